Context: an optimization exercise on an open-source flow, tuned for small area. The choices shown serve that exercise and are no tape-out recipe.
Only simulation tests tie the RTL to the original design; equivalence was not proved.
Runs are listed by start time; runs that overlapped did not see each other's results, and the first one shown may already differ from the original design.
Not every run is shown, and edits may drop behaviour that the tests do not exercise.
Power is estimated from default activity; no workload was simulated.

## flow/constraint.sdc

```tcl
create_clock -name core_clock -period 10.0 [get_ports {clk_in}]
set_input_delay 2.0000 -clock core_clock [delete_from_list [all_inputs] [get_ports {clk_in}]]
set_output_delay 2.0000 -clock core_clock [all_outputs]
set_load 0.01 [all_outputs]
```

## flow/block_buffer.mem

```
4
7
1
3
6
2
5
6
2
1
3
7
4
5
1
2
4
5
7
3
6
3
4
2
6
1
7
5
3
2
7
1
6
5
4
4
2
3
7
5
1
6
4
5
2
1
6
3
7
4
7
2
6
1
5
3
2
5
1
7
4
3
6
5
4
3
1
7
2
6
7
4
3
2
6
5
1
4
7
3
2
1
6
5
3
5
1
4
2
7
6
2
6
3
5
4
7
1
7
2
1
5
6
4
3
5
3
7
6
4
2
1
6
5
7
4
2
3
1
5
1
6
7
4
3
2
4
5
3
6
2
7
1
2
5
4
1
7
3
6
5
7
4
3
6
1
2
5
7
6
4
3
1
2
2
1
4
3
6
7
5
6
7
2
1
5
3
4
5
7
6
4
2
3
1
1
2
7
5
4
3
6
5
1
2
3
7
6
4
7
4
5
3
2
1
6
4
3
6
7
5
2
1
6
5
1
3
4
2
7
5
3
6
1
7
2
4
1
5
3
7
2
4
6
7
3
5
6
1
2
4
1
3
2
5
4
7
6
4
1
6
3
2
7
5
2
7
6
3
5
1
4
7
6
1
2
4
5
3
6
5
2
3
4
7
1
4
2
3
7
6
1
5
5
4
3
6
1
2
7
4
6
3
1
2
7
5
4
2
1
3
6
5
7
7
6
3
2
4
1
5
3
6
2
4
1
7
5
3
4
5
7
2
6
1
2
6
7
5
3
4
1
7
3
5
1
6
4
2
6
4
1
7
5
3
2
6
1
4
2
7
3
5
2
7
1
5
3
4
6
7
4
5
6
2
3
1
6
5
2
7
1
4
3
1
5
7
3
2
6
4
4
1
6
3
5
2
7
5
7
4
6
2
1
3
3
1
5
7
4
6
2
4
1
5
6
7
3
2
3
5
2
7
1
6
4
3
2
7
6
4
1
5
4
6
2
3
1
7
5
4
3
2
7
1
6
5
7
4
6
3
1
2
5
3
7
6
1
4
5
2
7
4
6
3
2
1
5
4
5
3
1
6
7
2
3
7
6
5
2
1
4
6
5
3
1
2
7
4
7
4
3
2
1
6
5
1
2
6
7
3
4
5
7
2
5
6
3
1
4
1
6
2
5
7
3
4
7
3
1
4
2
5
6
4
5
1
3
2
6
7
7
2
5
1
3
6
4
4
6
1
2
7
5
3
1
4
5
7
2
6
3
7
5
4
3
2
1
6
7
1
2
3
4
5
6
4
1
5
6
7
3
2
3
5
6
7
2
4
1
5
2
1
7
3
6
4
4
1
2
7
3
5
6
7
5
4
2
6
1
3
2
3
1
5
6
4
7
2
5
1
7
4
3
6
3
7
2
6
1
4
5
3
2
1
7
5
6
4
6
4
1
3
7
2
5
6
5
7
1
4
2
3
6
1
3
4
2
7
5
5
3
2
1
4
7
6
2
1
6
5
7
4
3
4
3
5
1
2
7
6
5
6
1
2
4
3
7
3
2
6
4
5
7
1
5
6
1
7
3
4
2
6
4
5
1
7
3
2
1
4
7
5
6
3
2
5
2
1
3
6
4
7
3
7
5
1
6
4
2
4
1
6
5
2
7
3
1
3
6
7
4
5
2
7
6
2
5
1
3
4
2
3
4
6
5
1
7
7
3
6
5
1
4
2
4
2
5
6
1
7
3
1
4
5
2
3
6
7
4
7
1
2
6
5
3
1
2
5
6
4
7
3
2
1
5
4
3
7
6
2
6
3
1
5
4
7
6
4
3
5
2
1
7
2
4
6
1
3
7
5
6
5
4
7
1
2
3
2
7
4
6
1
3
5
1
7
3
5
4
6
2
2
5
3
4
1
6
7
2
5
1
3
7
4
6
1
5
3
4
6
2
7
7
5
4
6
2
1
3
6
2
7
3
1
5
4
4
6
1
7
2
5
3
1
7
6
5
3
2
4
6
3
7
5
4
1
2
1
6
2
7
5
4
3
2
7
3
4
5
1
6
4
1
6
3
5
2
7
6
1
5
4
2
7
3
2
4
1
3
7
6
5
3
2
7
5
6
1
4
3
5
2
6
1
7
4
2
4
3
7
6
1
5
6
7
5
1
3
2
4
6
7
2
4
1
3
5
7
3
2
1
6
4
5
5
6
4
1
3
2
7
5
4
2
1
3
7
6
1
3
5
4
7
2
6
4
1
7
2
6
3
5
3
6
1
7
2
4
5
5
1
4
2
3
6
7
6
3
2
1
4
7
5
6
2
3
7
1
5
4
7
4
2
3
1
5
6
1
4
3
6
2
5
7
5
3
1
4
6
2
7
1
6
5
7
4
3
2
4
7
5
2
6
3
1
2
7
1
4
5
6
3
6
3
2
7
5
4
1
2
7
5
4
1
3
6
2
3
7
4
6
1
5
4
7
3
1
5
6
2
1
7
5
6
3
4
2
3
4
2
7
1
6
5
4
1
7
3
5
6
2
7
2
5
1
4
6
3
5
1
3
2
7
6
4
2
3
7
4
6
1
5
4
7
5
1
2
3
6
6
7
5
4
3
2
1
4
1
5
6
7
3
2
7
4
5
1
3
6
2
1
2
6
7
3
5
4
4
5
2
7
1
3
6
6
7
2
5
3
1
4
1
4
6
5
3
7
2
3
6
7
1
4
5
2
1
3
5
2
7
4
6
7
1
5
4
3
2
6
6
3
5
1
4
2
7
3
5
4
6
2
7
1
3
6
2
4
1
7
5
1
7
5
6
2
3
4
4
6
5
3
1
7
2
5
7
3
1
4
2
6
4
2
1
7
3
5
6
6
5
4
1
7
3
2
5
6
7
2
1
3
4
4
6
3
7
1
5
2
6
2
5
3
1
7
4
1
5
3
2
6
7
4
2
4
5
6
7
3
1
4
1
6
5
3
2
7
2
5
1
3
4
6
7
5
1
2
7
6
3
4
2
4
7
1
5
6
3
2
1
5
7
6
4
3
1
6
7
5
3
4
2
3
5
2
6
7
4
1
3
2
6
5
1
4
7
3
1
2
4
7
5
6
1
7
4
3
5
2
6
7
2
1
5
6
4
3
5
6
7
3
2
4
1
2
5
7
4
1
6
3
2
7
6
3
4
1
5
1
3
6
2
5
4
7
3
1
2
5
7
6
4
7
1
3
5
4
6
2
2
3
5
4
7
1
6
3
2
7
6
4
5
1
1
6
4
7
2
3
5
7
1
2
5
4
3
6
7
5
2
1
3
4
6
7
6
2
5
4
1
3
3
7
2
6
4
5
1
3
2
6
5
1
7
4
5
2
1
3
4
7
6
2
1
5
3
6
4
7
7
2
1
6
4
5
3
4
2
5
3
6
1
7
2
5
1
4
7
6
3
7
3
2
6
5
4
1
6
4
7
1
3
2
5
4
6
3
5
7
2
1
6
7
1
3
4
2
5
4
6
1
3
2
7
5
5
6
4
7
3
1
2
3
4
1
7
6
2
5
3
2
6
1
4
7
5
1
7
6
5
4
2
3
4
1
2
5
6
3
7
3
6
7
4
1
5
2
5
3
7
4
6
2
1
7
6
3
1
5
2
4
5
3
4
2
1
7
6
7
4
2
5
3
1
6
1
6
4
5
2
3
7
1
7
6
4
2
5
3
7
5
3
6
1
2
4
2
3
7
5
4
1
6
4
7
2
6
5
3
1
1
4
6
3
2
5
7
1
3
5
4
2
7
6
1
2
5
7
6
3
4
4
1
2
3
7
6
5
6
1
3
4
2
7
5
7
3
1
6
5
2
4
2
7
5
3
4
1
6
6
7
3
4
1
2
5
2
7
4
5
6
3
1
4
2
3
1
6
7
5
4
3
6
1
5
2
7
1
5
7
3
2
6
4
4
2
1
3
5
7
6
6
2
3
7
4
1
5
6
3
4
7
5
2
1
7
6
2
3
5
1
4
1
5
3
7
2
4
6
3
6
4
7
2
5
1
5
2
6
7
4
1
3
2
7
3
6
5
4
1
7
4
1
5
3
6
2
1
5
2
6
3
7
4
1
6
5
4
3
2
7
5
2
6
3
1
7
4
3
1
6
4
2
7
5
2
7
5
3
1
4
6
3
5
6
4
2
7
1
5
3
2
7
4
6
1
7
4
1
5
6
3
2
6
2
3
4
5
7
1
6
3
7
5
4
1
2
1
4
2
3
6
7
5
7
5
3
2
6
4
1
6
1
2
5
4
7
3
7
1
5
3
2
6
4
2
5
7
1
6
4
3
5
1
6
3
2
4
7
4
3
7
6
2
1
5
5
3
6
4
7
2
1
6
2
5
1
4
3
7
7
2
5
3
6
1
4
3
4
2
6
7
5
1
6
2
3
7
4
5
1
2
6
3
7
4
1
5
2
5
4
1
6
3
7
3
5
6
4
2
1
7
4
5
2
7
1
6
3
3
6
4
1
2
7
5
7
6
3
2
4
1
5
7
3
4
5
1
2
6
7
2
3
6
1
4
5
5
2
1
6
3
7
4
4
2
3
5
7
1
6
5
6
4
1
3
2
7
4
7
5
1
3
6
2
6
4
1
5
3
7
2
1
5
6
7
2
3
4
6
4
5
7
1
2
3
1
7
6
4
2
3
5
7
1
5
4
6
3
2
2
3
5
7
4
6
1
7
2
1
3
6
5
4
5
1
2
6
7
4
3
4
7
2
6
5
3
1
7
6
2
4
1
5
3
3
2
6
7
5
4
1
6
1
7
4
2
3
5
7
5
6
4
3
1
2
5
3
4
7
6
1
2
3
4
7
1
6
5
2
7
4
1
3
6
2
5
1
6
2
5
7
4
3
7
6
5
4
2
1
3
1
4
2
3
6
7
5
3
7
1
5
6
2
4
3
7
6
4
1
2
5
3
2
6
5
7
1
4
5
3
4
1
6
7
2
7
2
5
3
1
6
4
1
7
4
3
5
2
6
5
7
2
4
1
3
6
5
6
3
1
4
2
7
4
7
2
6
3
1
5
2
5
3
7
1
4
6
2
1
6
3
5
7
4
3
4
7
1
2
6
5
4
7
2
3
5
6
1
2
3
4
5
7
1
6
1
7
5
4
6
2
3
3
4
7
1
2
5
6
4
5
6
3
7
2
1
5
3
6
7
1
2
4
7
4
1
2
3
6
5
7
2
3
6
5
4
1
5
7
6
3
2
1
4
1
7
5
3
6
4
2
2
7
3
4
5
6
1
5
4
1
7
3
6
2
3
5
4
7
6
1
2
4
2
6
7
1
5
3
4
5
2
3
7
1
6
4
6
2
7
3
1
5
2
5
3
1
6
7
4
1
2
6
7
3
4
5
1
6
7
3
4
2
5
7
3
6
2
4
1
5
1
3
5
4
6
2
7
4
6
7
3
2
5
1
7
5
3
4
2
1
6
1
6
4
7
3
5
2
1
5
6
2
3
7
4
7
3
6
2
1
5
4
7
3
5
2
1
6
4
3
5
6
1
2
4
7
3
2
4
6
5
7
1
4
2
7
1
3
6
5
1
6
7
3
5
4
2
6
5
4
7
1
2
3
1
4
3
2
6
5
7
6
2
1
7
3
5
4
6
2
3
7
1
5
4
7
3
5
1
2
6
4
5
3
7
1
4
6
2
4
1
2
6
5
7
3
1
5
6
2
4
3
7
1
2
7
5
4
3
6
5
3
1
4
7
6
2
4
7
6
3
1
2
5
6
7
5
4
3
2
1
1
6
5
2
7
3
4
1
5
7
6
2
3
4
7
3
6
4
5
1
2
6
2
7
4
3
1
5
1
2
6
4
7
3
5
4
6
1
5
7
3
2
6
3
1
4
7
5
2
5
3
6
7
1
4
2
3
2
7
6
5
4
1
5
6
2
1
7
4
3
4
7
3
6
2
1
5
5
4
2
7
1
3
6
5
4
3
1
2
7
6
4
1
3
5
6
7
2
3
5
4
6
7
1
2
4
7
6
2
5
3
1
7
2
5
1
3
4
6
1
4
2
6
3
5
7
4
5
3
2
6
7
1
7
2
5
6
3
1
4
3
7
6
5
2
4
1
4
3
1
7
6
5
2
4
3
2
6
1
7
5
4
3
5
2
6
1
7
4
7
6
1
2
5
3
6
5
1
3
4
2
7
7
6
5
4
2
3
1
7
5
4
2
3
6
1
2
6
1
7
3
5
4
3
5
1
6
7
2
4
1
3
5
2
6
7
4
1
4
6
3
7
2
5
1
4
5
6
7
3
2
4
1
3
2
7
6
5
2
6
1
3
4
5
7
4
5
7
6
2
1
3
3
5
1
4
7
6
2
2
5
7
1
3
4
6
1
5
2
6
7
3
4
1
4
6
2
7
3
5
4
3
5
1
2
6
7
5
1
3
7
6
2
4
6
5
4
1
2
3
7
3
5
2
4
6
7
1
6
7
4
5
3
2
1
2
7
1
3
6
4
5
1
5
4
7
2
3
6
2
3
7
4
5
6
1
4
5
1
3
7
6
2
2
6
5
1
3
7
4
7
6
3
5
1
2
4
5
2
7
4
3
1
6
5
7
2
1
3
4
6
2
7
4
5
3
6
1
7
2
6
4
1
5
3
3
6
1
7
5
2
4
5
3
2
6
7
4
1
7
3
4
5
6
1
2
5
2
3
6
4
1
7
4
6
1
7
3
5
2
4
5
7
6
1
3
2
2
1
5
7
3
6
4
4
5
3
2
6
7
1
4
7
1
5
2
3
6
6
5
7
4
3
2
1
7
5
2
1
3
4
6
6
3
4
2
7
5
1
5
6
4
7
1
3
2
1
3
4
5
6
7
2
4
2
7
5
3
1
6
1
4
2
6
7
5
3
4
7
5
1
6
3
2
4
2
1
7
3
5
6
1
5
3
2
7
6
4
3
7
1
2
6
4
5
3
1
5
7
2
6
4
1
3
6
5
7
2
4
1
6
5
4
7
3
2
1
5
7
2
3
6
4
5
6
1
4
7
3
2
7
6
3
2
4
5
1
7
5
6
1
3
4
2
1
7
6
3
2
4
5
4
7
6
3
2
5
1
1
5
6
4
2
3
7
1
3
5
7
4
2
6
3
5
7
4
6
1
2
2
5
4
1
7
6
3
5
6
3
7
4
2
1
7
3
6
4
2
5
1
7
4
2
5
6
1
3
2
6
7
4
3
1
5
6
5
1
4
2
7
3
5
3
1
4
2
7
6
2
6
1
3
5
4
7
4
3
2
6
7
1
5
2
3
4
6
1
7
5
1
3
5
4
2
7
6
2
7
5
4
1
6
3
1
5
4
6
7
2
3
2
6
5
4
1
3
7
2
1
6
3
7
4
5
6
5
1
2
4
7
3
2
1
7
3
5
6
4
3
5
2
4
6
1
7
4
6
1
7
3
2
5
4
2
5
7
3
6
1
6
2
4
7
1
3
5
1
7
6
2
4
3
5
6
1
5
4
2
7
3
3
4
7
2
1
5
6
2
5
6
7
1
4
3
3
7
2
1
6
4
5
3
7
4
6
5
1
2
1
5
3
4
6
2
7
4
2
3
1
7
6
5
4
6
5
2
1
3
7
1
4
6
5
2
7
3
6
4
5
2
1
3
7
3
1
6
5
7
2
4
1
4
7
2
6
3
5
1
3
6
5
7
4
2
5
1
4
2
6
3
7
7
5
3
2
1
6
4
1
5
4
2
7
3
6
7
4
6
2
3
5
1
1
2
7
6
3
5
4
3
2
7
4
1
6
5
2
1
7
3
6
4
5
2
7
1
6
4
5
3
2
3
7
5
6
1
4
6
3
5
4
2
1
7
2
7
6
3
1
4
5
6
7
2
3
1
4
5
5
1
7
2
3
4
6
1
5
7
6
4
2
3
3
1
5
4
7
6
2
1
2
6
3
7
5
4
4
1
7
5
2
3
6
3
7
1
2
6
5
4
3
6
2
5
1
4
7
3
7
5
2
4
6
1
6
1
3
5
2
7
4
4
1
2
5
3
7
6
6
2
7
5
1
3
4
3
7
6
5
1
2
4
3
1
4
6
2
7
5
1
2
7
3
6
4
5
1
3
7
6
4
5
2
3
1
4
7
2
6
5
6
4
7
2
3
5
1
7
5
2
4
6
3
1
1
6
2
3
5
4
7
1
2
3
7
6
4
5
1
2
5
6
7
3
4
7
2
6
1
3
5
4
5
7
4
6
2
1
3
3
6
4
7
5
2
1
4
2
6
3
5
7
1
1
4
6
7
3
2
5
1
6
2
3
7
4
5
1
4
7
6
3
2
5
4
2
1
5
6
7
3
7
6
1
2
4
5
3
5
2
3
7
6
4
1
5
3
1
2
7
4
6
7
5
2
1
3
6
4
2
4
5
3
6
1
7
7
5
6
2
1
3
4
5
1
7
2
4
6
3
4
5
7
6
2
1
3
1
7
3
5
2
4
6
7
6
1
5
4
3
2
2
7
5
6
4
1
3
5
7
1
6
2
3
4
6
1
4
7
5
3
2
4
7
6
3
1
5
2
2
3
5
4
7
6
1
4
6
7
5
1
2
3
6
2
3
4
1
7
5
3
6
2
4
7
1
5
5
4
2
7
1
3
6
7
5
6
1
4
2
3
5
2
7
6
4
3
1
1
6
3
5
2
4
7
4
6
5
3
2
1
7
4
1
7
2
6
3
5
4
7
3
1
2
6
5
3
5
7
2
6
4
1
6
4
7
5
1
3
2
3
5
4
1
7
2
6
2
4
3
6
5
7
1
5
3
2
4
1
6
7
1
4
7
6
5
3
2
7
4
2
5
3
6
1
5
7
6
4
2
1
3
1
6
3
4
7
5
2
2
7
1
4
3
6
5
3
2
1
4
7
6
5
1
5
3
7
4
6
2
4
5
2
7
6
3
1
7
5
3
1
6
2
4
1
2
4
3
6
5
7
7
6
4
5
1
2
3
5
6
2
1
7
4
3
3
1
5
7
4
2
6
5
2
7
4
6
3
1
1
7
4
6
5
2
3
6
5
1
3
4
2
7
2
5
4
3
7
1
6
4
6
5
7
1
3
2
5
4
1
3
6
2
7
3
6
2
1
7
5
4
7
5
6
3
4
1
2
1
4
3
7
6
2
5
5
4
7
6
2
3
1
5
2
3
4
6
7
1
2
6
5
1
4
7
3
1
4
6
7
2
3
5
3
5
4
7
1
2
6
4
1
7
3
6
2
5
5
2
6
7
3
4
1
3
2
4
5
6
1
7
3
```

## flow/design.v

```verilog
`timescale 1ns / 1ps
module fill_map( input clka,
                 input wea,
                 input [8:0] addra,
                 input dina,
                 output logic douta
    );
    function automatic logic is_field(input [8:0] a);
        is_field = (a % 14 >= 3) && (a % 14 <= 12) && (a / 14 <= 20);
    endfunction
    function automatic [7:0] field_index(input [8:0] a);
        field_index = 8'((a / 14) * 10 + (a % 14) - 3);
    endfunction
    function automatic logic wall(input [8:0] a);
        wall = (a < 308) && ((a / 14 == 0) || (a / 14 == 21) || (a % 14 < 3) || (a % 14 == 13));
    endfunction
    logic cells [0:209];
    logic rd;
    always_ff @(posedge clka) begin
        if (wea && is_field(addra)) cells[field_index(addra)] <= dina;
        rd <= wea ? dina : (is_field(addra) ? cells[field_index(addra)] : wall(addra));
        douta <= rd;
    end
endmodule
module square_map( input clka,
                   input wea,
                   input [8:0] addra,
                   input [3:0] dina,
                   input clkb,
                   input [8:0] addrb,
                   output logic [3:0] doutb
    );
    function automatic logic is_field(input [8:0] a);
        is_field = (a % 14 >= 3) && (a % 14 <= 12) && (a / 14 <= 20);
    endfunction
    function automatic [7:0] field_index(input [8:0] a);
        field_index = 8'((a / 14) * 10 + (a % 14) - 3);
    endfunction
    logic [3:0] cells [0:209];
    always_ff @(posedge clka)
        if (wea && is_field(addra)) cells[field_index(addra)] <= dina;
    always_ff @(posedge clkb)
        doutb <= is_field(addrb) ? cells[field_index(addrb)] : 4'b0;
endmodule
module block_buffer_rom( input clka,
                         input [11:0] addra,
                         output logic [2:0] douta
    );
    logic [2:0] rom [0:4095];
    initial $readmemh("block_buffer.mem", rom);
    logic [2:0] rd;
    always_ff @(posedge clka) begin
        rd <= rom[addra];
        douta <= rd;
    end
endmodule
`timescale 1ns / 1ps
module block_addresses( input clk_in,
                        input [2:0] block_color,
                        input [1:0] block_state,
                        input [3:0] block_x,
                        input [4:0] block_y,
                        output logic [8:0] addr1, addr2, addr3, addr4
    );
    parameter RED = 3'b001;
    parameter ORANGE = 3'b010;
    parameter YELLOW = 3'b011;
    parameter GREEN = 3'b100;
    parameter BLUE = 3'b101;
    parameter PURPLE = 3'b110;
    parameter CYAN = 3'b111;
    parameter MAP_WIDTH = 14;
    always_ff @(posedge clk_in) begin
        case(block_color)
            RED: begin
                case(block_state)
                    0: begin
                        addr1 <= (block_x) + (block_y + 1) * MAP_WIDTH;
                        addr2 <= (block_x + 1) + (block_y + 1) * MAP_WIDTH;
                        addr3 <= (block_x + 1) + (block_y + 2) * MAP_WIDTH;
                        addr4 <= (block_x + 2) + (block_y + 2) * MAP_WIDTH;
                    end
                    1: begin
                        addr1 <= (block_x + 2) + (block_y + 1) * MAP_WIDTH;
                        addr2 <= (block_x + 1) + (block_y + 2) * MAP_WIDTH;
                        addr3 <= (block_x + 2) + (block_y + 2) * MAP_WIDTH;
                        addr4 <= (block_x + 1) + (block_y + 3) * MAP_WIDTH;
                    end
                    2: begin
                        addr1 <= (block_x) + (block_y + 2) * MAP_WIDTH;
                        addr2 <= (block_x + 1) + (block_y + 2) * MAP_WIDTH;
                        addr3 <= (block_x + 1) + (block_y + 3) * MAP_WIDTH;
                        addr4 <= (block_x + 2) + (block_y + 3) * MAP_WIDTH;
                    end
                    3: begin
                        addr1 <= (block_x + 1) + (block_y + 1) * MAP_WIDTH;
                        addr2 <= (block_x) + (block_y + 2) * MAP_WIDTH;
                        addr3 <= (block_x + 1) + (block_y + 2) * MAP_WIDTH;
                        addr4 <= (block_x) + (block_y + 3) * MAP_WIDTH;
                    end
                endcase
            end
            ORANGE: begin
                case(block_state)
                    0: begin
                        addr1 <= (block_x + 2) + (block_y + 1) * MAP_WIDTH;
                        addr2 <= (block_x) + (block_y + 2) * MAP_WIDTH;
                        addr3 <= (block_x + 1) + (block_y + 2) * MAP_WIDTH;
                        addr4 <= (block_x + 2) + (block_y + 2) * MAP_WIDTH;
                    end
                    1: begin
                        addr1 <= (block_x + 1) + (block_y + 1) * MAP_WIDTH;
                        addr2 <= (block_x + 1) + (block_y + 2) * MAP_WIDTH;
                        addr3 <= (block_x + 1) + (block_y + 3) * MAP_WIDTH;
                        addr4 <= (block_x + 2) + (block_y + 3) * MAP_WIDTH;
                    end
                    2: begin
                        addr1 <= (block_x) + (block_y + 2) * MAP_WIDTH;
                        addr2 <= (block_x + 1) + (block_y + 2) * MAP_WIDTH;
                        addr3 <= (block_x + 2) + (block_y + 2) * MAP_WIDTH;
                        addr4 <= (block_x) + (block_y + 3) * MAP_WIDTH;
                    end
                    3: begin
                        addr1 <= (block_x) + (block_y + 1) * MAP_WIDTH;
                        addr2 <= (block_x + 1) + (block_y + 1) * MAP_WIDTH;
                        addr3 <= (block_x + 1) + (block_y + 2) * MAP_WIDTH;
                        addr4 <= (block_x + 1) + (block_y + 3) * MAP_WIDTH;
                    end
                endcase
            end
            YELLOW: begin
                case(block_state)
                    0: begin
                        addr1 <= (block_x + 1) + (block_y + 1) * MAP_WIDTH;
                        addr2 <= (block_x + 2) + (block_y + 1) * MAP_WIDTH;
                        addr3 <= (block_x + 1) + (block_y + 2) * MAP_WIDTH;
                        addr4 <= (block_x + 2) + (block_y + 2) * MAP_WIDTH;
                    end
                    1: begin
                        addr1 <= (block_x + 1) + (block_y + 1) * MAP_WIDTH;
                        addr2 <= (block_x + 2) + (block_y + 1) * MAP_WIDTH;
                        addr3 <= (block_x + 1) + (block_y + 2) * MAP_WIDTH;
                        addr4 <= (block_x + 2) + (block_y + 2) * MAP_WIDTH;
                    end
                    2: begin
                        addr1 <= (block_x + 1) + (block_y + 1) * MAP_WIDTH;
                        addr2 <= (block_x + 2) + (block_y + 1) * MAP_WIDTH;
                        addr3 <= (block_x + 1) + (block_y + 2) * MAP_WIDTH;
                        addr4 <= (block_x + 2) + (block_y + 2) * MAP_WIDTH;
                    end
                    3: begin
                        addr1 <= (block_x + 1) + (block_y + 1) * MAP_WIDTH;
                        addr2 <= (block_x + 2) + (block_y + 1) * MAP_WIDTH;
                        addr3 <= (block_x + 1) + (block_y + 2) * MAP_WIDTH;
                        addr4 <= (block_x + 2) + (block_y + 2) * MAP_WIDTH;
                    end
                endcase
            end
            GREEN: begin
                case(block_state)
                    0: begin
                        addr1 <= (block_x + 1) + (block_y + 1) * MAP_WIDTH;
                        addr2 <= (block_x + 2) + (block_y + 1) * MAP_WIDTH;
                        addr3 <= (block_x) + (block_y + 2) * MAP_WIDTH;
                        addr4 <= (block_x + 1) + (block_y + 2) * MAP_WIDTH;
                    end
                    1: begin
                        addr1 <= (block_x + 1) + (block_y + 1) * MAP_WIDTH;
                        addr2 <= (block_x + 1) + (block_y + 2) * MAP_WIDTH;
                        addr3 <= (block_x + 2) + (block_y + 2) * MAP_WIDTH;
                        addr4 <= (block_x + 2) + (block_y + 3) * MAP_WIDTH;
                    end
                    2: begin
                        addr1 <= (block_x + 1) + (block_y + 2) * MAP_WIDTH;
                        addr2 <= (block_x + 2) + (block_y + 2) * MAP_WIDTH;
                        addr3 <= (block_x) + (block_y + 3) * MAP_WIDTH;
                        addr4 <= (block_x + 1) + (block_y + 3) * MAP_WIDTH;
                    end
                    3: begin
                        addr1 <= (block_x) + (block_y + 1) * MAP_WIDTH;
                        addr2 <= (block_x) + (block_y + 2) * MAP_WIDTH;
                        addr3 <= (block_x + 1) + (block_y + 2) * MAP_WIDTH;
                        addr4 <= (block_x + 1) + (block_y + 3) * MAP_WIDTH;
                    end
                endcase
            end
            BLUE: begin
                case(block_state)
                    0: begin
                        addr1 <= (block_x) + (block_y + 1) * MAP_WIDTH;
                        addr2 <= (block_x) + (block_y + 2) * MAP_WIDTH;
                        addr3 <= (block_x + 1) + (block_y + 2) * MAP_WIDTH;
                        addr4 <= (block_x + 2) + (block_y + 2) * MAP_WIDTH;
                    end
                    1: begin
                        addr1 <= (block_x + 1) + (block_y + 1) * MAP_WIDTH;
                        addr2 <= (block_x + 2) + (block_y + 1) * MAP_WIDTH;
                        addr3 <= (block_x + 1) + (block_y + 2) * MAP_WIDTH;
                        addr4 <= (block_x + 1) + (block_y + 3) * MAP_WIDTH;
                    end
                    2: begin
                        addr1 <= (block_x) + (block_y + 2) * MAP_WIDTH;
                        addr2 <= (block_x + 1) + (block_y + 2) * MAP_WIDTH;
                        addr3 <= (block_x + 2) + (block_y + 2) * MAP_WIDTH;
                        addr4 <= (block_x + 2) + (block_y + 3) * MAP_WIDTH;
                    end
                    3: begin
                        addr1 <= (block_x + 1) + (block_y + 1) * MAP_WIDTH;
                        addr2 <= (block_x + 1) + (block_y + 2) * MAP_WIDTH;
                        addr3 <= (block_x) + (block_y + 3) * MAP_WIDTH;
                        addr4 <= (block_x + 1) + (block_y + 3) * MAP_WIDTH;
                    end
                endcase
            end 
            PURPLE: begin
                case(block_state)
                    0: begin
                        addr1 <= (block_x + 1) + (block_y + 1) * MAP_WIDTH;
                        addr2 <= (block_x) + (block_y + 2) * MAP_WIDTH;
                        addr3 <= (block_x + 1) + (block_y + 2) * MAP_WIDTH;
                        addr4 <= (block_x + 2) + (block_y + 2) * MAP_WIDTH;
                    end
                    1: begin
                        addr1 <= (block_x + 1) + (block_y + 1) * MAP_WIDTH;
                        addr2 <= (block_x + 1) + (block_y + 2) * MAP_WIDTH;
                        addr3 <= (block_x + 2) + (block_y + 2) * MAP_WIDTH;
                        addr4 <= (block_x + 1) + (block_y + 3) * MAP_WIDTH;
                    end
                    2: begin
                        addr1 <= (block_x) + (block_y + 2) * MAP_WIDTH;
                        addr2 <= (block_x + 1) + (block_y + 2) * MAP_WIDTH;
                        addr3 <= (block_x + 2) + (block_y + 2) * MAP_WIDTH;
                        addr4 <= (block_x + 1) + (block_y + 3) * MAP_WIDTH;
                    end
                    3: begin
                        addr1 <= (block_x + 1) + (block_y + 1) * MAP_WIDTH;
                        addr2 <= (block_x) + (block_y + 2) * MAP_WIDTH;
                        addr3 <= (block_x + 1) + (block_y + 2) * MAP_WIDTH;
                        addr4 <= (block_x + 1) + (block_y + 3) * MAP_WIDTH;
                    end
                endcase
            end
            CYAN: begin
                case(block_state)
                    0: begin
                        addr1 <= (block_x) + (block_y + 1) * MAP_WIDTH;
                        addr2 <= (block_x + 1) + (block_y + 1) * MAP_WIDTH;
                        addr3 <= (block_x + 2) + (block_y + 1) * MAP_WIDTH;
                        addr4 <= (block_x + 3) + (block_y + 1) * MAP_WIDTH;
                    end
                    1: begin
                        addr1 <= (block_x + 2) + (block_y) * MAP_WIDTH;
                        addr2 <= (block_x + 2) + (block_y + 1) * MAP_WIDTH;
                        addr3 <= (block_x + 2) + (block_y + 2) * MAP_WIDTH;
                        addr4 <= (block_x + 2) + (block_y + 3) * MAP_WIDTH;
                    end
                    2: begin
                        addr1 <= (block_x) + (block_y + 2) * MAP_WIDTH;
                        addr2 <= (block_x + 1) + (block_y + 2) * MAP_WIDTH;
                        addr3 <= (block_x + 2) + (block_y + 2) * MAP_WIDTH;
                        addr4 <= (block_x + 3) + (block_y + 2) * MAP_WIDTH;
                    end
                    3: begin
                        addr1 <= (block_x + 1) + (block_y) * MAP_WIDTH;
                        addr2 <= (block_x + 1) + (block_y + 1) * MAP_WIDTH;
                        addr3 <= (block_x + 1) + (block_y + 2) * MAP_WIDTH;
                        addr4 <= (block_x + 1) + (block_y + 3) * MAP_WIDTH;
                    end
                endcase
            end
        endcase
    end 
endmodule
`timescale 1ns / 1ps
module fall_time( input clk_in,
                  input [4:0] level,
                  output logic [27:0] fall_time
    );
    parameter LEVEL_1_FALL_TIME = 14850;
    parameter LEVEL_2_FALL_TIME = 11776;
    parameter LEVEL_3_FALL_TIME = 9174;
    parameter LEVEL_4_FALL_TIME = 7020;
    parameter LEVEL_5_FALL_TIME = 5275;
    parameter LEVEL_6_FALL_TIME = 3891;
    parameter LEVEL_7_FALL_TIME = 2817;
    parameter LEVEL_8_FALL_TIME = 2001;
    parameter LEVEL_9_FALL_TIME = 1394;
    parameter LEVEL_10_FALL_TIME = 953;
    parameter LEVEL_11_FALL_TIME = 638;
    parameter LEVEL_12_FALL_TIME = 419;
    parameter LEVEL_13_FALL_TIME = 270;
    parameter LEVEL_14_FALL_TIME = 170;
    parameter LEVEL_15_FALL_TIME = 105;
    parameter LEVEL_16_FALL_TIME = 63;
    parameter LEVEL_17_FALL_TIME = 37;
    parameter LEVEL_18_FALL_TIME = 22;
    parameter LEVEL_19_FALL_TIME = 12;
    always_ff @ (posedge clk_in) begin
        case(level)
            1: fall_time <= LEVEL_1_FALL_TIME;
            2: fall_time <= LEVEL_2_FALL_TIME;
            3: fall_time <= LEVEL_3_FALL_TIME;
            4: fall_time <= LEVEL_4_FALL_TIME;
            5: fall_time <= LEVEL_5_FALL_TIME;
            6: fall_time <= LEVEL_6_FALL_TIME;
            7: fall_time <= LEVEL_7_FALL_TIME;
            8: fall_time <= LEVEL_8_FALL_TIME;
            9: fall_time <= LEVEL_9_FALL_TIME;
            10: fall_time <= LEVEL_10_FALL_TIME;
            11: fall_time <= LEVEL_11_FALL_TIME;
            12: fall_time <= LEVEL_12_FALL_TIME;
            13: fall_time <= LEVEL_13_FALL_TIME;
            14: fall_time <= LEVEL_14_FALL_TIME;
            15: fall_time <= LEVEL_15_FALL_TIME;
            16: fall_time <= LEVEL_16_FALL_TIME;
            17: fall_time <= LEVEL_17_FALL_TIME;
            18: fall_time <= LEVEL_18_FALL_TIME;
            19: fall_time <= LEVEL_19_FALL_TIME;
            default: fall_time <= LEVEL_19_FALL_TIME;
        endcase
    end
endmodule
`timescale 1ns / 1ps
module wall_kicks( input [2:0] block_color,
                   input [1:0] block_state,
                   input [3:0] block_x,
                   input [4:0] block_y,
                   input [2:0] kicks_tried,
                   output logic [3:0] kick_block_x,
                   output logic [4:0] kick_block_y
    );
    parameter RED = 3'b001;
    parameter ORANGE = 3'b010;
    parameter YELLOW = 3'b011;
    parameter GREEN = 3'b100;
    parameter BLUE = 3'b101;
    parameter PURPLE = 3'b110;
    parameter CYAN = 3'b111;
    always_comb begin
        if (block_color == RED || block_color == ORANGE || block_color == GREEN ||
          block_color == BLUE || block_color == PURPLE) begin
            case(block_state)
                0: begin
                    case(kicks_tried)
                        0: begin
                            kick_block_x = block_x - 1;
                            kick_block_y = block_y;
                        end
                        1: begin
                            kick_block_x = block_x - 1;
                            kick_block_y = block_y + 1;
                        end
                        2: begin
                            kick_block_x = block_x;
                            kick_block_y = block_y - 2;
                        end
                        3: begin
                            kick_block_x = block_x - 1;
                            kick_block_y = block_y - 2;
                        end
                        default: begin
                            kick_block_x = block_x;
                            kick_block_y = block_y;
                        end
                    endcase
                end
                1: begin
                    case(kicks_tried)
                        0: begin
                            kick_block_x = block_x + 1;
                            kick_block_y = block_y;
                        end
                        1: begin
                            kick_block_x = block_x + 1;
                            kick_block_y = block_y - 1;
                        end
                        2: begin
                            kick_block_x = block_x;
                            kick_block_y = block_y + 2;
                        end
                        3: begin
                            kick_block_x = block_x + 1;
                            kick_block_y = block_y + 2;
                        end
                        default: begin
                            kick_block_x = block_x;
                            kick_block_y = block_y;
                        end
                    endcase
                end
                2: begin
                    case(kicks_tried)
                        0: begin
                            kick_block_x = block_x + 1;
                            kick_block_y = block_y;
                        end
                        1: begin
                            kick_block_x = block_x + 1;
                            kick_block_y = block_y + 1;
                        end
                        2: begin
                            kick_block_x = block_x;
                            kick_block_y = block_y - 2;
                        end
                        3: begin
                            kick_block_x = block_x + 1;
                            kick_block_y = block_y - 2;
                        end
                        default: begin
                            kick_block_x = block_x;
                            kick_block_y = block_y;
                        end
                    endcase
                end
                3: begin
                    case(kicks_tried)
                        0: begin
                            kick_block_x = block_x - 1;
                            kick_block_y = block_y;
                        end
                        1: begin
                            kick_block_x = block_x - 1;
                            kick_block_y = block_y - 1;
                        end
                        2: begin
                            kick_block_x = block_x;
                            kick_block_y = block_y + 2;
                        end
                        3: begin
                            kick_block_x = block_x - 1;
                            kick_block_y = block_y + 2;
                        end
                        default: begin
                            kick_block_x = block_x;
                            kick_block_y = block_y;
                        end
                    endcase
                end
            endcase
        end else if (block_color == CYAN) begin
            case(block_state)
                0: begin
                    case(kicks_tried)
                        0: begin
                            kick_block_x = block_x - 2;
                            kick_block_y = block_y;
                        end
                        1: begin
                            kick_block_x = block_x + 1;
                            kick_block_y = block_y;
                        end
                        2: begin
                            kick_block_x = block_x - 2;
                            kick_block_y = block_y - 1;
                        end
                        3: begin
                            kick_block_x = block_x + 1;
                            kick_block_y = block_y + 2;
                        end
                        default: begin
                            kick_block_x = block_x;
                            kick_block_y = block_y;
                        end
                    endcase
                end
                1: begin
                    case(kicks_tried)
                        0: begin
                            kick_block_x = block_x - 1;
                            kick_block_y = block_y;
                        end
                        1: begin
                            kick_block_x = block_x + 2;
                            kick_block_y = block_y;
                        end
                        2: begin
                            kick_block_x = block_x - 1;
                            kick_block_y = block_y + 2;
                        end
                        3: begin
                            kick_block_x = block_x + 2;
                            kick_block_y = block_y - 1;
                        end
                        default: begin
                            kick_block_x = block_x;
                            kick_block_y = block_y;
                        end
                    endcase
                end
                2: begin
                    case(kicks_tried)
                        0: begin
                            kick_block_x = block_x + 2;
                            kick_block_y = block_y;
                        end
                        1: begin
                            kick_block_x = block_x - 1;
                            kick_block_y = block_y;
                        end
                        2: begin
                            kick_block_x = block_x + 2;
                            kick_block_y = block_y + 1;
                        end
                        3: begin
                            kick_block_x = block_x - 1;
                            kick_block_y = block_y - 2;
                        end
                        default: begin
                            kick_block_x = block_x;
                            kick_block_y = block_y;
                        end
                    endcase
                end
                3: begin
                    case(kicks_tried)
                        0: begin
                            kick_block_x = block_x + 1;
                            kick_block_y = block_y;
                        end
                        1: begin
                            kick_block_x = block_x - 2;
                            kick_block_y = block_y;
                        end
                        2: begin
                            kick_block_x = block_x + 1;
                            kick_block_y = block_y - 2;
                        end
                        3: begin
                            kick_block_x = block_x - 2;
                            kick_block_y = block_y + 1;
                        end
                        default: begin
                            kick_block_x = block_x;
                            kick_block_y = block_y;
                        end
                    endcase
                end
            endcase
        end else begin
            kick_block_x = block_x;
            kick_block_y = block_y;
        end   
    end
endmodule
`timescale 1ns / 1ps
module scoring( input clk_in,
                input [5:0] game_state,
                input start,
                input [2:0] rows_cleared,
                input [4:0] level,
                input [4:0] soft_drop_points,
                input [4:0] block_y,
                input [4:0] ghost_y,
                output logic [23:0] score
    );
    parameter RESET = 1;
    parameter IDLE = 0;
    parameter CALC_POINTS = 1;
    parameter ADD_SCORE = 2;
    parameter SINGLE = 1;
    parameter DOUBLE = 2;
    parameter TRIPLE = 3;
    parameter TETRIS = 4;
    logic [1:0] state;
    logic [10:0] clear_multiplier;
    logic [9:0] combo_multiplier;
    logic [15:0] clear_points;
    logic [13:0] combo_points;
    logic [5:0] hard_drop_points;
    logic [2:0] last_clear;
    logic [3:0] combo_count;
    always_ff @ (posedge clk_in) begin
        if (game_state == RESET) begin
            last_clear <= 0;
            combo_count <= 0;
            score <= 0;
            state <= IDLE;
        end else case(state)
            IDLE: begin
                if (start) begin
                    case(rows_cleared)
                        SINGLE: clear_multiplier <= 100;
                        DOUBLE: clear_multiplier <= 300;
                        TRIPLE: clear_multiplier <= 500;
                        TETRIS: clear_multiplier <= (last_clear == TETRIS) ? 1600 : 800;
                        default: clear_multiplier <= 0;
                    endcase
                    combo_multiplier <= (rows_cleared) ? 50 * combo_count : 0;
                    state <= CALC_POINTS;
                end else state <= IDLE;
            end
            CALC_POINTS: begin
                clear_points <= clear_multiplier * level;
                combo_points <= combo_multiplier * level;
                hard_drop_points <= 2 * (ghost_y - block_y);
                last_clear <= (rows_cleared > 0) ? rows_cleared : last_clear;
                combo_count <= (rows_cleared > 0) ? combo_count + 1 : 0;
                state <= ADD_SCORE;
            end
            ADD_SCORE: begin
                score <= score + clear_points + combo_points + soft_drop_points + hard_drop_points;
                state <= IDLE;
            end
        endcase
    end
endmodule
`timescale 1ns / 1ps
module binary_to_bcd( input clk_in,
                      input [5:0] game_state,
                      input start,
                      input [23:0] binary_in,
                      output logic [31:0] bcd_out,
                      output logic busy
    );
    parameter RESET = 1;
    parameter IDLE = 0;
    parameter BUSY = 1;
    parameter DONE = 2;
    logic [1:0] state;
    logic [23:0] bin_in;
    logic [3:0] D_7, D_6, D_5, D_4, D_3, D_2, D_1, D_0;
    assign bcd_out = {D_7, D_6, D_5, D_4, D_3, D_2, D_1, D_0};
    always_ff @ (posedge clk_in) begin
        if (game_state == RESET) begin
            D_7 <= 0;
            D_6 <= 0;
            D_5 <= 0;
            D_4 <= 0;
            D_3 <= 0;
            D_2 <= 0;
            D_1 <= 0;
            D_0 <= 0;
            bin_in <= 0;
            state <= IDLE;
            busy <= 0;
        end else case(state)
            IDLE: begin
                if (start) begin
                    D_7 <= (binary_in >= 10_000_000) ? 0 : 4'hA;
                    D_6 <= (binary_in >= 1_000_000) ? 0 : 4'hA;
                    D_5 <= (binary_in >= 100_000) ? 0 : 4'hA;
                    D_4 <= (binary_in >= 10_000) ? 0 : 4'hA;
                    D_3 <= (binary_in >= 1_000) ? 0 : 4'hA;
                    D_2 <= (binary_in >= 100) ? 0 : 4'hA;
                    D_1 <= (binary_in >= 10) ? 0 : 4'hA;
                    D_0 <= 0;
                    bin_in <= binary_in;
                    state <= BUSY;
                    busy <= 1;
                end else state <= IDLE;
            end
            BUSY: begin
                if (bin_in >= 10_000_000) begin
                    bin_in <= bin_in - 10_000_000;
                    D_7 <= D_7 + 1;
                end else if (bin_in >= 1_000_000) begin
                    bin_in <= bin_in - 1_000_000;
                    D_6 <= D_6 + 1;
                end else if (bin_in >= 100_000) begin
                    bin_in <= bin_in - 100_000;
                    D_5 <= D_5 + 1;
                end else if (bin_in >= 10_000) begin
                    bin_in <= bin_in - 10_000;
                    D_4 <= D_4 + 1;
                end else if (bin_in >= 1_000) begin
                    bin_in <= bin_in - 1_000;
                    D_3 <= D_3 + 1;
                end else if (bin_in >= 100) begin
                    bin_in <= bin_in - 100;
                    D_2 <= D_2 + 1;
                end else if (bin_in >= 10) begin
                    bin_in <= bin_in - 10;
                    D_1 <= D_1 + 1;
                end else begin
                    D_0 <= bin_in;
                    state <= DONE;
                    busy <= 0;
                end
            end
            DONE: begin
                state <= IDLE;
            end
            default: state <= IDLE;
        endcase                           
    end
endmodule
`timescale 1ns / 1ps
module increment_bcd( input clk_in,
                      input [5:0] game_state,
                      input start,
                      input [31:0] bcd_in,
                      output logic [31:0] bcd_out,
                      output logic busy
    );
    parameter RESET = 1;
    parameter IDLE = 0;
    parameter INCREMENT = 1;
    parameter CONVERT_BCD = 2;
    parameter REMOVE_LEADING_ZEROES = 3;
    parameter DONE = 4;
    logic [2:0] state;
    logic [3:0] D_7, D_6, D_5, D_4, D_3, D_2, D_1, D_0;
    assign D_0 = bcd_out[3:0];
    assign D_1 = bcd_out[7:4];
    assign D_2 = bcd_out[11:8];
    assign D_3 = bcd_out[15:12];
    assign D_4 = bcd_out[19:16];
    assign D_5 = bcd_out[23:20];
    assign D_6 = bcd_out[27:24];
    assign D_7 = bcd_out[31:28];
    always_ff @ (posedge clk_in) begin
        if (game_state == RESET) begin
            bcd_out <= 0;
            state <= IDLE;
            busy <= 0;
        end else case(state)
            IDLE: begin
                if (start) begin
                    bcd_out[31:28] <= (bcd_in[31:28] == 4'hA) ? 0 : bcd_in[31:28];
                    bcd_out[27:24] <= (bcd_in[27:24] == 4'hA) ? 0 : bcd_in[27:24];
                    bcd_out[23:20] <= (bcd_in[23:20] == 4'hA) ? 0 : bcd_in[23:20];
                    bcd_out[19:16] <= (bcd_in[19:16] == 4'hA) ? 0 : bcd_in[19:16];
                    bcd_out[15:12] <= (bcd_in[15:12] == 4'hA) ? 0 : bcd_in[15:12];
                    bcd_out[11:8] <= (bcd_in[11:8] == 4'hA) ? 0 : bcd_in[11:8];
                    bcd_out[7:4] <= (bcd_in[7:4] == 4'hA) ? 0 : bcd_in[7:4];
                    bcd_out[3:0] <= (bcd_in[3:0] == 4'hA) ? 0 : bcd_in[3:0];
                    state <= INCREMENT;
                    busy <= 1;
                end else state <= IDLE;
            end
            INCREMENT: begin
                bcd_out <= bcd_out + 1;
                state <= CONVERT_BCD;
            end
            CONVERT_BCD: begin
                if (D_0 == 4'hA)
                    bcd_out <= bcd_out + 4'h6;
                else if (D_1 == 4'hA)
                    bcd_out <= bcd_out + 8'h60;
                else if (D_2 == 4'hA)
                    bcd_out <= bcd_out + 12'h600;
                else if (D_3 == 4'hA)
                    bcd_out <= bcd_out + 16'h6000;
                else if (D_4 == 4'hA)
                    bcd_out <= bcd_out + 20'h60000;
                else if (D_5 == 4'hA)
                    bcd_out <= bcd_out + 24'h600000;
                else if (D_6 == 4'hA)
                    bcd_out <= bcd_out + 28'h6000000;
                else state <= REMOVE_LEADING_ZEROES;
            end
            REMOVE_LEADING_ZEROES: begin
                if (bcd_out < 32'h10_000_000)
                    bcd_out <= {4'hA, bcd_out[27:0]};
                else if (bcd_out[31:28] == 4'hA && bcd_out[27:0] < 28'h1_000_000)
                    bcd_out <= {8'hAA, bcd_out[23:0]};
                else if (bcd_out[31:24] == 8'hAA && bcd_out[23:0] < 24'h100_000)
                    bcd_out <= {12'hAAA, bcd_out[19:0]};
                else if (bcd_out[31:20] == 12'hAAA && bcd_out[19:0] < 20'h10_000)
                    bcd_out <= {16'hAAAA, bcd_out[15:0]};
                else if (bcd_out[31:16] == 16'hAAAA && bcd_out[15:0] < 16'h1_000)
                    bcd_out <= {20'hAAAAA, bcd_out[11:0]};
                else if (bcd_out[31:12] == 20'hAAAAA && bcd_out[11:0] < 12'h100)
                    bcd_out <= {24'hAAAAAA, bcd_out[7:0]};
                else if (bcd_out[31:8] == 24'hAAAAAA && bcd_out[7:0] < 8'h10)
                    bcd_out <= {28'hAAAAAAA, bcd_out[3:0]};
                else begin
                    busy <= 0;
                    state <= DONE;
                end
            end
            DONE: begin
                state <= IDLE;
            end
            default: state <= IDLE;
        endcase    
    end
endmodule
`timescale 1ns / 1ps
module tetris_game( input clk_in,
                    input reset_in,
                    input select_in,
                    input pause_in,
                    input up_in,
                    input down_in,
                    input left_in,
                    input right_in,
                    input rotate_in,
                    input hard_drop_in,
                    input soft_drop_in,
                    input hold_in,
                    output logic [5:0] game_state,
                    output logic pause_bgm,
                    output logic [1:0] sound_effect,
                    output logic start_blink,
                    output logic pause_select,
                    output logic game_over_select,
                    output logic write_enable,
                    output logic [8:0] square_write_addr,
                    output logic [3:0] write_color,
                    output logic flash_enable,
                    output logic [8:0] flash_addr,
                    output logic flash,
                    output logic speck_enable,
                    output logic [8:0] speck_addr,
                    output logic speck,
                    output logic [2:0] next_block_color,
                    output logic [2:0] hold_block_color,
                    output logic [31:0] score_bcd,
                    output logic [31:0] level_bcd,
                    output logic [31:0] lines_bcd
    );
    parameter RED = 3'b001;
    parameter ORANGE = 3'b010;
    parameter YELLOW = 3'b011;
    parameter GREEN = 3'b100;
    parameter BLUE = 3'b101;
    parameter PURPLE = 3'b110;
    parameter CYAN = 3'b111;
    parameter ROW_WIDTH = 10;
    parameter NUM_ROWS = 20;
    parameter ROW_START_X = 3;
    parameter ROW_START_Y = 1;
    parameter [3:0] MAP_WIDTH = 14;
    parameter BLOCK_X_START = 6;
    parameter BLOCK_Y_START = 0;
    parameter START_SCREEN = 0;
    parameter RESET = 1;
    parameter RESET_GRID = 2;
    parameter BLOCK_ADDR_WAIT = 3;
    parameter BLOCK_READ = 4;
    parameter BLOCK_READ_WAIT = 5;
    parameter BLOCK_CHECK = 6;
    parameter GHOST_WAIT = 7;
    parameter GHOST_CHECK = 8;
    parameter BLOCK_WRITE = 9;
    parameter GAME_PLAY = 10;
    parameter INCREMENT_SCORE = 11;
    parameter INCREMENT_SCORE_WAIT = 12;
    parameter PLACE_BLOCK = 13;
    parameter FALLING_SPECKS_ON = 14;
    parameter BLOCK_FLASH_ON = 15;
    parameter PLACE_FX_WAIT = 16;
    parameter FALLING_SPECKS_OFF = 17;
    parameter BLOCK_FLASH_OFF = 18;
    parameter ROW_READ = 19;
    parameter ROW_WAIT = 20;
    parameter ROW_CHECK = 21;
    parameter ROW_FLASH_ON = 22;
    parameter ROW_FLASH_ON_WAIT = 23;
    parameter ROW_FLASH_OFF = 24;
    parameter ROW_FLASH_OFF_WAIT = 25;
    parameter ROW_CLEAR = 26;
    parameter ROW_CLEAR_WAIT = 27;
    parameter ROW_SHIFT_READ = 28;
    parameter ROW_SHIFT_WAIT = 29;
    parameter ROW_SHIFT_WRITE = 30;
    parameter UPDATE_SCORE = 31;
    parameter SCORE_WAIT = 32;
    parameter GAME_PAUSE = 33;
    parameter GAME_OVER = 34;
    parameter NEW_BLOCK = 0;
    parameter FALL_DOWN = 1;
    parameter SOFT_DROP = 2;
    parameter HARD_DROP = 3;
    parameter ROTATE = 4;
    parameter MOVE_RIGHT = 5;
    parameter MOVE_LEFT = 6;
    parameter HOLD_SWITCH = 7;
    parameter LOCK_SOUND = 1;
    parameter CLEAR_SOUND = 2;
    logic [2:0] trigger;
    logic [2:0] block_color;
    logic [1:0] block_state;
    logic [3:0] block_x;
    logic [4:0] block_y;
    logic [8:0] curr_addr1, curr_addr2, curr_addr3, curr_addr4;
    logic [4:0] ghost_y;
    logic [8:0] ghost_addr1, ghost_addr2, ghost_addr3, ghost_addr4;
    logic [8:0] lines;
    logic [4:0] level;
    logic [23:0] score;
    logic [8:0] square_read_addr;
    logic [3:0] read_color;
    square_map main_square_map(.clka(clk_in), .wea(write_enable), .addra(square_write_addr), .dina(write_color),
       .clkb(clk_in), .addrb(square_read_addr), .doutb(read_color));
    logic [4:0] speck_y;
    logic [8:0] speck_addr1, speck_addr2, speck_addr3, speck_addr4;
    logic [11:0] block_buffer_addr;
    block_buffer_rom block_buffer(.clka(clk_in), .addra(block_buffer_addr), .douta(next_block_color));
    logic [8:0] fill_addr1, fill_addr2, fill_addr3, fill_addr4, fill_addr5, 
      fill_addr6, fill_addr7, fill_addr8, fill_addr9, fill_addr10;
    logic read_fill1, read_fill2, read_fill3, read_fill4, read_fill5, 
      read_fill6, read_fill7, read_fill8, read_fill9, read_fill10;
    logic fill_enable, write_fill;
    assign write_fill = (write_color) ? 1 : 0;
    fill_map fill_map1(.clka(clk_in), .wea(fill_enable), .addra(fill_addr1), .dina(write_fill), .douta(read_fill1));
    fill_map fill_map2(.clka(clk_in), .wea(fill_enable), .addra(fill_addr2), .dina(write_fill), .douta(read_fill2));
    fill_map fill_map3(.clka(clk_in), .wea(fill_enable), .addra(fill_addr3), .dina(write_fill), .douta(read_fill3));
    fill_map fill_map4(.clka(clk_in), .wea(fill_enable), .addra(fill_addr4), .dina(write_fill), .douta(read_fill4));
    fill_map fill_map5(.clka(clk_in), .wea(fill_enable), .addra(fill_addr5), .dina(write_fill), .douta(read_fill5));
    fill_map fill_map6(.clka(clk_in), .wea(fill_enable), .addra(fill_addr6), .dina(write_fill), .douta(read_fill6));
    fill_map fill_map7(.clka(clk_in), .wea(fill_enable), .addra(fill_addr7), .dina(write_fill), .douta(read_fill7));
    fill_map fill_map8(.clka(clk_in), .wea(fill_enable), .addra(fill_addr8), .dina(write_fill), .douta(read_fill8));
    fill_map fill_map9(.clka(clk_in), .wea(fill_enable), .addra(fill_addr9), .dina(write_fill), .douta(read_fill9));
    fill_map fill_map10(.clka(clk_in), .wea(fill_enable), .addra(fill_addr10), .dina(write_fill), .douta(read_fill10));
    logic [8:0] fill_addr;
    logic [8:0] read_addr1, read_addr2, read_addr3, read_addr4, read_addr5, 
      read_addr6, read_addr7, read_addr8, read_addr9, read_addr10;
    assign fill_addr1 = (write_enable) ? square_write_addr : (fill_enable) ? fill_addr : read_addr1;
    assign fill_addr2 = (write_enable) ? square_write_addr : (fill_enable) ? fill_addr : read_addr2;
    assign fill_addr3 = (write_enable) ? square_write_addr : (fill_enable) ? fill_addr : read_addr3;
    assign fill_addr4 = (write_enable) ? square_write_addr : (fill_enable) ? fill_addr : read_addr4;
    assign fill_addr5 = (write_enable) ? square_write_addr : (fill_enable) ? fill_addr : read_addr5;
    assign fill_addr6 = (write_enable) ? square_write_addr : (fill_enable) ? fill_addr : read_addr6;
    assign fill_addr7 = (write_enable) ? square_write_addr : (fill_enable) ? fill_addr : read_addr7;
    assign fill_addr8 = (write_enable) ? square_write_addr : (fill_enable) ? fill_addr : read_addr8;
    assign fill_addr9 = (write_enable) ? square_write_addr : (fill_enable) ? fill_addr : read_addr9;
    assign fill_addr10 = (write_enable) ? square_write_addr : (fill_enable) ? fill_addr : read_addr10;
    logic [8:0] new_addr1, new_addr2, new_addr3, new_addr4;
    logic [2:0] new_block_color;
    logic [1:0] new_block_state;
    logic [3:0] new_block_x;
    logic [4:0] new_block_y;
    block_addresses new_addresses(.clk_in(clk_in), .block_color(new_block_color), .block_state(new_block_state), .block_x(new_block_x),
       .block_y(new_block_y), .addr1(new_addr1), .addr2(new_addr2), .addr3(new_addr3), .addr4(new_addr4));
    logic [27:0] fall_time;
    fall_time fall_time1(.clk_in(clk_in), .level(level), .fall_time(fall_time));
    logic [27:0] fall_count;
    logic fall_down;
    assign fall_down = (fall_count == fall_time);
    logic [2:0] kicks_tried;
    logic [3:0] kick_block_x;
    logic [4:0] kick_block_y;
    wall_kicks wall_kicks1(.block_color(block_color), .block_state(block_state), .block_x(block_x),
       .block_y(block_y), .kicks_tried(kicks_tried), .kick_block_x(kick_block_x), .kick_block_y(kick_block_y));                   
    logic [26:0] lock_count;
    logic [3:0] move_count;
    logic [4:0] soft_drop_points;
    logic increment;
    logic [31:0] bcd_inc;
    logic incrementer_busy;
    increment_bcd increment_score(.clk_in(clk_in), .game_state(game_state), .start(increment), 
       .bcd_in(score_bcd), .bcd_out(bcd_inc), .busy(incrementer_busy));
    logic [4:0] old_level;
    logic [3:0] line_count;
    logic [2:0] rows_cleared;
    logic calc_score;
    scoring scoring1(.clk_in(clk_in), .game_state(game_state), .start(calc_score), .rows_cleared(rows_cleared),
       .level(old_level), .soft_drop_points(soft_drop_points), .block_y(block_y), .ghost_y(ghost_y), .score(score));
    logic lines_converted, level_converted, score_converted;
    logic convert;
    logic [23:0] binary_in;
    logic [31:0] bcd_out;
    logic converter_busy;
    binary_to_bcd btb1(.clk_in(clk_in), .game_state(game_state), .start(convert), .binary_in(binary_in),
       .bcd_out(bcd_out), .busy(converter_busy));
    assign binary_in = (!lines_converted) ? lines : (!level_converted) ? level : 
      (!score_converted) ? score : 0;
    logic read_wait;
    logic [3:0] i;
    logic [4:0] j;
    logic [35:0] block_write_buffer;
    logic [35:0] ghost_write_buffer;
    logic [35:0] block_clear_buffer;
    logic [35:0] ghost_clear_buffer;
    logic [4:0] row_number;
    logic [19:0] cleared_rows_buffer;
    logic [19:0] temp_rows_buffer;
    logic flash_count;
    logic [26:0] wait_count;
    logic hold_used;
    logic game_over;
    always_ff @(posedge clk_in) begin
        if (reset_in) begin
            game_state <= START_SCREEN;
            trigger <= 0;
            block_color <= 0;
            block_state <= 0;
            block_x <= 0;
            block_y <= 0;
            curr_addr1 <= 0;
            curr_addr2 <= 0;
            curr_addr3 <= 0;
            curr_addr4 <= 0;
            ghost_y <= 0;
            ghost_addr1 <= 0;
            ghost_addr2 <= 0;
            ghost_addr3 <= 0;
            ghost_addr4 <= 0;
            hold_block_color <= 0;
            lines <= 0;
            level <= 0;
            start_blink <= 0;
            pause_select <= 0;
            game_over_select <= 0;
            square_write_addr <= 0;
            square_read_addr <= 0;
            write_color <= 0;
            write_enable <= 0;
            speck_enable <= 0;
            speck_addr <= 0;
            speck <= 0;
            speck_y <= 0;
            speck_addr1 <= 0;
            speck_addr2 <= 0;
            speck_addr3 <= 0;
            speck_addr4 <= 0;
            flash_enable <= 0;
            flash_addr <= 0;
            flash <= 0;
            block_buffer_addr <= 0;
            lines_bcd <= 0;
            level_bcd <= 0;
            score_bcd <= 0;
            fill_enable <= 0;
            fill_addr <= 0;
            read_addr1 <= 0;
            read_addr2 <= 0;
            read_addr3 <= 0;
            read_addr4 <= 0;
            read_addr5 <= 0;
            read_addr6 <= 0;
            read_addr7 <= 0;
            read_addr8 <= 0;
            read_addr9 <= 0;
            read_addr10 <= 0;
            new_block_color <= 0;
            new_block_state <= 0;
            new_block_x <= 0;
            new_block_y <= 0;
            fall_count <= 0;
            kicks_tried <= 0;
            lock_count <= 0;
            move_count <= 0;
            soft_drop_points <= 0;
            increment <= 0;
            old_level <= 0;
            line_count <= 0;
            rows_cleared <= 0;
            calc_score <= 0;
            lines_converted <= 0;
            level_converted <= 0;
            score_converted <= 0;
            convert <= 0;
            read_wait <= 0;
            i <= 0;
            j <= 0;
            block_write_buffer <= 0;
            ghost_write_buffer <= 0;
            block_clear_buffer <= 0;
            ghost_clear_buffer <= 0;
            row_number <= 0;
            cleared_rows_buffer <= 0;
            temp_rows_buffer <= 0;
            flash_count <= 0;
            wait_count <= 0;
            hold_used <= 0;
            game_over <= 0;
            pause_bgm <= 0;
            sound_effect <= 0;
        end else case (game_state)
            START_SCREEN: begin
                block_buffer_addr <= block_buffer_addr + 1;
                wait_count <= (wait_count == 11138) ? 0 : wait_count + 1;
                start_blink <= (wait_count == 11138) ? ~start_blink : start_blink;
                if (select_in) begin
                    game_state <= RESET;
                end
            end
            RESET: begin
                game_over <= 0;
                hold_block_color <= 0;
                lines <= 0;
                level <= 1;
                line_count <= 0;
                lines_bcd <= 32'hAAAA_AAA0;
                level_bcd <= 32'hAAAA_AAA1;
                score_bcd <= 32'hAAAA_AAA0;
                pause_bgm <= 0;
                sound_effect <= 0;
                game_state <= RESET_GRID;
                i <= 0;
                j <= 0;
            end
            RESET_GRID: begin
                if (j <= NUM_ROWS) begin
                    write_enable <= 1;
                    fill_enable <= 1;
                    write_color <= 0;                   
                    square_write_addr <= (ROW_START_X + i) + j * MAP_WIDTH;
                    speck_enable <= 1;
                    speck <= 0;
                    speck_addr <= (ROW_START_X + i) + j * MAP_WIDTH;
                    flash_enable <= 1;
                    flash <= 0;
                    flash_addr <= (ROW_START_X + i) + j * MAP_WIDTH;
                    i <= (i == ROW_WIDTH - 1) ? 0 : i + 1;
                    j <= (i == ROW_WIDTH - 1) ? j + 1 : j;
                end else begin
                    write_enable <= 0;
                    fill_enable <= 0;
                    speck_enable <= 0;
                    flash_enable <= 0;
                    game_state <= BLOCK_ADDR_WAIT;
                    trigger <= NEW_BLOCK;
                    new_block_color <= next_block_color;
                    new_block_state <= 0;
                    new_block_x <= BLOCK_X_START;
                    new_block_y <= (next_block_color == CYAN) ? BLOCK_Y_START + 1 : BLOCK_Y_START;
                    block_buffer_addr <= block_buffer_addr + 1;
                    fall_count <= 0;
                    lock_count <= 0;
                    move_count <= 0;
                    soft_drop_points <= 0;
                    hold_used <= 0;
                end
            end
            BLOCK_ADDR_WAIT: begin
                game_state <= BLOCK_READ;
            end
            BLOCK_READ: begin
                read_addr1 <= new_addr1;
                read_addr2 <= new_addr2;
                read_addr3 <= new_addr3;
                read_addr4 <= new_addr4;
                game_state <= BLOCK_READ_WAIT;
                read_wait <= 0;
            end
            BLOCK_READ_WAIT: begin
                read_wait <= ~read_wait;
                game_state <= (read_wait) ? BLOCK_CHECK : BLOCK_READ_WAIT;
            end
            BLOCK_CHECK: begin
                if (~read_fill1 & ~read_fill2 & ~read_fill3 & ~read_fill4) begin
                    if (trigger != HARD_DROP) begin
                        block_color <= new_block_color;
                        block_state <= new_block_state;
                        block_x <= new_block_x;
                        block_y <= new_block_y;
                        lock_count <= 0;
                    end
                    curr_addr1 <= read_addr1;
                    curr_addr2 <= read_addr2;
                    curr_addr3 <= read_addr3;
                    curr_addr4 <= read_addr4;
                    block_clear_buffer <= (trigger == NEW_BLOCK) ? 0 : {curr_addr1, curr_addr2, curr_addr3, curr_addr4};
                    block_write_buffer <= {read_addr1, read_addr2, read_addr3, read_addr4};
                    if (trigger == FALL_DOWN || trigger == SOFT_DROP || trigger == HARD_DROP) begin
                        ghost_clear_buffer <= 0;
                        ghost_write_buffer <= 0;
                        if (trigger == HARD_DROP) begin
                            speck_y <= block_y + 1;
                            speck_addr1 <= curr_addr1 + MAP_WIDTH;
                            speck_addr2 <= curr_addr2 + MAP_WIDTH;
                            speck_addr3 <= curr_addr3 + MAP_WIDTH;
                            speck_addr4 <= curr_addr4 + MAP_WIDTH;
                        end
                        game_state <= BLOCK_WRITE;
                    end else begin
                        ghost_clear_buffer <= (trigger == NEW_BLOCK) ? 0 : {ghost_addr1, ghost_addr2, ghost_addr3, ghost_addr4};
                        ghost_y <= new_block_y;
                        read_addr1 <= read_addr1 + MAP_WIDTH;
                        read_addr2 <= read_addr2 + MAP_WIDTH;
                        read_addr3 <= read_addr3 + MAP_WIDTH;
                        read_addr4 <= read_addr4 + MAP_WIDTH;
                        game_state <= GHOST_WAIT;
                        read_wait <= 0;
                    end
                end else if (trigger == ROTATE && kicks_tried < 4) begin
                    new_block_x <= kick_block_x;
                    new_block_y <= kick_block_y;
                    kicks_tried <= kicks_tried + 1;
                    game_state <= BLOCK_ADDR_WAIT;
                end else if (trigger == NEW_BLOCK) begin
                    block_color <= new_block_color;
                    block_clear_buffer <= 0;
                    block_write_buffer <= {read_addr1 - MAP_WIDTH, read_addr2 - MAP_WIDTH, 
                      read_addr3 - MAP_WIDTH, read_addr4 - MAP_WIDTH};
                    ghost_clear_buffer <= 0;
                    ghost_write_buffer <= 0;
                    game_over <= 1;
                    game_state <= BLOCK_WRITE;
                end else if (trigger == HOLD_SWITCH) begin
                    block_color <= new_block_color;
                    block_clear_buffer <= {curr_addr1, curr_addr2, curr_addr3, curr_addr4};
                    block_write_buffer <= {read_addr1 - MAP_WIDTH, read_addr2 - MAP_WIDTH, 
                      read_addr3 - MAP_WIDTH, read_addr4 - MAP_WIDTH};
                    ghost_clear_buffer <= {ghost_addr1, ghost_addr2, ghost_addr3, ghost_addr4};
                    ghost_write_buffer <= 0;
                    game_over <= 1;
                    game_state <= BLOCK_WRITE;
                end else game_state <= GAME_PLAY;
            end
            GHOST_WAIT: begin
                read_wait <= ~read_wait;
                game_state <= (read_wait) ? GHOST_CHECK : GHOST_WAIT;
            end
            GHOST_CHECK: begin
                if (read_fill1 | read_fill2 | read_fill3 | read_fill4) begin
                    ghost_addr1 <= read_addr1 - MAP_WIDTH;
                    ghost_addr2 <= read_addr2 - MAP_WIDTH;
                    ghost_addr3 <= read_addr3 - MAP_WIDTH;
                    ghost_addr4 <= read_addr4 - MAP_WIDTH;
                    ghost_write_buffer <= {read_addr1 - MAP_WIDTH, read_addr2 - MAP_WIDTH, read_addr3 - MAP_WIDTH, read_addr4 - MAP_WIDTH};
                    game_state <= BLOCK_WRITE;
                end else begin
                    ghost_y <= ghost_y + 1;
                    read_addr1 <= read_addr1 + MAP_WIDTH;
                    read_addr2 <= read_addr2 + MAP_WIDTH;
                    read_addr3 <= read_addr3 + MAP_WIDTH;
                    read_addr4 <= read_addr4 + MAP_WIDTH;
                    game_state <= GHOST_WAIT;
                    read_wait <= 0;
                end
            end
            BLOCK_WRITE: begin
                if (ghost_clear_buffer) begin
                    write_enable <= 1;
                    write_color <= 0;
                    square_write_addr <= ghost_clear_buffer[8:0];
                    ghost_clear_buffer <= {9'b0, ghost_clear_buffer[35:9]};
                end else if (block_clear_buffer) begin
                    write_enable <= 1;
                    write_color <= 0;
                    square_write_addr <= block_clear_buffer[8:0];
                    block_clear_buffer <= {9'b0, block_clear_buffer[35:9]};
                end else if (ghost_write_buffer) begin
                    write_enable <= 1;
                    write_color <= {1'b1, block_color};
                    square_write_addr <= ghost_write_buffer[8:0];
                    ghost_write_buffer <= {9'b0, ghost_write_buffer[35:9]};
                end else if (block_write_buffer) begin
                    write_enable <= 1;
                    write_color <= block_color;
                    square_write_addr <= block_write_buffer[8:0];
                    block_write_buffer <= {9'b0, block_write_buffer[35:9]};
                end else begin
                    write_enable <= 0;
                    if (trigger == SOFT_DROP) begin
                        game_state <= INCREMENT_SCORE;
                    end else if (trigger == HARD_DROP) begin
                        block_write_buffer <= {curr_addr1, curr_addr2, curr_addr3, curr_addr4};
                        game_state <= PLACE_BLOCK;
                    end else if ((trigger == NEW_BLOCK || trigger == HOLD_SWITCH) && (game_over)) begin
                        game_state <= GAME_OVER;
                        game_over_select <= 0;
                        pause_bgm <= 1;
                    end else game_state <= GAME_PLAY;
                end
            end
            GAME_PLAY: begin
                fall_count <= (fall_down) ? 0 : fall_count + 1;
                lock_count <= lock_count + 1;
                if (pause_in) begin
                    game_state <= GAME_PAUSE;
                    pause_select <= 0;
                    pause_bgm <= 1;
                end else if (block_y == ghost_y && (lock_count == 7425 || move_count >= 15)) begin
                    block_write_buffer <= {curr_addr1, curr_addr2, curr_addr3, curr_addr4};
                    game_state <= PLACE_BLOCK;
                end else if ((fall_down) && (block_y != ghost_y)) begin
                    game_state <= BLOCK_ADDR_WAIT;
                    trigger <= FALL_DOWN;
                    new_block_color <= block_color;
                    new_block_state <= block_state;
                    new_block_x <= block_x;
                    new_block_y <= block_y + 1;
                end else if ((soft_drop_in) && (block_y != ghost_y)) begin
                    soft_drop_points <= soft_drop_points + 1;
                    game_state <= BLOCK_ADDR_WAIT;
                    trigger <= SOFT_DROP;
                    new_block_color <= block_color;
                    new_block_state <= block_state;
                    new_block_x <= block_x;
                    new_block_y <= block_y + 1;
                end else if (hard_drop_in) begin
                    game_state <= BLOCK_READ_WAIT;
                    trigger <= HARD_DROP;
                    read_addr1 <= ghost_addr1;
                    read_addr2 <= ghost_addr2;
                    read_addr3 <= ghost_addr3;
                    read_addr4 <= ghost_addr4;
                    read_wait <= 0;
                end else if (rotate_in && block_color != YELLOW) begin
                    game_state <= BLOCK_ADDR_WAIT;
                    trigger <= ROTATE;
                    new_block_color <= block_color;
                    new_block_state <= block_state + 1;
                    new_block_x <= block_x;
                    new_block_y <= block_y;
                    kicks_tried <= 0;
                    move_count <= (block_y == ghost_y) ? move_count + 1 : move_count;
                end else if (right_in) begin
                    game_state <= BLOCK_ADDR_WAIT;
                    trigger <= MOVE_RIGHT;
                    new_block_color <= block_color;
                    new_block_state <= block_state;
                    new_block_x <= block_x + 1;
                    new_block_y <= block_y;
                    move_count <= (block_y == ghost_y) ? move_count + 1 : move_count;
                end else if (left_in) begin
                    game_state <= BLOCK_ADDR_WAIT;
                    trigger <= MOVE_LEFT;
                    new_block_color <= block_color;
                    new_block_state <= block_state;
                    new_block_x <= block_x - 1;
                    new_block_y <= block_y;
                    move_count <= (block_y == ghost_y) ? move_count + 1 : move_count;
                end else if (hold_in & ~hold_used) begin
                    hold_block_color <= block_color;
                    hold_used <= 1;
                    if (hold_block_color) begin
                        game_state <= BLOCK_ADDR_WAIT;
                        trigger <= HOLD_SWITCH;
                        new_block_color <= hold_block_color;
                        new_block_state <= 0;
                        new_block_x <= BLOCK_X_START;
                        new_block_y <= (hold_block_color == CYAN) ? BLOCK_Y_START + 1 : BLOCK_Y_START;
                        fall_count <= 0;
                    end else begin
                        game_state <= BLOCK_ADDR_WAIT;
                        trigger <= HOLD_SWITCH;
                        new_block_color <= next_block_color;
                        new_block_state <= 0;
                        new_block_x <= BLOCK_X_START;
                        new_block_y <= (next_block_color == CYAN) ? BLOCK_Y_START + 1 : BLOCK_Y_START;
                        block_buffer_addr <= block_buffer_addr + 1;
                        fall_count <= 0;
                    end
                end else game_state <= GAME_PLAY;
            end
            INCREMENT_SCORE: begin
                increment <= 1;
                game_state <= (incrementer_busy) ? INCREMENT_SCORE_WAIT : INCREMENT_SCORE;
            end
            INCREMENT_SCORE_WAIT: begin
                if (!incrementer_busy) begin
                    score_bcd <= bcd_inc;
                    game_state <= GAME_PLAY;
                end else game_state <= INCREMENT_SCORE_WAIT;
            end
            PLACE_BLOCK: begin
                if (block_write_buffer) begin
                    fill_enable <= 1;
                    write_color <= block_color;
                    fill_addr <= block_write_buffer[8:0];
                    block_write_buffer <= {9'b0, block_write_buffer[35:9]};
                    sound_effect <= LOCK_SOUND;
                end else begin
                    fill_enable <= 0;
                    sound_effect <= 0;
                    game_state <= (trigger == HARD_DROP) ? FALLING_SPECKS_ON : BLOCK_FLASH_ON;
                    block_write_buffer <= (trigger == HARD_DROP) ? {speck_addr1, speck_addr2, speck_addr3, speck_addr4} :
                      {curr_addr1, curr_addr2, curr_addr3, curr_addr4};
                end
            end
            FALLING_SPECKS_ON: begin
                if (speck_y < ghost_y) begin
                    if (block_write_buffer) begin
                        speck_enable <= 1;
                        speck <= 1;
                        speck_addr <= block_write_buffer[8:0];
                        block_write_buffer <= {9'b0, block_write_buffer[35:9]};
                    end else begin
                        speck_y <= speck_y + 1;
                        speck_addr1 <= speck_addr1 + MAP_WIDTH;
                        speck_addr2 <= speck_addr2 + MAP_WIDTH;
                        speck_addr3 <= speck_addr3 + MAP_WIDTH;
                        speck_addr4 <= speck_addr4 + MAP_WIDTH;
                        block_write_buffer <= {speck_addr1 + MAP_WIDTH, speck_addr2 + MAP_WIDTH, 
                          speck_addr3 + MAP_WIDTH, speck_addr4 + MAP_WIDTH};
                    end
                end else begin
                    speck_enable <= 0;
                    game_state <= BLOCK_FLASH_ON;
                    block_write_buffer <= {curr_addr1, curr_addr2, curr_addr3, curr_addr4};
                end
            end
            BLOCK_FLASH_ON: begin
                if (block_write_buffer) begin
                    flash_enable <= 1;
                    flash <= 1;
                    flash_addr <= block_write_buffer[8:0];
                    block_write_buffer <= {9'b0, block_write_buffer[35:9]};
                end else begin
                    flash_enable <= 0;
                    game_state <= PLACE_FX_WAIT;
                    wait_count <= 0;
                end
            end
            PLACE_FX_WAIT: begin
                if (wait_count == 1485) begin
                    game_state <= (trigger == HARD_DROP) ? FALLING_SPECKS_OFF : BLOCK_FLASH_OFF;
                    block_write_buffer <= (trigger == HARD_DROP) ? 0 : {curr_addr1, curr_addr2, curr_addr3, curr_addr4};
                end else wait_count <= wait_count + 1;
            end
            FALLING_SPECKS_OFF: begin
                if (speck_y > block_y) begin
                    if (block_write_buffer) begin
                        speck_enable <= 1;
                        speck <= 0;
                        speck_addr <= block_write_buffer[8:0];
                        block_write_buffer <= {9'b0, block_write_buffer[35:9]};
                    end else begin
                        speck_y <= speck_y - 1;
                        speck_addr1 <= speck_addr1 - MAP_WIDTH;
                        speck_addr2 <= speck_addr2 - MAP_WIDTH;
                        speck_addr3 <= speck_addr3 - MAP_WIDTH;
                        speck_addr4 <= speck_addr4 - MAP_WIDTH;
                        block_write_buffer <= {speck_addr1 - MAP_WIDTH, speck_addr2 - MAP_WIDTH, 
                          speck_addr3 - MAP_WIDTH, speck_addr4 - MAP_WIDTH};
                    end
                end else begin
                    speck_enable <= 0;
                    game_state <= BLOCK_FLASH_OFF;
                    block_write_buffer <= {curr_addr1, curr_addr2, curr_addr3, curr_addr4};
                end
            end
            BLOCK_FLASH_OFF: begin
                if (block_write_buffer) begin
                    flash_enable <= 1;
                    flash <= 0;
                    flash_addr <= block_write_buffer[8:0];
                    block_write_buffer <= {9'b0, block_write_buffer[35:9]};
                end else begin
                    flash_enable <= 0;
                    game_state <= ROW_READ;
                    row_number <= NUM_ROWS;
                    cleared_rows_buffer <= 0;
                    rows_cleared <= 0;
                    old_level <= level;
                end
            end
            ROW_READ: begin
                if (row_number > 0) begin
                    game_state <= ROW_WAIT;
                    read_addr1 <= (ROW_START_X + 0) + row_number * MAP_WIDTH;
                    read_addr2 <= (ROW_START_X + 1) + row_number * MAP_WIDTH;
                    read_addr3 <= (ROW_START_X + 2) + row_number * MAP_WIDTH;
                    read_addr4 <= (ROW_START_X + 3) + row_number * MAP_WIDTH;
                    read_addr5 <= (ROW_START_X + 4) + row_number * MAP_WIDTH;
                    read_addr6 <= (ROW_START_X + 5) + row_number * MAP_WIDTH;
                    read_addr7 <= (ROW_START_X + 6) + row_number * MAP_WIDTH;
                    read_addr8 <= (ROW_START_X + 7) + row_number * MAP_WIDTH;
                    read_addr9 <= (ROW_START_X + 8) + row_number * MAP_WIDTH;
                    read_addr10 <= (ROW_START_X + 9) + row_number * MAP_WIDTH;
                    read_wait <= 0;
                end else begin
                    if (rows_cleared == 4) begin
                        game_state <= ROW_FLASH_ON;
                        flash_count <= 0;
                        temp_rows_buffer <= cleared_rows_buffer;
                        i <= 0;
                    end else if (rows_cleared) begin
                        game_state <= ROW_CLEAR;
                        sound_effect <= CLEAR_SOUND;
                        temp_rows_buffer <= cleared_rows_buffer;
                        i <= 0;
                    end else begin
                        game_state <= UPDATE_SCORE;
                        calc_score <= 1;
                        lines_converted <= 0;
                        level_converted <= 0;
                        score_converted <= 0;
                        convert <= 1;
                    end
                end
            end
            ROW_WAIT: begin
                read_wait <= ~read_wait;
                game_state <= (read_wait) ? ROW_CHECK : ROW_WAIT;
            end
            ROW_CHECK: begin
                if (read_fill1 & read_fill2 & read_fill3 & read_fill4 & read_fill5 
                  & read_fill6 & read_fill7 & read_fill8 & read_fill9 & read_fill10) begin
                    rows_cleared <= rows_cleared + 1;
                    lines <= lines + 1;
                    line_count <= (line_count == 9) ? 0 : line_count + 1;
                    level <= (line_count == 9) ? level + 1 : level;
                    cleared_rows_buffer <= {cleared_rows_buffer[14:0], row_number};
                end
                game_state <= ROW_READ;
                row_number <= row_number - 1;
            end
            ROW_FLASH_ON: begin
                if (temp_rows_buffer[4:0]) begin
                    flash_enable <= 1;
                    flash <= 1;
                    flash_addr <= (ROW_START_X + i) + temp_rows_buffer[4:0] * MAP_WIDTH;
                    i <= (i == ROW_WIDTH - 1) ? 0 : i + 1;
                    temp_rows_buffer <= (i == ROW_WIDTH - 1) ? {5'b0, temp_rows_buffer[19:5]} : temp_rows_buffer;
                end else begin
                    flash_enable <= 0;
                    game_state <= ROW_FLASH_ON_WAIT;
                    wait_count <= 0;
                end
            end
            ROW_FLASH_ON_WAIT: begin
                if (wait_count == 2970) begin
                    game_state <= ROW_FLASH_OFF;
                    temp_rows_buffer <= cleared_rows_buffer;
                    i <= 0;
                end else wait_count <= wait_count + 1;
            end
            ROW_FLASH_OFF: begin
                if (temp_rows_buffer[4:0]) begin
                    flash_enable <= 1;
                    flash <= 0;
                    flash_addr <= (ROW_START_X + i) + temp_rows_buffer[4:0] * MAP_WIDTH;
                    i <= (i == ROW_WIDTH - 1) ? 0 : i + 1;
                    temp_rows_buffer <= (i == ROW_WIDTH - 1) ? {5'b0, temp_rows_buffer[19:5]} : temp_rows_buffer;
                end else begin
                    flash_enable <= 0;
                    game_state <= ROW_FLASH_OFF_WAIT;
                    wait_count <= 0;
                end
            end
            ROW_FLASH_OFF_WAIT: begin
                if (wait_count == 2970) begin
                    flash_count <= flash_count + 1;
                    game_state <= (flash_count) ? ROW_CLEAR : ROW_FLASH_ON;
                    temp_rows_buffer <= cleared_rows_buffer;
                    i <= 0;
                    sound_effect <= (flash_count) ? CLEAR_SOUND : 0;
                end else wait_count <= wait_count + 1;
            end
            ROW_CLEAR: begin
                sound_effect <= 0;
                if (i < ROW_WIDTH) begin
                    if (temp_rows_buffer[4:0]) begin
                        write_enable <= 1;
                        write_color <= 0;
                        square_write_addr <= (ROW_START_X + i) + temp_rows_buffer[4:0] * MAP_WIDTH;
                        temp_rows_buffer <= {5'b0, temp_rows_buffer[19:5]};
                    end else begin
                        write_enable <= 0;
                        game_state <= ROW_CLEAR_WAIT;
                        wait_count <= 0;
                    end
                end else begin
                    game_state <= ROW_SHIFT_READ;
                    i <= 0;
                    j <= 0;
                end    
            end
            ROW_CLEAR_WAIT: begin
                if (wait_count == 743) begin
                    game_state <= ROW_CLEAR;
                    temp_rows_buffer <= cleared_rows_buffer;
                    i <= i + 1;
                end else wait_count <= wait_count + 1;
            end
            ROW_SHIFT_READ: begin
                if (cleared_rows_buffer) begin
                    if (j < cleared_rows_buffer[4:0]) begin
                        square_read_addr <= (ROW_START_X + i) + ((cleared_rows_buffer[4:0] - j) - 1) * MAP_WIDTH;
                        game_state <= ROW_SHIFT_WAIT;
                    end else begin
                        cleared_rows_buffer <= {5'b0, cleared_rows_buffer[19:5]};
                        i <= 0;
                        j <= 0;
                    end
                end else begin
                    write_enable <= 0;
                    fill_enable <= 0;
                    game_state <= UPDATE_SCORE;
                    calc_score <= 1;
                    lines_converted <= 0;
                    level_converted <= 0;
                    score_converted <= 0;
                    convert <= 1;
                end
            end
            ROW_SHIFT_WAIT: begin
                game_state <= ROW_SHIFT_WRITE;
            end
            ROW_SHIFT_WRITE: begin
                write_enable <= 1;
                fill_enable <= 1;
                write_color <= read_color;
                square_write_addr <= square_read_addr + MAP_WIDTH;
                game_state <= ROW_SHIFT_READ;
                i <= (i == ROW_WIDTH - 1) ? 0 : i + 1;
                j <= (i == ROW_WIDTH - 1) ? j + 1 : j;
            end
            UPDATE_SCORE: begin
                calc_score <= 0;
                if (!lines_converted)
                    game_state <= (converter_busy) ? SCORE_WAIT : UPDATE_SCORE;
                else if (!level_converted)
                    game_state <= (converter_busy) ? SCORE_WAIT : UPDATE_SCORE;    
                else if (!score_converted)
                    game_state <= (converter_busy) ? SCORE_WAIT : UPDATE_SCORE;
                else begin
                    game_state <= BLOCK_ADDR_WAIT;
                    trigger <= NEW_BLOCK;
                    new_block_color <= next_block_color;
                    new_block_state <= 0;
                    new_block_x <= BLOCK_X_START;
                    new_block_y <= (next_block_color == CYAN) ? BLOCK_Y_START + 1 : BLOCK_Y_START;;
                    block_buffer_addr <= block_buffer_addr + 1;
                    fall_count <= 0;
                    lock_count <= 0;
                    move_count <= 0;
                    soft_drop_points <= 0;
                    hold_used <= 0;
                end
            end
            SCORE_WAIT: begin
                if (!lines_converted) begin
                    if (!converter_busy) begin
                        lines_bcd <= bcd_out;
                        lines_converted <= 1;
                        game_state <= UPDATE_SCORE;
                    end else game_state <= SCORE_WAIT;
                end else if (!level_converted) begin
                    if (!converter_busy) begin
                        level_bcd <= bcd_out;
                        level_converted <= 1;
                        game_state <= UPDATE_SCORE;
                    end else game_state <= SCORE_WAIT;
                end else if (!score_converted) begin
                    if (!converter_busy) begin
                        score_bcd <= bcd_out;
                        score_converted <= 1;
                        convert <= 0;
                        game_state <= UPDATE_SCORE;
                    end else game_state <= SCORE_WAIT;
                end
            end
            GAME_PAUSE: begin
                pause_select <= (down_in) ? 1 : (up_in) ? 0 : pause_select;
                if (select_in) begin
                    game_state <= (pause_select) ? START_SCREEN : GAME_PLAY;
                    pause_bgm <= (pause_select) ? 1 : 0;
                end
            end                    
            GAME_OVER: begin
                game_over_select <= (down_in) ? 1 : (up_in) ? 0 : game_over_select;
                if (select_in) begin
                    game_state <= (game_over_select) ? START_SCREEN : RESET;
                    pause_bgm <= (game_over_select) ? 1 : 0;
                end
            end
            default: game_state <= START_SCREEN;
        endcase
    end
endmodule
```

## flow/config.mk

```make
export PLATFORM = sky130hd
export DESIGN_NAME = tetris_game
export DESIGN_NICKNAME = tetris_game
export VERILOG_FILES = /design/flow/design.v
export SDC_FILE = /design/flow/constraint.sdc
export NUM_CORES = 4
export LEC_CHECK = 0
export CAP_MARGIN = 20
export CORE_MARGIN = 2
export CORE_UTILIZATION = 30
export PLACE_DENSITY = 0.42
export SLEW_MARGIN = 20
export SYNTH_MEMORY_MAX_BITS = 16384
```

## flow/run.sh

```bash
#!/bin/bash
# synth_recipe.tcl (not shown) runs the flow's synth.tcl, then flattens the netlist and writes it again
# the make line also repeats each setting of config.mk as NAME=value (left out here)
make -C /OpenROAD-flow-scripts/flow DESIGN_CONFIG=/design/flow/config.mk WORK_HOME=/design/flow/orfs CLKGATE_MAP_FILE= SYNTH_SCRIPT=/design/flow/synth_recipe.tcl finish
```

==> results_dict.tcl, run 1 <==
set metrics [dict create \
    grt-ovfl-total 0 \
    r2r-end "fill_map3.cells[61]" \
    clock_sinks 3919 \
    synth_simple_gate_area_share_pct 16.0 \
    finalHoldViolCount 0 \
    cts_tree "built" \
    core_um2 744000 \
    rsz0062_at_grt "false" \
    avgSynthCellArea_um2 10.4 \
    slew_headroom_pct 7.60 \
    synth_mux_area_share_pct 10.2 \
    synth_area_um2 224000 \
    layout-drive-gt1-share_pct 12.1 \
    cp-startpoint "write_enable" \
    placementRows 317 \
    final_area_um2 252000 \
    ant_nets 0 \
    timing.fmax_mhz 106 \
    fin_crit_ns 9.47 \
    grt_max_degree 258 \
    gp_congestion 1.06 \
    ctsHoldBuffers 0 \
    first_pass_iters 9 \
    fin_util_pct 33.9 \
    drtIter0Drc 18933 \
    grt_pass1_vias 174615 \
    finClkSkew_ns 0.119 \
    tightest_slew_ns 1.39 \
    ys.flop_type "edfxtp_1" \
    wire_per_inst_um 29.1 \
    route.detailed.drc 0 \
    die_w_um 867 \
    synth_xor_area_share_pct 2.88 \
    vias_per_cell 5.67 \
    dpl.hpwl_um 630000 \
    synth_edf_count 3025 \
    worst-path-max-fanout 23 \
    nFillCells 75445 \
    die_h_um 867 \
    root_buffer "clkbuf_16" \
    slew_viol_final 0 \
    synth_top_family_by_area "simple AND/OR/NAND/NOR gates" \
    io_pins 162 \
    critPathSlowestCell "a2111oi_0" \
    io_buffers 161 \
    seq_area_frac_synth_pct 48.6 \
    crit_type "reg -> reg" \
    cts_made_buffers 452 \
    period_share_pct 94.7 \
    h-tree-depth 5 \
    startpoint_type "flop" \
    synthArstFlopShare_pct 0 \
    die_area_um2 752000 \
    status "finished clean" \
    cts.repair.resized 0 \
    clkLatencyLatePin_ns 1.09 \
    setup_viol 0 \
    syn2layout_area_growth_pct 12.8 \
    holdWs_ns 0.323 \
    antenna_found_initial 69 \
    crit_path_frequent_cell "ha_1" \
    layout.nets 22068 \
    post_cts_buffers 0 \
    clk_pin_slew_ns 0.07 \
    slowest_delay_ns 0.72 \
    r2r_cells 28 \
    synth-seq-cells 3919 \
    grt_use_total_pct 23.5 \
    yosysWarnings 10 \
    vias 178896 \
    syn_inst 21569 \
    clk_path_buf_depth 4 \
    cp-endpoint "fill_map3.cells[61]" \
    hold_path.class "reg -> reg" \
    reg2reg_from "write_enable" \
    reg2reg_slack_ns 0.53 \
    grt_pass1_wl_um 1310000 \
    placed_area_um2 237000 \
    synth_cell_types 114 \
    drv_cap 0 \
    synthAdderAreaFrac_pct 5.14 \
    tns_ns 0 \
    cp.arrival_ns 10.22 \
    initial_utilization_pct 30.1 \
    end_kind "flop" \
    critical_path_required_ns 10.75 \
    synth-compound-area-share_pct 13.4 \
    wirelength_um 919000 \
]
[final cells by class]
cell class / instances / area, um2 / share of cell area [%]
clock buffers: 592 / 12200 / 4.84
inverters: 622 / 2350 / 0.930
well taps: 9889 / 12400 / 4.91
diodes: 33 / 82.6 / 0.0327
multi-input cells: 15440 / 107000 / 42.6
flip-flops and latches: 3919 / 109000 / 43.1
repair buffers: 794 / 6640 / 2.63
clock inverters: 236 / 2230 / 0.883
[placed cells by master (no fill, tap or decap), types with 105 or more instances in the layout]
master           Yosys  routed
a211oi_1           358     358
a21o_1             150     150
a21oi_1           1418    1414
a221oi_1           190     190
a22oi_1            138     138
a311oi_1           114     114
a31oi_1            221     220
and2_1             128     123
and3_1             114     114
buf_4                6     608
clkbuf_1          1286     109
clkbuf_16            0     458
clkdlybuf4s50_1      0     160
clkinv_1            15     105
dfxtp_1            894     878
edfxtp_1          3025    3025
fa_1               143     141
ha_1               684     671
inv_1              594     591
mux2i_1            146     146
mux4_2             937     937
nand2_1           2011    1990
nand2b_1           130     124
nand3_1            485     480
nand4_1            113     113
nor2_1            3529    3466
nor2b_1            179     173
nor3_1             787     775
nor4_1             269     263
o211ai_1           139     139
o21ai_0            920     907
o22ai_1            156     156
or3_1              122     119
xnor2_1            431     416
xor2_1             296     283
[worst min path at each step]
| stage | start | slack (ns) | end | cells after the start |
|---|---|---|---|---|
| 2_1_floorplan | block_buffer.rd[0] | 0.31 | block_buffer.douta[0] | 0 |
| 3_3_place_gp | fill_map4.rd | 0.31 | fill_map4.douta | 0 |
| 3_5_place_dp | fill_map4.rd | 0.31 | fill_map4.douta | 0 |
| 4_1_cts | fill_map9.rd | 0.32 | fill_map9.douta | 0 |
| 5_1_grt | fill_map9.rd | 0.33 | fill_map9.douta | 0 |
| 6_report | fill_map4.rd | 0.32 | fill_map4.douta | 0 |
[through the flow]
stage	setup WS, ns	std cells
CTS	0.615	31482
global route	0.0485	31497
floorplan	-8.69	21569
detailed placement	0.705	30654
finish	0.533	31525
global placement	0.412	30653
[critical path, delay by kind of cell (launching register included)]
| kind | cells | cell delay, ns |
|---|---|---|
| AOI/OAI and AO/OA | 11 | 3.67 |
| xor gates and xnor gates | 2 | 0.51 |
| adders and majority gates | 6 | 1.87 |
| buffers and inverters | 3 | 0.38 |
| DFF | 1 | 0.69 |
| muxes | 1 | 0.22 |
| and+or+nand+nor | 5 | 1.77 |
[cell families after synthesis]
group                    Yosys count
buffers and inverters           2210
flip-flops                      3919
XOR/XNOR                         730
multiplexers                    1104
adder cells (fa/ha/maj)          835
AO/OA/AOI/OAI                   4661
AND/OR/NAND/NOR                 8110
[cell usage after synthesis, drive strengths merged (60+ instances only)]
| master | instances | area, um2 |
|---|---|---|
| nor2 | 3530 | 13300 |
| edfxtp | 3025 | 90800 |
| nand2 | 2011 | 7550 |
| a21oi | 1425 | 7160 |
| clkbuf | 1288 | 4840 |
| o21ai | 987 | 4970 |
| mux4 | 937 | 21100 |
| dfxtp | 894 | 17900 |
| nor3 | 799 | 4060 |
| ha | 684 | 8560 |
| inv | 607 | 2280 |
| nand3 | 502 | 2600 |
| xnor2 | 432 | 3790 |
| a211oi | 361 | 2730 |
| buf | 300 | 1320 |
| xor2 | 296 | 2590 |
| nor4 | 272 | 1740 |
| a31oi | 221 | 1380 |
| a221oi | 192 | 1690 |
| nor2b | 179 | 1120 |
| o22ai | 156 | 976 |
| a21o | 150 | 1130 |
| mux2i | 147 | 1480 |
| fa | 143 | 2860 |
| o211ai | 139 | 1040 |
| a22oi | 138 | 1040 |
| and2 | 134 | 838 |
| nand2b | 130 | 813 |
| or3 | 122 | 763 |
| a311oi | 114 | 998 |
| and3 | 114 | 713 |
| nand4 | 113 | 707 |
| o221ai | 86 | 766 |
| o21a | 80 | 601 |
| o31ai | 66 | 523 |
| o21bai | 61 | 458 |
| or2 | 60 | 375 |
[flip-flops by register name, summed over array words and instances, names as in the netlist, 36 cells and up]
signal,cells
fill_map8.cells,210
block_clear_buffer,36
fill_map6.cells,210
ghost_clear_buffer,36
fill_map9.cells,210
main_square_map.cells,840
fill_map4.cells,210
block_write_buffer,36
fill_map7.cells,210
ghost_write_buffer,36
fill_map1.cells,210
fill_map5.cells,210
fill_map2.cells,210
fill_map10.cells,210
fill_map3.cells,210
[layer usage]
layer | vias to the layer above | wire length [um] | track usage, %
li1 | 79544 | - | -
met1 | 90542 | 398000 | 32.0
met2 | 7030 | 409000 | 36.6
met3 | 1746 | 67900 | 4.83
met4 | 34 | 43000 | 9.31
met5 | - | 398 | 0
Power of run 1 is left out: the tool's default activity adds up to more than one toggle a clock period on the data nets, which glitch-free logic cannot reach.
==> inputs of run 2 (changes only) <==
--- a/flow/design.v
+++ b/flow/design.v
@@ -1,55 +1,681 @@
 `timescale 1ns / 1ps
-module fill_map( input clka,
-                 input wea,
-                 input [8:0] addra,
-                 input dina,
-                 output logic douta
+module field_map( input clk,
+                  input we,
+                  input [8:0] waddr,
+                  input [2:0] wdata,
+                  input [8:0] ra,
+                  output logic fill_a,
+                  input [4:0] row,
+                  output logic row_full,
+                  input [8:0] rb,
+                  output logic [3:0] cell_b
     );
-    function automatic logic is_field(input [8:0] a);
-        is_field = (a % 14 >= 3) && (a % 14 <= 12) && (a / 14 <= 20);
-    endfunction
-    function automatic [7:0] field_index(input [8:0] a);
-        field_index = 8'((a / 14) * 10 + (a % 14) - 3);
-    endfunction
-    function automatic logic wall(input [8:0] a);
-        wall = (a < 308) && ((a / 14 == 0) || (a / 14 == 21) || (a % 14 < 3) || (a % 14 == 13));
-    endfunction
-    logic cells [0:209];
-    logic rd;
-    always_ff @(posedge clka) begin
-        if (wea && is_field(addra)) cells[field_index(addra)] <= dina;
-        rd <= wea ? dina : (is_field(addra) ? cells[field_index(addra)] : wall(addra));
-        douta <= rd;
-    end
+    logic [2:0] cells [0:20][0:9];
+    logic [31:0] full;
+    logic [511:0] fill_at;
+    logic [3:0] color_at [0:511];
+    genvar r, c, a;
+    generate
+        for (r = 0; r <= 20; r = r + 1) begin : g_row
+            logic [9:0] f;
+            for (c = 0; c < 10; c = c + 1) begin : g_col
+                always_ff @(posedge clk)
+                    if (we && waddr == 9'(r * 14 + c + 3)) cells[r][c] <= wdata;
+                assign f[c] = |cells[r][c];
+            end
+            assign full[r] = &f;
+        end
+        for (a = 0; a < 512; a = a + 1) begin : g_addr
+            if ((a % 14 >= 3) && (a % 14 <= 12) && (a / 14 <= 20)) begin : g_field
+                assign fill_at[a] = |cells[a / 14][a % 14 - 3];
+                assign color_at[a] = {1'b0, cells[a / 14][a % 14 - 3]};
+            end else begin : g_wall
+                assign fill_at[a] = (a < 308);
+                assign color_at[a] = {(a < 308) ? 1'b1 : 1'b0, 3'b0};
+            end
+        end
+    endgenerate
+    assign full[31:21] = '0;
+    assign fill_a = fill_at[ra];
+    assign row_full = full[row];
+    assign cell_b = color_at[rb];
 endmodule
-module square_map( input clka,
-                   input wea,
-                   input [8:0] addra,
-                   input [3:0] dina,
-                   input clkb,
-                   input [8:0] addrb,
-                   output logic [3:0] doutb
+module piece_sequence( input [9:0] bag,
+                       input [2:0] pos,
+                       input [7:1] used,
+                       output logic [2:0] cur,
+                       output logic [9:0] next_bag,
+                       output logic [2:0] next_pos,
+                       output logic [7:1] next_used
     );
-    function automatic logic is_field(input [8:0] a);
-        is_field = (a % 14 >= 3) && (a % 14 <= 12) && (a / 14 <= 20);
-    endfunction
-    function automatic [7:0] field_index(input [8:0] a);
-        field_index = 8'((a / 14) * 10 + (a % 14) - 3);
-    endfunction
-    logic [3:0] cells [0:209];
-    always_ff @(posedge clka)
-        if (wea && is_field(addra)) cells[field_index(addra)] <= dina;
-    always_ff @(posedge clkb)
-        doutb <= is_field(addrb) ? cells[field_index(addrb)] : 4'b0;
+    logic [13:0] digits;
+    logic [2:0] d;
+    piece_digits table1(.bag(bag), .digits(digits));
+    always_comb begin
+        case (pos)
+            3'd0: d = digits[2:0];
+            3'd1: d = digits[5:3];
+            3'd2: d = digits[8:6];
+            3'd3: d = {1'b0, digits[10:9]};
+            3'd4: d = {1'b0, digits[12:11]};
+            3'd5: d = {2'b0, digits[13]};
+            default: d = 3'd0;
+        endcase
+    end
+    always_comb begin
+        logic [2:0] n;
+        n = 3'd0;
+        cur = 3'd0;
+        for (int k = 1; k <= 7; k++) begin
+            if (!used[k]) begin
+                if (n == d) cur = 3'(k);
+                n = n + 3'd1;
+            end
+        end
+    end
+    always_comb begin
+        if (pos == 3'd6 || bag == 10'd585) begin
+            next_bag = (bag == 10'd585) ? 10'd0 : bag + 10'd1;
+            next_pos = 3'd0;
+            next_used = 7'd0;
+        end else begin
+            next_bag = bag;
+            next_pos = pos + 3'd1;
+            next_used = used | (7'd1 << (cur - 3'd1));
+        end
+    end
 endmodule
-module block_buffer_rom( input clka,
-                         input [11:0] addra,
-                         output logic [2:0] douta
+module piece_digits( input [9:0] bag,
+                     output logic [13:0] digits
     );
-    logic [2:0] rom [0:4095];
-    initial $readmemh("block_buffer.mem", rom);
-    logic [2:0] rd;
-    always_ff @(posedge clka) begin
-        rd <= rom[addra];
-        douta <= rd;
+    always_comb begin
+        case (bag)
+            10'd0: digits = 14'h122b;
+            10'd1: digits = 14'h100d;
+            10'd2: digits = 14'h1240;
+            10'd3: digits = 14'h2452;
+            10'd4: digits = 14'h310a;
+            10'd5: digits = 14'h0e4b;
+            10'd6: digits = 14'h085b;
+            10'd7: digits = 14'h266b;
+            10'd8: digits = 14'h0e19;
+            10'd9: digits = 14'h109c;
+            10'd10: digits = 14'h329e;
+            10'd11: digits = 14'h22ab;
+            10'd12: digits = 14'h221a;
+            10'd13: digits = 14'h2c61;
+            10'd14: digits = 14'h340e;
+            10'd15: digits = 14'h3714;
+            10'd16: digits = 14'h2f25;
+            10'd17: digits = 14'h36c4;
+            10'd18: digits = 14'h2c9b;
+            10'd19: digits = 14'h1099;
+            10'd20: digits = 14'h14ec;
+            10'd21: digits = 14'h172c;
+            10'd22: digits = 14'h2841;
+            10'd23: digits = 14'h106d;
+            10'd24: digits = 14'h2f2c;
+            10'd25: digits = 14'h0d00;
+            10'd26: digits = 14'h3004;
+            10'd27: digits = 14'h0cde;
+            10'd28: digits = 14'h36d3;
+            10'd29: digits = 14'h0a25;
+            10'd30: digits = 14'h10d4;
+            10'd31: digits = 14'h0658;
+            10'd32: digits = 14'h06d6;
+            10'd33: digits = 14'h2208;
+            10'd34: digits = 14'h22c3;
+            10'd35: digits = 14'h1329;
+            10'd36: digits = 14'h282e;
+            10'd37: digits = 14'h2a65;
+            10'd38: digits = 14'h164b;
+            10'd39: digits = 14'h049c;
+            10'd40: digits = 14'h20a3;
+            10'd41: digits = 14'h080b;
+            10'd42: digits = 14'h0aae;
+            10'd43: digits = 14'h2262;
+            10'd44: digits = 14'h2e92;
+            10'd45: digits = 14'h2f21;
+            10'd46: digits = 14'h30d6;
+            10'd47: digits = 14'h361d;
+            10'd48: digits = 14'h1085;
+            10'd49: digits = 14'h0429;
+            10'd50: digits = 14'h2ede;
+            10'd51: digits = 14'h2665;
+            10'd52: digits = 14'h2318;
+            10'd53: digits = 14'h0ac3;
+            10'd54: digits = 14'h0eec;
+            10'd55: digits = 14'h2e82;
+            10'd56: digits = 14'h3483;
+            10'd57: digits = 14'h265a;
+            10'd58: digits = 14'h0f0a;
+            10'd59: digits = 14'h2263;
+            10'd60: digits = 14'h2653;
+            10'd61: digits = 14'h051e;
+            10'd62: digits = 14'h292a;
+            10'd63: digits = 14'h0d1e;
+            10'd64: digits = 14'h289b;
+            10'd65: digits = 14'h0f2a;
+            10'd66: digits = 14'h20a5;
+            10'd67: digits = 14'h229e;
+            10'd68: digits = 14'h06c0;
+            10'd69: digits = 14'h0ece;
+            10'd70: digits = 14'h1420;
+            10'd71: digits = 14'h0216;
+            10'd72: digits = 14'h021b;
+            10'd73: digits = 14'h20ce;
+            10'd74: digits = 14'h3023;
+            10'd75: digits = 14'h2690;
+            10'd76: digits = 14'h0ce6;
+            10'd77: digits = 14'h0006;
+            10'd78: digits = 14'h3483;
+            10'd79: digits = 14'h2eda;
+            10'd80: digits = 14'h260c;
+            10'd81: digits = 14'h0603;
+            10'd82: digits = 14'h12e6;
+            10'd83: digits = 14'h0a09;
+            10'd84: digits = 14'h0e19;
+            10'd85: digits = 14'h066a;
+            10'd86: digits = 14'h2e0a;
+            10'd87: digits = 14'h121d;
+            10'd88: digits = 14'h1125;
+            10'd89: digits = 14'h2245;
+            10'd90: digits = 14'h2054;
+            10'd91: digits = 14'h34c1;
+            10'd92: digits = 14'h2093;
+            10'd93: digits = 14'h0824;
+            10'd94: digits = 14'h2aca;
+            10'd95: digits = 14'h2e24;
+            10'd96: digits = 14'h30dd;
+            10'd97: digits = 14'h3510;
+            10'd98: digits = 14'h080c;
+            10'd99: digits = 14'h30ea;
+            10'd100: digits = 14'h24c3;
+            10'd101: digits = 14'h2ec8;
+            10'd102: digits = 14'h066e;
+            10'd103: digits = 14'h0c49;
+            10'd104: digits = 14'h2716;
+            10'd105: digits = 14'h248b;
+            10'd106: digits = 14'h0090;
+            10'd107: digits = 14'h302b;
+            10'd108: digits = 14'h2c80;
+            10'd109: digits = 14'h2281;
+            10'd110: digits = 14'h0861;
+            10'd111: digits = 14'h0c9d;
+            10'd112: digits = 14'h20d1;
+            10'd113: digits = 14'h06e5;
+            10'd114: digits = 14'h06a9;
+            10'd115: digits = 14'h2c68;
+            10'd116: digits = 14'h0259;
+            10'd117: digits = 14'h1019;
+            10'd118: digits = 14'h0a58;
+            10'd119: digits = 14'h0ee6;
+            10'd120: digits = 14'h230d;
+            10'd121: digits = 14'h2623;
+            10'd122: digits = 14'h0f28;
+            10'd123: digits = 14'h1715;
+            10'd124: digits = 14'h3620;
+            10'd125: digits = 14'h0a69;
+            10'd126: digits = 14'h0ac3;
+            10'd127: digits = 14'h24c5;
+            10'd128: digits = 14'h3011;
+            10'd129: digits = 14'h150a;
+            10'd130: digits = 14'h245a;
+            10'd131: digits = 14'h1651;
+            10'd132: digits = 14'h092d;
+            10'd133: digits = 14'h046d;
+            10'd134: digits = 14'h1056;
+            10'd135: digits = 14'h08e4;
+            10'd136: digits = 14'h205c;
+            10'd137: digits = 14'h1288;
+            10'd138: digits = 14'h1103;
+            10'd139: digits = 14'h0622;
+            10'd140: digits = 14'h0084;
+            10'd141: digits = 14'h2055;
+            10'd142: digits = 14'h264d;
+            10'd143: digits = 14'h025e;
+            10'd144: digits = 14'h0450;
+            10'd145: digits = 14'h0a14;
+            10'd146: digits = 14'h36e0;
+            10'd147: digits = 14'h32eb;
+            10'd148: digits = 14'h2a29;
+            10'd149: digits = 14'h3655;
+            10'd150: digits = 14'h04e9;
+            10'd151: digits = 14'h1309;
+            10'd152: digits = 14'h28ab;
+            10'd153: digits = 14'h2ee8;
+            10'd154: digits = 14'h2652;
+            10'd155: digits = 14'h2b03;
+            10'd156: digits = 14'h28ce;
+            10'd157: digits = 14'h3044;
+            10'd158: digits = 14'h1309;
+            10'd159: digits = 14'h00eb;
+            10'd160: digits = 14'h372d;
+            10'd161: digits = 14'h3483;
+            10'd162: digits = 14'h28de;
+            10'd163: digits = 14'h26c0;
+            10'd164: digits = 14'h065b;
+            10'd165: digits = 14'h0e6d;
+            10'd166: digits = 14'h2cd0;
+            10'd167: digits = 14'h2922;
+            10'd168: digits = 14'h1088;
+            10'd169: digits = 14'h0cc6;
+            10'd170: digits = 14'h08d5;
+            10'd171: digits = 14'h2c9a;
+            10'd172: digits = 14'h2262;
+            10'd173: digits = 14'h06e8;
+            10'd174: digits = 14'h24e3;
+            10'd175: digits = 14'h08ac;
+            10'd176: digits = 14'h060b;
+            10'd177: digits = 14'h30e5;
+            10'd178: digits = 14'h0324;
+            10'd179: digits = 14'h26a3;
+            10'd180: digits = 14'h22cd;
+            10'd181: digits = 14'h2858;
+            10'd182: digits = 14'h3491;
+            10'd183: digits = 14'h0cc3;
+            10'd184: digits = 14'h0019;
+            10'd185: digits = 14'h1604;
+            10'd186: digits = 14'h2911;
+            10'd187: digits = 14'h3681;
+            10'd188: digits = 14'h2f20;
+            10'd189: digits = 14'h345a;
+            10'd190: digits = 14'h04ca;
+            10'd191: digits = 14'h1002;
+            10'd192: digits = 14'h0aa8;
+            10'd193: digits = 14'h340e;
+            10'd194: digits = 14'h2d24;
+            10'd195: digits = 14'h2519;
+            10'd196: digits = 14'h0b29;
+            10'd197: digits = 14'h08c8;
+            10'd198: digits = 14'h3202;
+            10'd199: digits = 14'h2c46;
+            10'd200: digits = 14'h1289;
+            10'd201: digits = 14'h2f0a;
+            10'd202: digits = 14'h06a0;
+            10'd203: digits = 14'h0c06;
+            10'd204: digits = 14'h0066;
+            10'd205: digits = 14'h166e;
+            10'd206: digits = 14'h2e6a;
+            10'd207: digits = 14'h24ca;
+            10'd208: digits = 14'h200c;
+            10'd209: digits = 14'h0881;
+            10'd210: digits = 14'h2e0e;
+            10'd211: digits = 14'h0a8b;
+            10'd212: digits = 14'h3219;
+            10'd213: digits = 14'h3656;
+            10'd214: digits = 14'h091d;
+            10'd215: digits = 14'h34a3;
+            10'd216: digits = 14'h0a2d;
+            10'd217: digits = 14'h2223;
+            10'd218: digits = 14'h16e4;
+            10'd219: digits = 14'h1612;
+            10'd220: digits = 14'h20ca;
+            10'd221: digits = 14'h1728;
+            10'd222: digits = 14'h0a03;
+            10'd223: digits = 14'h2522;
+            10'd224: digits = 14'h3514;
+            10'd225: digits = 14'h10ae;
+            10'd226: digits = 14'h2294;
+            10'd227: digits = 14'h0c5e;
+            10'd228: digits = 14'h04a0;
+            10'd229: digits = 14'h2528;
+            10'd230: digits = 14'h06a6;
+            10'd231: digits = 14'h0d09;
+            10'd232: digits = 14'h366b;
+            10'd233: digits = 14'h02d0;
+            10'd234: digits = 14'h2288;
+            10'd235: digits = 14'h1680;
+            10'd236: digits = 14'h3003;
+            10'd237: digits = 14'h2245;
+            10'd238: digits = 14'h1616;
+            10'd239: digits = 14'h0ae9;
+            10'd240: digits = 14'h04ad;
+            10'd241: digits = 14'h34a9;
+            10'd242: digits = 14'h284b;
+            10'd243: digits = 14'h08d3;
+            10'd244: digits = 14'h2318;
+            10'd245: digits = 14'h200b;
+            10'd246: digits = 14'h0e4d;
+            10'd247: digits = 14'h3695;
+            10'd248: digits = 14'h126e;
+            10'd249: digits = 14'h0658;
+            10'd250: digits = 14'h2ea2;
+            10'd251: digits = 14'h16cc;
+            10'd252: digits = 14'h3669;
+            10'd253: digits = 14'h2c1e;
+            10'd254: digits = 14'h2418;
+            10'd255: digits = 14'h0ce0;
+            10'd256: digits = 14'h22cc;
+            10'd257: digits = 14'h22c2;
+            10'd258: digits = 14'h02e9;
+            10'd259: digits = 14'h2cda;
+            10'd260: digits = 14'h2e54;
+            10'd261: digits = 14'h341e;
+            10'd262: digits = 14'h2a4d;
+            10'd263: digits = 14'h1715;
+            10'd264: digits = 14'h2810;
+            10'd265: digits = 14'h32a6;
+            10'd266: digits = 14'h2c05;
+            10'd267: digits = 14'h22c6;
+            10'd268: digits = 14'h3119;
+            10'd269: digits = 14'h02c4;
+            10'd270: digits = 14'h0f13;
+            10'd271: digits = 14'h34d4;
+            10'd272: digits = 14'h08cd;
+            10'd273: digits = 14'h12ce;
+            10'd274: digits = 14'h3452;
+            10'd275: digits = 14'h2e4d;
+            10'd276: digits = 14'h0e61;
+            10'd277: digits = 14'h0899;
+            10'd278: digits = 14'h0cda;
+            10'd279: digits = 14'h265b;
+            10'd280: digits = 14'h20a2;
+            10'd281: digits = 14'h0aae;
+            10'd282: digits = 14'h0496;
+            10'd283: digits = 14'h064e;
+            10'd284: digits = 14'h240c;
+            10'd285: digits = 14'h124b;
+            10'd286: digits = 14'h08e4;
+            10'd287: digits = 14'h28eb;
+            10'd288: digits = 14'h2c1d;
+            10'd289: digits = 14'h06d8;
+            10'd290: digits = 14'h06dd;
+            10'd291: digits = 14'h0528;
+            10'd292: digits = 14'h34c6;
+            10'd293: digits = 14'h2e89;
+            10'd294: digits = 14'h300e;
+            10'd295: digits = 14'h3404;
+            10'd296: digits = 14'h366b;
+            10'd297: digits = 14'h246e;
+            10'd298: digits = 14'h36ca;
+            10'd299: digits = 14'h0505;
+            10'd300: digits = 14'h1726;
+            10'd301: digits = 14'h1694;
+            10'd302: digits = 14'h3112;
+            10'd303: digits = 14'h121e;
+            10'd304: digits = 14'h3420;
+            10'd305: digits = 14'h0f2e;
+            10'd306: digits = 14'h2810;
+            10'd307: digits = 14'h142a;
+            10'd308: digits = 14'h052a;
+            10'd309: digits = 14'h14ca;
+            10'd310: digits = 14'h2894;
+            10'd311: digits = 14'h22ce;
+            10'd312: digits = 14'h0aa8;
+            10'd313: digits = 14'h046c;
+            10'd314: digits = 14'h08a4;
+            10'd315: digits = 14'h0e6b;
+            10'd316: digits = 14'h0659;
+            10'd317: digits = 14'h28c1;
+            10'd318: digits = 14'h2112;
+            10'd319: digits = 14'h2a6b;
+            10'd320: digits = 14'h1249;
+            10'd321: digits = 14'h14e8;
+            10'd322: digits = 14'h0112;
+            10'd323: digits = 14'h34db;
+            10'd324: digits = 14'h06d4;
+            10'd325: digits = 14'h201e;
+            10'd326: digits = 14'h364e;
+            10'd327: digits = 14'h0d2c;
+            10'd328: digits = 14'h32e8;
+            10'd329: digits = 14'h2a69;
+            10'd330: digits = 14'h2e1c;
+            10'd331: digits = 14'h169a;
+            10'd332: digits = 14'h26cb;
+            10'd333: digits = 14'h125b;
+            10'd334: digits = 14'h0e63;
+            10'd335: digits = 14'h2859;
+            10'd336: digits = 14'h06c0;
+            10'd337: digits = 14'h0b20;
+            10'd338: digits = 14'h0b16;
+            10'd339: digits = 14'h0a88;
+            10'd340: digits = 14'h2d23;
+            10'd341: digits = 14'h0ca6;
+            10'd342: digits = 14'h2ea0;
+            10'd343: digits = 14'h20d8;
+            10'd344: digits = 14'h2316;
+            10'd345: digits = 14'h22d6;
+            10'd346: digits = 14'h00da;
+            10'd347: digits = 14'h2c4a;
+            10'd348: digits = 14'h210b;
+            10'd349: digits = 14'h3320;
+            10'd350: digits = 14'h06e5;
+            10'd351: digits = 14'h0850;
+            10'd352: digits = 14'h260d;
+            10'd353: digits = 14'h264d;
+            10'd354: digits = 14'h20d6;
+            10'd355: digits = 14'h2914;
+            10'd356: digits = 14'h2c03;
+            10'd357: digits = 14'h08d8;
+            10'd358: digits = 14'h0d00;
+            10'd359: digits = 14'h3214;
+            10'd360: digits = 14'h052b;
+            10'd361: digits = 14'h372d;
+            10'd362: digits = 14'h10e0;
+            10'd363: digits = 14'h0718;
+            10'd364: digits = 14'h1516;
+            10'd365: digits = 14'h0d0d;
+            10'd366: digits = 14'h12c0;
+            10'd367: digits = 14'h3423;
+            10'd368: digits = 14'h3215;
+            10'd369: digits = 14'h26d4;
+            10'd370: digits = 14'h370a;
+            10'd371: digits = 14'h3064;
+            10'd372: digits = 14'h0eab;
+            10'd373: digits = 14'h065c;
+            10'd374: digits = 14'h209c;
+            10'd375: digits = 14'h2a43;
+            10'd376: digits = 14'h149a;
+            10'd377: digits = 14'h332b;
+            10'd378: digits = 14'h00ce;
+            10'd379: digits = 14'h0410;
+            10'd380: digits = 14'h2a9b;
+            10'd381: digits = 14'h0ece;
+            10'd382: digits = 14'h2f2a;
+            10'd383: digits = 14'h3613;
+            10'd384: digits = 14'h2453;
+            10'd385: digits = 14'h0a93;
+            10'd386: digits = 14'h212b;
+            10'd387: digits = 14'h0a25;
+            10'd388: digits = 14'h2f2e;
+            10'd389: digits = 14'h2ae6;
+            10'd390: digits = 14'h2621;
+            10'd391: digits = 14'h141a;
+            10'd392: digits = 14'h2888;
+            10'd393: digits = 14'h12d0;
+            10'd394: digits = 14'h3490;
+            10'd395: digits = 14'h3043;
+            10'd396: digits = 14'h0021;
+            10'd397: digits = 14'h0f1b;
+            10'd398: digits = 14'h321a;
+            10'd399: digits = 14'h0119;
+            10'd400: digits = 14'h1418;
+            10'd401: digits = 14'h10d0;
+            10'd402: digits = 14'h0093;
+            10'd403: digits = 14'h1644;
+            10'd404: digits = 14'h00e5;
+            10'd405: digits = 14'h2a5a;
+            10'd406: digits = 14'h36ed;
+            10'd407: digits = 14'h1029;
+            10'd408: digits = 14'h0698;
+            10'd409: digits = 14'h2b09;
+            10'd410: digits = 14'h321b;
+            10'd411: digits = 14'h20e1;
+            10'd412: digits = 14'h06ae;
+            10'd413: digits = 14'h0d0c;
+            10'd414: digits = 14'h006c;
+            10'd415: digits = 14'h2ca9;
+            10'd416: digits = 14'h250e;
+            10'd417: digits = 14'h1622;
+            10'd418: digits = 14'h3454;
+            10'd419: digits = 14'h1496;
+            10'd420: digits = 14'h0c4c;
+            10'd421: digits = 14'h2e23;
+            10'd422: digits = 14'h271b;
+            10'd423: digits = 14'h2681;
+            10'd424: digits = 14'h2a9b;
+            10'd425: digits = 14'h042b;
+            10'd426: digits = 14'h3725;
+            10'd427: digits = 14'h0066;
+            10'd428: digits = 14'h3295;
+            10'd429: digits = 14'h26e4;
+            10'd430: digits = 14'h2a48;
+            10'd431: digits = 14'h0d0b;
+            10'd432: digits = 14'h3410;
+            10'd433: digits = 14'h30eb;
+            10'd434: digits = 14'h060b;
+            10'd435: digits = 14'h3058;
+            10'd436: digits = 14'h102a;
+            10'd437: digits = 14'h2682;
+            10'd438: digits = 14'h14c8;
+            10'd439: digits = 14'h34e0;
+            10'd440: digits = 14'h2118;
+            10'd441: digits = 14'h3424;
+            10'd442: digits = 14'h2aae;
+            10'd443: digits = 14'h2926;
+            10'd444: digits = 14'h0328;
+            10'd445: digits = 14'h2d2b;
+            10'd446: digits = 14'h04d8;
+            10'd447: digits = 14'h0e88;
+            10'd448: digits = 14'h151a;
+            10'd449: digits = 14'h3099;
+            10'd450: digits = 14'h36a4;
+            10'd451: digits = 14'h2d16;
+            10'd452: digits = 14'h145e;
+            10'd453: digits = 14'h0d21;
+            10'd454: digits = 14'h2425;
+            10'd455: digits = 14'h2214;
+            10'd456: digits = 14'h0821;
+            10'd457: digits = 14'h1453;
+            10'd458: digits = 14'h2449;
+            10'd459: digits = 14'h2288;
+            10'd460: digits = 14'h24e9;
+            10'd461: digits = 14'h1498;
+            10'd462: digits = 14'h04e1;
+            10'd463: digits = 14'h10c1;
+            10'd464: digits = 14'h2825;
+            10'd465: digits = 14'h2901;
+            10'd466: digits = 14'h0a5a;
+            10'd467: digits = 14'h0e23;
+            10'd468: digits = 14'h2e8b;
+            10'd469: digits = 14'h068d;
+            10'd470: digits = 14'h0928;
+            10'd471: digits = 14'h24c5;
+            10'd472: digits = 14'h0312;
+            10'd473: digits = 14'h26d9;
+            10'd474: digits = 14'h106a;
+            10'd475: digits = 14'h16aa;
+            10'd476: digits = 14'h0a58;
+            10'd477: digits = 14'h304b;
+            10'd478: digits = 14'h02e3;
+            10'd479: digits = 14'h24d0;
+            10'd480: digits = 14'h02dd;
+            10'd481: digits = 14'h14c2;
+            10'd482: digits = 14'h1110;
+            10'd483: digits = 14'h34c8;
+            10'd484: digits = 14'h0884;
+            10'd485: digits = 14'h22a6;
+            10'd486: digits = 14'h1098;
+            10'd487: digits = 14'h2b1e;
+            10'd488: digits = 14'h2700;
+            10'd489: digits = 14'h230a;
+            10'd490: digits = 14'h1101;
+            10'd491: digits = 14'h2e29;
+            10'd492: digits = 14'h1509;
+            10'd493: digits = 14'h0cd5;
+            10'd494: digits = 14'h0329;
+            10'd495: digits = 14'h026d;
+            10'd496: digits = 14'h0104;
+            10'd497: digits = 14'h1718;
+            10'd498: digits = 14'h3282;
+            10'd499: digits = 14'h30c0;
+            10'd500: digits = 14'h0503;
+            10'd501: digits = 14'h302a;
+            10'd502: digits = 14'h0462;
+            10'd503: digits = 14'h2aea;
+            10'd504: digits = 14'h2445;
+            10'd505: digits = 14'h2203;
+            10'd506: digits = 14'h070d;
+            10'd507: digits = 14'h072a;
+            10'd508: digits = 14'h2442;
+            10'd509: digits = 14'h1100;
+            10'd510: digits = 14'h2f08;
+            10'd511: digits = 14'h2642;
+            10'd512: digits = 14'h2b1d;
+            10'd513: digits = 14'h3466;
+            10'd514: digits = 14'h0820;
+            10'd515: digits = 14'h1600;
+            10'd516: digits = 14'h1480;
+            10'd517: digits = 14'h210e;
+            10'd518: digits = 14'h0eec;
+            10'd519: digits = 14'h36a2;
+            10'd520: digits = 14'h2acb;
+            10'd521: digits = 14'h0ed0;
+            10'd522: digits = 14'h1020;
+            10'd523: digits = 14'h0f10;
+            10'd524: digits = 14'h2a0b;
+            10'd525: digits = 14'h282e;
+            10'd526: digits = 14'h364c;
+            10'd527: digits = 14'h1014;
+            10'd528: digits = 14'h2066;
+            10'd529: digits = 14'h0a91;
+            10'd530: digits = 14'h0326;
+            10'd531: digits = 14'h2904;
+            10'd532: digits = 14'h0f1b;
+            10'd533: digits = 14'h0468;
+            10'd534: digits = 14'h362e;
+            10'd535: digits = 14'h16e9;
+            10'd536: digits = 14'h062c;
+            10'd537: digits = 14'h3685;
+            10'd538: digits = 14'h252b;
+            10'd539: digits = 14'h3289;
+            10'd540: digits = 14'h0723;
+            10'd541: digits = 14'h224d;
+            10'd542: digits = 14'h1262;
+            10'd543: digits = 14'h065c;
+            10'd544: digits = 14'h1126;
+            10'd545: digits = 14'h370c;
+            10'd546: digits = 14'h0460;
+            10'd547: digits = 14'h0ce3;
+            10'd548: digits = 14'h1103;
+            10'd549: digits = 14'h20ab;
+            10'd550: digits = 14'h331a;
+            10'd551: digits = 14'h271d;
+            10'd552: digits = 14'h109a;
+            10'd553: digits = 14'h2c51;
+            10'd554: digits = 14'h0254;
+            10'd555: digits = 14'h3710;
+            10'd556: digits = 14'h2c5e;
+            10'd557: digits = 14'h0f2c;
+            10'd558: digits = 14'h3260;
+            10'd559: digits = 14'h2229;
+            10'd560: digits = 14'h300a;
+            10'd561: digits = 14'h2e58;
+            10'd562: digits = 14'h365b;
+            10'd563: digits = 14'h10a6;
+            10'd564: digits = 14'h0840;
+            10'd565: digits = 14'h06ee;
+            10'd566: digits = 14'h3064;
+            10'd567: digits = 14'h0e82;
+            10'd568: digits = 14'h350c;
+            10'd569: digits = 14'h16a8;
+            10'd570: digits = 14'h0a25;
+            10'd571: digits = 14'h1299;
+            10'd572: digits = 14'h26e3;
+            10'd573: digits = 14'h0a1c;
+            10'd574: digits = 14'h3062;
+            10'd575: digits = 14'h1526;
+            10'd576: digits = 14'h1650;
+            10'd577: digits = 14'h2f1c;
+            10'd578: digits = 14'h2a4c;
+            10'd579: digits = 14'h28e1;
+            10'd580: digits = 14'h06d0;
+            10'd581: digits = 14'h069a;
+            10'd582: digits = 14'h1303;
+            10'd583: digits = 14'h2ecc;
+            10'd584: digits = 14'h0a4a;
+            10'd585: digits = 14'h0002;
+            default: digits = 14'h0000;
+        endcase
     end
@@ -57,4 +683,3 @@
 `timescale 1ns / 1ps
-module block_addresses( input clk_in,
-                        input [2:0] block_color,
+module block_addresses( input [2:0] block_color,
                         input [1:0] block_state,
@@ -64,210 +689,42 @@
     );
-    parameter RED = 3'b001;
-    parameter ORANGE = 3'b010;
-    parameter YELLOW = 3'b011;
-    parameter GREEN = 3'b100;
-    parameter BLUE = 3'b101;
-    parameter PURPLE = 3'b110;
-    parameter CYAN = 3'b111;
-    parameter MAP_WIDTH = 14;
-    always_ff @(posedge clk_in) begin
-        case(block_color)
-            RED: begin
-                case(block_state)
-                    0: begin
-                        addr1 <= (block_x) + (block_y + 1) * MAP_WIDTH;
-                        addr2 <= (block_x + 1) + (block_y + 1) * MAP_WIDTH;
-                        addr3 <= (block_x + 1) + (block_y + 2) * MAP_WIDTH;
-                        addr4 <= (block_x + 2) + (block_y + 2) * MAP_WIDTH;
-                    end
-                    1: begin
-                        addr1 <= (block_x + 2) + (block_y + 1) * MAP_WIDTH;
-                        addr2 <= (block_x + 1) + (block_y + 2) * MAP_WIDTH;
-                        addr3 <= (block_x + 2) + (block_y + 2) * MAP_WIDTH;
-                        addr4 <= (block_x + 1) + (block_y + 3) * MAP_WIDTH;
-                    end
-                    2: begin
-                        addr1 <= (block_x) + (block_y + 2) * MAP_WIDTH;
-                        addr2 <= (block_x + 1) + (block_y + 2) * MAP_WIDTH;
-                        addr3 <= (block_x + 1) + (block_y + 3) * MAP_WIDTH;
-                        addr4 <= (block_x + 2) + (block_y + 3) * MAP_WIDTH;
-                    end
-                    3: begin
-                        addr1 <= (block_x + 1) + (block_y + 1) * MAP_WIDTH;
-                        addr2 <= (block_x) + (block_y + 2) * MAP_WIDTH;
-                        addr3 <= (block_x + 1) + (block_y + 2) * MAP_WIDTH;
-                        addr4 <= (block_x) + (block_y + 3) * MAP_WIDTH;
-                    end
-                endcase
-            end
-            ORANGE: begin
-                case(block_state)
-                    0: begin
-                        addr1 <= (block_x + 2) + (block_y + 1) * MAP_WIDTH;
-                        addr2 <= (block_x) + (block_y + 2) * MAP_WIDTH;
-                        addr3 <= (block_x + 1) + (block_y + 2) * MAP_WIDTH;
-                        addr4 <= (block_x + 2) + (block_y + 2) * MAP_WIDTH;
-                    end
-                    1: begin
-                        addr1 <= (block_x + 1) + (block_y + 1) * MAP_WIDTH;
-                        addr2 <= (block_x + 1) + (block_y + 2) * MAP_WIDTH;
-                        addr3 <= (block_x + 1) + (block_y + 3) * MAP_WIDTH;
-                        addr4 <= (block_x + 2) + (block_y + 3) * MAP_WIDTH;
-                    end
-                    2: begin
-                        addr1 <= (block_x) + (block_y + 2) * MAP_WIDTH;
-                        addr2 <= (block_x + 1) + (block_y + 2) * MAP_WIDTH;
-                        addr3 <= (block_x + 2) + (block_y + 2) * MAP_WIDTH;
-                        addr4 <= (block_x) + (block_y + 3) * MAP_WIDTH;
-                    end
-                    3: begin
-                        addr1 <= (block_x) + (block_y + 1) * MAP_WIDTH;
-                        addr2 <= (block_x + 1) + (block_y + 1) * MAP_WIDTH;
-                        addr3 <= (block_x + 1) + (block_y + 2) * MAP_WIDTH;
-                        addr4 <= (block_x + 1) + (block_y + 3) * MAP_WIDTH;
-                    end
-                endcase
-            end
-            YELLOW: begin
-                case(block_state)
-                    0: begin
-                        addr1 <= (block_x + 1) + (block_y + 1) * MAP_WIDTH;
-                        addr2 <= (block_x + 2) + (block_y + 1) * MAP_WIDTH;
-                        addr3 <= (block_x + 1) + (block_y + 2) * MAP_WIDTH;
-                        addr4 <= (block_x + 2) + (block_y + 2) * MAP_WIDTH;
-                    end
-                    1: begin
-                        addr1 <= (block_x + 1) + (block_y + 1) * MAP_WIDTH;
-                        addr2 <= (block_x + 2) + (block_y + 1) * MAP_WIDTH;
-                        addr3 <= (block_x + 1) + (block_y + 2) * MAP_WIDTH;
-                        addr4 <= (block_x + 2) + (block_y + 2) * MAP_WIDTH;
-                    end
-                    2: begin
-                        addr1 <= (block_x + 1) + (block_y + 1) * MAP_WIDTH;
-                        addr2 <= (block_x + 2) + (block_y + 1) * MAP_WIDTH;
-                        addr3 <= (block_x + 1) + (block_y + 2) * MAP_WIDTH;
-                        addr4 <= (block_x + 2) + (block_y + 2) * MAP_WIDTH;
-                    end
-                    3: begin
-                        addr1 <= (block_x + 1) + (block_y + 1) * MAP_WIDTH;
-                        addr2 <= (block_x + 2) + (block_y + 1) * MAP_WIDTH;
-                        addr3 <= (block_x + 1) + (block_y + 2) * MAP_WIDTH;
-                        addr4 <= (block_x + 2) + (block_y + 2) * MAP_WIDTH;
-                    end
-                endcase
-            end
-            GREEN: begin
-                case(block_state)
-                    0: begin
-                        addr1 <= (block_x + 1) + (block_y + 1) * MAP_WIDTH;
-                        addr2 <= (block_x + 2) + (block_y + 1) * MAP_WIDTH;
-                        addr3 <= (block_x) + (block_y + 2) * MAP_WIDTH;
-                        addr4 <= (block_x + 1) + (block_y + 2) * MAP_WIDTH;
-                    end
-                    1: begin
-                        addr1 <= (block_x + 1) + (block_y + 1) * MAP_WIDTH;
-                        addr2 <= (block_x + 1) + (block_y + 2) * MAP_WIDTH;
-                        addr3 <= (block_x + 2) + (block_y + 2) * MAP_WIDTH;
-                        addr4 <= (block_x + 2) + (block_y + 3) * MAP_WIDTH;
-                    end
-                    2: begin
-                        addr1 <= (block_x + 1) + (block_y + 2) * MAP_WIDTH;
-                        addr2 <= (block_x + 2) + (block_y + 2) * MAP_WIDTH;
-                        addr3 <= (block_x) + (block_y + 3) * MAP_WIDTH;
-                        addr4 <= (block_x + 1) + (block_y + 3) * MAP_WIDTH;
-                    end
-                    3: begin
-                        addr1 <= (block_x) + (block_y + 1) * MAP_WIDTH;
-                        addr2 <= (block_x) + (block_y + 2) * MAP_WIDTH;
-                        addr3 <= (block_x + 1) + (block_y + 2) * MAP_WIDTH;
-                        addr4 <= (block_x + 1) + (block_y + 3) * MAP_WIDTH;
-                    end
-                endcase
-            end
-            BLUE: begin
-                case(block_state)
-                    0: begin
-                        addr1 <= (block_x) + (block_y + 1) * MAP_WIDTH;
-                        addr2 <= (block_x) + (block_y + 2) * MAP_WIDTH;
-                        addr3 <= (block_x + 1) + (block_y + 2) * MAP_WIDTH;
-                        addr4 <= (block_x + 2) + (block_y + 2) * MAP_WIDTH;
-                    end
-                    1: begin
-                        addr1 <= (block_x + 1) + (block_y + 1) * MAP_WIDTH;
-                        addr2 <= (block_x + 2) + (block_y + 1) * MAP_WIDTH;
-                        addr3 <= (block_x + 1) + (block_y + 2) * MAP_WIDTH;
-                        addr4 <= (block_x + 1) + (block_y + 3) * MAP_WIDTH;
-                    end
-                    2: begin
-                        addr1 <= (block_x) + (block_y + 2) * MAP_WIDTH;
-                        addr2 <= (block_x + 1) + (block_y + 2) * MAP_WIDTH;
-                        addr3 <= (block_x + 2) + (block_y + 2) * MAP_WIDTH;
-                        addr4 <= (block_x + 2) + (block_y + 3) * MAP_WIDTH;
-                    end
-                    3: begin
-                        addr1 <= (block_x + 1) + (block_y + 1) * MAP_WIDTH;
-                        addr2 <= (block_x + 1) + (block_y + 2) * MAP_WIDTH;
-                        addr3 <= (block_x) + (block_y + 3) * MAP_WIDTH;
-                        addr4 <= (block_x + 1) + (block_y + 3) * MAP_WIDTH;
-                    end
-                endcase
-            end 
-            PURPLE: begin
-                case(block_state)
-                    0: begin
-                        addr1 <= (block_x + 1) + (block_y + 1) * MAP_WIDTH;
-                        addr2 <= (block_x) + (block_y + 2) * MAP_WIDTH;
-                        addr3 <= (block_x + 1) + (block_y + 2) * MAP_WIDTH;
-                        addr4 <= (block_x + 2) + (block_y + 2) * MAP_WIDTH;
-                    end
-                    1: begin
-                        addr1 <= (block_x + 1) + (block_y + 1) * MAP_WIDTH;
-                        addr2 <= (block_x + 1) + (block_y + 2) * MAP_WIDTH;
-                        addr3 <= (block_x + 2) + (block_y + 2) * MAP_WIDTH;
-                        addr4 <= (block_x + 1) + (block_y + 3) * MAP_WIDTH;
-                    end
-                    2: begin
-                        addr1 <= (block_x) + (block_y + 2) * MAP_WIDTH;
-                        addr2 <= (block_x + 1) + (block_y + 2) * MAP_WIDTH;
-                        addr3 <= (block_x + 2) + (block_y + 2) * MAP_WIDTH;
-                        addr4 <= (block_x + 1) + (block_y + 3) * MAP_WIDTH;
-                    end
-                    3: begin
-                        addr1 <= (block_x + 1) + (block_y + 1) * MAP_WIDTH;
-                        addr2 <= (block_x) + (block_y + 2) * MAP_WIDTH;
-                        addr3 <= (block_x + 1) + (block_y + 2) * MAP_WIDTH;
-                        addr4 <= (block_x + 1) + (block_y + 3) * MAP_WIDTH;
-                    end
-                endcase
-            end
-            CYAN: begin
-                case(block_state)
-                    0: begin
-                        addr1 <= (block_x) + (block_y + 1) * MAP_WIDTH;
-                        addr2 <= (block_x + 1) + (block_y + 1) * MAP_WIDTH;
-                        addr3 <= (block_x + 2) + (block_y + 1) * MAP_WIDTH;
-                        addr4 <= (block_x + 3) + (block_y + 1) * MAP_WIDTH;
-                    end
-                    1: begin
-                        addr1 <= (block_x + 2) + (block_y) * MAP_WIDTH;
-                        addr2 <= (block_x + 2) + (block_y + 1) * MAP_WIDTH;
-                        addr3 <= (block_x + 2) + (block_y + 2) * MAP_WIDTH;
-                        addr4 <= (block_x + 2) + (block_y + 3) * MAP_WIDTH;
-                    end
-                    2: begin
-                        addr1 <= (block_x) + (block_y + 2) * MAP_WIDTH;
-                        addr2 <= (block_x + 1) + (block_y + 2) * MAP_WIDTH;
-                        addr3 <= (block_x + 2) + (block_y + 2) * MAP_WIDTH;
-                        addr4 <= (block_x + 3) + (block_y + 2) * MAP_WIDTH;
-                    end
-                    3: begin
-                        addr1 <= (block_x + 1) + (block_y) * MAP_WIDTH;
-                        addr2 <= (block_x + 1) + (block_y + 1) * MAP_WIDTH;
-                        addr3 <= (block_x + 1) + (block_y + 2) * MAP_WIDTH;
-                        addr4 <= (block_x + 1) + (block_y + 3) * MAP_WIDTH;
-                    end
-                endcase
-            end
+    logic [5:0] off1, off2, off3, off4;
+    logic [8:0] base;
+    assign base = block_x + block_y * 9'd14;
+    always_comb begin
+        case({block_color, block_state})
+            5'd4: begin off1 = 6'd14; off2 = 6'd15; off3 = 6'd29; off4 = 6'd30; end
+            5'd5: begin off1 = 6'd16; off2 = 6'd29; off3 = 6'd30; off4 = 6'd43; end
+            5'd6: begin off1 = 6'd28; off2 = 6'd29; off3 = 6'd43; off4 = 6'd44; end
+            5'd7: begin off1 = 6'd15; off2 = 6'd28; off3 = 6'd29; off4 = 6'd42; end
+            5'd8: begin off1 = 6'd16; off2 = 6'd28; off3 = 6'd29; off4 = 6'd30; end
+            5'd9: begin off1 = 6'd15; off2 = 6'd29; off3 = 6'd43; off4 = 6'd44; end
+            5'd10: begin off1 = 6'd28; off2 = 6'd29; off3 = 6'd30; off4 = 6'd42; end
+            5'd11: begin off1 = 6'd14; off2 = 6'd15; off3 = 6'd29; off4 = 6'd43; end
+            5'd12: begin off1 = 6'd15; off2 = 6'd16; off3 = 6'd29; off4 = 6'd30; end
+            5'd13: begin off1 = 6'd15; off2 = 6'd16; off3 = 6'd29; off4 = 6'd30; end
+            5'd14: begin off1 = 6'd15; off2 = 6'd16; off3 = 6'd29; off4 = 6'd30; end
+            5'd15: begin off1 = 6'd15; off2 = 6'd16; off3 = 6'd29; off4 = 6'd30; end
+            5'd16: begin off1 = 6'd15; off2 = 6'd16; off3 = 6'd28; off4 = 6'd29; end
+            5'd17: begin off1 = 6'd15; off2 = 6'd29; off3 = 6'd30; off4 = 6'd44; end
+            5'd18: begin off1 = 6'd29; off2 = 6'd30; off3 = 6'd42; off4 = 6'd43; end
+            5'd19: begin off1 = 6'd14; off2 = 6'd28; off3 = 6'd29; off4 = 6'd43; end
+            5'd20: begin off1 = 6'd14; off2 = 6'd28; off3 = 6'd29; off4 = 6'd30; end
+            5'd21: begin off1 = 6'd15; off2 = 6'd16; off3 = 6'd29; off4 = 6'd43; end
+            5'd22: begin off1 = 6'd28; off2 = 6'd29; off3 = 6'd30; off4 = 6'd44; end
+            5'd23: begin off1 = 6'd15; off2 = 6'd29; off3 = 6'd42; off4 = 6'd43; end
+            5'd24: begin off1 = 6'd15; off2 = 6'd28; off3 = 6'd29; off4 = 6'd30; end
+            5'd25: begin off1 = 6'd15; off2 = 6'd29; off3 = 6'd30; off4 = 6'd43; end
+            5'd26: begin off1 = 6'd28; off2 = 6'd29; off3 = 6'd30; off4 = 6'd43; end
+            5'd27: begin off1 = 6'd15; off2 = 6'd28; off3 = 6'd29; off4 = 6'd43; end
+            5'd28: begin off1 = 6'd14; off2 = 6'd15; off3 = 6'd16; off4 = 6'd17; end
+            5'd29: begin off1 = 6'd2; off2 = 6'd16; off3 = 6'd30; off4 = 6'd44; end
+            5'd30: begin off1 = 6'd28; off2 = 6'd29; off3 = 6'd30; off4 = 6'd31; end
+            5'd31: begin off1 = 6'd1; off2 = 6'd15; off3 = 6'd29; off4 = 6'd43; end
+            default: begin off1 = 6'd0; off2 = 6'd0; off3 = 6'd0; off4 = 6'd0; end
         endcase
-    end 
+        addr1 = base + off1;
+        addr2 = base + off2;
+        addr3 = base + off3;
+        addr4 = base + off4;
+    end
 endmodule
@@ -276,3 +733,3 @@
                   input [4:0] level,
-                  output logic [27:0] fall_time
+                  output logic [13:0] fall_time
     );
@@ -297,24 +754,24 @@
     parameter LEVEL_19_FALL_TIME = 12;
-    always_ff @ (posedge clk_in) begin
+    always_comb begin
         case(level)
-            1: fall_time <= LEVEL_1_FALL_TIME;
-            2: fall_time <= LEVEL_2_FALL_TIME;
-            3: fall_time <= LEVEL_3_FALL_TIME;
-            4: fall_time <= LEVEL_4_FALL_TIME;
-            5: fall_time <= LEVEL_5_FALL_TIME;
-            6: fall_time <= LEVEL_6_FALL_TIME;
-            7: fall_time <= LEVEL_7_FALL_TIME;
-            8: fall_time <= LEVEL_8_FALL_TIME;
-            9: fall_time <= LEVEL_9_FALL_TIME;
-            10: fall_time <= LEVEL_10_FALL_TIME;
-            11: fall_time <= LEVEL_11_FALL_TIME;
-            12: fall_time <= LEVEL_12_FALL_TIME;
-            13: fall_time <= LEVEL_13_FALL_TIME;
-            14: fall_time <= LEVEL_14_FALL_TIME;
-            15: fall_time <= LEVEL_15_FALL_TIME;
-            16: fall_time <= LEVEL_16_FALL_TIME;
-            17: fall_time <= LEVEL_17_FALL_TIME;
-            18: fall_time <= LEVEL_18_FALL_TIME;
-            19: fall_time <= LEVEL_19_FALL_TIME;
-            default: fall_time <= LEVEL_19_FALL_TIME;
+            1: fall_time = LEVEL_1_FALL_TIME;
+            2: fall_time = LEVEL_2_FALL_TIME;
+            3: fall_time = LEVEL_3_FALL_TIME;
+            4: fall_time = LEVEL_4_FALL_TIME;
+            5: fall_time = LEVEL_5_FALL_TIME;
+            6: fall_time = LEVEL_6_FALL_TIME;
+            7: fall_time = LEVEL_7_FALL_TIME;
+            8: fall_time = LEVEL_8_FALL_TIME;
+            9: fall_time = LEVEL_9_FALL_TIME;
+            10: fall_time = LEVEL_10_FALL_TIME;
+            11: fall_time = LEVEL_11_FALL_TIME;
+            12: fall_time = LEVEL_12_FALL_TIME;
+            13: fall_time = LEVEL_13_FALL_TIME;
+            14: fall_time = LEVEL_14_FALL_TIME;
+            15: fall_time = LEVEL_15_FALL_TIME;
+            16: fall_time = LEVEL_16_FALL_TIME;
+            17: fall_time = LEVEL_17_FALL_TIME;
+            18: fall_time = LEVEL_18_FALL_TIME;
+            19: fall_time = LEVEL_19_FALL_TIME;
+            default: fall_time = LEVEL_19_FALL_TIME;
         endcase
@@ -564,4 +1021,7 @@
     logic [1:0] state;
-    logic [10:0] clear_multiplier;
-    logic [9:0] combo_multiplier;
+    logic [2:0] last_clear;
+    logic [3:0] combo_count;
+    logic back_to_back;
+    logic [3:0] prev_combo;
+    assign prev_combo = combo_count - 4'd1;
     logic [15:0] clear_points;
@@ -569,4 +1029,13 @@
     logic [5:0] hard_drop_points;
-    logic [2:0] last_clear;
-    logic [3:0] combo_count;
+    always_comb begin
+        case(rows_cleared)
+            SINGLE: clear_points = 16'(level * 100);
+            DOUBLE: clear_points = 16'(level * 300);
+            TRIPLE: clear_points = 16'(level * 500);
+            TETRIS: clear_points = back_to_back ? 16'(level * 1600) : 16'(level * 800);
+            default: clear_points = 16'd0;
+        endcase
+        combo_points = (rows_cleared != 0) ? 14'(prev_combo * level * 50) : 14'd0;
+        hard_drop_points = 6'(2 * (ghost_y - block_y));
+    end
     always_ff @ (posedge clk_in) begin
@@ -579,18 +1048,6 @@
             IDLE: begin
-                if (start) begin
-                    case(rows_cleared)
-                        SINGLE: clear_multiplier <= 100;
-                        DOUBLE: clear_multiplier <= 300;
-                        TRIPLE: clear_multiplier <= 500;
-                        TETRIS: clear_multiplier <= (last_clear == TETRIS) ? 1600 : 800;
-                        default: clear_multiplier <= 0;
-                    endcase
-                    combo_multiplier <= (rows_cleared) ? 50 * combo_count : 0;
-                    state <= CALC_POINTS;
-                end else state <= IDLE;
+                state <= (start) ? CALC_POINTS : IDLE;
             end
             CALC_POINTS: begin
-                clear_points <= clear_multiplier * level;
-                combo_points <= combo_multiplier * level;
-                hard_drop_points <= 2 * (ghost_y - block_y);
+                back_to_back <= (last_clear == TETRIS);
                 last_clear <= (rows_cleared > 0) ? rows_cleared : last_clear;
@@ -620,14 +1077,33 @@
     logic [23:0] bin_in;
-    logic [3:0] D_7, D_6, D_5, D_4, D_3, D_2, D_1, D_0;
-    assign bcd_out = {D_7, D_6, D_5, D_4, D_3, D_2, D_1, D_0};
+    logic [7:1] ge;
+    assign ge[7] = bin_in >= 10_000_000;
+    assign ge[6] = bin_in >= 1_000_000;
+    assign ge[5] = bin_in >= 100_000;
+    assign ge[4] = bin_in >= 10_000;
+    assign ge[3] = bin_in >= 1_000;
+    assign ge[2] = bin_in >= 100;
+    assign ge[1] = bin_in >= 10;
+    logic [7:1] sel;
+    logic [23:0] pow;
+    always_comb begin
+        sel = 7'd0;
+        pow = 24'd0;
+        if (ge[7]) begin sel[7] = 1'b1; pow = 24'd10_000_000; end
+        else if (ge[6]) begin sel[6] = 1'b1; pow = 24'd1_000_000; end
+        else if (ge[5]) begin sel[5] = 1'b1; pow = 24'd100_000; end
+        else if (ge[4]) begin sel[4] = 1'b1; pow = 24'd10_000; end
+        else if (ge[3]) begin sel[3] = 1'b1; pow = 24'd1_000; end
+        else if (ge[2]) begin sel[2] = 1'b1; pow = 24'd100; end
+        else if (ge[1]) begin sel[1] = 1'b1; pow = 24'd10; end
+    end
+    logic [3:0] digit, digit_inc;
+    always_comb begin
+        digit = 4'd0;
+        for (int k = 1; k <= 7; k++)
+            if (sel[k]) digit = digit | bcd_out[4*k +: 4];
+        digit_inc = digit + 4'd1;
+    end
     always_ff @ (posedge clk_in) begin
         if (game_state == RESET) begin
-            D_7 <= 0;
-            D_6 <= 0;
-            D_5 <= 0;
-            D_4 <= 0;
-            D_3 <= 0;
-            D_2 <= 0;
-            D_1 <= 0;
-            D_0 <= 0;
+            bcd_out <= 0;
             bin_in <= 0;
@@ -638,10 +1114,10 @@
                 if (start) begin
-                    D_7 <= (binary_in >= 10_000_000) ? 0 : 4'hA;
-                    D_6 <= (binary_in >= 1_000_000) ? 0 : 4'hA;
-                    D_5 <= (binary_in >= 100_000) ? 0 : 4'hA;
-                    D_4 <= (binary_in >= 10_000) ? 0 : 4'hA;
-                    D_3 <= (binary_in >= 1_000) ? 0 : 4'hA;
-                    D_2 <= (binary_in >= 100) ? 0 : 4'hA;
-                    D_1 <= (binary_in >= 10) ? 0 : 4'hA;
-                    D_0 <= 0;
+                    bcd_out[31:28] <= (binary_in >= 10_000_000) ? 4'h0 : 4'hA;
+                    bcd_out[27:24] <= (binary_in >= 1_000_000) ? 4'h0 : 4'hA;
+                    bcd_out[23:20] <= (binary_in >= 100_000) ? 4'h0 : 4'hA;
+                    bcd_out[19:16] <= (binary_in >= 10_000) ? 4'h0 : 4'hA;
+                    bcd_out[15:12] <= (binary_in >= 1_000) ? 4'h0 : 4'hA;
+                    bcd_out[11:8] <= (binary_in >= 100) ? 4'h0 : 4'hA;
+                    bcd_out[7:4] <= (binary_in >= 10) ? 4'h0 : 4'hA;
+                    bcd_out[3:0] <= 4'h0;
                     bin_in <= binary_in;
@@ -652,25 +1128,8 @@
             BUSY: begin
-                if (bin_in >= 10_000_000) begin
-                    bin_in <= bin_in - 10_000_000;
-                    D_7 <= D_7 + 1;
-                end else if (bin_in >= 1_000_000) begin
-                    bin_in <= bin_in - 1_000_000;
-                    D_6 <= D_6 + 1;
-                end else if (bin_in >= 100_000) begin
-                    bin_in <= bin_in - 100_000;
-                    D_5 <= D_5 + 1;
-                end else if (bin_in >= 10_000) begin
-                    bin_in <= bin_in - 10_000;
-                    D_4 <= D_4 + 1;
-                end else if (bin_in >= 1_000) begin
-                    bin_in <= bin_in - 1_000;
-                    D_3 <= D_3 + 1;
-                end else if (bin_in >= 100) begin
-                    bin_in <= bin_in - 100;
-                    D_2 <= D_2 + 1;
-                end else if (bin_in >= 10) begin
-                    bin_in <= bin_in - 10;
-                    D_1 <= D_1 + 1;
+                if (sel != 7'd0) begin
+                    bin_in <= bin_in - pow;
+                    for (int k = 1; k <= 7; k++)
+                        if (sel[k]) bcd_out[4*k +: 4] <= digit_inc;
                 end else begin
-                    D_0 <= bin_in;
+                    bcd_out[3:0] <= bin_in[3:0];
                     state <= DONE;
@@ -683,3 +1142,3 @@
             default: state <= IDLE;
-        endcase                           
+        endcase
     end
@@ -701,11 +1160,27 @@
     logic [2:0] state;
-    logic [3:0] D_7, D_6, D_5, D_4, D_3, D_2, D_1, D_0;
-    assign D_0 = bcd_out[3:0];
-    assign D_1 = bcd_out[7:4];
-    assign D_2 = bcd_out[11:8];
-    assign D_3 = bcd_out[15:12];
-    assign D_4 = bcd_out[19:16];
-    assign D_5 = bcd_out[23:20];
-    assign D_6 = bcd_out[27:24];
-    assign D_7 = bcd_out[31:28];
+    logic [3:0] D [0:7];
+    logic [7:0] is_a, is_0;
+    always_comb
+        for (int k = 0; k < 8; k++) begin
+            D[k] = bcd_out[4*k +: 4];
+            is_a[k] = (D[k] == 4'hA);
+            is_0[k] = (D[k] == 4'h0);
+        end
+    logic [7:0] carry_at;
+    always_comb begin
+        carry_at = 8'd0;
+        for (int k = 6; k >= 0; k--)
+            if (is_a[k]) carry_at = 8'd1 << k;
+    end
+    logic [7:0] blank_at;
+    always_comb begin
+        logic above;
+        blank_at = 8'd0;
+        blank_at[7] = is_0[7];
+        above = is_a[7];
+        for (int k = 6; k >= 1; k--) begin
+            blank_at[k] = above & is_0[k];
+            above = above & is_a[k];
+        end
+    end
     always_ff @ (posedge clk_in) begin
@@ -718,10 +1193,4 @@
                 if (start) begin
-                    bcd_out[31:28] <= (bcd_in[31:28] == 4'hA) ? 0 : bcd_in[31:28];
-                    bcd_out[27:24] <= (bcd_in[27:24] == 4'hA) ? 0 : bcd_in[27:24];
-                    bcd_out[23:20] <= (bcd_in[23:20] == 4'hA) ? 0 : bcd_in[23:20];
-                    bcd_out[19:16] <= (bcd_in[19:16] == 4'hA) ? 0 : bcd_in[19:16];
-                    bcd_out[15:12] <= (bcd_in[15:12] == 4'hA) ? 0 : bcd_in[15:12];
-                    bcd_out[11:8] <= (bcd_in[11:8] == 4'hA) ? 0 : bcd_in[11:8];
-                    bcd_out[7:4] <= (bcd_in[7:4] == 4'hA) ? 0 : bcd_in[7:4];
-                    bcd_out[3:0] <= (bcd_in[3:0] == 4'hA) ? 0 : bcd_in[3:0];
+                    for (int k = 0; k < 8; k++)
+                        bcd_out[4*k +: 4] <= (bcd_in[4*k +: 4] == 4'hA) ? 4'h0 : bcd_in[4*k +: 4];
                     state <= INCREMENT;
@@ -731,3 +1200,3 @@
             INCREMENT: begin
-                bcd_out <= bcd_out + 1;
+                bcd_out[3:0] <= bcd_out[3:0] + 4'd1;
                 state <= CONVERT_BCD;
@@ -735,34 +1204,15 @@
             CONVERT_BCD: begin
-                if (D_0 == 4'hA)
-                    bcd_out <= bcd_out + 4'h6;
-                else if (D_1 == 4'hA)
-                    bcd_out <= bcd_out + 8'h60;
-                else if (D_2 == 4'hA)
-                    bcd_out <= bcd_out + 12'h600;
-                else if (D_3 == 4'hA)
-                    bcd_out <= bcd_out + 16'h6000;
-                else if (D_4 == 4'hA)
-                    bcd_out <= bcd_out + 20'h60000;
-                else if (D_5 == 4'hA)
-                    bcd_out <= bcd_out + 24'h600000;
-                else if (D_6 == 4'hA)
-                    bcd_out <= bcd_out + 28'h6000000;
-                else state <= REMOVE_LEADING_ZEROES;
+                if (carry_at != 8'd0) begin
+                    for (int k = 0; k < 7; k++)
+                        if (carry_at[k]) begin
+                            bcd_out[4*k +: 4] <= 4'h0;
+                            bcd_out[4*(k+1) +: 4] <= D[k+1] + 4'd1;
+                        end
+                end else state <= REMOVE_LEADING_ZEROES;
             end
             REMOVE_LEADING_ZEROES: begin
-                if (bcd_out < 32'h10_000_000)
-                    bcd_out <= {4'hA, bcd_out[27:0]};
-                else if (bcd_out[31:28] == 4'hA && bcd_out[27:0] < 28'h1_000_000)
-                    bcd_out <= {8'hAA, bcd_out[23:0]};
-                else if (bcd_out[31:24] == 8'hAA && bcd_out[23:0] < 24'h100_000)
-                    bcd_out <= {12'hAAA, bcd_out[19:0]};
-                else if (bcd_out[31:20] == 12'hAAA && bcd_out[19:0] < 20'h10_000)
-                    bcd_out <= {16'hAAAA, bcd_out[15:0]};
-                else if (bcd_out[31:16] == 16'hAAAA && bcd_out[15:0] < 16'h1_000)
-                    bcd_out <= {20'hAAAAA, bcd_out[11:0]};
-                else if (bcd_out[31:12] == 20'hAAAAA && bcd_out[11:0] < 12'h100)
-                    bcd_out <= {24'hAAAAAA, bcd_out[7:0]};
-                else if (bcd_out[31:8] == 24'hAAAAAA && bcd_out[7:0] < 8'h10)
-                    bcd_out <= {28'hAAAAAAA, bcd_out[3:0]};
-                else begin
+                if (blank_at != 8'd0) begin
+                    for (int k = 1; k < 8; k++)
+                        if (blank_at[k]) bcd_out[4*k +: 4] <= 4'hA;
+                end else begin
                     busy <= 0;
@@ -775,3 +1225,3 @@
             default: state <= IDLE;
-        endcase    
+        endcase
     end
@@ -809,4 +1259,4 @@
                     output logic [31:0] score_bcd,
-                    output logic [31:0] level_bcd,
-                    output logic [31:0] lines_bcd
+                    output [31:0] level_bcd,
+                    output [31:0] lines_bcd
     );
@@ -883,38 +1333,35 @@
     logic [8:0] square_read_addr;
-    logic [3:0] read_color;
-    square_map main_square_map(.clka(clk_in), .wea(write_enable), .addra(square_write_addr), .dina(write_color),
-       .clkb(clk_in), .addrb(square_read_addr), .doutb(read_color));
+    logic [2:0] read_color;
     logic [4:0] speck_y;
     logic [8:0] speck_addr1, speck_addr2, speck_addr3, speck_addr4;
-    logic [11:0] block_buffer_addr;
-    block_buffer_rom block_buffer(.clka(clk_in), .addra(block_buffer_addr), .douta(next_block_color));
-    logic [8:0] fill_addr1, fill_addr2, fill_addr3, fill_addr4, fill_addr5, 
-      fill_addr6, fill_addr7, fill_addr8, fill_addr9, fill_addr10;
-    logic read_fill1, read_fill2, read_fill3, read_fill4, read_fill5, 
-      read_fill6, read_fill7, read_fill8, read_fill9, read_fill10;
-    logic fill_enable, write_fill;
-    assign write_fill = (write_color) ? 1 : 0;
-    fill_map fill_map1(.clka(clk_in), .wea(fill_enable), .addra(fill_addr1), .dina(write_fill), .douta(read_fill1));
-    fill_map fill_map2(.clka(clk_in), .wea(fill_enable), .addra(fill_addr2), .dina(write_fill), .douta(read_fill2));
-    fill_map fill_map3(.clka(clk_in), .wea(fill_enable), .addra(fill_addr3), .dina(write_fill), .douta(read_fill3));
-    fill_map fill_map4(.clka(clk_in), .wea(fill_enable), .addra(fill_addr4), .dina(write_fill), .douta(read_fill4));
-    fill_map fill_map5(.clka(clk_in), .wea(fill_enable), .addra(fill_addr5), .dina(write_fill), .douta(read_fill5));
-    fill_map fill_map6(.clka(clk_in), .wea(fill_enable), .addra(fill_addr6), .dina(write_fill), .douta(read_fill6));
-    fill_map fill_map7(.clka(clk_in), .wea(fill_enable), .addra(fill_addr7), .dina(write_fill), .douta(read_fill7));
-    fill_map fill_map8(.clka(clk_in), .wea(fill_enable), .addra(fill_addr8), .dina(write_fill), .douta(read_fill8));
-    fill_map fill_map9(.clka(clk_in), .wea(fill_enable), .addra(fill_addr9), .dina(write_fill), .douta(read_fill9));
-    fill_map fill_map10(.clka(clk_in), .wea(fill_enable), .addra(fill_addr10), .dina(write_fill), .douta(read_fill10));
+    logic [9:0] seq_bag, seq_next_bag;
+    logic [2:0] seq_pos, seq_next_pos;
+    logic [7:1] seq_used, seq_next_used;
+    logic [2:0] seq_color, seq_rd;
+    piece_sequence block_buffer(.bag(seq_bag), .pos(seq_pos), .used(seq_used), .cur(seq_color),
+       .next_bag(seq_next_bag), .next_pos(seq_next_pos), .next_used(seq_next_used));
+    always_ff @(posedge clk_in) begin
+        seq_rd <= seq_color;
+        next_block_color <= seq_rd;
+    end
+    logic fill_enable;
     logic [8:0] fill_addr;
-    logic [8:0] read_addr1, read_addr2, read_addr3, read_addr4, read_addr5, 
-      read_addr6, read_addr7, read_addr8, read_addr9, read_addr10;
-    assign fill_addr1 = (write_enable) ? square_write_addr : (fill_enable) ? fill_addr : read_addr1;
-    assign fill_addr2 = (write_enable) ? square_write_addr : (fill_enable) ? fill_addr : read_addr2;
-    assign fill_addr3 = (write_enable) ? square_write_addr : (fill_enable) ? fill_addr : read_addr3;
-    assign fill_addr4 = (write_enable) ? square_write_addr : (fill_enable) ? fill_addr : read_addr4;
-    assign fill_addr5 = (write_enable) ? square_write_addr : (fill_enable) ? fill_addr : read_addr5;
-    assign fill_addr6 = (write_enable) ? square_write_addr : (fill_enable) ? fill_addr : read_addr6;
-    assign fill_addr7 = (write_enable) ? square_write_addr : (fill_enable) ? fill_addr : read_addr7;
-    assign fill_addr8 = (write_enable) ? square_write_addr : (fill_enable) ? fill_addr : read_addr8;
-    assign fill_addr9 = (write_enable) ? square_write_addr : (fill_enable) ? fill_addr : read_addr9;
-    assign fill_addr10 = (write_enable) ? square_write_addr : (fill_enable) ? fill_addr : read_addr10;
+    logic [8:0] read_addr1, read_addr2, read_addr3, read_addr4;
+    logic any_filled, row_full;
+    logic [4:0] row_number;
+    logic read_wait;
+    logic bcd_blank;
+    logic [11:0] lines_lo;
+    logic [7:0] level_lo;
+    assign lines_bcd = {{5{bcd_blank, 1'b0, bcd_blank, 1'b0}}, lines_lo};
+    assign level_bcd = {{6{bcd_blank, 1'b0, bcd_blank, 1'b0}}, level_lo};
+    logic fill_a;
+    logic [3:0] cell_b;
+    field_map field(.clk(clk_in), .we(fill_enable), .waddr((write_enable) ? square_write_addr : fill_addr),
+       .wdata(write_color[2:0]), .ra((read_wait) ? read_addr3 : read_addr1), .fill_a(fill_a),
+       .row(row_number), .row_full(row_full),
+       .rb((game_state == ROW_SHIFT_WRITE) ? square_read_addr : (read_wait) ? read_addr4 : read_addr2), .cell_b(cell_b));
+    assign read_color = cell_b[2:0];
+    logic collide;
+    assign any_filled = collide;
     logic [8:0] new_addr1, new_addr2, new_addr3, new_addr4;
@@ -924,7 +1371,7 @@
     logic [4:0] new_block_y;
-    block_addresses new_addresses(.clk_in(clk_in), .block_color(new_block_color), .block_state(new_block_state), .block_x(new_block_x),
+    block_addresses new_addresses(.block_color(new_block_color), .block_state(new_block_state), .block_x(new_block_x),
        .block_y(new_block_y), .addr1(new_addr1), .addr2(new_addr2), .addr3(new_addr3), .addr4(new_addr4));
-    logic [27:0] fall_time;
+    logic [13:0] fall_time;
     fall_time fall_time1(.clk_in(clk_in), .level(level), .fall_time(fall_time));
-    logic [27:0] fall_count;
+    logic [13:0] fall_count;
     logic fall_down;
@@ -959,3 +1406,2 @@
       (!score_converted) ? score : 0;
-    logic read_wait;
     logic [3:0] i;
@@ -966,3 +1412,2 @@
     logic [35:0] ghost_clear_buffer;
-    logic [4:0] row_number;
     logic [19:0] cleared_rows_buffer;
@@ -970,3 +1415,3 @@
     logic flash_count;
-    logic [26:0] wait_count;
+    logic [13:0] wait_count;
     logic hold_used;
@@ -1011,5 +1456,8 @@
             flash <= 0;
-            block_buffer_addr <= 0;
-            lines_bcd <= 0;
-            level_bcd <= 0;
+            seq_bag <= 0;
+            seq_pos <= 0;
+            seq_used <= 0;
+            bcd_blank <= 0;
+            lines_lo <= 0;
+            level_lo <= 0;
             score_bcd <= 0;
@@ -1021,8 +1469,2 @@
             read_addr4 <= 0;
-            read_addr5 <= 0;
-            read_addr6 <= 0;
-            read_addr7 <= 0;
-            read_addr8 <= 0;
-            read_addr9 <= 0;
-            read_addr10 <= 0;
             new_block_color <= 0;
@@ -1063,3 +1505,3 @@
             START_SCREEN: begin
-                block_buffer_addr <= block_buffer_addr + 1;
+                begin seq_bag <= seq_next_bag; seq_pos <= seq_next_pos; seq_used <= seq_next_used; end
                 wait_count <= (wait_count == 11138) ? 0 : wait_count + 1;
@@ -1076,4 +1518,5 @@
                 line_count <= 0;
-                lines_bcd <= 32'hAAAA_AAA0;
-                level_bcd <= 32'hAAAA_AAA1;
+                bcd_blank <= 1;
+                lines_lo <= 12'hAA0;
+                level_lo <= 8'hA1;
                 score_bcd <= 32'hAAAA_AAA0;
@@ -1110,3 +1553,3 @@
                     new_block_y <= (next_block_color == CYAN) ? BLOCK_Y_START + 1 : BLOCK_Y_START;
-                    block_buffer_addr <= block_buffer_addr + 1;
+                    begin seq_bag <= seq_next_bag; seq_pos <= seq_next_pos; seq_used <= seq_next_used; end
                     fall_count <= 0;
@@ -1130,2 +1573,3 @@
             BLOCK_READ_WAIT: begin
+                collide <= (read_wait & collide) | fill_a | (|cell_b);
                 read_wait <= ~read_wait;
@@ -1134,3 +1578,3 @@
             BLOCK_CHECK: begin
-                if (~read_fill1 & ~read_fill2 & ~read_fill3 & ~read_fill4) begin
+                if (!any_filled) begin
                     if (trigger != HARD_DROP) begin
@@ -1195,2 +1639,3 @@
             GHOST_WAIT: begin
+                collide <= (read_wait & collide) | fill_a | (|cell_b);
                 read_wait <= ~read_wait;
@@ -1199,3 +1644,3 @@
             GHOST_CHECK: begin
-                if (read_fill1 | read_fill2 | read_fill3 | read_fill4) begin
+                if (any_filled) begin
                     ghost_addr1 <= read_addr1 - MAP_WIDTH;
@@ -1327,3 +1772,3 @@
                         new_block_y <= (next_block_color == CYAN) ? BLOCK_Y_START + 1 : BLOCK_Y_START;
-                        block_buffer_addr <= block_buffer_addr + 1;
+                        begin seq_bag <= seq_next_bag; seq_pos <= seq_next_pos; seq_used <= seq_next_used; end
                         fall_count <= 0;
@@ -1437,12 +1882,2 @@
                     game_state <= ROW_WAIT;
-                    read_addr1 <= (ROW_START_X + 0) + row_number * MAP_WIDTH;
-                    read_addr2 <= (ROW_START_X + 1) + row_number * MAP_WIDTH;
-                    read_addr3 <= (ROW_START_X + 2) + row_number * MAP_WIDTH;
-                    read_addr4 <= (ROW_START_X + 3) + row_number * MAP_WIDTH;
-                    read_addr5 <= (ROW_START_X + 4) + row_number * MAP_WIDTH;
-                    read_addr6 <= (ROW_START_X + 5) + row_number * MAP_WIDTH;
-                    read_addr7 <= (ROW_START_X + 6) + row_number * MAP_WIDTH;
-                    read_addr8 <= (ROW_START_X + 7) + row_number * MAP_WIDTH;
-                    read_addr9 <= (ROW_START_X + 8) + row_number * MAP_WIDTH;
-                    read_addr10 <= (ROW_START_X + 9) + row_number * MAP_WIDTH;
                     read_wait <= 0;
@@ -1474,4 +1909,3 @@
             ROW_CHECK: begin
-                if (read_fill1 & read_fill2 & read_fill3 & read_fill4 & read_fill5 
-                  & read_fill6 & read_fill7 & read_fill8 & read_fill9 & read_fill10) begin
+                if (row_full) begin
                     rows_cleared <= rows_cleared + 1;
@@ -1580,3 +2014,3 @@
                 fill_enable <= 1;
-                write_color <= read_color;
+                write_color <= {1'b0, read_color};
                 square_write_addr <= square_read_addr + MAP_WIDTH;
@@ -1601,3 +2035,3 @@
                     new_block_y <= (next_block_color == CYAN) ? BLOCK_Y_START + 1 : BLOCK_Y_START;;
-                    block_buffer_addr <= block_buffer_addr + 1;
+                    begin seq_bag <= seq_next_bag; seq_pos <= seq_next_pos; seq_used <= seq_next_used; end
                     fall_count <= 0;
@@ -1612,3 +2046,3 @@
                     if (!converter_busy) begin
-                        lines_bcd <= bcd_out;
+                        lines_lo <= bcd_out[11:0];
                         lines_converted <= 1;
@@ -1618,3 +2052,3 @@
                     if (!converter_busy) begin
-                        level_bcd <= bcd_out;
+                        level_lo <= bcd_out[7:0];
                         level_converted <= 1;
removed: flow/block_buffer.mem
==> run 2 against run 1 <==
Net effect: still clean; maximum frequency grew 4.0%; die area shrank 57%; via count shrank 42%; synthesized cell count shrank 47%; clock skew shrank 0.024 ns; setup slack gained 0.36 ns; global-route usage grew 16 points; final area shrank 56%; final cell count shrank 50%; register-to-register slack gained 0.36 ns; critical path type unchanged; critical endpoint is now scoring1.score[22].
==> results_dict.tcl, run 2 <==
set metrics [dict create \
    status "finished clean" \
    grt_use_total_pct 39.5 \
    root_buffer "clkbuf_16" \
    yosysMostFrequentCell "nor2_1" \
    synth_cell_types 111 \
    antenna_found_initial 95 \
    synth_edf_count 632 \
    crit_buf_inv 6 \
    route.detailed.drc 0 \
    finClkSkew_ns 0.0942 \
    cts.repair.resized 0 \
    post_cts_buffers 0 \
    clk_pin_slew_ns 0.06 \
    syn_inst 11417 \
    die_w_um 567 \
    grt_pass1_wl_um 882000 \
    clkLatencyLatePin_ns 0.93 \
    avgSynthCellArea_um2 8.33 \
    tns_ns 0 \
    die_area_um2 322000 \
    initial_utilization_pct 30.2 \
    dpl.hpwl_um 498000 \
    ant_nets 0 \
    vias 104019 \
    syn2layout_area_growth_pct 15.4 \
    crit_path_frequent_cell "ha_1" \
    gp_congestion 1.08 \
    layout_commonest_cell "nor2_1" \
    period_share_pct 91.0 \
    setup_ws_ns 0.897 \
    largest_reg_flops 630 \
    first_pass_iters 7 \
    synthArstFlopShare_pct 0 \
    crit_family "adder cells" \
    cts_tree "built" \
    tightest_slew_ns 1.37 \
    synth_top_area_share_pct 20.0 \
    drtIter0Drc 15175 \
    hold_path.class "reg -> reg" \
    timing.fmax_mhz 110 \
    clock_sinks 1442 \
    startpoint_type "flop" \
    h-tree-depth 4 \
    slowest_delay_ns 0.58 \
    finalHoldViolCount 0 \
    grt_max_degree 127 \
    ir_drop_mv 0.225 \
    end_kind "flop" \
    place_ws_ns 0.826 \
    yosysWarnings 13 \
    synth_top_area_cell "edfxtp_1" \
    synth_area_um2 95100 \
    critPathSlowestCell "fa_1" \
    final_area_um2 110000 \
    fin_crit_ns 9.10 \
    grt-ovfl-total 0 \
    top_register "field.cells" \
    power.density_nw_per_um2 234 \
    nFillCells 32902 \
    slew_headroom_pct 7.83 \
    layout-drive-gt1-share_pct 10.1 \
    cp.arrival_ns 9.82 \
    critical_path_required_ns 10.72 \
    grt_pass1_vias 96842 \
    die_h_um 567 \
    layout.nets 11901 \
    cts_made_buffers 185 \
    placed_area_um2 103000 \
    ctsHoldBuffers 0 \
    slew_viol_final 0 \
    ys_top_cells_by_count "nor2_1, nand2_1, a21oi_1, dfxtp_1, clkbuf_1" \
    worst-path-max-fanout 8 \
    drv_cap 0 \
    final_cell_mix "nor2_1, nand2_1, a21oi_1" \
    cellLeakagePower_uw 0.0389 \
    seq_area_frac_synth_pct 37.0 \
    ys.flop_type "dfxtp_1" \
    wirelength_um 662000 \
    synth_area_leaders "edfxtp_1, dfxtp_1, nor2_1" \
    crit_type "reg -> reg" \
    placementRows 206 \
    fin_util_pct 34.8 \
    setup_viol 0 \
    core_um2 315000 \
    vias_per_cell 6.59 \
    synth-seq-cells 1442 \
    wire_per_inst_um 41.9 \
    io_pins 162 \
    io_buffers 139 \
    clk_path_buf_depth 4 \
    rsz0062_at_grt "false" \
]
-- run 2: cell types whose count changed in the layout (fill, tap and decap cells not counted), sizes merged, moves of 300 or more --
cell,before,now
edfxtp,3025,632
nor2,3530,1310
nand2,2011,997
mux4,937,14
a21oi,1425,846
o21ai,987,621
clkbuf,592,237
ha,684,384
-- run 2: cell type report --
type / instances / area, um2 / area share, %
diodes: 39 / 97.6 / 0.0890
flip-flops and latches: 1442 / 35200 / 32.1
repair buffers: 710 / 5840 / 5.33
well taps: 4160 / 5200 / 4.74
inverters: 367 / 1390 / 1.27
clock inverters: 104 / 1180 / 1.08
multi-input cells: 8721 / 55700 / 50.8
clock buffers: 235 / 5070 / 4.62
-- run 2: kinds of logic (layout without fill, tap and decap cells) --
family	after synthesis	after routing	synth area share [%]
flip-flops	1442	1442	37.0
other	1	61	0.00394
AO/OA/AOI/OAI	3518	3518	25.1
buffers and inverters	1275	1416	5.40
multiplexers	153	153	1.82
AND/OR/NAND/NOR	4160	4160	20.2
adder cells (fa/ha/maj)	462	462	6.69
XOR/XNOR	406	406	3.75
-- run 2: path summary, 6_finish.rpt --
path	from	endpoint	slack (ns)	depth (start not counted)
hold reg to reg	seq_rd[2]	next_block_color[2]	0.33	0
setup / recovery	scoring1.combo_count[0]	scoring1.score[22]	0.90	35
setup reg to reg	scoring1.combo_count[0]	scoring1.score[22]	0.90	35
hold / removal	seq_rd[2]	next_block_color[2]	0.33	0
-- run 2: metal layers --
metal | up-vias | wire length (um) | global-route usage, %
met3 | 1890 | 70000 | 11.3
met1 | 52129 | 263000 | 50.0
met2 | 7037 | 277000 | 58.3
li1 | 42907 | - | -
met4 | 56 | 51600 | 25.5
met5 | - | 628 | 0.565
-- run 2: per-stage QoR --
stage	hold slack (ns)	cells	power [uW]
detailed placement	0.313	15397	18300
CTS	0.326	15736	25400
finish	0.326	15778	25700
global route	0.332	15743	26500
floorplan	0.310	11438	13400
global placement	0.316	15393	18300
-- run 2: power breakdown --
| part | switching, uW | internal, uW | leakage (uW) |
|---|---|---|---|
| combinational | 7680 | 3450 | 0.0235 |
| clock | 3010 | 4070 | 0.00302 |
| sequential | 899 | 6610 | 0.0124 |
| total | 11600 | 14100 | 0.0389 |
==> inputs of run 3 (changes only) <==
--- a/flow/design.v
+++ b/flow/design.v
@@ -683,48 +683,128 @@
 `timescale 1ns / 1ps
-module block_addresses( input [2:0] block_color,
-                        input [1:0] block_state,
-                        input [3:0] block_x,
-                        input [4:0] block_y,
-                        output logic [8:0] addr1, addr2, addr3, addr4
+module block_address( input [2:0] block_color,
+                      input [1:0] block_state,
+                      input [3:0] block_x,
+                      input [7:0] row,
+                      input [1:0] square,
+                      output logic [8:0] addr
     );
-    logic [5:0] off1, off2, off3, off4;
-    logic [8:0] base;
-    assign base = block_x + block_y * 9'd14;
+    logic [5:0] off;
     always_comb begin
-        case({block_color, block_state})
-            5'd4: begin off1 = 6'd14; off2 = 6'd15; off3 = 6'd29; off4 = 6'd30; end
-            5'd5: begin off1 = 6'd16; off2 = 6'd29; off3 = 6'd30; off4 = 6'd43; end
-            5'd6: begin off1 = 6'd28; off2 = 6'd29; off3 = 6'd43; off4 = 6'd44; end
-            5'd7: begin off1 = 6'd15; off2 = 6'd28; off3 = 6'd29; off4 = 6'd42; end
-            5'd8: begin off1 = 6'd16; off2 = 6'd28; off3 = 6'd29; off4 = 6'd30; end
-            5'd9: begin off1 = 6'd15; off2 = 6'd29; off3 = 6'd43; off4 = 6'd44; end
-            5'd10: begin off1 = 6'd28; off2 = 6'd29; off3 = 6'd30; off4 = 6'd42; end
-            5'd11: begin off1 = 6'd14; off2 = 6'd15; off3 = 6'd29; off4 = 6'd43; end
-            5'd12: begin off1 = 6'd15; off2 = 6'd16; off3 = 6'd29; off4 = 6'd30; end
-            5'd13: begin off1 = 6'd15; off2 = 6'd16; off3 = 6'd29; off4 = 6'd30; end
-            5'd14: begin off1 = 6'd15; off2 = 6'd16; off3 = 6'd29; off4 = 6'd30; end
-            5'd15: begin off1 = 6'd15; off2 = 6'd16; off3 = 6'd29; off4 = 6'd30; end
-            5'd16: begin off1 = 6'd15; off2 = 6'd16; off3 = 6'd28; off4 = 6'd29; end
-            5'd17: begin off1 = 6'd15; off2 = 6'd29; off3 = 6'd30; off4 = 6'd44; end
-            5'd18: begin off1 = 6'd29; off2 = 6'd30; off3 = 6'd42; off4 = 6'd43; end
-            5'd19: begin off1 = 6'd14; off2 = 6'd28; off3 = 6'd29; off4 = 6'd43; end
-            5'd20: begin off1 = 6'd14; off2 = 6'd28; off3 = 6'd29; off4 = 6'd30; end
-            5'd21: begin off1 = 6'd15; off2 = 6'd16; off3 = 6'd29; off4 = 6'd43; end
-            5'd22: begin off1 = 6'd28; off2 = 6'd29; off3 = 6'd30; off4 = 6'd44; end
-            5'd23: begin off1 = 6'd15; off2 = 6'd29; off3 = 6'd42; off4 = 6'd43; end
-            5'd24: begin off1 = 6'd15; off2 = 6'd28; off3 = 6'd29; off4 = 6'd30; end
-            5'd25: begin off1 = 6'd15; off2 = 6'd29; off3 = 6'd30; off4 = 6'd43; end
-            5'd26: begin off1 = 6'd28; off2 = 6'd29; off3 = 6'd30; off4 = 6'd43; end
-            5'd27: begin off1 = 6'd15; off2 = 6'd28; off3 = 6'd29; off4 = 6'd43; end
-            5'd28: begin off1 = 6'd14; off2 = 6'd15; off3 = 6'd16; off4 = 6'd17; end
-            5'd29: begin off1 = 6'd2; off2 = 6'd16; off3 = 6'd30; off4 = 6'd44; end
-            5'd30: begin off1 = 6'd28; off2 = 6'd29; off3 = 6'd30; off4 = 6'd31; end
-            5'd31: begin off1 = 6'd1; off2 = 6'd15; off3 = 6'd29; off4 = 6'd43; end
-            default: begin off1 = 6'd0; off2 = 6'd0; off3 = 6'd0; off4 = 6'd0; end
+        case({block_color, block_state, square})
+            7'd16: off = 6'd14;
+            7'd17: off = 6'd15;
+            7'd18: off = 6'd29;
+            7'd19: off = 6'd30;
+            7'd20: off = 6'd16;
+            7'd21: off = 6'd29;
+            7'd22: off = 6'd30;
+            7'd23: off = 6'd43;
+            7'd24: off = 6'd28;
+            7'd25: off = 6'd29;
+            7'd26: off = 6'd43;
+            7'd27: off = 6'd44;
+            7'd28: off = 6'd15;
+            7'd29: off = 6'd28;
+            7'd30: off = 6'd29;
+            7'd31: off = 6'd42;
+            7'd32: off = 6'd16;
+            7'd33: off = 6'd28;
+            7'd34: off = 6'd29;
+            7'd35: off = 6'd30;
+            7'd36: off = 6'd15;
+            7'd37: off = 6'd29;
+            7'd38: off = 6'd43;
+            7'd39: off = 6'd44;
+            7'd40: off = 6'd28;
+            7'd41: off = 6'd29;
+            7'd42: off = 6'd30;
+            7'd43: off = 6'd42;
+            7'd44: off = 6'd14;
+            7'd45: off = 6'd15;
+            7'd46: off = 6'd29;
+            7'd47: off = 6'd43;
+            7'd48: off = 6'd15;
+            7'd49: off = 6'd16;
+            7'd50: off = 6'd29;
+            7'd51: off = 6'd30;
+            7'd52: off = 6'd15;
+            7'd53: off = 6'd16;
+            7'd54: off = 6'd29;
+            7'd55: off = 6'd30;
+            7'd56: off = 6'd15;
+            7'd57: off = 6'd16;
+            7'd58: off = 6'd29;
+            7'd59: off = 6'd30;
+            7'd60: off = 6'd15;
+            7'd61: off = 6'd16;
+            7'd62: off = 6'd29;
+            7'd63: off = 6'd30;
+            7'd64: off = 6'd15;
+            7'd65: off = 6'd16;
+            7'd66: off = 6'd28;
+            7'd67: off = 6'd29;
+            7'd68: off = 6'd15;
+            7'd69: off = 6'd29;
+            7'd70: off = 6'd30;
+            7'd71: off = 6'd44;
+            7'd72: off = 6'd29;
+            7'd73: off = 6'd30;
+            7'd74: off = 6'd42;
+            7'd75: off = 6'd43;
+            7'd76: off = 6'd14;
+            7'd77: off = 6'd28;
+            7'd78: off = 6'd29;
+            7'd79: off = 6'd43;
+            7'd80: off = 6'd14;
+            7'd81: off = 6'd28;
+            7'd82: off = 6'd29;
+            7'd83: off = 6'd30;
+            7'd84: off = 6'd15;
+            7'd85: off = 6'd16;
+            7'd86: off = 6'd29;
+            7'd87: off = 6'd43;
+            7'd88: off = 6'd28;
+            7'd89: off = 6'd29;
+            7'd90: off = 6'd30;
+            7'd91: off = 6'd44;
+            7'd92: off = 6'd15;
+            7'd93: off = 6'd29;
+            7'd94: off = 6'd42;
+            7'd95: off = 6'd43;
+            7'd96: off = 6'd15;
+            7'd97: off = 6'd28;
+            7'd98: off = 6'd29;
+            7'd99: off = 6'd30;
+            7'd100: off = 6'd15;
+            7'd101: off = 6'd29;
+            7'd102: off = 6'd30;
+            7'd103: off = 6'd43;
+            7'd104: off = 6'd28;
+            7'd105: off = 6'd29;
+            7'd106: off = 6'd30;
+            7'd107: off = 6'd43;
+            7'd108: off = 6'd15;
+            7'd109: off = 6'd28;
+            7'd110: off = 6'd29;
+            7'd111: off = 6'd43;
+            7'd112: off = 6'd14;
+            7'd113: off = 6'd15;
+            7'd114: off = 6'd16;
+            7'd115: off = 6'd17;
+            7'd116: off = 6'd2;
+            7'd117: off = 6'd16;
+            7'd118: off = 6'd30;
+            7'd119: off = 6'd44;
+            7'd120: off = 6'd28;
+            7'd121: off = 6'd29;
+            7'd122: off = 6'd30;
+            7'd123: off = 6'd31;
+            7'd124: off = 6'd1;
+            7'd125: off = 6'd15;
+            7'd126: off = 6'd29;
+            7'd127: off = 6'd43;
+            default: off = 6'd0;
         endcase
-        addr1 = base + off1;
-        addr2 = base + off2;
-        addr3 = base + off3;
-        addr4 = base + off4;
     end
+    assign addr = block_x + row * 9'd14 + off;
 endmodule
@@ -1014,4 +1094,6 @@
     parameter IDLE = 0;
-    parameter CALC_POINTS = 1;
-    parameter ADD_SCORE = 2;
+    parameter ADD_COMBO = 1;
+    parameter ADD_CLEAR = 2;
+    parameter ADD_HARD = 3;
+    parameter ADD_SOFT = 4;
     parameter SINGLE = 1;
@@ -1020,8 +1102,6 @@
     parameter TETRIS = 4;
-    logic [1:0] state;
+    logic [2:0] state;
     logic [2:0] last_clear;
     logic [3:0] combo_count;
-    logic back_to_back;
-    logic [3:0] prev_combo;
-    assign prev_combo = combo_count - 4'd1;
+    logic [8:0] lc;
     logic [15:0] clear_points;
@@ -1029,12 +1109,20 @@
     logic [5:0] hard_drop_points;
+    logic [15:0] term;
     always_comb begin
         case(rows_cleared)
-            SINGLE: clear_points = 16'(level * 100);
-            DOUBLE: clear_points = 16'(level * 300);
-            TRIPLE: clear_points = 16'(level * 500);
-            TETRIS: clear_points = back_to_back ? 16'(level * 1600) : 16'(level * 800);
-            default: clear_points = 16'd0;
+            SINGLE: lc = {4'd0, level};
+            DOUBLE: lc = 9'(level * 3);
+            TRIPLE: lc = 9'(level * 5);
+            TETRIS: lc = (last_clear == TETRIS) ? {level, 4'd0} : {1'b0, level, 3'd0};
+            default: lc = 9'd0;
         endcase
-        combo_points = (rows_cleared != 0) ? 14'(prev_combo * level * 50) : 14'd0;
+        clear_points = 16'(lc * 100);
+        combo_points = (rows_cleared != 0) ? 14'(combo_count * level * 50) : 14'd0;
         hard_drop_points = 6'(2 * (ghost_y - block_y));
+        case (state)
+            ADD_COMBO: term = {2'd0, combo_points};
+            ADD_CLEAR: term = clear_points;
+            ADD_HARD: term = {10'd0, hard_drop_points};
+            default: term = {11'd0, soft_drop_points};
+        endcase
     end
@@ -1048,14 +1136,23 @@
             IDLE: begin
-                state <= (start) ? CALC_POINTS : IDLE;
+                state <= (start) ? ADD_COMBO : IDLE;
+            end
+            ADD_COMBO: begin
+                score <= score + term;
+                state <= ADD_CLEAR;
             end
-            CALC_POINTS: begin
-                back_to_back <= (last_clear == TETRIS);
+            ADD_CLEAR: begin
+                score <= score + term;
                 last_clear <= (rows_cleared > 0) ? rows_cleared : last_clear;
                 combo_count <= (rows_cleared > 0) ? combo_count + 1 : 0;
-                state <= ADD_SCORE;
+                state <= ADD_HARD;
             end
-            ADD_SCORE: begin
-                score <= score + clear_points + combo_points + soft_drop_points + hard_drop_points;
+            ADD_HARD: begin
+                score <= score + term;
+                state <= ADD_SOFT;
+            end
+            ADD_SOFT: begin
+                score <= score + term;
                 state <= IDLE;
             end
+            default: state <= IDLE;
         endcase
@@ -1326,5 +1423,9 @@
     logic [4:0] block_y;
-    logic [8:0] curr_addr1, curr_addr2, curr_addr3, curr_addr4;
+    logic curr_is_ghost;             
+    logic [7:0] ghost_row;           
     logic [4:0] ghost_y;
-    logic [8:0] ghost_addr1, ghost_addr2, ghost_addr3, ghost_addr4;
+    assign ghost_y = ghost_row[4:0];
+    logic [7:0] read_row;            
+    logic gc_pend, bc_pend, gw_pend, bw_pend;
+    logic [1:0] lst_idx;
     logic [8:0] lines;
@@ -1334,4 +1435,5 @@
     logic [2:0] read_color;
+    logic [7:0] speck_row;
     logic [4:0] speck_y;
-    logic [8:0] speck_addr1, speck_addr2, speck_addr3, speck_addr4;
+    assign speck_y = speck_row[4:0];
     logic [9:0] seq_bag, seq_next_bag;
@@ -1348,3 +1450,2 @@
     logic [8:0] fill_addr;
-    logic [8:0] read_addr1, read_addr2, read_addr3, read_addr4;
     logic any_filled, row_full;
@@ -1359,6 +1460,7 @@
     logic [3:0] cell_b;
+    logic [8:0] read_a, read_b, write_addr;
     field_map field(.clk(clk_in), .we(fill_enable), .waddr((write_enable) ? square_write_addr : fill_addr),
-       .wdata(write_color[2:0]), .ra((read_wait) ? read_addr3 : read_addr1), .fill_a(fill_a),
+       .wdata(write_color[2:0]), .ra(read_a), .fill_a(fill_a),
        .row(row_number), .row_full(row_full),
-       .rb((game_state == ROW_SHIFT_WRITE) ? square_read_addr : (read_wait) ? read_addr4 : read_addr2), .cell_b(cell_b));
+       .rb((game_state == ROW_SHIFT_WRITE) ? square_read_addr : read_b), .cell_b(cell_b));
     assign read_color = cell_b[2:0];
@@ -1366,3 +1468,2 @@
     assign any_filled = collide;
-    logic [8:0] new_addr1, new_addr2, new_addr3, new_addr4;
     logic [2:0] new_block_color;
@@ -1371,4 +1472,41 @@
     logic [4:0] new_block_y;
-    block_addresses new_addresses(.block_color(new_block_color), .block_state(new_block_state), .block_x(new_block_x),
-       .block_y(new_block_y), .addr1(new_addr1), .addr2(new_addr2), .addr3(new_addr3), .addr4(new_addr4));
+    block_address read_addr_a(.block_color(new_block_color), .block_state(new_block_state), .block_x(new_block_x),
+       .row(read_row), .square({read_wait, 1'b0}), .addr(read_a));
+    block_address read_addr_b(.block_color(new_block_color), .block_state(new_block_state), .block_x(new_block_x),
+       .row(read_row), .square({read_wait, 1'b1}), .addr(read_b));
+    logic [2:0] w_color;
+    logic [1:0] w_state;
+    logic [3:0] w_x;
+    logic [7:0] w_row;
+    logic [7:0] curr_row;
+    assign curr_row = (curr_is_ghost) ? ghost_row : {3'b0, block_y};
+    always_comb begin
+        w_color = block_color;
+        w_state = block_state;
+        w_x = block_x;
+        w_row = curr_row;
+        if (game_state == BLOCK_WRITE) begin
+            if (gc_pend) begin
+                w_row = ghost_row;
+            end else if (bc_pend) begin
+                w_row = {3'b0, block_y};
+            end else begin
+                w_color = new_block_color;
+                w_state = new_block_state;
+                w_x = new_block_x;
+                if (gw_pend | game_over)
+                    w_row = read_row - 8'd1;
+                else if (trigger == HARD_DROP)
+                    w_row = read_row;
+                else
+                    w_row = {3'b0, new_block_y};
+            end
+        end else if (game_state == FALLING_SPECKS_ON || game_state == FALLING_SPECKS_OFF) begin
+            w_row = speck_row;
+        end
+    end
+    block_address write_addr1(.block_color(w_color), .block_state(w_state), .block_x(w_x),
+       .row(w_row), .square(2'd3 - lst_idx), .addr(write_addr));
+    logic lst_last;
+    assign lst_last = (lst_idx == 2'd3);
     logic [13:0] fall_time;
@@ -1408,6 +1546,2 @@
     logic [4:0] j;
-    logic [35:0] block_write_buffer;
-    logic [35:0] ghost_write_buffer;
-    logic [35:0] block_clear_buffer;
-    logic [35:0] ghost_clear_buffer;
     logic [19:0] cleared_rows_buffer;
@@ -1426,11 +1560,10 @@
             block_y <= 0;
-            curr_addr1 <= 0;
-            curr_addr2 <= 0;
-            curr_addr3 <= 0;
-            curr_addr4 <= 0;
-            ghost_y <= 0;
-            ghost_addr1 <= 0;
-            ghost_addr2 <= 0;
-            ghost_addr3 <= 0;
-            ghost_addr4 <= 0;
+            curr_is_ghost <= 0;
+            ghost_row <= 0;
+            read_row <= 0;
+            gc_pend <= 0;
+            bc_pend <= 0;
+            gw_pend <= 0;
+            bw_pend <= 0;
+            lst_idx <= 0;
             hold_block_color <= 0;
@@ -1448,7 +1581,3 @@
             speck <= 0;
-            speck_y <= 0;
-            speck_addr1 <= 0;
-            speck_addr2 <= 0;
-            speck_addr3 <= 0;
-            speck_addr4 <= 0;
+            speck_row <= 0;
             flash_enable <= 0;
@@ -1465,6 +1594,2 @@
             fill_addr <= 0;
-            read_addr1 <= 0;
-            read_addr2 <= 0;
-            read_addr3 <= 0;
-            read_addr4 <= 0;
             new_block_color <= 0;
@@ -1490,6 +1615,2 @@
             j <= 0;
-            block_write_buffer <= 0;
-            ghost_write_buffer <= 0;
-            block_clear_buffer <= 0;
-            ghost_clear_buffer <= 0;
             row_number <= 0;
@@ -1565,6 +1686,3 @@
             BLOCK_READ: begin
-                read_addr1 <= new_addr1;
-                read_addr2 <= new_addr2;
-                read_addr3 <= new_addr3;
-                read_addr4 <= new_addr4;
+                read_row <= {3'b0, new_block_y};
                 game_state <= BLOCK_READ_WAIT;
@@ -1580,23 +1698,12 @@
                     if (trigger != HARD_DROP) begin
-                        block_color <= new_block_color;
-                        block_state <= new_block_state;
-                        block_x <= new_block_x;
-                        block_y <= new_block_y;
                         lock_count <= 0;
                     end
-                    curr_addr1 <= read_addr1;
-                    curr_addr2 <= read_addr2;
-                    curr_addr3 <= read_addr3;
-                    curr_addr4 <= read_addr4;
-                    block_clear_buffer <= (trigger == NEW_BLOCK) ? 0 : {curr_addr1, curr_addr2, curr_addr3, curr_addr4};
-                    block_write_buffer <= {read_addr1, read_addr2, read_addr3, read_addr4};
+                    curr_is_ghost <= (trigger == HARD_DROP);
+                    bc_pend <= (trigger != NEW_BLOCK);
+                    bw_pend <= 1;
                     if (trigger == FALL_DOWN || trigger == SOFT_DROP || trigger == HARD_DROP) begin
-                        ghost_clear_buffer <= 0;
-                        ghost_write_buffer <= 0;
+                        gc_pend <= 0;
+                        gw_pend <= 0;
                         if (trigger == HARD_DROP) begin
-                            speck_y <= block_y + 1;
-                            speck_addr1 <= curr_addr1 + MAP_WIDTH;
-                            speck_addr2 <= curr_addr2 + MAP_WIDTH;
-                            speck_addr3 <= curr_addr3 + MAP_WIDTH;
-                            speck_addr4 <= curr_addr4 + MAP_WIDTH;
+                            speck_row <= {3'b0, block_y} + 8'd1;
                         end
@@ -1604,8 +1711,4 @@
                     end else begin
-                        ghost_clear_buffer <= (trigger == NEW_BLOCK) ? 0 : {ghost_addr1, ghost_addr2, ghost_addr3, ghost_addr4};
-                        ghost_y <= new_block_y;
-                        read_addr1 <= read_addr1 + MAP_WIDTH;
-                        read_addr2 <= read_addr2 + MAP_WIDTH;
-                        read_addr3 <= read_addr3 + MAP_WIDTH;
-                        read_addr4 <= read_addr4 + MAP_WIDTH;
+                        gc_pend <= (trigger != NEW_BLOCK);
+                        read_row <= read_row + 8'd1;
                         game_state <= GHOST_WAIT;
@@ -1619,8 +1722,6 @@
                 end else if (trigger == NEW_BLOCK) begin
-                    block_color <= new_block_color;
-                    block_clear_buffer <= 0;
-                    block_write_buffer <= {read_addr1 - MAP_WIDTH, read_addr2 - MAP_WIDTH, 
-                      read_addr3 - MAP_WIDTH, read_addr4 - MAP_WIDTH};
-                    ghost_clear_buffer <= 0;
-                    ghost_write_buffer <= 0;
+                    bc_pend <= 0;
+                    bw_pend <= 1;
+                    gc_pend <= 0;
+                    gw_pend <= 0;
                     game_over <= 1;
@@ -1628,8 +1729,6 @@
                 end else if (trigger == HOLD_SWITCH) begin
-                    block_color <= new_block_color;
-                    block_clear_buffer <= {curr_addr1, curr_addr2, curr_addr3, curr_addr4};
-                    block_write_buffer <= {read_addr1 - MAP_WIDTH, read_addr2 - MAP_WIDTH, 
-                      read_addr3 - MAP_WIDTH, read_addr4 - MAP_WIDTH};
-                    ghost_clear_buffer <= {ghost_addr1, ghost_addr2, ghost_addr3, ghost_addr4};
-                    ghost_write_buffer <= 0;
+                    bc_pend <= 1;
+                    bw_pend <= 1;
+                    gc_pend <= 1;
+                    gw_pend <= 0;
                     game_over <= 1;
@@ -1645,14 +1744,6 @@
                 if (any_filled) begin
-                    ghost_addr1 <= read_addr1 - MAP_WIDTH;
-                    ghost_addr2 <= read_addr2 - MAP_WIDTH;
-                    ghost_addr3 <= read_addr3 - MAP_WIDTH;
-                    ghost_addr4 <= read_addr4 - MAP_WIDTH;
-                    ghost_write_buffer <= {read_addr1 - MAP_WIDTH, read_addr2 - MAP_WIDTH, read_addr3 - MAP_WIDTH, read_addr4 - MAP_WIDTH};
+                    gw_pend <= 1;
                     game_state <= BLOCK_WRITE;
                 end else begin
-                    ghost_y <= ghost_y + 1;
-                    read_addr1 <= read_addr1 + MAP_WIDTH;
-                    read_addr2 <= read_addr2 + MAP_WIDTH;
-                    read_addr3 <= read_addr3 + MAP_WIDTH;
-                    read_addr4 <= read_addr4 + MAP_WIDTH;
+                    read_row <= read_row + 8'd1;
                     game_state <= GHOST_WAIT;
@@ -1662,24 +1753,25 @@
             BLOCK_WRITE: begin
-                if (ghost_clear_buffer) begin
+                if (gc_pend | bc_pend | gw_pend | bw_pend) begin
                     write_enable <= 1;
-                    write_color <= 0;
-                    square_write_addr <= ghost_clear_buffer[8:0];
-                    ghost_clear_buffer <= {9'b0, ghost_clear_buffer[35:9]};
-                end else if (block_clear_buffer) begin
-                    write_enable <= 1;
-                    write_color <= 0;
-                    square_write_addr <= block_clear_buffer[8:0];
-                    block_clear_buffer <= {9'b0, block_clear_buffer[35:9]};
-                end else if (ghost_write_buffer) begin
-                    write_enable <= 1;
-                    write_color <= {1'b1, block_color};
-                    square_write_addr <= ghost_write_buffer[8:0];
-                    ghost_write_buffer <= {9'b0, ghost_write_buffer[35:9]};
-                end else if (block_write_buffer) begin
-                    write_enable <= 1;
-                    write_color <= block_color;
-                    square_write_addr <= block_write_buffer[8:0];
-                    block_write_buffer <= {9'b0, block_write_buffer[35:9]};
+                    write_color <= (gc_pend | bc_pend) ? 4'd0 : {gw_pend, new_block_color};
+                    square_write_addr <= write_addr;
+                    lst_idx <= lst_idx + 2'd1;
+                    if (lst_last) begin
+                        if (gc_pend) gc_pend <= 0;
+                        else if (bc_pend) bc_pend <= 0;
+                        else if (gw_pend) gw_pend <= 0;
+                        else bw_pend <= 0;
+                    end
                 end else begin
                     write_enable <= 0;
+                    if (game_over) begin
+                        block_color <= new_block_color;
+                    end else if (trigger != HARD_DROP) begin
+                        block_color <= new_block_color;
+                        block_state <= new_block_state;
+                        block_x <= new_block_x;
+                        block_y <= new_block_y;
+                        if (trigger != FALL_DOWN && trigger != SOFT_DROP)
+                            ghost_row <= read_row - 8'd1;
+                    end
                     if (trigger == SOFT_DROP) begin
@@ -1687,3 +1779,3 @@
                     end else if (trigger == HARD_DROP) begin
-                        block_write_buffer <= {curr_addr1, curr_addr2, curr_addr3, curr_addr4};
+                        bw_pend <= 1;
                         game_state <= PLACE_BLOCK;
@@ -1704,3 +1796,3 @@
                 end else if (block_y == ghost_y && (lock_count == 7425 || move_count >= 15)) begin
-                    block_write_buffer <= {curr_addr1, curr_addr2, curr_addr3, curr_addr4};
+                    bw_pend <= 1;
                     game_state <= PLACE_BLOCK;
@@ -1724,6 +1816,6 @@
                     trigger <= HARD_DROP;
-                    read_addr1 <= ghost_addr1;
-                    read_addr2 <= ghost_addr2;
-                    read_addr3 <= ghost_addr3;
-                    read_addr4 <= ghost_addr4;
+                    new_block_color <= block_color;
+                    new_block_state <= block_state;
+                    new_block_x <= block_x;
+                    read_row <= ghost_row;
                     read_wait <= 0;
@@ -1788,7 +1880,8 @@
             PLACE_BLOCK: begin
-                if (block_write_buffer) begin
+                if (bw_pend) begin
                     fill_enable <= 1;
                     write_color <= block_color;
-                    fill_addr <= block_write_buffer[8:0];
-                    block_write_buffer <= {9'b0, block_write_buffer[35:9]};
+                    fill_addr <= write_addr;
+                    lst_idx <= lst_idx + 2'd1;
+                    bw_pend <= ~lst_last;
                     sound_effect <= LOCK_SOUND;
@@ -1798,4 +1891,3 @@
                     game_state <= (trigger == HARD_DROP) ? FALLING_SPECKS_ON : BLOCK_FLASH_ON;
-                    block_write_buffer <= (trigger == HARD_DROP) ? {speck_addr1, speck_addr2, speck_addr3, speck_addr4} :
-                      {curr_addr1, curr_addr2, curr_addr3, curr_addr4};
+                    bw_pend <= 1;
                 end
@@ -1804,15 +1896,11 @@
                 if (speck_y < ghost_y) begin
-                    if (block_write_buffer) begin
+                    if (bw_pend) begin
                         speck_enable <= 1;
                         speck <= 1;
-                        speck_addr <= block_write_buffer[8:0];
-                        block_write_buffer <= {9'b0, block_write_buffer[35:9]};
+                        speck_addr <= write_addr;
+                        lst_idx <= lst_idx + 2'd1;
+                        bw_pend <= ~lst_last;
                     end else begin
-                        speck_y <= speck_y + 1;
-                        speck_addr1 <= speck_addr1 + MAP_WIDTH;
-                        speck_addr2 <= speck_addr2 + MAP_WIDTH;
-                        speck_addr3 <= speck_addr3 + MAP_WIDTH;
-                        speck_addr4 <= speck_addr4 + MAP_WIDTH;
-                        block_write_buffer <= {speck_addr1 + MAP_WIDTH, speck_addr2 + MAP_WIDTH, 
-                          speck_addr3 + MAP_WIDTH, speck_addr4 + MAP_WIDTH};
+                        speck_row <= speck_row + 8'd1;
+                        bw_pend <= 1;
                     end
@@ -1821,3 +1909,3 @@
                     game_state <= BLOCK_FLASH_ON;
-                    block_write_buffer <= {curr_addr1, curr_addr2, curr_addr3, curr_addr4};
+                    bw_pend <= 1;
                 end
@@ -1825,7 +1913,8 @@
             BLOCK_FLASH_ON: begin
-                if (block_write_buffer) begin
+                if (bw_pend) begin
                     flash_enable <= 1;
                     flash <= 1;
-                    flash_addr <= block_write_buffer[8:0];
-                    block_write_buffer <= {9'b0, block_write_buffer[35:9]};
+                    flash_addr <= write_addr;
+                    lst_idx <= lst_idx + 2'd1;
+                    bw_pend <= ~lst_last;
                 end else begin
@@ -1839,3 +1928,3 @@
                     game_state <= (trigger == HARD_DROP) ? FALLING_SPECKS_OFF : BLOCK_FLASH_OFF;
-                    block_write_buffer <= (trigger == HARD_DROP) ? 0 : {curr_addr1, curr_addr2, curr_addr3, curr_addr4};
+                    bw_pend <= (trigger != HARD_DROP);
                 end else wait_count <= wait_count + 1;
@@ -1844,15 +1933,11 @@
                 if (speck_y > block_y) begin
-                    if (block_write_buffer) begin
+                    if (bw_pend) begin
                         speck_enable <= 1;
                         speck <= 0;
-                        speck_addr <= block_write_buffer[8:0];
-                        block_write_buffer <= {9'b0, block_write_buffer[35:9]};
+                        speck_addr <= write_addr;
+                        lst_idx <= lst_idx + 2'd1;
+                        bw_pend <= ~lst_last;
                     end else begin
-                        speck_y <= speck_y - 1;
-                        speck_addr1 <= speck_addr1 - MAP_WIDTH;
-                        speck_addr2 <= speck_addr2 - MAP_WIDTH;
-                        speck_addr3 <= speck_addr3 - MAP_WIDTH;
-                        speck_addr4 <= speck_addr4 - MAP_WIDTH;
-                        block_write_buffer <= {speck_addr1 - MAP_WIDTH, speck_addr2 - MAP_WIDTH, 
-                          speck_addr3 - MAP_WIDTH, speck_addr4 - MAP_WIDTH};
+                        speck_row <= speck_row - 8'd1;
+                        bw_pend <= 1;
                     end
@@ -1861,3 +1946,3 @@
                     game_state <= BLOCK_FLASH_OFF;
-                    block_write_buffer <= {curr_addr1, curr_addr2, curr_addr3, curr_addr4};
+                    bw_pend <= 1;
                 end
@@ -1865,7 +1950,8 @@
             BLOCK_FLASH_OFF: begin
-                if (block_write_buffer) begin
+                if (bw_pend) begin
                     flash_enable <= 1;
                     flash <= 0;
-                    flash_addr <= block_write_buffer[8:0];
-                    block_write_buffer <= {9'b0, block_write_buffer[35:9]};
+                    flash_addr <= write_addr;
+                    lst_idx <= lst_idx + 2'd1;
+                    bw_pend <= ~lst_last;
                 end else begin
--- a/flow/config.mk
+++ b/flow/config.mk
@@ -9,4 +9,5 @@
 export CORE_MARGIN = 2
-export CORE_UTILIZATION = 30
-export PLACE_DENSITY = 0.42
+export CORE_UTILIZATION = 60
+export GPL_TIMING_DRIVEN = 0
+export PLACE_DENSITY = 0.7
 export SLEW_MARGIN = 20
==> run 3 against run 2 <==
Net effect: the run now fails in global routing (5_1_grt); area after synthesis decreased by 14%; synthesized cell count decreased by 14%.
==> results_dict.tcl, run 3 <==
set metrics [dict create \
    post_cts_buffers 0 \
    synthArstFlopShare_pct 0 \
    io_buffers 138 \
    yosysMostFrequentCell "nor2_1" \
    initial_utilization_pct 60.3 \
    avgSynthCellArea_um2 8.34 \
    clk_path_buf_depth 3 \
    synth-seq-cells 1156 \
    seq_area_frac_synth_pct 36.1 \
    placementRows 135 \
    grt_use_total_pct 81.6 \
    yosysWarnings 13 \
    synth_area_leaders "edfxtp_1, dfxtp_1, ha_1" \
    io_pins 162 \
    ys.flop_type "edfxtp_1" \
    synth_top_area_cell "edfxtp_1" \
    haltStage "global routing (5_1_grt)" \
    synth_top_area_share_pct 23.2 \
    die_h_um 373 \
    synth_edf_count 631 \
    clock_sinks 1156 \
    h-tree-depth 3 \
    firstError "[ERROR GRT-0116] Global routing finished with congestion. Check the congestion regions in the DRC Viewer." \
    gp_congestion 1.64 \
    syn_inst 9771 \
    cts_made_buffers 121 \
    grt-ovfl-total 2610 \
    die_w_um 373 \
    grt_pass1_vias 106406 \
    cts.repair.resized 0 \
    grt_max_degree 73 \
    root_buffer "clkbuf_16" \
    synth_cell_types 123 \
    dpl.hpwl_um 369000 \
    ys_top_cells_by_count "nor2_1, nand2_1, a21oi_1, edfxtp_1, o21ai_0" \
    status "aborted with a tool error" \
    synth_area_um2 81500 \
    grt_pass1_wl_um 832000 \
    ctsHoldBuffers 0 \
]
## run 3: cells by family after synthesis
family | after synthesis | synth area share (%)
mux | 155 | 2.38
flops | 1156 | 36.1
simple gates | 3662 | 20.9
xor+xnor | 304 | 3.31
compound gates | 3056 | 25.3
other cells | 1 | 0.00460
buf+inv | 1027 | 5.23
fa+ha+maj | 410 | 6.83
## run 3: routing by layer
metal	track usage, %	overflow
met2	97.0	1351
met5	40.5	39
met1	82.3	260
met4	76.4	747
met3	68.8	213
## run 3: how the worst max path moves through the flow
stage          depth (start not counted)                      end
2_1_floorplan                         25       scoring1.score[20]
3_3_place_gp                          20  block_buffer.digits[11]
3_5_place_dp                          21   block_buffer.digits[7]
4_1_cts                               25                  collide
## run 3: per-stage QoR
step	setup slack, ns	cell area, um2	cells
floorplan	3.65	81600	9792
global placement	-1.14	85200	11711
detailed placement	-0.187	86800	11799
CTS	0.351	91000	12023
==> inputs of run 4 (changes only) <==
--- a/flow/design.v
+++ b/flow/design.v
@@ -683,10 +683,7 @@
 `timescale 1ns / 1ps
-module block_address( input [2:0] block_color,
-                      input [1:0] block_state,
-                      input [3:0] block_x,
-                      input [7:0] row,
-                      input [1:0] square,
-                      output logic [8:0] addr
+module block_offset( input [2:0] block_color,
+                     input [1:0] block_state,
+                     input [1:0] square,
+                     output logic [5:0] off
     );
-    logic [5:0] off;
     always_comb begin
@@ -808,3 +805,2 @@
     end
-    assign addr = block_x + row * 9'd14 + off;
 endmodule
@@ -875,206 +871,43 @@
     parameter CYAN = 3'b111;
+    logic kicks;
+    logic [3:0] dx;
+    logic [4:0] dy;
+    assign kicks = (block_color != 3'd0) && (block_color != YELLOW) && !kicks_tried[2];
     always_comb begin
-        if (block_color == RED || block_color == ORANGE || block_color == GREEN ||
-          block_color == BLUE || block_color == PURPLE) begin
-            case(block_state)
-                0: begin
-                    case(kicks_tried)
-                        0: begin
-                            kick_block_x = block_x - 1;
-                            kick_block_y = block_y;
-                        end
-                        1: begin
-                            kick_block_x = block_x - 1;
-                            kick_block_y = block_y + 1;
-                        end
-                        2: begin
-                            kick_block_x = block_x;
-                            kick_block_y = block_y - 2;
-                        end
-                        3: begin
-                            kick_block_x = block_x - 1;
-                            kick_block_y = block_y - 2;
-                        end
-                        default: begin
-                            kick_block_x = block_x;
-                            kick_block_y = block_y;
-                        end
-                    endcase
-                end
-                1: begin
-                    case(kicks_tried)
-                        0: begin
-                            kick_block_x = block_x + 1;
-                            kick_block_y = block_y;
-                        end
-                        1: begin
-                            kick_block_x = block_x + 1;
-                            kick_block_y = block_y - 1;
-                        end
-                        2: begin
-                            kick_block_x = block_x;
-                            kick_block_y = block_y + 2;
-                        end
-                        3: begin
-                            kick_block_x = block_x + 1;
-                            kick_block_y = block_y + 2;
-                        end
-                        default: begin
-                            kick_block_x = block_x;
-                            kick_block_y = block_y;
-                        end
-                    endcase
-                end
-                2: begin
-                    case(kicks_tried)
-                        0: begin
-                            kick_block_x = block_x + 1;
-                            kick_block_y = block_y;
-                        end
-                        1: begin
-                            kick_block_x = block_x + 1;
-                            kick_block_y = block_y + 1;
-                        end
-                        2: begin
-                            kick_block_x = block_x;
-                            kick_block_y = block_y - 2;
-                        end
-                        3: begin
-                            kick_block_x = block_x + 1;
-                            kick_block_y = block_y - 2;
-                        end
-                        default: begin
-                            kick_block_x = block_x;
-                            kick_block_y = block_y;
-                        end
-                    endcase
-                end
-                3: begin
-                    case(kicks_tried)
-                        0: begin
-                            kick_block_x = block_x - 1;
-                            kick_block_y = block_y;
-                        end
-                        1: begin
-                            kick_block_x = block_x - 1;
-                            kick_block_y = block_y - 1;
-                        end
-                        2: begin
-                            kick_block_x = block_x;
-                            kick_block_y = block_y + 2;
-                        end
-                        3: begin
-                            kick_block_x = block_x - 1;
-                            kick_block_y = block_y + 2;
-                        end
-                        default: begin
-                            kick_block_x = block_x;
-                            kick_block_y = block_y;
-                        end
-                    endcase
-                end
-            endcase
-        end else if (block_color == CYAN) begin
-            case(block_state)
-                0: begin
-                    case(kicks_tried)
-                        0: begin
-                            kick_block_x = block_x - 2;
-                            kick_block_y = block_y;
-                        end
-                        1: begin
-                            kick_block_x = block_x + 1;
-                            kick_block_y = block_y;
-                        end
-                        2: begin
-                            kick_block_x = block_x - 2;
-                            kick_block_y = block_y - 1;
-                        end
-                        3: begin
-                            kick_block_x = block_x + 1;
-                            kick_block_y = block_y + 2;
-                        end
-                        default: begin
-                            kick_block_x = block_x;
-                            kick_block_y = block_y;
-                        end
-                    endcase
-                end
-                1: begin
-                    case(kicks_tried)
-                        0: begin
-                            kick_block_x = block_x - 1;
-                            kick_block_y = block_y;
-                        end
-                        1: begin
-                            kick_block_x = block_x + 2;
-                            kick_block_y = block_y;
-                        end
-                        2: begin
-                            kick_block_x = block_x - 1;
-                            kick_block_y = block_y + 2;
-                        end
-                        3: begin
-                            kick_block_x = block_x + 2;
-                            kick_block_y = block_y - 1;
-                        end
-                        default: begin
-                            kick_block_x = block_x;
-                            kick_block_y = block_y;
-                        end
-                    endcase
-                end
-                2: begin
-                    case(kicks_tried)
-                        0: begin
-                            kick_block_x = block_x + 2;
-                            kick_block_y = block_y;
-                        end
-                        1: begin
-                            kick_block_x = block_x - 1;
-                            kick_block_y = block_y;
-                        end
-                        2: begin
-                            kick_block_x = block_x + 2;
-                            kick_block_y = block_y + 1;
-                        end
-                        3: begin
-                            kick_block_x = block_x - 1;
-                            kick_block_y = block_y - 2;
-                        end
-                        default: begin
-                            kick_block_x = block_x;
-                            kick_block_y = block_y;
-                        end
-                    endcase
-                end
-                3: begin
-                    case(kicks_tried)
-                        0: begin
-                            kick_block_x = block_x + 1;
-                            kick_block_y = block_y;
-                        end
-                        1: begin
-                            kick_block_x = block_x - 2;
-                            kick_block_y = block_y;
-                        end
-                        2: begin
-                            kick_block_x = block_x + 1;
-                            kick_block_y = block_y - 2;
-                        end
-                        3: begin
-                            kick_block_x = block_x - 2;
-                            kick_block_y = block_y + 1;
-                        end
-                        default: begin
-                            kick_block_x = block_x;
-                            kick_block_y = block_y;
-                        end
-                    endcase
-                end
-            endcase
-        end else begin
-            kick_block_x = block_x;
-            kick_block_y = block_y;
-        end   
+        case ({block_color == CYAN, block_state, kicks_tried[1:0]})
+            5'b0_00_00: begin dx = -4'd1; dy = 5'd0; end
+            5'b0_00_01: begin dx = -4'd1; dy = 5'd1; end
+            5'b0_00_10: begin dx = 4'd0; dy = -5'd2; end
+            5'b0_00_11: begin dx = -4'd1; dy = -5'd2; end
+            5'b0_01_00: begin dx = 4'd1; dy = 5'd0; end
+            5'b0_01_01: begin dx = 4'd1; dy = -5'd1; end
+            5'b0_01_10: begin dx = 4'd0; dy = 5'd2; end
+            5'b0_01_11: begin dx = 4'd1; dy = 5'd2; end
+            5'b0_10_00: begin dx = 4'd1; dy = 5'd0; end
+            5'b0_10_01: begin dx = 4'd1; dy = 5'd1; end
+            5'b0_10_10: begin dx = 4'd0; dy = -5'd2; end
+            5'b0_10_11: begin dx = 4'd1; dy = -5'd2; end
+            5'b0_11_00: begin dx = -4'd1; dy = 5'd0; end
+            5'b0_11_01: begin dx = -4'd1; dy = -5'd1; end
+            5'b0_11_10: begin dx = 4'd0; dy = 5'd2; end
+            5'b0_11_11: begin dx = -4'd1; dy = 5'd2; end
+            5'b1_00_00: begin dx = -4'd2; dy = 5'd0; end
+            5'b1_00_01: begin dx = 4'd1; dy = 5'd0; end
+            5'b1_00_10: begin dx = -4'd2; dy = -5'd1; end
+            5'b1_00_11: begin dx = 4'd1; dy = 5'd2; end
+            5'b1_01_00: begin dx = -4'd1; dy = 5'd0; end
+            5'b1_01_01: begin dx = 4'd2; dy = 5'd0; end
+            5'b1_01_10: begin dx = -4'd1; dy = 5'd2; end
+            5'b1_01_11: begin dx = 4'd2; dy = -5'd1; end
+            5'b1_10_00: begin dx = 4'd2; dy = 5'd0; end
+            5'b1_10_01: begin dx = -4'd1; dy = 5'd0; end
+            5'b1_10_10: begin dx = 4'd2; dy = 5'd1; end
+            5'b1_10_11: begin dx = -4'd1; dy = -5'd2; end
+            5'b1_11_00: begin dx = 4'd1; dy = 5'd0; end
+            5'b1_11_01: begin dx = -4'd2; dy = 5'd0; end
+            5'b1_11_10: begin dx = 4'd1; dy = -5'd2; end
+            5'b1_11_11: begin dx = -4'd2; dy = 5'd1; end
+        endcase
+        kick_block_x = (kicks) ? block_x + dx : block_x;
+        kick_block_y = (kicks) ? block_y + dy : block_y;
     end
@@ -1174,2 +1007,3 @@
     logic [23:0] bin_in;
+    logic first;
     logic [7:1] ge;
@@ -1206,2 +1040,3 @@
             bin_in <= 0;
+            first <= 0;
             state <= IDLE;
@@ -1211,11 +1046,4 @@
                 if (start) begin
-                    bcd_out[31:28] <= (binary_in >= 10_000_000) ? 4'h0 : 4'hA;
-                    bcd_out[27:24] <= (binary_in >= 1_000_000) ? 4'h0 : 4'hA;
-                    bcd_out[23:20] <= (binary_in >= 100_000) ? 4'h0 : 4'hA;
-                    bcd_out[19:16] <= (binary_in >= 10_000) ? 4'h0 : 4'hA;
-                    bcd_out[15:12] <= (binary_in >= 1_000) ? 4'h0 : 4'hA;
-                    bcd_out[11:8] <= (binary_in >= 100) ? 4'h0 : 4'hA;
-                    bcd_out[7:4] <= (binary_in >= 10) ? 4'h0 : 4'hA;
-                    bcd_out[3:0] <= 4'h0;
                     bin_in <= binary_in;
+                    first <= 1;
                     state <= BUSY;
@@ -1225,2 +1053,6 @@
             BUSY: begin
+                first <= 0;
+                if (first)
+                    for (int k = 1; k <= 7; k++)
+                        bcd_out[4*k +: 4] <= (ge[k]) ? 4'h0 : 4'hA;
                 if (sel != 7'd0) begin
@@ -1228,3 +1060,3 @@
                     for (int k = 1; k <= 7; k++)
-                        if (sel[k]) bcd_out[4*k +: 4] <= digit_inc;
+                        if (sel[k]) bcd_out[4*k +: 4] <= (first) ? 4'h1 : digit_inc;
                 end else begin
@@ -1433,3 +1265,2 @@
     logic [23:0] score;
-    logic [8:0] square_read_addr;
     logic [2:0] read_color;
@@ -1448,4 +1279,17 @@
     end
-    logic fill_enable;
-    logic [8:0] fill_addr;
+    logic field_we;
+    logic [8:0] field_waddr;
+    logic [2:0] field_wdata;
+    always_comb begin
+        if (game_state == PLACE_BLOCK) begin
+            field_we = bw_pend;
+            field_waddr = write_addr;
+            field_wdata = block_color;
+        end else begin
+            field_we = write_enable && (game_state == RESET_GRID || game_state == ROW_SHIFT_READ ||
+                game_state == ROW_SHIFT_WAIT || game_state == ROW_SHIFT_WRITE);
+            field_waddr = square_write_addr;
+            field_wdata = write_color[2:0];
+        end
+    end
     logic any_filled, row_full;
@@ -1461,7 +1305,6 @@
     logic [8:0] read_a, read_b, write_addr;
-    field_map field(.clk(clk_in), .we(fill_enable), .waddr((write_enable) ? square_write_addr : fill_addr),
-       .wdata(write_color[2:0]), .ra(read_a), .fill_a(fill_a),
+    field_map field(.clk(clk_in), .we(field_we), .waddr(field_waddr),
+       .wdata(field_wdata), .ra(read_a), .fill_a(fill_a),
        .row(row_number), .row_full(row_full),
-       .rb((game_state == ROW_SHIFT_WRITE) ? square_read_addr : read_b), .cell_b(cell_b));
-    assign read_color = cell_b[2:0];
+       .rb(read_b), .cell_b(cell_b));
     logic collide;
@@ -1472,6 +1315,2 @@
     logic [4:0] new_block_y;
-    block_address read_addr_a(.block_color(new_block_color), .block_state(new_block_state), .block_x(new_block_x),
-       .row(read_row), .square({read_wait, 1'b0}), .addr(read_a));
-    block_address read_addr_b(.block_color(new_block_color), .block_state(new_block_state), .block_x(new_block_x),
-       .row(read_row), .square({read_wait, 1'b1}), .addr(read_b));
     logic [2:0] w_color;
@@ -1507,4 +1346,43 @@
     end
-    block_address write_addr1(.block_color(w_color), .block_state(w_state), .block_x(w_x),
-       .row(w_row), .square(2'd3 - lst_idx), .addr(write_addr));
+    logic read_mode, row_mode;
+    assign read_mode = (game_state == BLOCK_READ_WAIT || game_state == GHOST_WAIT);
+    assign row_mode = (game_state == RESET_GRID || game_state == ROW_FLASH_ON || game_state == ROW_FLASH_OFF ||
+        game_state == ROW_CLEAR || game_state == ROW_SHIFT_WAIT || game_state == ROW_SHIFT_WRITE);
+    logic [2:0] g_color;
+    logic [1:0] g_state, g_square;
+    logic [3:0] g_x;
+    logic [7:0] g_row;
+    logic [5:0] off_a, off_b;
+    logic [8:0] g_base;
+    always_comb begin
+        if (read_mode) begin
+            g_color = new_block_color;
+            g_state = new_block_state;
+            g_x = new_block_x;
+            g_row = read_row;
+            g_square = {read_wait, 1'b0};
+        end else if (row_mode) begin
+            g_color = w_color;
+            g_state = w_state;
+            g_x = i;
+            g_row = {3'b0, op_row};
+            g_square = 2'd0;
+        end else begin
+            g_color = w_color;
+            g_state = w_state;
+            g_x = w_x;
+            g_row = w_row;
+            g_square = 2'd3 - lst_idx;
+        end
+    end
+    logic [5:0] table_a;
+    block_offset offset_a(.block_color(g_color), .block_state(g_state), .square(g_square), .off(table_a));
+    block_offset offset_b(.block_color(g_color), .block_state(g_state), .square({read_wait, 1'b1}), .off(table_b));
+    logic [5:0] table_b;
+    assign off_a = (row_mode) ? 6'd3 : table_a;
+    assign off_b = (row_mode) ? 6'd3 : table_b;
+    assign g_base = g_x + g_row * 9'd14;
+    assign read_a = g_base + off_a;
+    assign read_b = g_base + off_b;
+    assign write_addr = read_a;
     logic lst_last;
@@ -1547,3 +1425,22 @@
     logic [19:0] cleared_rows_buffer;
-    logic [19:0] temp_rows_buffer;
+    logic [2:0] row_idx;
+    logic [4:0] cur_row;
+    always_comb begin
+        case (row_idx)
+            3'd0: cur_row = cleared_rows_buffer[4:0];
+            3'd1: cur_row = cleared_rows_buffer[9:5];
+            3'd2: cur_row = cleared_rows_buffer[14:10];
+            3'd3: cur_row = cleared_rows_buffer[19:15];
+            default: cur_row = 5'd0;
+        endcase
+    end
+    logic [4:0] op_row;
+    always_comb begin
+        if (game_state == RESET_GRID) op_row = j;
+        else if (game_state == ROW_SHIFT_WAIT) op_row = cur_row - j - 5'd1;
+        else if (game_state == ROW_SHIFT_WRITE) op_row = cur_row - j;
+        else op_row = cur_row;
+    end
+    logic [8:0] row_addr;
+    assign row_addr = read_a;
     logic flash_count;
@@ -1575,3 +1472,3 @@
             square_write_addr <= 0;
-            square_read_addr <= 0;
+            read_color <= 0;
             write_color <= 0;
@@ -1592,4 +1489,2 @@
             score_bcd <= 0;
-            fill_enable <= 0;
-            fill_addr <= 0;
             new_block_color <= 0;
@@ -1617,3 +1512,3 @@
             cleared_rows_buffer <= 0;
-            temp_rows_buffer <= 0;
+            row_idx <= 0;
             flash_count <= 0;
@@ -1652,11 +1547,10 @@
                     write_enable <= 1;
-                    fill_enable <= 1;
                     write_color <= 0;                   
-                    square_write_addr <= (ROW_START_X + i) + j * MAP_WIDTH;
+                    square_write_addr <= row_addr;
                     speck_enable <= 1;
                     speck <= 0;
-                    speck_addr <= (ROW_START_X + i) + j * MAP_WIDTH;
+                    speck_addr <= row_addr;
                     flash_enable <= 1;
                     flash <= 0;
-                    flash_addr <= (ROW_START_X + i) + j * MAP_WIDTH;
+                    flash_addr <= row_addr;
                     i <= (i == ROW_WIDTH - 1) ? 0 : i + 1;
@@ -1665,3 +1559,2 @@
                     write_enable <= 0;
-                    fill_enable <= 0;
                     speck_enable <= 0;
@@ -1881,5 +1774,3 @@
                 if (bw_pend) begin
-                    fill_enable <= 1;
                     write_color <= block_color;
-                    fill_addr <= write_addr;
                     lst_idx <= lst_idx + 2'd1;
@@ -1888,3 +1779,2 @@
                 end else begin
-                    fill_enable <= 0;
                     sound_effect <= 0;
@@ -1973,3 +1863,3 @@
                         flash_count <= 0;
-                        temp_rows_buffer <= cleared_rows_buffer;
+                        row_idx <= 0;
                         i <= 0;
@@ -1978,3 +1868,3 @@
                         sound_effect <= CLEAR_SOUND;
-                        temp_rows_buffer <= cleared_rows_buffer;
+                        row_idx <= 0;
                         i <= 0;
@@ -2006,8 +1896,8 @@
             ROW_FLASH_ON: begin
-                if (temp_rows_buffer[4:0]) begin
+                if (cur_row != 0) begin
                     flash_enable <= 1;
                     flash <= 1;
-                    flash_addr <= (ROW_START_X + i) + temp_rows_buffer[4:0] * MAP_WIDTH;
+                    flash_addr <= row_addr;
                     i <= (i == ROW_WIDTH - 1) ? 0 : i + 1;
-                    temp_rows_buffer <= (i == ROW_WIDTH - 1) ? {5'b0, temp_rows_buffer[19:5]} : temp_rows_buffer;
+                    if (i == ROW_WIDTH - 1) row_idx <= row_idx + 3'd1;
                 end else begin
@@ -2021,3 +1911,3 @@
                     game_state <= ROW_FLASH_OFF;
-                    temp_rows_buffer <= cleared_rows_buffer;
+                    row_idx <= 0;
                     i <= 0;
@@ -2026,8 +1916,8 @@
             ROW_FLASH_OFF: begin
-                if (temp_rows_buffer[4:0]) begin
+                if (cur_row != 0) begin
                     flash_enable <= 1;
                     flash <= 0;
-                    flash_addr <= (ROW_START_X + i) + temp_rows_buffer[4:0] * MAP_WIDTH;
+                    flash_addr <= row_addr;
                     i <= (i == ROW_WIDTH - 1) ? 0 : i + 1;
-                    temp_rows_buffer <= (i == ROW_WIDTH - 1) ? {5'b0, temp_rows_buffer[19:5]} : temp_rows_buffer;
+                    if (i == ROW_WIDTH - 1) row_idx <= row_idx + 3'd1;
                 end else begin
@@ -2042,3 +1932,3 @@
                     game_state <= (flash_count) ? ROW_CLEAR : ROW_FLASH_ON;
-                    temp_rows_buffer <= cleared_rows_buffer;
+                    row_idx <= 0;
                     i <= 0;
@@ -2050,7 +1940,7 @@
                 if (i < ROW_WIDTH) begin
-                    if (temp_rows_buffer[4:0]) begin
+                    if (cur_row != 0) begin
                         write_enable <= 1;
                         write_color <= 0;
-                        square_write_addr <= (ROW_START_X + i) + temp_rows_buffer[4:0] * MAP_WIDTH;
-                        temp_rows_buffer <= {5'b0, temp_rows_buffer[19:5]};
+                        square_write_addr <= row_addr;
+                        row_idx <= row_idx + 3'd1;
                     end else begin
@@ -2062,2 +1952,3 @@
                     game_state <= ROW_SHIFT_READ;
+                    row_idx <= 0;
                     i <= 0;
@@ -2069,3 +1960,3 @@
                     game_state <= ROW_CLEAR;
-                    temp_rows_buffer <= cleared_rows_buffer;
+                    row_idx <= 0;
                     i <= i + 1;
@@ -2074,8 +1965,7 @@
             ROW_SHIFT_READ: begin
-                if (cleared_rows_buffer) begin
-                    if (j < cleared_rows_buffer[4:0]) begin
-                        square_read_addr <= (ROW_START_X + i) + ((cleared_rows_buffer[4:0] - j) - 1) * MAP_WIDTH;
+                if (cur_row != 0) begin
+                    if (j < cur_row) begin
                         game_state <= ROW_SHIFT_WAIT;
                     end else begin
-                        cleared_rows_buffer <= {5'b0, cleared_rows_buffer[19:5]};
+                        row_idx <= row_idx + 3'd1;
                         i <= 0;
@@ -2085,3 +1975,2 @@
                     write_enable <= 0;
-                    fill_enable <= 0;
                     game_state <= UPDATE_SCORE;
@@ -2095,2 +1984,3 @@
             ROW_SHIFT_WAIT: begin
+                read_color <= cell_b[2:0];
                 game_state <= ROW_SHIFT_WRITE;
@@ -2099,5 +1989,4 @@
                 write_enable <= 1;
-                fill_enable <= 1;
                 write_color <= {1'b0, read_color};
-                square_write_addr <= square_read_addr + MAP_WIDTH;
+                square_write_addr <= row_addr;
                 game_state <= ROW_SHIFT_READ;
==> flow/flow/run.sh (new file) <==
#!/bin/bash
# The standard layout (ORFS, the standard flow's config.mk and synthesis script), with
# these changes: the buffers abc inserted are removed at floorplan, ports get
# the smallest buffer, and clock tree synthesis adds no dummy loads and uses
# clkbuf_4. Each tool's output: make.log (and ORFS's logs under orfs/logs),
# write_def.log.
set -euo pipefail
W=$PWD
make -C "$FLOW_HOME" DESIGN_CONFIG="$FLOW_CONFIG" WORK_HOME="$W/orfs" CLKGATE_MAP_FILE= \
  SYNTH_SCRIPT="$W/synth_recipe.tcl" \
  REMOVE_ABC_BUFFERS=1 GPL_TIMING_DRIVEN=0 \
  BUFFER_PORTS_ARGS="-buffer_cell sky130_fd_sc_hd__buf_1" \
  CTS_ARGS="-sink_clustering_enable -repair_clock_nets -dont_use_dummy_load -buf_list sky130_fd_sc_hd__clkbuf_4" \
  finish > "$W/make.log" 2>&1
: # left out here: write the final layout as DEF
==> flow/standard.sh (new file) <==
#!/bin/bash
# synth_recipe.tcl (not shown) runs the flow's synth.tcl, then flattens the netlist and writes it again
# the make line also repeats each setting of config.mk as NAME=value (left out here)
make -C /OpenROAD-flow-scripts/flow DESIGN_CONFIG=/design/flow/config.mk WORK_HOME=/design/flow/orfs CLKGATE_MAP_FILE= SYNTH_SCRIPT=/design/flow/synth_recipe.tcl "${@:-finish}"
--- a/flow/config.mk
+++ b/flow/config.mk
@@ -9,5 +9,6 @@
 export CORE_MARGIN = 2
-export CORE_UTILIZATION = 60
+export CORE_UTILIZATION = 40
+export CTS_BUF_LIST = sky130_fd_sc_hd__clkbuf_4
 export GPL_TIMING_DRIVEN = 0
-export PLACE_DENSITY = 0.7
+export PLACE_DENSITY = 0.5
 export SLEW_MARGIN = 20
removed: flow/run.sh
==> run 4 against run 3 <==
Net effect: now fails the layout checks on negative setup slack; synthesized cell count down 7.7%; area after synthesis down 7.9%.
==> results_dict.tcl, run 4 <==
set metrics [dict create \
    io_buffers 139 \
    power.density_nw_per_um2 298 \
    antenna_found_initial 47 \
    cts_made_buffers 329 \
    initial_utilization_pct 40.1 \
    clk_pin_slew_ns 0.06 \
    die_w_um 437 \
    clk_path_buf_depth 4 \
    placementRows 159 \
    worst-path-max-fanout 20 \
    synthArstFlopShare_pct 0 \
    dpl.hpwl_um 342000 \
    vias_per_cell 7.18 \
    hold_path.class "reg -> reg" \
    end_kind "flop" \
    synth_top_family_by_area "compound AO/OA/AOI/OAI gates" \
    final_cell_mix "nor2_1, nand2_1, a21oi_1" \
    seq_area_frac_synth_pct 38.4 \
    synth_xor_area_share_pct 2.79 \
    die_area_um2 191000 \
    largest_reg_flops 630 \
    drv_cap 0 \
    vias 84130 \
    gp_congestion 1.10 \
    synth-compound-area-share_pct 24.1 \
    synth_edf_count 631 \
    ant_nets 0 \
    route.detailed.drc 0 \
    top_register "field.cells" \
    layout_commonest_cell "nor2_1" \
    syn_inst 9016 \
    h-tree-depth 5 \
    avgSynthCellArea_um2 8.33 \
    status "complete, but fails checks" \
    finalHoldViolCount 0 \
    first_pass_iters 10 \
    grt-ovfl-total 0 \
    die_h_um 437 \
    cp.arrival_ns 11.53 \
    ys_top_cells_by_count "nor2_1, nand2_1, a21oi_1, edfxtp_1, clkbuf_1" \
    layout.nets 9523 \
    synth_simple_gate_area_share_pct 21.7 \
    final_area_um2 86400 \
    critical_path_required_ns 11.24 \
    placed_area_um2 81500 \
    setup_ws_ns -0.288 \
    layout-drive-gt1-share_pct 13.0 \
    synth_top_area_share_pct 25.2 \
    syn2layout_area_growth_pct 15.0 \
    timing.fmax_mhz 97.2 \
    synth_mux_area_share_pct 2.48 \
    tns_ns -0.441 \
    cts_tree "built" \
    finClkSkew_ns 0.212 \
    grt_use_total_pct 47.6 \
    period_share_pct 103 \
    synth_cell_types 105 \
    io_pins 162 \
    wire_per_inst_um 40.2 \
    crit_type "reg -> reg" \
    core_um2 187000 \
    ir_drop_mv 0.357 \
    cellLeakagePower_uw 0.0299 \
    synth_top_area_cell "edfxtp_1" \
    ys.flop_type "edfxtp_1" \
    drtIter0Drc 14240 \
    wirelength_um 470000 \
    synthAdderAreaFrac_pct 5.73 \
    clock_sinks 1124 \
    fin_crit_ns 10.29 \
    rsz0062_at_grt "true" \
    yosysWarnings 13 \
    so_faults "negative setup slack" \
    grt_pass1_vias 77256 \
    yosysMostFrequentCell "nor2_1" \
    tightest_slew_ns 1.34 \
    ctsHoldBuffers 0 \
    grt_pass1_wl_um 638000 \
    synth_area_leaders "edfxtp_1, dfxtp_1, nor2_1" \
    startpoint_type "flop" \
    synth_area_um2 75100 \
    slew_headroom_pct 9.44 \
    slew_viol_final 0 \
    grt_max_degree 112 \
    synth-seq-cells 1124 \
    clkLatencyLatePin_ns 1.48 \
    holdWs_ns 0.378 \
    setup_viol 2 \
    place_ws_ns -3.09 \
    root_buffer "clkbuf_4" \
]
## run 4: critical path: stages (launching register included)
cell and delay [ns]:
dfxtp_1 0.59, inv_1 0.27, ha_1 0.37, nand4_1 0.08, nor2_1 0.55, a21o_1 0.65, a41o_1 0.53, o211ai_1 0.31
a32oi_4 0.78, buf_16 0.24, clkinvlp_4 0.57, ha_2 0.75, nor2_1 1.05, nand2_1 1.05, a31oi_1 0.46, nor4_1 0.09
nor3_1 0.63, nor3_1 0.34, a31oi_1 0.68
## run 4: stage by stage
step / instances / util, % / power (uW)
after CTS: 11611 / 45.5 / 24200
after floorplan: 8356 / - / 13000
after global placement: 10990 / 40.7 / 18900
after detailed placement: 11237 / 43.5 / 20300
after global routing: 11688 / 46.1 / 26100
final: 11714 / 46.2 / 25800
## run 4: what timing repair did
| action | 4_1_cts | 5_1_grt |
|---|---|---|
| pin swaps | 36 | 55 |
| cloned | 2 | 1 |
| gates resized for setup | 150 | 99 |
| setup endpoints to repair | 592 | 211 |
| buffers inserted | 43 | 62 |
## run 4: logic make-up (layout without fill, tap and decap cells)
family,Yosys count,in the layout
buffers and inverters,915,1059
AOI/OAI and AO/OA,2750,2750
DFF,1124,1124
other,1,57
and+or+nand+nor,3521,3522
muxes,146,146
xor gates and xnor gates,234,236
adders and majority gates,325,325
## run 4: worst paths after layout
path / from / to / slack, ns / cells past startpoint
worst max register to register: block_y[1] / block_buffer.digits[5] / -0.29 / 18
worst min-delay path: new_block_x[2] / block_x[2] / 0.38 / 2
worst max-delay path: block_y[1] / block_buffer.digits[5] / -0.29 / 18
worst min register to register: new_block_x[2] / block_x[2] / 0.38 / 2
## run 4: routing by layer
| metal | up-vias | global-route usage (%) | wire length [um] |
|---|---|---|---|
| met5 | - | 0.328 | 320 |
| li1 | 34353 | - | - |
| met2 | 7009 | 68.5 | 192000 |
| met1 | 40534 | 54.0 | 163000 |
| met4 | 38 | 43.8 | 55500 |
| met3 | 2196 | 18.4 | 59000 |
## run 4: layout make-up
type	count	area (um2)
Antenna cell	35	87.6
Multi-Input combinational cell	7001	45400
Inverter	234	925
Clock buffer	329	2470
Sequential cell	1124	28800
Fill cell	18406	101000
Timing Repair Buffer	496	5550
Tap cell	2495	3120
## run 4: power breakdown
group	internal, uW	leakage, uW	switching, uW
combinational	5080	0.0186	11300
clock	1490	0.00151	1900
sequential	5460	0.00981	526
total	12000	0.0299	13700
==> inputs of run 5 (changes only) <==
--- a/flow/design.v
+++ b/flow/design.v
@@ -45,2 +45,3 @@
                        input [7:1] used,
+                       input [13:0] digits,        
                        output logic [2:0] cur,
@@ -48,7 +49,9 @@
                        output logic [2:0] next_pos,
-                       output logic [7:1] next_used
+                       output logic [7:1] next_used,
+                       output logic [13:0] next_digits,
+                       output logic [13:0] first_digits   
     );
-    logic [13:0] digits;
+    logic [13:0] ahead;
+    piece_digits table1(.bag(bag + 10'd1), .digits(ahead), .first(first_digits));
     logic [2:0] d;
-    piece_digits table1(.bag(bag), .digits(digits));
     always_comb begin
@@ -80,2 +83,3 @@
             next_used = 7'd0;
+            next_digits = (bag == 10'd585) ? first_digits : ahead;
         end else begin
@@ -84,2 +88,3 @@
             next_used = used | (7'd1 << (cur - 3'd1));
+            next_digits = digits;
         end
@@ -88,4 +93,6 @@
 module piece_digits( input [9:0] bag,
-                     output logic [13:0] digits
+                     output logic [13:0] digits,
+                     output logic [13:0] first      
     );
+    assign first = 14'h122b;
     always_comb begin
@@ -1272,5 +1279,7 @@
     logic [7:1] seq_used, seq_next_used;
+    logic [13:0] seq_digits, seq_next_digits, seq_first_digits;
     logic [2:0] seq_color, seq_rd;
-    piece_sequence block_buffer(.bag(seq_bag), .pos(seq_pos), .used(seq_used), .cur(seq_color),
-       .next_bag(seq_next_bag), .next_pos(seq_next_pos), .next_used(seq_next_used));
+    piece_sequence block_buffer(.bag(seq_bag), .pos(seq_pos), .used(seq_used), .digits(seq_digits),
+       .cur(seq_color), .next_bag(seq_next_bag), .next_pos(seq_next_pos), .next_used(seq_next_used),
+       .next_digits(seq_next_digits), .first_digits(seq_first_digits));
     always_ff @(posedge clk_in) begin
@@ -1279,17 +1288,4 @@
     end
-    logic field_we;
-    logic [8:0] field_waddr;
-    logic [2:0] field_wdata;
-    always_comb begin
-        if (game_state == PLACE_BLOCK) begin
-            field_we = bw_pend;
-            field_waddr = write_addr;
-            field_wdata = block_color;
-        end else begin
-            field_we = write_enable && (game_state == RESET_GRID || game_state == ROW_SHIFT_READ ||
-                game_state == ROW_SHIFT_WAIT || game_state == ROW_SHIFT_WRITE);
-            field_waddr = square_write_addr;
-            field_wdata = write_color[2:0];
-        end
-    end
+    logic fill_enable;
+    logic [8:0] fill_addr;
     logic any_filled, row_full;
@@ -1305,6 +1301,8 @@
     logic [8:0] read_a, read_b, write_addr;
-    field_map field(.clk(clk_in), .we(field_we), .waddr(field_waddr),
-       .wdata(field_wdata), .ra(read_a), .fill_a(fill_a),
+    logic shift_rd;
+    logic [8:0] shift_addr;
+    field_map field(.clk(clk_in), .we(fill_enable), .waddr((write_enable) ? square_write_addr : fill_addr),
+       .wdata(write_color[2:0]), .ra(read_a), .fill_a(fill_a),
        .row(row_number), .row_full(row_full),
-       .rb(read_b), .cell_b(cell_b));
+       .rb((shift_rd) ? shift_addr : read_b), .cell_b(cell_b));
     logic collide;
@@ -1346,43 +1344,60 @@
     end
-    logic read_mode, row_mode;
-    assign read_mode = (game_state == BLOCK_READ_WAIT || game_state == GHOST_WAIT);
+    logic [2:0] p_color;
+    logic [1:0] p_state;
+    logic [3:0] p_x;
+    logic [7:0] p_row;
+    logic p_second;
+    always_comb begin
+        p_color = new_block_color;
+        p_state = new_block_state;
+        p_x = new_block_x;
+        p_row = read_row;
+        p_second = 1'b1;
+        case (game_state)
+            BLOCK_READ: begin
+                p_row = {3'b0, new_block_y};
+                p_second = 1'b0;
+            end
+            GAME_PLAY: begin
+                p_color = block_color;
+                p_state = block_state;
+                p_x = block_x;
+                p_row = ghost_row;
+                p_second = 1'b0;
+            end
+            BLOCK_CHECK, GHOST_CHECK: begin
+                p_row = read_row + 8'd1;
+                p_second = 1'b0;
+            end
+            default: ;
+        endcase
+    end
+    logic [5:0] off_ra, off_rb;
+    logic [8:0] r_base;
+    block_offset offset_ra(.block_color(p_color), .block_state(p_state), .square({p_second, 1'b0}), .off(off_ra));
+    block_offset offset_rb(.block_color(p_color), .block_state(p_state), .square({p_second, 1'b1}), .off(off_rb));
+    assign r_base = p_x + p_row * 9'd14;
+    always_ff @(posedge clk_in) begin
+        read_a <= r_base + off_ra;
+        read_b <= r_base + off_rb;
+    end
+    logic row_mode;
     assign row_mode = (game_state == RESET_GRID || game_state == ROW_FLASH_ON || game_state == ROW_FLASH_OFF ||
-        game_state == ROW_CLEAR || game_state == ROW_SHIFT_WAIT || game_state == ROW_SHIFT_WRITE);
-    logic [2:0] g_color;
-    logic [1:0] g_state, g_square;
+        game_state == ROW_CLEAR || game_state == ROW_SHIFT_READ || game_state == ROW_SHIFT_WRITE);
     logic [3:0] g_x;
     logic [7:0] g_row;
-    logic [5:0] off_a, off_b;
-    logic [8:0] g_base;
+    logic [5:0] off_w, table_w;
+    block_offset offset_w(.block_color(w_color), .block_state(w_state), .square(2'd3 - lst_idx), .off(table_w));
     always_comb begin
-        if (read_mode) begin
-            g_color = new_block_color;
-            g_state = new_block_state;
-            g_x = new_block_x;
-            g_row = read_row;
-            g_square = {read_wait, 1'b0};
-        end else if (row_mode) begin
-            g_color = w_color;
-            g_state = w_state;
+        if (row_mode) begin
             g_x = i;
             g_row = {3'b0, op_row};
-            g_square = 2'd0;
+            off_w = 6'd3;
         end else begin
-            g_color = w_color;
-            g_state = w_state;
             g_x = w_x;
             g_row = w_row;
-            g_square = 2'd3 - lst_idx;
+            off_w = table_w;
         end
     end
-    logic [5:0] table_a;
-    block_offset offset_a(.block_color(g_color), .block_state(g_state), .square(g_square), .off(table_a));
-    block_offset offset_b(.block_color(g_color), .block_state(g_state), .square({read_wait, 1'b1}), .off(table_b));
-    logic [5:0] table_b;
-    assign off_a = (row_mode) ? 6'd3 : table_a;
-    assign off_b = (row_mode) ? 6'd3 : table_b;
-    assign g_base = g_x + g_row * 9'd14;
-    assign read_a = g_base + off_a;
-    assign read_b = g_base + off_b;
-    assign write_addr = read_a;
+    assign write_addr = g_x + g_row * 9'd14 + off_w;
     logic lst_last;
@@ -1439,3 +1454,3 @@
         if (game_state == RESET_GRID) op_row = j;
-        else if (game_state == ROW_SHIFT_WAIT) op_row = cur_row - j - 5'd1;
+        else if (game_state == ROW_SHIFT_READ) op_row = cur_row - j - 5'd1;
         else if (game_state == ROW_SHIFT_WRITE) op_row = cur_row - j;
@@ -1444,3 +1459,3 @@
     logic [8:0] row_addr;
-    assign row_addr = read_a;
+    assign row_addr = write_addr;
     logic flash_count;
@@ -1473,2 +1488,6 @@
             read_color <= 0;
+            shift_rd <= 0;
+            shift_addr <= 0;
+            fill_enable <= 0;
+            fill_addr <= 0;
             write_color <= 0;
@@ -1485,2 +1504,3 @@
             seq_used <= 0;
+            seq_digits <= seq_first_digits;
             bcd_blank <= 0;
@@ -1521,3 +1541,3 @@
             START_SCREEN: begin
-                begin seq_bag <= seq_next_bag; seq_pos <= seq_next_pos; seq_used <= seq_next_used; end
+                begin seq_bag <= seq_next_bag; seq_pos <= seq_next_pos; seq_used <= seq_next_used; seq_digits <= seq_next_digits; end
                 wait_count <= (wait_count == 11138) ? 0 : wait_count + 1;
@@ -1547,2 +1567,3 @@
                     write_enable <= 1;
+                    fill_enable <= 1;
                     write_color <= 0;                   
@@ -1559,2 +1580,3 @@
                     write_enable <= 0;
+                    fill_enable <= 0;
                     speck_enable <= 0;
@@ -1567,3 +1589,3 @@
                     new_block_y <= (next_block_color == CYAN) ? BLOCK_Y_START + 1 : BLOCK_Y_START;
-                    begin seq_bag <= seq_next_bag; seq_pos <= seq_next_pos; seq_used <= seq_next_used; end
+                    begin seq_bag <= seq_next_bag; seq_pos <= seq_next_pos; seq_used <= seq_next_used; seq_digits <= seq_next_digits; end
                     fall_count <= 0;
@@ -1757,3 +1779,3 @@
                         new_block_y <= (next_block_color == CYAN) ? BLOCK_Y_START + 1 : BLOCK_Y_START;
-                        begin seq_bag <= seq_next_bag; seq_pos <= seq_next_pos; seq_used <= seq_next_used; end
+                        begin seq_bag <= seq_next_bag; seq_pos <= seq_next_pos; seq_used <= seq_next_used; seq_digits <= seq_next_digits; end
                         fall_count <= 0;
@@ -1774,3 +1796,5 @@
                 if (bw_pend) begin
+                    fill_enable <= 1;
                     write_color <= block_color;
+                    fill_addr <= write_addr;
                     lst_idx <= lst_idx + 2'd1;
@@ -1779,2 +1803,3 @@
                 end else begin
+                    fill_enable <= 0;
                     sound_effect <= 0;
@@ -1967,2 +1992,4 @@
                     if (j < cur_row) begin
+                        shift_addr <= row_addr;
+                        shift_rd <= 1;
                         game_state <= ROW_SHIFT_WAIT;
@@ -1975,2 +2002,3 @@
                     write_enable <= 0;
+                    fill_enable <= 0;
                     game_state <= UPDATE_SCORE;
@@ -1985,2 +2013,3 @@
                 read_color <= cell_b[2:0];
+                shift_rd <= 0;
                 game_state <= ROW_SHIFT_WRITE;
@@ -1989,2 +2018,3 @@
                 write_enable <= 1;
+                fill_enable <= 1;
                 write_color <= {1'b0, read_color};
@@ -2010,3 +2040,3 @@
                     new_block_y <= (next_block_color == CYAN) ? BLOCK_Y_START + 1 : BLOCK_Y_START;;
-                    begin seq_bag <= seq_next_bag; seq_pos <= seq_next_pos; seq_used <= seq_next_used; end
+                    begin seq_bag <= seq_next_bag; seq_pos <= seq_next_pos; seq_used <= seq_next_used; seq_digits <= seq_next_digits; end
                     fall_count <= 0;
==> flow/run.sh (new file) <==
#!/bin/bash
# synth_recipe.tcl (not shown) runs the flow's synth.tcl, then flattens the netlist and writes it again
# the make line also repeats each setting of config.mk as NAME=value (left out here)
make -C /OpenROAD-flow-scripts/flow DESIGN_CONFIG=/design/flow/config.mk WORK_HOME=/design/flow/orfs CLKGATE_MAP_FILE= SYNTH_SCRIPT=/design/flow/synth_recipe.tcl finish
==> flow/config.mk (replaced) <==
export PLATFORM = sky130hd
export DESIGN_NAME = tetris_game
export DESIGN_NICKNAME = tetris_game
export VERILOG_FILES = /design/flow/design.v
export SDC_FILE = /design/flow/constraint.sdc
export NUM_CORES = 4
export LEC_CHECK = 0
export CAP_MARGIN = 35
export CORE_MARGIN = 2
export CORE_UTILIZATION = 30
export CTS_BUF_LIST = sky130_fd_sc_hd__clkbuf_8
export CTS_CLUSTER_DIAMETER = 60
export CTS_CLUSTER_SIZE = 10
export PLACE_DENSITY = 0.42
export SETUP_SLACK_MARGIN = 0.2
export SLEW_MARGIN = 35
export SYNTH_MEMORY_MAX_BITS = 16384
removed: flow/flow/run.sh
removed: flow/standard.sh
==> run 5 against run 4 <==
Net effect: now clean on timing, DRC and antenna; final cell count is 8.4% higher; combinational power is 46% lower; critical path depth is 9 higher; worst hold slack worse by 0.039 ns; wire length is 0.64% lower; synthesized cell count is 2.7% higher; first-iteration DRC count is 17% lower; total power is 25% lower; sequential power is 7.0% higher.
==> results_dict.tcl, run 5 <==
set metrics [dict create \
    place_ws_ns 2.82 \
    tightest_slew_ns 1.13 \
    layout-drive-gt1-share_pct 8.87 \
    synth-seq-cells 1162 \
    wire_per_inst_um 36.8 \
    critical_path_required_ns 10.90 \
    io_buffers 139 \
    core_um2 257000 \
    power.density_nw_per_um2 221 \
    h-tree-depth 4 \
    ctsHoldBuffers 0 \
    finalHoldViolCount 0 \
    finClkSkew_ns 0.0597 \
    layout.nets 9545 \
    cp.arrival_ns 8.03 \
    timing.fmax_mhz 140 \
    initial_utilization_pct 30.2 \
    post_cts_buffers 0 \
    die_area_um2 262000 \
    clk_pin_slew_ns 0.08 \
    gp_congestion 1.07 \
    setup_ws_ns 2.88 \
    die_h_um 512 \
    r2r_cells 27 \
    multi_input_area_um2 45100 \
    io_pins 162 \
    rsz0062_at_grt "false" \
    vias 81476 \
    antenna_found_initial 32 \
    final_cell_mix "nor2_1, nand2_1, a21oi_1" \
    yosysMostFrequentCell "nor2_1" \
    reg2reg_slack_ns 2.88 \
    synthArstFlopShare_pct 0 \
    nFillCells 27172 \
    ys.flop_type "edfxtp_1" \
    grt_max_degree 114 \
    avgSynthCellArea_um2 8.37 \
    tns_ns 0 \
    cts_made_buffers 161 \
    seq_area_frac_synth_pct 38.2 \
    slew_headroom_pct 24.3 \
    register_area_um2 29600 \
    ys_top_cells_by_count "nor2_1, nand2_1, a21oi_1, edfxtp_1, o21ai_0" \
    first_pass_iters 9 \
    hold_path.class "reg -> reg" \
    die_w_um 512 \
    grt_pass1_wl_um 640000 \
    vias_per_cell 6.41 \
    crit_type "reg -> reg" \
    clkLatencyLatePin_ns 0.96 \
    fin_util_pct 33.9 \
    synth_area_um2 77500 \
    cellLeakagePower_uw 0.0298 \
    drv_cap 0 \
    grt_use_total_pct 34.2 \
    synth_top_area_cell "edfxtp_1" \
    period_share_pct 71.2 \
    fin_crit_ns 7.12 \
    grt-ovfl-total 0 \
    synth_edf_count 631 \
    wirelength_um 467000 \
    syn_inst 9255 \
    setup_viol 0 \
    syn2layout_area_growth_pct 12.3 \
    ant_nets 0 \
    startpoint_type "flop" \
    layout_commonest_cell "nor2_1" \
    slew_viol_final 0 \
    synth_area_leaders "edfxtp_1, dfxtp_1, nor2_1" \
    cts.repair.resized 0 \
    clock_sinks 1162 \
    top_register "field.cells" \
    placementRows 186 \
    route.detailed.drc 0 \
    worst-path-max-fanout 12 \
    synth_cell_types 95 \
    yosysWarnings 13 \
    synth_top_area_share_pct 24.5 \
    cts_tree "built" \
    end_kind "flop" \
    ir_drop_mv 0.135 \
    grt_pass1_vias 76966 \
    worstHoldPathCells 0 \
    drtIter0Drc 11755 \
    clk_path_buf_depth 3 \
    power.total_uw 19200 \
    root_buffer "clkbuf_8" \
    status "finished clean" \
    dpl.hpwl_um 343000 \
    largest_reg_flops 630 \
]
run 5: critical path, cell delays in order (launching register included):
cell	delay [ns]
dfxtp_1	0.60
nand2_1	0.14
fa_1	0.56
inv_1	0.05
fa_1	0.48
ha_1	0.29
a21o_1	0.17
a21oi_1	0.21
xnor2_1	0.25
ha_1	0.31
ha_1	0.28
inv_1	0.05
fa_1	0.50
inv_1	0.05
ha_1	0.31
a21oi_1	0.14
o21bai_1	0.10
a21o_1	0.18
a21oi_1	0.17
xnor2_1	0.14
o22ai_1	0.11
ha_1	0.40
nand3_1	0.09
a2111o_1	0.33
a311oi_1	0.49
nor2_1	0.15
or3_1	0.37
a21oi_1	0.14
run 5: final timing paths:
| kind | startpoint | endpoint |
|---|---|---|
| min reg2reg | seq_rd[1] | next_block_color[1] |
| max reg2reg | old_level[2] | scoring1.score[23] |
| min | seq_rd[1] | next_block_color[1] |
| max | old_level[2] | scoring1.score[23] |
run 5: area by class of cell:
cell class              count  area share, %
clock inverters            99          0.878
flip-flops and latches   1162           34.0
well taps                3384           4.87
inverters                 263           1.14
repair buffers            452           4.43
diodes                     17         0.0489
clock buffers             176           2.79
multi-input cells        7150           51.8
run 5: metrics by stage:
stage          hold slack [ns]  area [um2]  cells
6_report                 0.338       87000  12703
2_1_floorplan            0.310       77600   9276
5_1_grt                  0.353       86900  12688
3_3_place_gp             0.322       83400  12405
3_5_place_dp             0.322       83600  12408
4_1_cts                  0.347       86800  12683
run 5: power by group:
part / internal [uW] / total [uW] / switching [uW]
clock: 1840 / 3970 / 2130
sequential: 5710 / 6410 / 706
combinational: 2770 / 8850 / 6080
total: 10300 / 19200 / 8920
run 5: cell families after synthesis:
| kind of cell | Yosys count | synth area share (%) |
|---|---|---|
| xor gates and xnor gates | 256 | 2.97 |
| and+or+nand+nor | 3498 | 20.8 |
| buffers and inverters | 964 | 4.90 |
| adders and majority gates | 343 | 5.95 |
| other | 1 | 0.00484 |
| DFF | 1162 | 38.2 |
| AOI/OAI and AO/OA | 2866 | 24.4 |
| muxes | 165 | 2.72 |
run 5: metal layers:
metal	wire, um	global-route usage [%]
met5	167	0
met4	29700	18.0
met3	50300	9.85
met2	197000	50.6
met1	190000	44.9
==> inputs of run 6 (changes only) <==
--- a/flow/config.mk
+++ b/flow/config.mk
@@ -10,5 +10,2 @@
 export CORE_UTILIZATION = 30
-export CTS_BUF_LIST = sky130_fd_sc_hd__clkbuf_8
-export CTS_CLUSTER_DIAMETER = 60
-export CTS_CLUSTER_SIZE = 10
 export PLACE_DENSITY = 0.42
==> run 6 against run 5 <==
Net effect: synthesized cell count unchanged; count of clock-buffer cells in the layout increased by 15; first-iteration DRC count increased by 1.4%; non-clock buffer count unchanged; final area increased by 1.9%; total power increased by 8.1%; maximum frequency about the same.
==> results_dict.tcl, run 6 <==
set metrics [dict create \
    critPathSlowestCell "dfxtp_1" \
    fin_util_pct 34.5 \
    layout_commonest_cell "nor2_1" \
    synth_cell_types 95 \
    worstHoldPathCells 0 \
    yosysWarnings 13 \
    reg2reg_slack_ns 2.88 \
    crit_cells 27 \
    crit_path_frequent_cell "ha_1" \
    finClkSkew_ns 0.0494 \
    crit_family "adder cells" \
    grt-ovfl-total 0 \
    end_kind "flop" \
    synth_top_area_share_pct 24.5 \
    antenna_found_initial 34 \
    largest_reg_flops 630 \
    slew_headroom_pct 17.0 \
    hold_path.class "reg -> reg" \
    clk_pin_slew_ns 0.06 \
    die_w_um 512 \
    grt_pass1_wl_um 639000 \
    gp_congestion 1.07 \
    clkLatencyLatePin_ns 0.82 \
    r2r_cells 27 \
    placementRows 186 \
    root_buffer "clkbuf_16" \
    cellLeakagePower_uw 0.0304 \
    seq_area_frac_synth_pct 38.2 \
    r2r-end "scoring1.score[23]" \
    io_buffers 139 \
    crit_type "reg -> reg" \
    crit_buf_inv 3 \
    synth_edf_count 631 \
    cts_made_buffers 149 \
    top_register "field.cells" \
    power.density_nw_per_um2 235 \
    layout.nets 9533 \
    tns_ns 0 \
    route.detailed.drc 0 \
    fin_crit_ns 7.12 \
    worst-path-max-fanout 12 \
    status "finished clean" \
    final_cell_mix "nor2_1, nand2_1, a21oi_1" \
    slowest_delay_ns 0.58 \
    drtIter0Drc 11923 \
    first_pass_iters 9 \
    clock_sinks 1162 \
    setup_viol 0 \
    hp-start "seq_rd[2]" \
    cp.arrival_ns 7.87 \
    timing.fmax_mhz 140 \
    syn2layout_area_growth_pct 14.4 \
    final_area_um2 88600 \
    wire_per_inst_um 36.8 \
    avgSynthCellArea_um2 8.37 \
    layout-drive-gt1-share_pct 8.84 \
    cts_tree "built" \
    placed_area_um2 83600 \
    grt_use_total_pct 34.2 \
    yosysMostFrequentCell "nor2_1" \
    core_um2 257000 \
    critical_path_required_ns 10.74 \
    finalHoldViolCount 0 \
    io_pins 162 \
    ant_nets 0 \
    holdPathEnd "next_block_color[2]" \
    ir_drop_mv 0.193 \
    wirelength_um 467000 \
    syn_inst 9255 \
    dpl.hpwl_um 343000 \
    die_area_um2 262000 \
    vias_per_cell 6.42 \
    cts.repair.resized 0 \
    synth_area_leaders "edfxtp_1, dfxtp_1, nor2_1" \
    grt_pass1_vias 77089 \
    grt_max_degree 114 \
    tightest_slew_ns 1.24 \
    rsz0062_at_grt "false" \
    clk_path_buf_depth 3 \
    nFillCells 26956 \
    synth_top_area_cell "edfxtp_1" \
    slew_viol_final 0 \
    startpoint_type "flop" \
    die_h_um 512 \
    ctsHoldBuffers 0 \
    reg2reg_from "old_level[2]" \
    synth-seq-cells 1162 \
    post_cts_buffers 0 \
    synth_area_um2 77500 \
    ys.flop_type "edfxtp_1" \
    period_share_pct 71.2 \
    synthArstFlopShare_pct 0 \
    vias 81485 \
    drv_cap 0 \
    h-tree-depth 4 \
    initial_utilization_pct 30.2 \
    ys_top_cells_by_count "nor2_1, nand2_1, a21oi_1, edfxtp_1, o21ai_0" \
]
run 6: cell counts after synthesis:
No cell type changed its count.
run 6: final cells by class:
cell class | count | area [um2] | share of cell area (%)
multi-input combinational | 7150 | 45100 | 50.8
sequential | 1162 | 29600 | 33.4
tap | 3384 | 4230 | 4.78
clock buffer | 191 | 4060 | 4.58
timing repair buffer | 452 | 3850 | 4.34
inverter | 263 | 987 | 1.11
clock inverter | 73 | 817 | 0.922
antenna | 16 | 40.0 | 0.0452
run 6: kinds of logic after synthesis:
kind of cell	after synthesis	synth area share [%]
AOI/OAI and AO/OA	2866	24.4
xor gates and xnor gates	256	2.97
buffers and inverters	964	4.90
other	1	0.00484
muxes	165	2.72
adders and majority gates	343	5.95
DFF	1162	38.2
and+or+nand+nor	3498	20.8
run 6: metal layers:
layer	global-route usage, %	wire length (um)	part of all wire (%)
met3	10.2	51000	11
met2	50.2	195000	42
met1	44.8	190000	41
met4	18.4	30400	6.5
met5	0.0183	175	0.037
run 6: worst max path at each step:
stage                  from                  to  slack (ns)
2_1_floorplan  old_level[1]  scoring1.score[23]        3.52
5_1_grt        old_level[2]  scoring1.score[23]        2.20
6_report       old_level[2]  scoring1.score[23]        2.88
4_1_cts        old_level[2]  scoring1.score[23]        2.82
3_5_place_dp   old_level[2]  scoring1.score[23]        2.82
3_3_place_gp   old_level[2]  scoring1.score[23]        2.69
run 6: power breakdown:
part	total (uW)	leakage (uW)	switching [uW]	internal (uW)
logic	8860	0.0179	6090	2780
clock network	5510	0.00239	2300	3210
registers	6420	0.0101	705	5720
total	20800	0.0304	9090	11700
run 6: through the flow:
step | hold slack, ns | power (uW) | worst slack (ns) | cells
finish | 0.332 | 20800 | 2.88 | 12691
global route | 0.339 | 21600 | 2.20 | 12676
CTS | 0.339 | 20600 | 2.82 | 12672
detailed placement | 0.322 | 15100 | 2.82 | 12408
global placement | 0.322 | 15000 | 2.69 | 12405
floorplan | 0.310 | 11400 | 3.52 | 9276

## separate check: timing with driven ports
The flow's constraints put no driver on any port. The routed layouts listed below were extracted and timed again, unchanged, in two steps. Step 1 (the two cells are an assumption about what drives the block):
set clk [get_ports {clk_in}]
set_driving_cell -lib_cell sky130_fd_sc_hd__clkbuf_16 $clk
set_driving_cell -lib_cell sky130_fd_sc_hd__buf_2 [delete_from_list [all_inputs] $clk]
Step 2 times the ports against the registers' clock, not the clock port: input delays grow and output delays shrink by t, the midpoint of the rising clock arrivals with the driver on. Slacks: no drivers / after step 1 / after step 2; pairs: no drivers / after step 1.
run	t, ns	setup WS [ns]	cell pins on the clock port's net
run 1	1.165	0.533 / 0.533 / 0.533	1
run 2	0.988	0.897 / 0.897 / 0.897	1
run 4	1.474	-0.288 / -0.288 / -1.273	1
run 5	1.034	2.875 / 2.875 / 2.875	1
run 6	0.893	2.876 / 2.876 / 2.876	1
The setup slack of run 4, which loses most, moves by 0.000 ns with the drivers and by -0.985 ns with both steps.
